What follows belongs to an exercise in optimizing a design on an open flow for small area, a short achievable clock period and few clock cycles per item; a production flow would make more cautious choices.
RTL that was checked went through simulation tests only; none was proved equivalent to the original.
The runs stand in the order in which they began. Some may have run side by side, so a run need not build on the results above it, and the first need not be the original design.
Not every run is shown, and edits may drop behaviour that the tests do not exercise.
The RTL of runs 3 to 5 was laid out without a check of its function.

`design/flow/config.mk`:
```
export PLATFORM = sky130hd
export DESIGN_NAME = processor
export DESIGN_NICKNAME = processor
export VERILOG_FILES = /design/flow/design.v
export SDC_FILE = /design/flow/constraint.sdc
export NUM_CORES = 4
export LEC_CHECK = 0
export CAP_MARGIN = 20
export CORE_MARGIN = 2
export CORE_UTILIZATION = 40
export PLACE_DENSITY = 0.6
export SLEW_MARGIN = 20
```
`design/flow/constraint.sdc`:
```
create_clock -name core_clock -period 10.0 [get_ports {clock}]
set_input_delay 2.0000 -clock core_clock [delete_from_list [all_inputs] [get_ports {clock}]]
set_output_delay 2.0000 -clock core_clock [all_outputs]
set_load 0.01 [all_outputs]
```
`design/flow/design.v`:
```
module shifter #(parameter REG_WIDTH=32) (
    input  logic sin,
    input  logic [REG_WIDTH-1:0] op_a,
    output logic [REG_WIDTH-1:0] result,
    output logic sout,
    input  logic [4:0] nbits,
    input  logic [2:0] mode
);
always_comb begin
    result = '0;
    sout = 1'b0;
    case (mode)
        3'b000: begin  
            result = op_a << nbits;
            if (nbits > 0)
                sout = op_a[REG_WIDTH - nbits];
            else
                sout = 1'b0;
        end
        3'b001: begin  
            result = op_a >> nbits;
            if (nbits > 0)
                sout = op_a[nbits-1];
            else
                sout = 1'b0;
        end
        3'b010: begin  
            result = $signed(op_a) >>> nbits;
            if (nbits > 0)
                sout = op_a[nbits-1];
            else
                sout = 1'b0;
        end
        default: begin
            result = op_a;
            sout = 1'b0;
        end
    endcase
end
endmodule
module alu (
    input logic clock,
    input logic reset,
    input  logic nss,
    input  logic sclk,
    input  logic mosi,
    output logic miso
);
    typedef enum logic [2:0] { 
        IDLE     = 3'b001,
        RECEIVE  = 3'b010,
        THINK    = 3'b011,
        SEND     = 3'b101
    } slave_state_t;
    slave_state_t state; 
    logic [2:0]  opcode;
    logic [31:0] opa;
    logic [31:0] opb;
    logic [31:0] res;
    logic [66:0] buffer;
    logic [6:0]  counter;
    logic        sclkPrev;
    logic        sclkRise;
    assign opcode = buffer[66:64];
    assign opa    = buffer[63:32];
    assign opb    = buffer[31:0];
    assign sclkRise = sclk & ~sclkPrev;
    assign miso = (state == SEND) ? res[31] : 1'b0;
    logic [31:0] thinkRes;
    always_comb begin
        case (opcode)
            3'b000: thinkRes = opa + opb;  
            3'b001: thinkRes = opa & opb;  
            3'b010: thinkRes = opa | opb;  
            default: thinkRes = 32'h0;
        endcase
    end
    always_ff @(posedge clock or negedge reset) begin
        if (!reset) begin
            state <= IDLE;
            sclkPrev <= 1'b0;
            counter <= 0;
            buffer <= 0;
            res <= 0;
        end else begin
            sclkPrev <= sclk;
            case (state)
                IDLE: begin
                    counter <= 0;
                    if (~nss) begin
                        state <= RECEIVE;
                    end
                end
                RECEIVE: begin
                    if (nss) begin
                        state <= IDLE;
                    end else if (sclkRise) begin
                        buffer <= {buffer[65:0], mosi};
                        counter <= counter + 1;
                        if (counter == 7'd66) begin
                            state <= THINK;
                        end
                    end
                end
                THINK: begin
                    res <= thinkRes;
                    counter <= 0;
                    state <= SEND;
                end
                SEND: begin
                    if (nss) begin
                        state <= IDLE;
                    end else if (sclkRise) begin
                        res <= {res[30:0], 1'b0};
                        counter <= counter + 1;
                        if (counter == 7'd31) begin
                            state <= IDLE;
                        end
                    end
                end
                default: state <= IDLE;
            endcase
        end
    end
endmodule
module mul (
    input logic clock,
    input logic reset,
    input  logic nss,
    input  logic sclk,
    input  logic mosi,
    output logic miso
);
    typedef enum logic [2:0] { 
        IDLE     = 3'b001,
        RECEIVE  = 3'b010,
        THINK    = 3'b011,
        SEND     = 3'b101
    } slave_state_t;
    slave_state_t state; 
    logic [2:0]  opcode;
    logic [31:0] opa;
    logic [31:0] opb;
    logic [31:0] res;
    logic [66:0] buffer;
    logic [6:0]  counter;
    logic        sclkPrev;
    logic        sclkRise;
    assign opcode = buffer[66:64];
    assign opa    = buffer[63:32];
    assign opb    = buffer[31:0];
    assign sclkRise = sclk & ~sclkPrev;
    assign miso = (state == SEND) ? res[31] : 1'b0;
    logic [31:0] thinkRes;
    assign thinkRes = opa * opb;
    always_ff @(posedge clock or negedge reset) begin
        if (!reset) begin
            state <= IDLE;
            sclkPrev <= 1'b0;
            counter <= 0;
            buffer <= 0;
            res <= 0;
        end else begin
            sclkPrev <= sclk;
            case (state)
                IDLE: begin
                    counter <= 0;
                    if (~nss) begin
                        state <= RECEIVE;
                    end
                end
                RECEIVE: begin
                    if (nss) begin
                        state <= IDLE;
                    end else if (sclkRise) begin
                        buffer <= {buffer[65:0], mosi};
                        counter <= counter + 1;
                        if (counter == 7'd66) begin
                            state <= THINK;
                        end
                    end
                end
                THINK: begin
                    res <= thinkRes;
                    counter <= 0;
                    state <= SEND;
                end
                SEND: begin
                    if (nss) begin
                        state <= IDLE;
                    end else if (sclkRise) begin
                        res <= {res[30:0], 1'b0};
                        counter <= counter + 1;
                        if (counter == 7'd31) begin
                            state <= IDLE;
                        end
                    end
                end
                default: state <= IDLE;
            endcase
        end
    end
endmodule
module bas (
    input logic clock,
    input logic reset,
    input  logic nss,
    input  logic sclk,
    input  logic mosi,
    output logic miso
);
    typedef enum logic [2:0] { 
        IDLE     = 3'b001,
        RECEIVE  = 3'b010,
        THINK    = 3'b011,
        SEND     = 3'b101
    } slave_state_t;
    slave_state_t state; 
    logic [2:0]  opcode;
    logic [31:0] opa;
    logic [31:0] opb;
    logic [31:0] res;
    logic [66:0] buffer;
    logic [6:0]  counter;
    logic        sclkPrev;
    logic        sclkRise;
    assign opcode = buffer[66:64];
    assign opa    = buffer[63:32];
    assign opb    = buffer[31:0];
    assign sclkRise = sclk & ~sclkPrev;
    assign miso = (state == SEND) ? res[31] : 1'b0;
    logic [31:0] thinkRes;
    logic [2:0]  shifterMode;
    always_comb begin
        case (opcode)
            3'b100: shifterMode = 3'b000;
            3'b101: shifterMode = 3'b001;
            default: shifterMode = 3'b111;
        endcase
    end
    shifter #(32) barrel_shifter_inst (
        .sin(1'b0),
        .op_a(opa),
        .result(thinkRes),
        .sout(),
        .nbits(opb[4:0]),
        .mode(shifterMode)
    );
    always_ff @(posedge clock or negedge reset) begin
        if (!reset) begin
            state <= IDLE;
            sclkPrev <= 1'b0;
            counter <= 0;
            buffer <= 0;
            res <= 0;
        end else begin
            sclkPrev <= sclk;
            case (state)
                IDLE: begin
                    counter <= 0;
                    if (~nss) begin
                        state <= RECEIVE;
                    end
                end
                RECEIVE: begin
                    if (nss) begin
                        state <= IDLE;
                    end else if (sclkRise) begin
                        buffer <= {buffer[65:0], mosi};
                        counter <= counter + 1;
                        if (counter == 7'd66) begin
                            state <= THINK;
                        end
                    end
                end
                THINK: begin
                    res <= thinkRes;
                    counter <= 0;
                    state <= SEND;
                end
                SEND: begin
                    if (nss) begin
                        state <= IDLE;
                    end else if (sclkRise) begin
                        res <= {res[30:0], 1'b0};
                        counter <= counter + 1;
                        if (counter == 7'd31) begin
                            state <= IDLE;
                        end
                    end
                end
                default: state <= IDLE;
            endcase
        end
    end
endmodule
module execute (
    input logic clock,
    input logic reset,
    input logic activateExecute,
    input logic [2:0]   decOpcode,
    input logic [31:0]  decOpa,
    input logic [31:0]  decOpb,
    input logic [3:0]   decAddr,
    output logic [31:0] dataRes,
    output logic [3:0]  dataAddr,
    output logic doneExecute
);
    typedef enum logic [2:0] {
        IDLE,
        START,
        SHIFT_OUT,
        GAP,
        SHIFT_IN,
        FINISH
    } executeState_t;
    executeState_t state;
    logic [66:0] dataSend;
    logic [31:0] result;
    logic [6:0]  counter;
    logic mosi;
    logic sclk;
    logic miso;
    logic nssAlu;
    logic nssMul;
    logic nssBas;
    assign dataAddr = decAddr;
    always_ff @(posedge clock or negedge reset) begin
        if(!reset) begin
            state <= IDLE;
            mosi <= 1'b0;
            sclk <= 1'b0;
            nssAlu <= 1'b1;  
            nssMul <= 1'b1;  
            nssBas <= 1'b1;  
            doneExecute <= 1'b0;
            counter <= '0;
            dataSend <= '0;
            result <= '0;
            dataRes <= '0;
        end 
        else begin
            doneExecute <= 1'b0;
            case(state) 
                IDLE: begin
                    if (activateExecute) begin
                        dataSend <= {decOpcode, decOpa, decOpb};
                        counter <= 7'd67;
                        state <= START;
                    end
                end
                START: begin
                    if (decOpcode <= 3'b010) begin  
                        nssAlu <= 1'b0;
                    end
                    else if (decOpcode == 3'b011) begin  
                        nssMul <= 1'b0;
                    end
                    else begin  
                        nssBas <= 1'b0;
                    end
                    state <= SHIFT_OUT;
                end
                SHIFT_OUT: begin
                    if (~sclk) begin
                        sclk <= 1'b1;
                        mosi <= dataSend[66];
                        dataSend <= {dataSend[65:0], 1'b0};
                    end
                    else begin
                        sclk <= 1'b0;
                        counter <= counter - 1;
                        if (counter == 7'd1) begin
                            state <= GAP;
                        end
                    end
                end
                GAP: begin
                    counter <= 7'd32;
                    state <= SHIFT_IN;
                end
                SHIFT_IN: begin
                    if (~sclk) begin
                        sclk <= 1'b1;
                    end
                    else begin
                        sclk <= 1'b0;
                        counter <= counter - 1;
                        result <= {result[30:0], miso};
                        if (counter == 7'd1) begin
                            nssAlu <= 1'b1;
                            nssMul <= 1'b1;
                            nssBas <= 1'b1;
                            state <= FINISH;
                        end
                    end
                end
                FINISH: begin
                    doneExecute <= 1'b1;
                    dataRes <= result;
                    state <= IDLE;
                end
                default: state <= IDLE;
            endcase
        end
    end
    logic miso_alu, miso_mul, miso_bas;
    assign miso = miso_alu | miso_mul | miso_bas; 
    alu alu_inst (
        .clock(clock),
        .reset(reset),
        .nss(nssAlu),  
        .sclk(sclk),
        .mosi(mosi),
        .miso(miso_alu)
    );
    mul mul_inst (
        .clock(clock),
        .reset(reset),
        .nss(nssMul), 
        .sclk(sclk),
        .mosi(mosi),
        .miso(miso_mul) 
    );
    bas bas_inst (
        .clock(clock),
        .reset(reset),
        .nss(nssBas),  
        .sclk(sclk),
        .mosi(mosi),
        .miso(miso_bas) 
    );
endmodule
module fetch (
    input clock,
    input reset,
    input activateFetch,
    input logic [15:0]  dataIn,
    output logic [7:0]   addr,
    output logic [15:0] dataOut
);
    logic [7:0] PC;
    assign addr = PC;
    logic [15:0] barreiraTemp;
    assign dataOut = barreiraTemp;
    always_ff @(posedge clock or negedge reset) begin
        if (!reset) begin
            PC <= 0;
            barreiraTemp <= 0;
        end 
        else if (activateFetch) begin
            barreiraTemp <= dataIn;
            PC <= PC + 1;
        end
    end
endmodule
module decode (
    input  logic         clock,
    input  logic         reset,
    input  logic         activateDecoder,
    input  logic [15:0]  dataFetch,
    input  logic [511:0] regbank,
    output logic [2:0]   opcode,
    output logic [31:0]  dataOpa,
    output logic [31:0]  dataOpb,
    output logic [3:0]   addrMor
); 
    logic [2:0] Topcode;
    logic       i;
    logic [3:0] TaddrMor;
    logic [3:0] Topa; 
    logic [3:0] Topb;
    logic [7:0] Timm;
    assign Topcode  = dataFetch[15:13];
    assign i        = dataFetch[12];
    assign TaddrMor = dataFetch[11:8];
    assign Topa     = dataFetch[7:4]; 
    assign Topb     = dataFetch[3:0];
    assign Timm     = dataFetch[7:0];
    always_ff @(posedge clock or negedge reset) begin
        if (!reset) begin
            opcode  <= 0;
            dataOpa <= 0;
            dataOpb <= 0;
            addrMor <= 0;
        end
        else if (activateDecoder) begin
            opcode   <= Topcode;
            dataOpa  <= regbank[Topa*32 +: 32];
            addrMor  <= TaddrMor;
            if (i) begin
                dataOpb <= {{24{Timm[7]}}, Timm};
            end
            else begin
                dataOpb <= regbank[Topb*32 +: 32];
            end
        end
    end
endmodule
module write_back (
    input  logic        activateWb,
    input  logic [31:0] exeRes,
    input  logic [3:0]  exeAddr,
    output logic        wbEn,
    output logic [3:0]  wbAddr,
    output logic [31:0] wbData
);
    assign wbAddr = exeAddr;
    assign wbData = exeRes;
    assign wbEn = activateWb;
endmodule
module processor (
    input  logic        clock,
    input  logic        reset,
    output logic [7:0]  memAddr,
    input  logic [15:0] memDataIn,
    output logic        wbEn,
    output logic [3:0]  wbAddr,
    output logic [31:0] wbData
);
    typedef enum logic [2:0] { FETCH, DECODE, EXECUTE, EXEC_WAIT, WRITE_BACK } processorState_t;
    processorState_t state, nextState;
    logic doneExecute;
    always_ff @(posedge clock or negedge reset) begin
        if (!reset) state <= FETCH;
        else        state <= nextState;
    end
    always_comb begin
        case (state)
            FETCH:      nextState = DECODE;
            DECODE:     nextState = EXECUTE;
            EXECUTE:    nextState = EXEC_WAIT;
            EXEC_WAIT:  nextState = doneExecute ? WRITE_BACK : EXEC_WAIT;
            WRITE_BACK: nextState = FETCH;
            default:    nextState = FETCH;
        endcase
    end
    logic activateFetch;
    logic activateDecode;
    logic activateExecute;
    logic activateWb;
    assign activateFetch   = (state == FETCH);
    assign activateDecode  = (state == DECODE);
    assign activateExecute = (state == EXECUTE);
    assign activateWb      = (state == WRITE_BACK);
    logic [31:0] regbank [0:15];
    logic [511:0] regbankFlat;
    always_ff @(posedge clock) begin
        if (wbEn) begin
            regbank[wbAddr] <= wbData;
        end
    end
    genvar g;
    generate
        for (g = 0; g < 16; g = g + 1) begin : flat
            assign regbankFlat[g*32 +: 32] = regbank[g];
        end
    endgenerate
    logic [15:0] fetchInstruction;
    logic [2:0]  decOpcode;
    logic [31:0] decOpa;
    logic [31:0] decOpb;
    logic [3:0]  decAddr;
    logic [31:0] exeRes;
    logic [3:0]  exeAddr;
    fetch fetchStage (
        .clock(clock),
        .reset(reset),
        .activateFetch(activateFetch),
        .dataIn(memDataIn),
        .addr(memAddr),
        .dataOut(fetchInstruction)
    );
    decode decodeStage (
        .clock(clock),
        .reset(reset),
        .activateDecoder(activateDecode),
        .dataFetch(fetchInstruction),
        .regbank(regbankFlat),
        .opcode(decOpcode),
        .dataOpa(decOpa),
        .dataOpb(decOpb),
        .addrMor(decAddr)
    );
    execute executeStage (
        .clock(clock),
        .reset(reset),
        .activateExecute(activateExecute),
        .decOpcode(decOpcode),
        .decOpa(decOpa),
        .decOpb(decOpb),
        .decAddr(decAddr),
        .dataRes(exeRes),
        .dataAddr(exeAddr),
        .doneExecute(doneExecute)
    );
    write_back wbStage (
        .activateWb(activateWb),
        .exeRes(exeRes),
        .exeAddr(exeAddr),
        .wbEn(wbEn),
        .wbAddr(wbAddr),
        .wbData(wbData)
    );
endmodule
```
`design/flow/run.sh`:
```
#!/bin/bash
# synth_recipe.tcl (not shown) runs the flow's synth.tcl, then flattens the netlist and writes it again
# the make line also repeats each setting of config.mk as NAME=value (left out here)
make -C /OpenROAD-flow-scripts/flow DESIGN_CONFIG=/design/flow/config.mk WORK_HOME=/design/flow/orfs CLKGATE_MAP_FILE= SYNTH_SCRIPT=/design/flow/synth_recipe.tcl finish
```
==> metrics.yaml, run 1 <==
status: "finished clean"
nets: 6250
drtPass1Iterations: 5
hold_depth: 2
slew_headroom_pct: 24.8
postCtsSetupBuffers: 0
synth_nets: 6363
gr-total-overflow: 0
ant_nets: 0
crit_arrival_ns: 8.28
worstPathCellList: "and2_1 > fa_1 > inv_1 > fa_1 > fa_1 > fa_1 > inv_1 > fa_1 > fa_1 > fa_1 > fa_1 > ha_1 > nand2_1 > nor3_1 > nand3_1 > a211oi_1 > o2111ai_1 > nand4b_1 > xnor2_1 > nand2_1 > a21oi_1"
min_period_ns: 7.64
cpMostUsedCell: "fa_1"
avgSynthCellArea_um2: 11.9
ff2ff_path_depth: 21
critPathBufInv: 2
grt_pass1_vias: 45700
grt_max_degree: 159
dieArea_um2: 174000
crit_slowest_cell: "dfrtp_1"
hp-class: "flop to flop"
core-area_um2: 169000
path_depth: 21
die_x_um: 417
place.gp.congestion: 0.867
start_util_pct: 40.2
vias: 44000
path_clk_slew_ns: 0.06
h-tree-depth: 3
finClkSkew_ns: 0.0569
final_layout_size_suffix_gt1_share_pct: 14.7
drv_slew: 0
numCtsBuffers: 117
cts_buffer_depth: 3
cts_resized: 0
ios: 63
hold_viol_final: 0
syn2layout_area_growth_pct: 9.98
drt_iter0_markers: 3567
drc: 0
maxCapViolCount: 0
clock.fmax_mhz: 131
synth_edf_count: 512
clk_latency_ns: 0.77
rsz0062_at_grt: "false"
antenna_found_initial: 0
grt_pass1_wl_mm: 276
synth_cell_type_count: 81
antenna_cells: 0
syn-cell-area_um2: 68100
clock_sinks: 1082
setup_viol: 0
async_reset_ff_share_pct: 52.7
crit_fanout: 30
drt-vias-per-instance: 5.54
die_y_um: 417
grt_use_total_pct: 20.4
rows: 151
crit_family: "adder cells"
cp-start-kind: "flop"
totalWireLength_mm: 174
period_share_pct: 76.4
portBuffers: 62
cts_hold_buf: 0
cp.required_ns: 10.65
ys_seq_elements: 1082
critical_path_class: "flop to flop"
end_kind: "flop"
dp_hpwl_mm: 112
finalSetupTns_ns: 0
synthFlopType: "dfrtp_1"
cts_tree: "done"
synth_warnings: 8
synthCells: 5740
worstMarginPinSlew_ns: 1.13
max_stage_delay_ns: 0.99
root_buffer: "clkbuf_16"
post_drt_wl_per_cell_um: 22.0
seq_area_frac_synth_pct: 43.5
==> layout make-up <==
cell class                      instances  area [µm²]
Inverter                              468        1760
Multi-Input combinational cell       3807       35400
Fill cell                           15600       94400
Timing Repair Buffer                  151        1360
Clock inverter                         69         718
Tap cell                             2218        2780
Sequential cell                      1082       29700
Clock buffer                          153        3190
==> sequential cells by signal, summed over array words and instances, names as in the netlist, 4 cells and up <==
| signal | flops |
|---|---|
| executeStage.dataSend | 67 |
| executeStage.bas_inst.counter | 7 |
| decodeStage.dataOpa | 32 |
| executeStage.alu_inst.counter | 7 |
| fetchStage.barreiraTemp | 16 |
| decodeStage.dataOpb | 32 |
| decodeStage.addrMor | 4 |
| executeStage.mul_inst.buffer | 64 |
| regbank | 512 |
| executeStage.counter | 7 |
| fetchStage.PC | 8 |
| executeStage.alu_inst.res | 32 |
| executeStage.mul_inst.res | 32 |
| executeStage.bas_inst.buffer | 67 |
| executeStage.bas_inst.res | 32 |
| executeStage.alu_inst.buffer | 67 |
| executeStage.dataRes | 32 |
| executeStage.result | 32 |
| executeStage.mul_inst.counter | 7 |
==> worst paths after layout <==
| check | start | end | slack (ns) |
|---|---|---|---|
| setup reg to reg | executeStage.mul_inst.buffer[4] | executeStage.mul_inst.res[31] | 2.36 |
| min in group asynchronous | reset | executeStage.mul_inst.buffer[52] | 1.25 |
| hold / removal | executeStage.mul_inst.res[11] | executeStage.mul_inst.res[11] | 0.47 |
| setup / recovery | executeStage.mul_inst.buffer[4] | executeStage.mul_inst.res[31] | 2.36 |
| hold reg to reg | executeStage.mul_inst.res[11] | executeStage.mul_inst.res[11] | 0.47 |
| max in group asynchronous | reset | fetchStage.barreiraTemp[7] | 6.69 |
==> Yosys cell counts, types with 6 or more instances <==
library cell | count | area, µm²
o21a_1 | 11 | 82.6
buf_2 | 29 | 145
dfrtp_1 | 564 | 14100
edfxtp_1 | 512 | 15400
xor2_1 | 31 | 272
mux2i_1 | 211 | 2110
xnor2_1 | 87 | 762
a221o_1 | 20 | 200
o31ai_1 | 9 | 67.6
ha_1 | 196 | 2450
a21o_1 | 29 | 218
nand2_1 | 786 | 2950
nor2_1 | 211 | 792
and3_1 | 31 | 194
inv_1 | 466 | 1750
mux2_2 | 189 | 2130
o21bai_1 | 9 | 67.6
a221oi_1 | 38 | 333
nand3_1 | 44 | 220
o22ai_1 | 49 | 307
dfstp_2 | 6 | 158
o211ai_1 | 13 | 97.6
nor3b_1 | 6 | 45.0
nor2b_1 | 21 | 131
a22o_1 | 13 | 114
nand4_1 | 9 | 56.3
a21oi_1 | 144 | 721
nor3_1 | 50 | 250
a31oi_1 | 17 | 106
o21ai_0 | 346 | 1730
nand2b_1 | 40 | 250
a2111oi_0 | 6 | 52.6
a211oi_1 | 18 | 135
or3_1 | 8 | 50.1
buf_1 | 51 | 191
mux4_2 | 321 | 7230
fa_1 | 409 | 8190
clkbuf_1 | 303 | 1140
nor4_1 | 10 | 62.6
a22oi_1 | 17 | 128
and2_1 | 320 | 2000
o21ai_1 | 18 | 90.1
==> through the flow <==
| stage | cells | worst slack (ns) | instance area (µm²) | utilization (%) | hold WS, ns |
|---|---|---|---|---|---|
| 6_report | 7948 | 2.36 | 74900 | 44.3 | 0.471 |
| 5_1_grt | 7948 | 2.00 | 74900 | 44.3 | 0.497 |
| 4_1_cts | 7946 | 2.33 | 74900 | 44.2 | 0.474 |
| 3_5_place_dp | 7724 | 2.35 | 71000 | 41.9 | 0.460 |
| 3_3_place_gp | 7724 | 2.37 | 71000 | 41.9 | 0.451 |
| 2_1_floorplan | 5740 | 3.35 | 68100 | - | 0.352 |
==> worst register-to-register path: stages, from the launching register on <==
cell	delay, ns
dfrtp_1	0.99
and2_1	0.26
fa_1	0.41
inv_1	0.08
fa_1	0.42
fa_1	0.54
fa_1	0.59
inv_1	0.06
fa_1	0.48
fa_1	0.62
fa_1	0.46
fa_1	0.44
ha_1	0.37
nand2_1	0.12
nor3_1	0.31
nand3_1	0.16
a211oi_1	0.57
o2111ai_1	0.22
nand4b_1	0.14
xnor2_1	0.12
nand2_1	0.07
a21oi_1	0.13
==> routing by layer <==
layer	GRT usage (%)	wire length [µm]	part of all wire (%)	vias up
met1	28.3	76300	44	22700
li1	-	-	-	19800
met2	33.7	84400	48	1210
met3	2.73	9470	5.4	274
met5	0	0	0	-
met4	5.15	4320	2.5	0
==> cells by family after synthesis <==
logic type	count (synthesis)	share of synthesized area, %
AND/OR/NAND/NOR	1561	10.6
flip-flops	1082	43.5
buffers and inverters	851	4.74
AO/OA/AOI/OAI	801	7.12
multiplexers	721	16.8
adder cells (fa/ha/maj)	605	15.6
XOR/XNOR	119	1.55
==> placed cells by master, fill, tap and decap left out, drive strengths merged, types with 10 or more instances in the layout <==
| cell | synthesis | final |
|---|---|---|
| nand2 | 786 | 786 |
| dfrtp | 564 | 564 |
| edfxtp | 512 | 512 |
| inv | 467 | 473 |
| fa | 409 | 409 |
| o21ai | 364 | 364 |
| and2 | 322 | 322 |
| mux4 | 321 | 321 |
| mux2i | 211 | 211 |
| nor2 | 211 | 211 |
| ha | 196 | 196 |
| mux2 | 189 | 189 |
| clkbuf | 303 | 153 |
| a21oi | 146 | 146 |
| buf | 80 | 90 |
| xnor2 | 87 | 87 |
| clkdlybuf4s50 | 0 | 61 |
| nor3 | 52 | 52 |
| o22ai | 49 | 49 |
| clkinv | 1 | 49 |
| nand3 | 44 | 44 |
| nand2b | 40 | 40 |
| a221oi | 38 | 38 |
| and3 | 32 | 32 |
| xor2 | 31 | 31 |
| a21o | 29 | 29 |
| nor2b | 21 | 21 |
| a221o | 20 | 20 |
| a211oi | 18 | 18 |
| a22oi | 17 | 17 |
| a31oi | 17 | 17 |
| a22o | 13 | 13 |
| o211ai | 13 | 13 |
| o21a | 11 | 11 |
| nor4 | 10 | 10 |
| o31ai | 10 | 10 |
Testbench counts, summed over its fixed seeds: cycles 421,888, instrs 2,048.
Power of run 1 is not shown: the default activity estimate is doubtful for this run.
==> run 2: changes to the inputs <==
==> design/flow/design.v (replaced) <==
module processor (
    input  logic        clock,
    input  logic        reset,
    output logic [7:0]  memAddr,
    input  logic [15:0] memDataIn,
    output logic        wbEn,
    output logic [3:0]  wbAddr,
    output logic [31:0] wbData
);
    logic [7:0]  pc;
    logic [15:0] ir;
    logic        irValid;
    assign memAddr = pc;
    always_ff @(posedge clock or negedge reset) begin
        if (!reset) begin
            pc      <= 8'd0;
            irValid <= 1'b0;
        end else begin
            pc      <= pc + 8'd1;
            irValid <= 1'b1;
        end
    end
    always_ff @(posedge clock) ir <= memDataIn;
    logic [31:0] rf [0:15];
    always_ff @(posedge clock) begin
        if (wbEn) rf[wbAddr] <= wbData;
    end
    logic [3:0] ra, rb, rd;
    assign ra = ir[7:4];
    assign rb = ir[3:0];
    assign rd = ir[11:8];
    logic [31:0] rdA, rdB;
    assign rdA = (wbEn && wbAddr == ra) ? wbData : rf[ra];
    assign rdB = ir[12] ? {{24{ir[7]}}, ir[7:0]} :
                 (wbEn && wbAddr == rb) ? wbData : rf[rb];
    logic [31:0] exA, exB;
    logic [2:0]  exOp;
    logic [3:0]  exRd;
    logic        exValid, exFwdA, exFwdB;
    always_ff @(posedge clock) begin
        exA  <= rdA;
        exB  <= rdB;
        exOp <= ir[15:13];
        exRd <= rd;
    end
    always_ff @(posedge clock or negedge reset) begin
        if (!reset) begin
            exValid <= 1'b0;
            exFwdA  <= 1'b0;
            exFwdB  <= 1'b0;
        end else begin
            exValid <= irValid;
            exFwdA  <= irValid && exValid && (exRd == ra);
            exFwdB  <= irValid && exValid && (exRd == rb) && !ir[12];
        end
    end
    logic [31:0] a, b, res;
    assign a = exFwdA ? wbData : exA;
    assign b = exFwdB ? wbData : exB;
    always_comb begin
        case (exOp)
            3'd0: res = a + b;
            3'd1: res = a & b;
            3'd2: res = a | b;
            3'd3: res = a * b;
            3'd4: res = a << b[4:0];
            3'd5: res = a >> b[4:0];
            default: res = a;
        endcase
    end
    always_ff @(posedge clock or negedge reset) begin
        if (!reset) wbEn <= 1'b0;
        else        wbEn <= exValid;
    end
    always_ff @(posedge clock) begin
        wbAddr <= exRd;
        wbData <= res;
    end
endmodule
==> metrics.yaml, run 2 <==
dp_hpwl_mm: 121
slew_headroom_pct: 27.3
antenna_found_initial: 2
setup_viol: 0
instances_no_fill: 5767
dieArea_um2: 123000
period_share_pct: 96.2
critical_path_class: "flop to flop"
synth_nets: 4637
met1_length_mm: 66.1
finalSetupTns_ns: 0
cts_tree: "done"
ys_top_cells_by_count: "edfxtp_1 (512), nor2_1 (503), inv_1 (436)"
placed_area_um2: 51400
drt_iter0_markers: 4444
wl_met2_mm: 80.5
synth_warnings: 1
final_cell_area_um2: 53400
highest_layer: "met5"
ff2ff_path_depth: 27
gr-total-overflow: 0
ios: 63
drc: 0
cts_buffer_depth: 3
grt_max_degree: 75
wl_met3_mm: 16.5
yosys-top-cells-area: "edfxtp_1 (32%), fa_1 (17%), mux4_2 (14%), ha_1 (4.9%), dfxtp_1 (4.0%)"
portBuffers: 62
synth_top_area_cell: "edfxtp_1"
status: "finished clean"
hold_depth: 0
dp_cells: 5648
netlist.area_leader.share_pct: 32.1
die_y_um: 350
fillers: 10800
maxCapViolCount: 0
grt_pass1_wl_mm: 250
drv_slew: 0
rsz0062_at_grt: "false"
synthFlopType: "edfxtp_1"
r2r_end: "wbData[31]"
post_drt_wl_per_cell_um: 29.9
avgSynthCellArea_um2: 11.9
ys_seq_elements: 620
start_util_pct: 40.5
drtPass1Iterations: 6
totalWireLength_mm: 172
ant_nets: 0
utilization_pct: 45.1
grt_use_total_pct: 28.3
worstHoldStart: "ir[9]"
antenna_cells: 0
cp.required_ns: 10.61
syn-cell-area_um2: 47900
path_clk_slew_ns: 0.08
end_kind: "flop"
hp-class: "flop to flop"
core-area_um2: 118000
syn2layout_area_growth_pct: 11.6
r2r_setup_slack_ns: 0.38
rows: 126
finClkSkew_ns: 0.0474
top_register: "rf"
numCtsBuffers: 61
top_regs: "rf (512), exB (32), wbData (32)"
die_x_um: 350
min_to: "exRd[1]"
synth_edf_count: 512
clk_latency_ns: 0.67
nets: 4733
synth_cell_type_count: 81
final_layout_size_suffix_gt1_share_pct: 17.0
grt_pass1_vias: 35400
yosysMostFrequentCell: "edfxtp_1"
clock.fmax_mhz: 104
async_reset_ff_share_pct: 2.10
layout_commonest_cell: "edfxtp_1"
crit_fanout: 13
vias: 34800
synthCells: 4021
drt-vias-per-instance: 6.03
clock_sinks: 620
most-common-layout-cells: "edfxtp_1 (512), nor2_1 (490), inv_1 (434)"
seq_area_frac_synth_pct: 36.7
worstMarginPinSlew_ns: 1.08
place.gp.congestion: 1.04
crit_arrival_ns: 10.23
cp-start-kind: "flop"
h-tree-depth: 2
root_buffer: "clkbuf_16"
hold_viol_final: 0
min_period_ns: 9.62
largest_register_ffs: 512
==> run 2: cell types whose count changed after synthesis, moves of 33 or more <==
cell      before  now
o22ai_1       49   16
clkbuf_1     303  152
dfxtp_1        0   95
mux2_2       189   26
nor2_1       211  503
a211oi_1      18   52
mux2i_1      211   81
and2_1       320    8
dfrtp_1      564   13
nand2_1      786  336
o21ai_0      346  122
==> run 2: worst max path at each step <==
| stage | startpoint | endpoint | slack (ns) | depth (start not counted) |
|---|---|---|---|---|
| finish | flop | wbData[31] | 0.38 | 27 |
| global route | flop | wbData[31] | 0.11 | 31 |
| CTS | flop | wbData[26] | 0.16 | 33 |
| detailed placement | flop | wbData[26] | 0.20 | 31 |
| global placement | flop | wbData[26] | 0.21 | 33 |
| floorplan | flop | wbData[31] | 0.75 | 34 |
==> run 2: cells by family (layout without fill, tap and decap cells) <==
family | Yosys count | in the layout | synth area share (%)
and+or+nand+nor | 1007 | 1007 | 8.64
buffers and inverters | 699 | 845 | 5.79
DFF | 620 | 620 | 36.7
adders and majority gates | 598 | 598 | 22.0
AOI/OAI and AO/OA | 563 | 563 | 7.77
muxes | 412 | 412 | 16.6
xor gates and xnor gates | 121 | 121 | 2.40
other | 1 | 1 | 0.00783
==> run 2: layer usage <==
| layer | vias to the layer above | global-route usage [%] |
|---|---|---|
| li1 | 14300 | - |
| met5 | - | 0 |
| met1 | 18000 | 37.3 |
| met2 | 2013 | 45.2 |
| met4 | 4 | 13.6 |
| met3 | 431 | 5.25 |
==> run 2: metrics by stage <==
step                setup slack, ns  hold WS, ns
global route                  0.113        0.312
CTS                           0.165        0.314
global placement              0.205        0.313
floorplan                     0.747        0.310
detailed placement            0.198        0.312
finish                        0.379        0.302
==> run 2: area by class of cell <==
type / count / area, µm² / area share, %
well taps: 1600 / 2000 / 3.75
clock buffers: 81 / 1640 / 3.07
clock inverters: 32 / 340 / 0.637
repair buffers: 273 / 2350 / 4.41
flip-flops and latches: 620 / 17600 / 33.0
multi-input cells: 2702 / 27800 / 51.9
inverters: 459 / 1730 / 3.24
==> run 2: repair_timing <==
| action | 4_1_cts | 5_1_grt |
|---|---|---|
| endpoints found under the setup margin | 0 | 6 |
| gates resized for setup | 0 | 7 |
| hold buffers | 0 | 0 |
| buffers inserted | 0 | 6 |
==> run 2: critical path: stages, from the launching register on <==
cell      delay [ns]
dfxtp_4         0.52
mux4_2          0.58
mux4_2          0.46
nand2_1         0.08
and2_1          0.61
buf_12          0.24
inv_2           0.05
ha_1            0.35
fa_1            0.58
inv_1           0.06
fa_1            0.47
fa_1            0.57
fa_1            0.45
fa_1            0.55
inv_1           0.06
fa_1            0.46
fa_1            0.51
fa_1            0.43
ha_1            0.36
and3_1          0.25
a311oi_1        0.27
o21ai_0         0.22
o21a_1          0.31
a31o_2          0.30
o41a_1          0.33
xnor2_1         0.17
a22oi_1         0.09
a22oi_2         0.19
Testbench counts for the RTL of run 2, summed over its fixed seeds: cycles 2,072, instrs 2,048.
Power of run 2 is not shown: default switching activity piles up to over one toggle a cycle in this logic, so the estimate is an artifact.
==> run 3: changes to the inputs <==
==> design/flow/design.v (replaced) <==
module mul_s1 (input logic [31:0] A, input logic [31:0] B, output logic [118:0] P);
    wire one0 = B[0] ^ 1'b0;
    wire two0 = (B[1] & ~B[0] & ~1'b0) | (~B[1] & B[0] & 1'b0);
    wire neg0 = B[1];
    wire pp0_0 = (one0 & A[0]) ^ neg0;
    wire pp0_1 = ((one0 & A[1]) | (two0 & A[0])) ^ neg0;
    wire pp0_2 = ((one0 & A[2]) | (two0 & A[1])) ^ neg0;
    wire pp0_3 = ((one0 & A[3]) | (two0 & A[2])) ^ neg0;
    wire pp0_4 = ((one0 & A[4]) | (two0 & A[3])) ^ neg0;
    wire pp0_5 = ((one0 & A[5]) | (two0 & A[4])) ^ neg0;
    wire pp0_6 = ((one0 & A[6]) | (two0 & A[5])) ^ neg0;
    wire pp0_7 = ((one0 & A[7]) | (two0 & A[6])) ^ neg0;
    wire pp0_8 = ((one0 & A[8]) | (two0 & A[7])) ^ neg0;
    wire pp0_9 = ((one0 & A[9]) | (two0 & A[8])) ^ neg0;
    wire pp0_10 = ((one0 & A[10]) | (two0 & A[9])) ^ neg0;
    wire pp0_11 = ((one0 & A[11]) | (two0 & A[10])) ^ neg0;
    wire pp0_12 = ((one0 & A[12]) | (two0 & A[11])) ^ neg0;
    wire pp0_13 = ((one0 & A[13]) | (two0 & A[12])) ^ neg0;
    wire pp0_14 = ((one0 & A[14]) | (two0 & A[13])) ^ neg0;
    wire pp0_15 = ((one0 & A[15]) | (two0 & A[14])) ^ neg0;
    wire pp0_16 = ((one0 & A[16]) | (two0 & A[15])) ^ neg0;
    wire pp0_17 = ((one0 & A[17]) | (two0 & A[16])) ^ neg0;
    wire pp0_18 = ((one0 & A[18]) | (two0 & A[17])) ^ neg0;
    wire pp0_19 = ((one0 & A[19]) | (two0 & A[18])) ^ neg0;
    wire pp0_20 = ((one0 & A[20]) | (two0 & A[19])) ^ neg0;
    wire pp0_21 = ((one0 & A[21]) | (two0 & A[20])) ^ neg0;
    wire pp0_22 = ((one0 & A[22]) | (two0 & A[21])) ^ neg0;
    wire pp0_23 = ((one0 & A[23]) | (two0 & A[22])) ^ neg0;
    wire pp0_24 = ((one0 & A[24]) | (two0 & A[23])) ^ neg0;
    wire pp0_25 = ((one0 & A[25]) | (two0 & A[24])) ^ neg0;
    wire pp0_26 = ((one0 & A[26]) | (two0 & A[25])) ^ neg0;
    wire pp0_27 = ((one0 & A[27]) | (two0 & A[26])) ^ neg0;
    wire pp0_28 = ((one0 & A[28]) | (two0 & A[27])) ^ neg0;
    wire pp0_29 = ((one0 & A[29]) | (two0 & A[28])) ^ neg0;
    wire pp0_30 = ((one0 & A[30]) | (two0 & A[29])) ^ neg0;
    wire pp0_31 = ((one0 & A[31]) | (two0 & A[30])) ^ neg0;
    wire one1 = B[2] ^ B[1];
    wire two1 = (B[3] & ~B[2] & ~B[1]) | (~B[3] & B[2] & B[1]);
    wire neg1 = B[3];
    wire pp1_0 = (one1 & A[0]) ^ neg1;
    wire pp1_1 = ((one1 & A[1]) | (two1 & A[0])) ^ neg1;
    wire pp1_2 = ((one1 & A[2]) | (two1 & A[1])) ^ neg1;
    wire pp1_3 = ((one1 & A[3]) | (two1 & A[2])) ^ neg1;
    wire pp1_4 = ((one1 & A[4]) | (two1 & A[3])) ^ neg1;
    wire pp1_5 = ((one1 & A[5]) | (two1 & A[4])) ^ neg1;
    wire pp1_6 = ((one1 & A[6]) | (two1 & A[5])) ^ neg1;
    wire pp1_7 = ((one1 & A[7]) | (two1 & A[6])) ^ neg1;
    wire pp1_8 = ((one1 & A[8]) | (two1 & A[7])) ^ neg1;
    wire pp1_9 = ((one1 & A[9]) | (two1 & A[8])) ^ neg1;
    wire pp1_10 = ((one1 & A[10]) | (two1 & A[9])) ^ neg1;
    wire pp1_11 = ((one1 & A[11]) | (two1 & A[10])) ^ neg1;
    wire pp1_12 = ((one1 & A[12]) | (two1 & A[11])) ^ neg1;
    wire pp1_13 = ((one1 & A[13]) | (two1 & A[12])) ^ neg1;
    wire pp1_14 = ((one1 & A[14]) | (two1 & A[13])) ^ neg1;
    wire pp1_15 = ((one1 & A[15]) | (two1 & A[14])) ^ neg1;
    wire pp1_16 = ((one1 & A[16]) | (two1 & A[15])) ^ neg1;
    wire pp1_17 = ((one1 & A[17]) | (two1 & A[16])) ^ neg1;
    wire pp1_18 = ((one1 & A[18]) | (two1 & A[17])) ^ neg1;
    wire pp1_19 = ((one1 & A[19]) | (two1 & A[18])) ^ neg1;
    wire pp1_20 = ((one1 & A[20]) | (two1 & A[19])) ^ neg1;
    wire pp1_21 = ((one1 & A[21]) | (two1 & A[20])) ^ neg1;
    wire pp1_22 = ((one1 & A[22]) | (two1 & A[21])) ^ neg1;
    wire pp1_23 = ((one1 & A[23]) | (two1 & A[22])) ^ neg1;
    wire pp1_24 = ((one1 & A[24]) | (two1 & A[23])) ^ neg1;
    wire pp1_25 = ((one1 & A[25]) | (two1 & A[24])) ^ neg1;
    wire pp1_26 = ((one1 & A[26]) | (two1 & A[25])) ^ neg1;
    wire pp1_27 = ((one1 & A[27]) | (two1 & A[26])) ^ neg1;
    wire pp1_28 = ((one1 & A[28]) | (two1 & A[27])) ^ neg1;
    wire pp1_29 = ((one1 & A[29]) | (two1 & A[28])) ^ neg1;
    wire one2 = B[4] ^ B[3];
    wire two2 = (B[5] & ~B[4] & ~B[3]) | (~B[5] & B[4] & B[3]);
    wire neg2 = B[5];
    wire pp2_0 = (one2 & A[0]) ^ neg2;
    wire pp2_1 = ((one2 & A[1]) | (two2 & A[0])) ^ neg2;
    wire pp2_2 = ((one2 & A[2]) | (two2 & A[1])) ^ neg2;
    wire pp2_3 = ((one2 & A[3]) | (two2 & A[2])) ^ neg2;
    wire pp2_4 = ((one2 & A[4]) | (two2 & A[3])) ^ neg2;
    wire pp2_5 = ((one2 & A[5]) | (two2 & A[4])) ^ neg2;
    wire pp2_6 = ((one2 & A[6]) | (two2 & A[5])) ^ neg2;
    wire pp2_7 = ((one2 & A[7]) | (two2 & A[6])) ^ neg2;
    wire pp2_8 = ((one2 & A[8]) | (two2 & A[7])) ^ neg2;
    wire pp2_9 = ((one2 & A[9]) | (two2 & A[8])) ^ neg2;
    wire pp2_10 = ((one2 & A[10]) | (two2 & A[9])) ^ neg2;
    wire pp2_11 = ((one2 & A[11]) | (two2 & A[10])) ^ neg2;
    wire pp2_12 = ((one2 & A[12]) | (two2 & A[11])) ^ neg2;
    wire pp2_13 = ((one2 & A[13]) | (two2 & A[12])) ^ neg2;
    wire pp2_14 = ((one2 & A[14]) | (two2 & A[13])) ^ neg2;
    wire pp2_15 = ((one2 & A[15]) | (two2 & A[14])) ^ neg2;
    wire pp2_16 = ((one2 & A[16]) | (two2 & A[15])) ^ neg2;
    wire pp2_17 = ((one2 & A[17]) | (two2 & A[16])) ^ neg2;
    wire pp2_18 = ((one2 & A[18]) | (two2 & A[17])) ^ neg2;
    wire pp2_19 = ((one2 & A[19]) | (two2 & A[18])) ^ neg2;
    wire pp2_20 = ((one2 & A[20]) | (two2 & A[19])) ^ neg2;
    wire pp2_21 = ((one2 & A[21]) | (two2 & A[20])) ^ neg2;
    wire pp2_22 = ((one2 & A[22]) | (two2 & A[21])) ^ neg2;
    wire pp2_23 = ((one2 & A[23]) | (two2 & A[22])) ^ neg2;
    wire pp2_24 = ((one2 & A[24]) | (two2 & A[23])) ^ neg2;
    wire pp2_25 = ((one2 & A[25]) | (two2 & A[24])) ^ neg2;
    wire pp2_26 = ((one2 & A[26]) | (two2 & A[25])) ^ neg2;
    wire pp2_27 = ((one2 & A[27]) | (two2 & A[26])) ^ neg2;
    wire one3 = B[6] ^ B[5];
    wire two3 = (B[7] & ~B[6] & ~B[5]) | (~B[7] & B[6] & B[5]);
    wire neg3 = B[7];
    wire pp3_0 = (one3 & A[0]) ^ neg3;
    wire pp3_1 = ((one3 & A[1]) | (two3 & A[0])) ^ neg3;
    wire pp3_2 = ((one3 & A[2]) | (two3 & A[1])) ^ neg3;
    wire pp3_3 = ((one3 & A[3]) | (two3 & A[2])) ^ neg3;
    wire pp3_4 = ((one3 & A[4]) | (two3 & A[3])) ^ neg3;
    wire pp3_5 = ((one3 & A[5]) | (two3 & A[4])) ^ neg3;
    wire pp3_6 = ((one3 & A[6]) | (two3 & A[5])) ^ neg3;
    wire pp3_7 = ((one3 & A[7]) | (two3 & A[6])) ^ neg3;
    wire pp3_8 = ((one3 & A[8]) | (two3 & A[7])) ^ neg3;
    wire pp3_9 = ((one3 & A[9]) | (two3 & A[8])) ^ neg3;
    wire pp3_10 = ((one3 & A[10]) | (two3 & A[9])) ^ neg3;
    wire pp3_11 = ((one3 & A[11]) | (two3 & A[10])) ^ neg3;
    wire pp3_12 = ((one3 & A[12]) | (two3 & A[11])) ^ neg3;
    wire pp3_13 = ((one3 & A[13]) | (two3 & A[12])) ^ neg3;
    wire pp3_14 = ((one3 & A[14]) | (two3 & A[13])) ^ neg3;
    wire pp3_15 = ((one3 & A[15]) | (two3 & A[14])) ^ neg3;
    wire pp3_16 = ((one3 & A[16]) | (two3 & A[15])) ^ neg3;
    wire pp3_17 = ((one3 & A[17]) | (two3 & A[16])) ^ neg3;
    wire pp3_18 = ((one3 & A[18]) | (two3 & A[17])) ^ neg3;
    wire pp3_19 = ((one3 & A[19]) | (two3 & A[18])) ^ neg3;
    wire pp3_20 = ((one3 & A[20]) | (two3 & A[19])) ^ neg3;
    wire pp3_21 = ((one3 & A[21]) | (two3 & A[20])) ^ neg3;
    wire pp3_22 = ((one3 & A[22]) | (two3 & A[21])) ^ neg3;
    wire pp3_23 = ((one3 & A[23]) | (two3 & A[22])) ^ neg3;
    wire pp3_24 = ((one3 & A[24]) | (two3 & A[23])) ^ neg3;
    wire pp3_25 = ((one3 & A[25]) | (two3 & A[24])) ^ neg3;
    wire one4 = B[8] ^ B[7];
    wire two4 = (B[9] & ~B[8] & ~B[7]) | (~B[9] & B[8] & B[7]);
    wire neg4 = B[9];
    wire pp4_0 = (one4 & A[0]) ^ neg4;
    wire pp4_1 = ((one4 & A[1]) | (two4 & A[0])) ^ neg4;
    wire pp4_2 = ((one4 & A[2]) | (two4 & A[1])) ^ neg4;
    wire pp4_3 = ((one4 & A[3]) | (two4 & A[2])) ^ neg4;
    wire pp4_4 = ((one4 & A[4]) | (two4 & A[3])) ^ neg4;
    wire pp4_5 = ((one4 & A[5]) | (two4 & A[4])) ^ neg4;
    wire pp4_6 = ((one4 & A[6]) | (two4 & A[5])) ^ neg4;
    wire pp4_7 = ((one4 & A[7]) | (two4 & A[6])) ^ neg4;
    wire pp4_8 = ((one4 & A[8]) | (two4 & A[7])) ^ neg4;
    wire pp4_9 = ((one4 & A[9]) | (two4 & A[8])) ^ neg4;
    wire pp4_10 = ((one4 & A[10]) | (two4 & A[9])) ^ neg4;
    wire pp4_11 = ((one4 & A[11]) | (two4 & A[10])) ^ neg4;
    wire pp4_12 = ((one4 & A[12]) | (two4 & A[11])) ^ neg4;
    wire pp4_13 = ((one4 & A[13]) | (two4 & A[12])) ^ neg4;
    wire pp4_14 = ((one4 & A[14]) | (two4 & A[13])) ^ neg4;
    wire pp4_15 = ((one4 & A[15]) | (two4 & A[14])) ^ neg4;
    wire pp4_16 = ((one4 & A[16]) | (two4 & A[15])) ^ neg4;
    wire pp4_17 = ((one4 & A[17]) | (two4 & A[16])) ^ neg4;
    wire pp4_18 = ((one4 & A[18]) | (two4 & A[17])) ^ neg4;
    wire pp4_19 = ((one4 & A[19]) | (two4 & A[18])) ^ neg4;
    wire pp4_20 = ((one4 & A[20]) | (two4 & A[19])) ^ neg4;
    wire pp4_21 = ((one4 & A[21]) | (two4 & A[20])) ^ neg4;
    wire pp4_22 = ((one4 & A[22]) | (two4 & A[21])) ^ neg4;
    wire pp4_23 = ((one4 & A[23]) | (two4 & A[22])) ^ neg4;
    wire one5 = B[10] ^ B[9];
    wire two5 = (B[11] & ~B[10] & ~B[9]) | (~B[11] & B[10] & B[9]);
    wire neg5 = B[11];
    wire pp5_0 = (one5 & A[0]) ^ neg5;
    wire pp5_1 = ((one5 & A[1]) | (two5 & A[0])) ^ neg5;
    wire pp5_2 = ((one5 & A[2]) | (two5 & A[1])) ^ neg5;
    wire pp5_3 = ((one5 & A[3]) | (two5 & A[2])) ^ neg5;
    wire pp5_4 = ((one5 & A[4]) | (two5 & A[3])) ^ neg5;
    wire pp5_5 = ((one5 & A[5]) | (two5 & A[4])) ^ neg5;
    wire pp5_6 = ((one5 & A[6]) | (two5 & A[5])) ^ neg5;
    wire pp5_7 = ((one5 & A[7]) | (two5 & A[6])) ^ neg5;
    wire pp5_8 = ((one5 & A[8]) | (two5 & A[7])) ^ neg5;
    wire pp5_9 = ((one5 & A[9]) | (two5 & A[8])) ^ neg5;
    wire pp5_10 = ((one5 & A[10]) | (two5 & A[9])) ^ neg5;
    wire pp5_11 = ((one5 & A[11]) | (two5 & A[10])) ^ neg5;
    wire pp5_12 = ((one5 & A[12]) | (two5 & A[11])) ^ neg5;
    wire pp5_13 = ((one5 & A[13]) | (two5 & A[12])) ^ neg5;
    wire pp5_14 = ((one5 & A[14]) | (two5 & A[13])) ^ neg5;
    wire pp5_15 = ((one5 & A[15]) | (two5 & A[14])) ^ neg5;
    wire pp5_16 = ((one5 & A[16]) | (two5 & A[15])) ^ neg5;
    wire pp5_17 = ((one5 & A[17]) | (two5 & A[16])) ^ neg5;
    wire pp5_18 = ((one5 & A[18]) | (two5 & A[17])) ^ neg5;
    wire pp5_19 = ((one5 & A[19]) | (two5 & A[18])) ^ neg5;
    wire pp5_20 = ((one5 & A[20]) | (two5 & A[19])) ^ neg5;
    wire pp5_21 = ((one5 & A[21]) | (two5 & A[20])) ^ neg5;
    wire one6 = B[12] ^ B[11];
    wire two6 = (B[13] & ~B[12] & ~B[11]) | (~B[13] & B[12] & B[11]);
    wire neg6 = B[13];
    wire pp6_0 = (one6 & A[0]) ^ neg6;
    wire pp6_1 = ((one6 & A[1]) | (two6 & A[0])) ^ neg6;
    wire pp6_2 = ((one6 & A[2]) | (two6 & A[1])) ^ neg6;
    wire pp6_3 = ((one6 & A[3]) | (two6 & A[2])) ^ neg6;
    wire pp6_4 = ((one6 & A[4]) | (two6 & A[3])) ^ neg6;
    wire pp6_5 = ((one6 & A[5]) | (two6 & A[4])) ^ neg6;
    wire pp6_6 = ((one6 & A[6]) | (two6 & A[5])) ^ neg6;
    wire pp6_7 = ((one6 & A[7]) | (two6 & A[6])) ^ neg6;
    wire pp6_8 = ((one6 & A[8]) | (two6 & A[7])) ^ neg6;
    wire pp6_9 = ((one6 & A[9]) | (two6 & A[8])) ^ neg6;
    wire pp6_10 = ((one6 & A[10]) | (two6 & A[9])) ^ neg6;
    wire pp6_11 = ((one6 & A[11]) | (two6 & A[10])) ^ neg6;
    wire pp6_12 = ((one6 & A[12]) | (two6 & A[11])) ^ neg6;
    wire pp6_13 = ((one6 & A[13]) | (two6 & A[12])) ^ neg6;
    wire pp6_14 = ((one6 & A[14]) | (two6 & A[13])) ^ neg6;
    wire pp6_15 = ((one6 & A[15]) | (two6 & A[14])) ^ neg6;
    wire pp6_16 = ((one6 & A[16]) | (two6 & A[15])) ^ neg6;
    wire pp6_17 = ((one6 & A[17]) | (two6 & A[16])) ^ neg6;
    wire pp6_18 = ((one6 & A[18]) | (two6 & A[17])) ^ neg6;
    wire pp6_19 = ((one6 & A[19]) | (two6 & A[18])) ^ neg6;
    wire one7 = B[14] ^ B[13];
    wire two7 = (B[15] & ~B[14] & ~B[13]) | (~B[15] & B[14] & B[13]);
    wire neg7 = B[15];
    wire pp7_0 = (one7 & A[0]) ^ neg7;
    wire pp7_1 = ((one7 & A[1]) | (two7 & A[0])) ^ neg7;
    wire pp7_2 = ((one7 & A[2]) | (two7 & A[1])) ^ neg7;
    wire pp7_3 = ((one7 & A[3]) | (two7 & A[2])) ^ neg7;
    wire pp7_4 = ((one7 & A[4]) | (two7 & A[3])) ^ neg7;
    wire pp7_5 = ((one7 & A[5]) | (two7 & A[4])) ^ neg7;
    wire pp7_6 = ((one7 & A[6]) | (two7 & A[5])) ^ neg7;
    wire pp7_7 = ((one7 & A[7]) | (two7 & A[6])) ^ neg7;
    wire pp7_8 = ((one7 & A[8]) | (two7 & A[7])) ^ neg7;
    wire pp7_9 = ((one7 & A[9]) | (two7 & A[8])) ^ neg7;
    wire pp7_10 = ((one7 & A[10]) | (two7 & A[9])) ^ neg7;
    wire pp7_11 = ((one7 & A[11]) | (two7 & A[10])) ^ neg7;
    wire pp7_12 = ((one7 & A[12]) | (two7 & A[11])) ^ neg7;
    wire pp7_13 = ((one7 & A[13]) | (two7 & A[12])) ^ neg7;
    wire pp7_14 = ((one7 & A[14]) | (two7 & A[13])) ^ neg7;
    wire pp7_15 = ((one7 & A[15]) | (two7 & A[14])) ^ neg7;
    wire pp7_16 = ((one7 & A[16]) | (two7 & A[15])) ^ neg7;
    wire pp7_17 = ((one7 & A[17]) | (two7 & A[16])) ^ neg7;
    wire one8 = B[16] ^ B[15];
    wire two8 = (B[17] & ~B[16] & ~B[15]) | (~B[17] & B[16] & B[15]);
    wire neg8 = B[17];
    wire pp8_0 = (one8 & A[0]) ^ neg8;
    wire pp8_1 = ((one8 & A[1]) | (two8 & A[0])) ^ neg8;
    wire pp8_2 = ((one8 & A[2]) | (two8 & A[1])) ^ neg8;
    wire pp8_3 = ((one8 & A[3]) | (two8 & A[2])) ^ neg8;
    wire pp8_4 = ((one8 & A[4]) | (two8 & A[3])) ^ neg8;
    wire pp8_5 = ((one8 & A[5]) | (two8 & A[4])) ^ neg8;
    wire pp8_6 = ((one8 & A[6]) | (two8 & A[5])) ^ neg8;
    wire pp8_7 = ((one8 & A[7]) | (two8 & A[6])) ^ neg8;
    wire pp8_8 = ((one8 & A[8]) | (two8 & A[7])) ^ neg8;
    wire pp8_9 = ((one8 & A[9]) | (two8 & A[8])) ^ neg8;
    wire pp8_10 = ((one8 & A[10]) | (two8 & A[9])) ^ neg8;
    wire pp8_11 = ((one8 & A[11]) | (two8 & A[10])) ^ neg8;
    wire pp8_12 = ((one8 & A[12]) | (two8 & A[11])) ^ neg8;
    wire pp8_13 = ((one8 & A[13]) | (two8 & A[12])) ^ neg8;
    wire pp8_14 = ((one8 & A[14]) | (two8 & A[13])) ^ neg8;
    wire pp8_15 = ((one8 & A[15]) | (two8 & A[14])) ^ neg8;
    wire one9 = B[18] ^ B[17];
    wire two9 = (B[19] & ~B[18] & ~B[17]) | (~B[19] & B[18] & B[17]);
    wire neg9 = B[19];
    wire pp9_0 = (one9 & A[0]) ^ neg9;
    wire pp9_1 = ((one9 & A[1]) | (two9 & A[0])) ^ neg9;
    wire pp9_2 = ((one9 & A[2]) | (two9 & A[1])) ^ neg9;
    wire pp9_3 = ((one9 & A[3]) | (two9 & A[2])) ^ neg9;
    wire pp9_4 = ((one9 & A[4]) | (two9 & A[3])) ^ neg9;
    wire pp9_5 = ((one9 & A[5]) | (two9 & A[4])) ^ neg9;
    wire pp9_6 = ((one9 & A[6]) | (two9 & A[5])) ^ neg9;
    wire pp9_7 = ((one9 & A[7]) | (two9 & A[6])) ^ neg9;
    wire pp9_8 = ((one9 & A[8]) | (two9 & A[7])) ^ neg9;
    wire pp9_9 = ((one9 & A[9]) | (two9 & A[8])) ^ neg9;
    wire pp9_10 = ((one9 & A[10]) | (two9 & A[9])) ^ neg9;
    wire pp9_11 = ((one9 & A[11]) | (two9 & A[10])) ^ neg9;
    wire pp9_12 = ((one9 & A[12]) | (two9 & A[11])) ^ neg9;
    wire pp9_13 = ((one9 & A[13]) | (two9 & A[12])) ^ neg9;
    wire one10 = B[20] ^ B[19];
    wire two10 = (B[21] & ~B[20] & ~B[19]) | (~B[21] & B[20] & B[19]);
    wire neg10 = B[21];
    wire pp10_0 = (one10 & A[0]) ^ neg10;
    wire pp10_1 = ((one10 & A[1]) | (two10 & A[0])) ^ neg10;
    wire pp10_2 = ((one10 & A[2]) | (two10 & A[1])) ^ neg10;
    wire pp10_3 = ((one10 & A[3]) | (two10 & A[2])) ^ neg10;
    wire pp10_4 = ((one10 & A[4]) | (two10 & A[3])) ^ neg10;
    wire pp10_5 = ((one10 & A[5]) | (two10 & A[4])) ^ neg10;
    wire pp10_6 = ((one10 & A[6]) | (two10 & A[5])) ^ neg10;
    wire pp10_7 = ((one10 & A[7]) | (two10 & A[6])) ^ neg10;
    wire pp10_8 = ((one10 & A[8]) | (two10 & A[7])) ^ neg10;
    wire pp10_9 = ((one10 & A[9]) | (two10 & A[8])) ^ neg10;
    wire pp10_10 = ((one10 & A[10]) | (two10 & A[9])) ^ neg10;
    wire pp10_11 = ((one10 & A[11]) | (two10 & A[10])) ^ neg10;
    wire one11 = B[22] ^ B[21];
    wire two11 = (B[23] & ~B[22] & ~B[21]) | (~B[23] & B[22] & B[21]);
    wire neg11 = B[23];
    wire pp11_0 = (one11 & A[0]) ^ neg11;
    wire pp11_1 = ((one11 & A[1]) | (two11 & A[0])) ^ neg11;
    wire pp11_2 = ((one11 & A[2]) | (two11 & A[1])) ^ neg11;
    wire pp11_3 = ((one11 & A[3]) | (two11 & A[2])) ^ neg11;
    wire pp11_4 = ((one11 & A[4]) | (two11 & A[3])) ^ neg11;
    wire pp11_5 = ((one11 & A[5]) | (two11 & A[4])) ^ neg11;
    wire pp11_6 = ((one11 & A[6]) | (two11 & A[5])) ^ neg11;
    wire pp11_7 = ((one11 & A[7]) | (two11 & A[6])) ^ neg11;
    wire pp11_8 = ((one11 & A[8]) | (two11 & A[7])) ^ neg11;
    wire pp11_9 = ((one11 & A[9]) | (two11 & A[8])) ^ neg11;
    wire one12 = B[24] ^ B[23];
    wire two12 = (B[25] & ~B[24] & ~B[23]) | (~B[25] & B[24] & B[23]);
    wire neg12 = B[25];
    wire pp12_0 = (one12 & A[0]) ^ neg12;
    wire pp12_1 = ((one12 & A[1]) | (two12 & A[0])) ^ neg12;
    wire pp12_2 = ((one12 & A[2]) | (two12 & A[1])) ^ neg12;
    wire pp12_3 = ((one12 & A[3]) | (two12 & A[2])) ^ neg12;
    wire pp12_4 = ((one12 & A[4]) | (two12 & A[3])) ^ neg12;
    wire pp12_5 = ((one12 & A[5]) | (two12 & A[4])) ^ neg12;
    wire pp12_6 = ((one12 & A[6]) | (two12 & A[5])) ^ neg12;
    wire pp12_7 = ((one12 & A[7]) | (two12 & A[6])) ^ neg12;
    wire one13 = B[26] ^ B[25];
    wire two13 = (B[27] & ~B[26] & ~B[25]) | (~B[27] & B[26] & B[25]);
    wire neg13 = B[27];
    wire pp13_0 = (one13 & A[0]) ^ neg13;
    wire pp13_1 = ((one13 & A[1]) | (two13 & A[0])) ^ neg13;
    wire pp13_2 = ((one13 & A[2]) | (two13 & A[1])) ^ neg13;
    wire pp13_3 = ((one13 & A[3]) | (two13 & A[2])) ^ neg13;
    wire pp13_4 = ((one13 & A[4]) | (two13 & A[3])) ^ neg13;
    wire pp13_5 = ((one13 & A[5]) | (two13 & A[4])) ^ neg13;
    wire one14 = B[28] ^ B[27];
    wire two14 = (B[29] & ~B[28] & ~B[27]) | (~B[29] & B[28] & B[27]);
    wire neg14 = B[29];
    wire pp14_0 = (one14 & A[0]) ^ neg14;
    wire pp14_1 = ((one14 & A[1]) | (two14 & A[0])) ^ neg14;
    wire pp14_2 = ((one14 & A[2]) | (two14 & A[1])) ^ neg14;
    wire pp14_3 = ((one14 & A[3]) | (two14 & A[2])) ^ neg14;
    wire one15 = B[30] ^ B[29];
    wire two15 = (B[31] & ~B[30] & ~B[29]) | (~B[31] & B[30] & B[29]);
    wire neg15 = B[31];
    wire pp15_0 = (one15 & A[0]) ^ neg15;
    wire pp15_1 = ((one15 & A[1]) | (two15 & A[0])) ^ neg15;
    wire s1 = pp0_24 ^ pp1_22;
    wire c2 = pp0_24 & pp1_22;
    wire s3 = pp0_25 ^ pp1_23;
    wire c4 = pp0_25 & pp1_23;
    wire s5 = pp0_26 ^ pp1_24 ^ pp2_22;
    wire c6 = (pp0_26 & pp1_24) | (pp0_26 & pp2_22) | (pp1_24 & pp2_22);
    wire s7 = pp3_20 ^ pp4_18;
    wire c8 = pp3_20 & pp4_18;
    wire s9 = pp0_27 ^ pp1_25 ^ pp2_23;
    wire c10 = (pp0_27 & pp1_25) | (pp0_27 & pp2_23) | (pp1_25 & pp2_23);
    wire s11 = pp3_21 ^ pp4_19;
    wire c12 = pp3_21 & pp4_19;
    wire s13 = pp0_28 ^ pp1_26 ^ pp2_24;
    wire c14 = (pp0_28 & pp1_26) | (pp0_28 & pp2_24) | (pp1_26 & pp2_24);
    wire s15 = pp3_22 ^ pp4_20 ^ pp5_18;
    wire c16 = (pp3_22 & pp4_20) | (pp3_22 & pp5_18) | (pp4_20 & pp5_18);
    wire s17 = pp6_16 ^ pp7_14;
    wire c18 = pp6_16 & pp7_14;
    wire s19 = pp0_29 ^ pp1_27 ^ pp2_25;
    wire c20 = (pp0_29 & pp1_27) | (pp0_29 & pp2_25) | (pp1_27 & pp2_25);
    wire s21 = pp3_23 ^ pp4_21 ^ pp5_19;
    wire c22 = (pp3_23 & pp4_21) | (pp3_23 & pp5_19) | (pp4_21 & pp5_19);
    wire s23 = pp6_17 ^ pp7_15;
    wire c24 = pp6_17 & pp7_15;
    wire s25 = pp0_30 ^ pp1_28 ^ pp2_26;
    wire c26 = (pp0_30 & pp1_28) | (pp0_30 & pp2_26) | (pp1_28 & pp2_26);
    wire s27 = pp3_24 ^ pp4_22 ^ pp5_20;
    wire c28 = (pp3_24 & pp4_22) | (pp3_24 & pp5_20) | (pp4_22 & pp5_20);
    wire s29 = pp6_18 ^ pp7_16 ^ pp8_14;
    wire c30 = (pp6_18 & pp7_16) | (pp6_18 & pp8_14) | (pp7_16 & pp8_14);
    wire s31 = pp9_12 ^ pp10_10;
    wire c32 = pp9_12 & pp10_10;
    wire s33 = pp0_31 ^ pp1_29 ^ pp2_27;
    wire s35 = pp3_25 ^ pp4_23 ^ pp5_21;
    wire s37 = pp6_19 ^ pp7_17 ^ pp8_15;
    wire s39 = pp9_13 ^ pp10_11;
    wire s41 = pp0_16 ^ pp1_14;
    wire c42 = pp0_16 & pp1_14;
    wire s43 = pp0_17 ^ pp1_15;
    wire c44 = pp0_17 & pp1_15;
    wire s45 = pp0_18 ^ pp1_16 ^ pp2_14;
    wire c46 = (pp0_18 & pp1_16) | (pp0_18 & pp2_14) | (pp1_16 & pp2_14);
    wire s47 = pp3_12 ^ pp4_10;
    wire c48 = pp3_12 & pp4_10;
    wire s49 = pp0_19 ^ pp1_17 ^ pp2_15;
    wire c50 = (pp0_19 & pp1_17) | (pp0_19 & pp2_15) | (pp1_17 & pp2_15);
    wire s51 = pp3_13 ^ pp4_11;
    wire c52 = pp3_13 & pp4_11;
    wire s53 = pp0_20 ^ pp1_18 ^ pp2_16;
    wire c54 = (pp0_20 & pp1_18) | (pp0_20 & pp2_16) | (pp1_18 & pp2_16);
    wire s55 = pp3_14 ^ pp4_12 ^ pp5_10;
    wire c56 = (pp3_14 & pp4_12) | (pp3_14 & pp5_10) | (pp4_12 & pp5_10);
    wire s57 = pp6_8 ^ pp7_6;
    wire c58 = pp6_8 & pp7_6;
    wire s59 = pp0_21 ^ pp1_19 ^ pp2_17;
    wire c60 = (pp0_21 & pp1_19) | (pp0_21 & pp2_17) | (pp1_19 & pp2_17);
    wire s61 = pp3_15 ^ pp4_13 ^ pp5_11;
    wire c62 = (pp3_15 & pp4_13) | (pp3_15 & pp5_11) | (pp4_13 & pp5_11);
    wire s63 = pp6_9 ^ pp7_7;
    wire c64 = pp6_9 & pp7_7;
    wire s65 = pp0_22 ^ pp1_20 ^ pp2_18;
    wire c66 = (pp0_22 & pp1_20) | (pp0_22 & pp2_18) | (pp1_20 & pp2_18);
    wire s67 = pp3_16 ^ pp4_14 ^ pp5_12;
    wire c68 = (pp3_16 & pp4_14) | (pp3_16 & pp5_12) | (pp4_14 & pp5_12);
    wire s69 = pp6_10 ^ pp7_8 ^ pp8_6;
    wire c70 = (pp6_10 & pp7_8) | (pp6_10 & pp8_6) | (pp7_8 & pp8_6);
    wire s71 = pp9_4 ^ pp10_2;
    wire c72 = pp9_4 & pp10_2;
    wire s73 = pp0_23 ^ pp1_21 ^ pp2_19;
    wire c74 = (pp0_23 & pp1_21) | (pp0_23 & pp2_19) | (pp1_21 & pp2_19);
    wire s75 = pp3_17 ^ pp4_15 ^ pp5_13;
    wire c76 = (pp3_17 & pp4_15) | (pp3_17 & pp5_13) | (pp4_15 & pp5_13);
    wire s77 = pp6_11 ^ pp7_9 ^ pp8_7;
    wire c78 = (pp6_11 & pp7_9) | (pp6_11 & pp8_7) | (pp7_9 & pp8_7);
    wire s79 = pp9_5 ^ pp10_3;
    wire c80 = pp9_5 & pp10_3;
    wire s81 = pp2_20 ^ pp3_18 ^ pp4_16;
    wire c82 = (pp2_20 & pp3_18) | (pp2_20 & pp4_16) | (pp3_18 & pp4_16);
    wire s83 = pp5_14 ^ pp6_12 ^ pp7_10;
    wire c84 = (pp5_14 & pp6_12) | (pp5_14 & pp7_10) | (pp6_12 & pp7_10);
    wire s85 = pp8_8 ^ pp9_6 ^ pp10_4;
    wire c86 = (pp8_8 & pp9_6) | (pp8_8 & pp10_4) | (pp9_6 & pp10_4);
    wire s87 = pp11_2 ^ pp12_0 ^ neg12;
    wire c88 = (pp11_2 & pp12_0) | (pp11_2 & neg12) | (pp12_0 & neg12);
    wire s89 = pp2_21 ^ pp3_19 ^ pp4_17;
    wire c90 = (pp2_21 & pp3_19) | (pp2_21 & pp4_17) | (pp3_19 & pp4_17);
    wire s91 = pp5_15 ^ pp6_13 ^ pp7_11;
    wire c92 = (pp5_15 & pp6_13) | (pp5_15 & pp7_11) | (pp6_13 & pp7_11);
    wire s93 = pp8_9 ^ pp9_7 ^ pp10_5;
    wire c94 = (pp8_9 & pp9_7) | (pp8_9 & pp10_5) | (pp9_7 & pp10_5);
    wire s95 = pp11_3 ^ pp12_1 ^ c2;
    wire c96 = (pp11_3 & pp12_1) | (pp11_3 & c2) | (pp12_1 & c2);
    wire s97 = pp5_16 ^ pp6_14 ^ pp7_12;
    wire c98 = (pp5_16 & pp6_14) | (pp5_16 & pp7_12) | (pp6_14 & pp7_12);
    wire s99 = pp8_10 ^ pp9_8 ^ pp10_6;
    wire c100 = (pp8_10 & pp9_8) | (pp8_10 & pp10_6) | (pp9_8 & pp10_6);
    wire s101 = pp11_4 ^ pp12_2 ^ pp13_0;
    wire c102 = (pp11_4 & pp12_2) | (pp11_4 & pp13_0) | (pp12_2 & pp13_0);
    wire s103 = neg13 ^ c4 ^ s5;
    wire c104 = (neg13 & c4) | (neg13 & s5) | (c4 & s5);
    wire s105 = pp5_17 ^ pp6_15 ^ pp7_13;
    wire c106 = (pp5_17 & pp6_15) | (pp5_17 & pp7_13) | (pp6_15 & pp7_13);
    wire s107 = pp8_11 ^ pp9_9 ^ pp10_7;
    wire c108 = (pp8_11 & pp9_9) | (pp8_11 & pp10_7) | (pp9_9 & pp10_7);
    wire s109 = pp11_5 ^ pp12_3 ^ pp13_1;
    wire c110 = (pp11_5 & pp12_3) | (pp11_5 & pp13_1) | (pp12_3 & pp13_1);
    wire s111 = c6 ^ c8 ^ s9;
    wire c112 = (c6 & c8) | (c6 & s9) | (c8 & s9);
    wire s113 = pp8_12 ^ pp9_10 ^ pp10_8;
    wire c114 = (pp8_12 & pp9_10) | (pp8_12 & pp10_8) | (pp9_10 & pp10_8);
    wire s115 = pp11_6 ^ pp12_4 ^ pp13_2;
    wire c116 = (pp11_6 & pp12_4) | (pp11_6 & pp13_2) | (pp12_4 & pp13_2);
    wire s117 = pp14_0 ^ neg14 ^ c10;
    wire c118 = (pp14_0 & neg14) | (pp14_0 & c10) | (neg14 & c10);
    wire s119 = c12 ^ s13 ^ s15;
    wire c120 = (c12 & s13) | (c12 & s15) | (s13 & s15);
    wire s121 = pp8_13 ^ pp9_11 ^ pp10_9;
    wire c122 = (pp8_13 & pp9_11) | (pp8_13 & pp10_9) | (pp9_11 & pp10_9);
    wire s123 = pp11_7 ^ pp12_5 ^ pp13_3;
    wire c124 = (pp11_7 & pp12_5) | (pp11_7 & pp13_3) | (pp12_5 & pp13_3);
    wire s125 = pp14_1 ^ c14 ^ c16;
    wire c126 = (pp14_1 & c14) | (pp14_1 & c16) | (c14 & c16);
    wire s127 = c18 ^ s19 ^ s21;
    wire c128 = (c18 & s19) | (c18 & s21) | (s19 & s21);
    wire s129 = pp11_8 ^ pp12_6 ^ pp13_4;
    wire c130 = (pp11_8 & pp12_6) | (pp11_8 & pp13_4) | (pp12_6 & pp13_4);
    wire s131 = pp14_2 ^ pp15_0 ^ neg15;
    wire c132 = (pp14_2 & pp15_0) | (pp14_2 & neg15) | (pp15_0 & neg15);
    wire s133 = c20 ^ c22 ^ c24;
    wire c134 = (c20 & c22) | (c20 & c24) | (c22 & c24);
    wire s135 = s25 ^ s27 ^ s29;
    wire c136 = (s25 & s27) | (s25 & s29) | (s27 & s29);
    wire s137 = pp11_9 ^ pp12_7 ^ pp13_5;
    wire s139 = pp14_3 ^ pp15_1 ^ c26;
    wire s141 = c28 ^ c30 ^ c32;
    wire s143 = s33 ^ s35 ^ s37;
    wire s145 = pp0_10 ^ pp1_8;
    wire c146 = pp0_10 & pp1_8;
    wire s147 = pp0_11 ^ pp1_9;
    wire c148 = pp0_11 & pp1_9;
    wire s149 = pp0_12 ^ pp1_10 ^ pp2_8;
    wire c150 = (pp0_12 & pp1_10) | (pp0_12 & pp2_8) | (pp1_10 & pp2_8);
    wire s151 = pp3_6 ^ pp4_4;
    wire c152 = pp3_6 & pp4_4;
    wire s153 = pp0_13 ^ pp1_11 ^ pp2_9;
    wire c154 = (pp0_13 & pp1_11) | (pp0_13 & pp2_9) | (pp1_11 & pp2_9);
    wire s155 = pp3_7 ^ pp4_5;
    wire c156 = pp3_7 & pp4_5;
    wire s157 = pp0_14 ^ pp1_12 ^ pp2_10;
    wire c158 = (pp0_14 & pp1_12) | (pp0_14 & pp2_10) | (pp1_12 & pp2_10);
    wire s159 = pp3_8 ^ pp4_6 ^ pp5_4;
    wire c160 = (pp3_8 & pp4_6) | (pp3_8 & pp5_4) | (pp4_6 & pp5_4);
    wire s161 = pp6_2 ^ pp7_0;
    wire c162 = pp6_2 & pp7_0;
    wire s163 = pp0_15 ^ pp1_13 ^ pp2_11;
    wire c164 = (pp0_15 & pp1_13) | (pp0_15 & pp2_11) | (pp1_13 & pp2_11);
    wire s165 = pp3_9 ^ pp4_7 ^ pp5_5;
    wire c166 = (pp3_9 & pp4_7) | (pp3_9 & pp5_5) | (pp4_7 & pp5_5);
    wire s167 = pp6_3 ^ pp7_1;
    wire c168 = pp6_3 & pp7_1;
    wire s169 = pp2_12 ^ pp3_10 ^ pp4_8;
    wire c170 = (pp2_12 & pp3_10) | (pp2_12 & pp4_8) | (pp3_10 & pp4_8);
    wire s171 = pp5_6 ^ pp6_4 ^ pp7_2;
    wire c172 = (pp5_6 & pp6_4) | (pp5_6 & pp7_2) | (pp6_4 & pp7_2);
    wire s173 = pp8_0 ^ neg8 ^ s41;
    wire c174 = (pp8_0 & neg8) | (pp8_0 & s41) | (neg8 & s41);
    wire s175 = pp2_13 ^ pp3_11 ^ pp4_9;
    wire c176 = (pp2_13 & pp3_11) | (pp2_13 & pp4_9) | (pp3_11 & pp4_9);
    wire s177 = pp5_7 ^ pp6_5 ^ pp7_3;
    wire c178 = (pp5_7 & pp6_5) | (pp5_7 & pp7_3) | (pp6_5 & pp7_3);
    wire s179 = pp8_1 ^ c42 ^ s43;
    wire c180 = (pp8_1 & c42) | (pp8_1 & s43) | (c42 & s43);
    wire s181 = pp5_8 ^ pp6_6 ^ pp7_4;
    wire c182 = (pp5_8 & pp6_6) | (pp5_8 & pp7_4) | (pp6_6 & pp7_4);
    wire s183 = pp8_2 ^ pp9_0 ^ neg9;
    wire c184 = (pp8_2 & pp9_0) | (pp8_2 & neg9) | (pp9_0 & neg9);
    wire s185 = c44 ^ s45 ^ s47;
    wire c186 = (c44 & s45) | (c44 & s47) | (s45 & s47);
    wire s187 = pp5_9 ^ pp6_7 ^ pp7_5;
    wire c188 = (pp5_9 & pp6_7) | (pp5_9 & pp7_5) | (pp6_7 & pp7_5);
    wire s189 = pp8_3 ^ pp9_1 ^ c46;
    wire c190 = (pp8_3 & pp9_1) | (pp8_3 & c46) | (pp9_1 & c46);
    wire s191 = c48 ^ s49 ^ s51;
    wire c192 = (c48 & s49) | (c48 & s51) | (s49 & s51);
    wire s193 = pp8_4 ^ pp9_2 ^ pp10_0;
    wire c194 = (pp8_4 & pp9_2) | (pp8_4 & pp10_0) | (pp9_2 & pp10_0);
    wire s195 = neg10 ^ c50 ^ c52;
    wire c196 = (neg10 & c50) | (neg10 & c52) | (c50 & c52);
    wire s197 = s53 ^ s55 ^ s57;
    wire c198 = (s53 & s55) | (s53 & s57) | (s55 & s57);
    wire s199 = pp8_5 ^ pp9_3 ^ pp10_1;
    wire c200 = (pp8_5 & pp9_3) | (pp8_5 & pp10_1) | (pp9_3 & pp10_1);
    wire s201 = c54 ^ c56 ^ c58;
    wire c202 = (c54 & c56) | (c54 & c58) | (c56 & c58);
    wire s203 = s59 ^ s61 ^ s63;
    wire c204 = (s59 & s61) | (s59 & s63) | (s61 & s63);
    wire s205 = pp11_0 ^ neg11 ^ c60;
    wire c206 = (pp11_0 & neg11) | (pp11_0 & c60) | (neg11 & c60);
    wire s207 = c62 ^ c64 ^ s65;
    wire c208 = (c62 & c64) | (c62 & s65) | (c64 & s65);
    wire s209 = s67 ^ s69 ^ s71;
    wire c210 = (s67 & s69) | (s67 & s71) | (s69 & s71);
    wire s211 = pp11_1 ^ c66 ^ c68;
    wire c212 = (pp11_1 & c66) | (pp11_1 & c68) | (c66 & c68);
    wire s213 = c70 ^ c72 ^ s73;
    wire c214 = (c70 & c72) | (c70 & s73) | (c72 & s73);
    wire s215 = s75 ^ s77 ^ s79;
    wire c216 = (s75 & s77) | (s75 & s79) | (s77 & s79);
    wire s217 = s1 ^ c74 ^ c76;
    wire c218 = (s1 & c74) | (s1 & c76) | (c74 & c76);
    wire s219 = c78 ^ c80 ^ s81;
    wire c220 = (c78 & c80) | (c78 & s81) | (c80 & s81);
    wire s221 = s83 ^ s85 ^ s87;
    wire c222 = (s83 & s85) | (s83 & s87) | (s85 & s87);
    wire s223 = s3 ^ c82 ^ c84;
    wire c224 = (s3 & c82) | (s3 & c84) | (c82 & c84);
    wire s225 = c86 ^ c88 ^ s89;
    wire c226 = (c86 & c88) | (c86 & s89) | (c88 & s89);
    wire s227 = s91 ^ s93 ^ s95;
    wire c228 = (s91 & s93) | (s91 & s95) | (s93 & s95);
    wire s229 = s7 ^ c90 ^ c92;
    wire c230 = (s7 & c90) | (s7 & c92) | (c90 & c92);
    wire s231 = c94 ^ c96 ^ s97;
    wire c232 = (c94 & c96) | (c94 & s97) | (c96 & s97);
    wire s233 = s99 ^ s101 ^ s103;
    wire c234 = (s99 & s101) | (s99 & s103) | (s101 & s103);
    wire s235 = s11 ^ c98 ^ c100;
    wire c236 = (s11 & c98) | (s11 & c100) | (c98 & c100);
    wire s237 = c102 ^ c104 ^ s105;
    wire c238 = (c102 & c104) | (c102 & s105) | (c104 & s105);
    wire s239 = s107 ^ s109 ^ s111;
    wire c240 = (s107 & s109) | (s107 & s111) | (s109 & s111);
    wire s241 = s17 ^ c106 ^ c108;
    wire c242 = (s17 & c106) | (s17 & c108) | (c106 & c108);
    wire s243 = c110 ^ c112 ^ s113;
    wire c244 = (c110 & c112) | (c110 & s113) | (c112 & s113);
    wire s245 = s115 ^ s117 ^ s119;
    wire c246 = (s115 & s117) | (s115 & s119) | (s117 & s119);
    wire s247 = s23 ^ c114 ^ c116;
    wire c248 = (s23 & c114) | (s23 & c116) | (c114 & c116);
    wire s249 = c118 ^ c120 ^ s121;
    wire c250 = (c118 & c120) | (c118 & s121) | (c120 & s121);
    wire s251 = s123 ^ s125 ^ s127;
    wire c252 = (s123 & s125) | (s123 & s127) | (s125 & s127);
    wire s253 = s31 ^ c122 ^ c124;
    wire c254 = (s31 & c122) | (s31 & c124) | (c122 & c124);
    wire s255 = c126 ^ c128 ^ s129;
    wire c256 = (c126 & c128) | (c126 & s129) | (c128 & s129);
    wire s257 = s131 ^ s133 ^ s135;
    wire c258 = (s131 & s133) | (s131 & s135) | (s133 & s135);
    wire s259 = s39 ^ c130 ^ c132;
    wire s261 = c134 ^ c136 ^ s137;
    wire s263 = s139 ^ s141 ^ s143;
    wire s265 = pp0_6 ^ pp1_4;
    wire c266 = pp0_6 & pp1_4;
    wire s267 = pp0_7 ^ pp1_5;
    wire c268 = pp0_7 & pp1_5;
    wire s269 = pp0_8 ^ pp1_6 ^ pp2_4;
    wire c270 = (pp0_8 & pp1_6) | (pp0_8 & pp2_4) | (pp1_6 & pp2_4);
    wire s271 = pp3_2 ^ pp4_0;
    wire c272 = pp3_2 & pp4_0;
    wire s273 = pp0_9 ^ pp1_7 ^ pp2_5;
    wire c274 = (pp0_9 & pp1_7) | (pp0_9 & pp2_5) | (pp1_7 & pp2_5);
    wire s275 = pp3_3 ^ pp4_1;
    wire c276 = pp3_3 & pp4_1;
    wire s277 = pp2_6 ^ pp3_4 ^ pp4_2;
    wire c278 = (pp2_6 & pp3_4) | (pp2_6 & pp4_2) | (pp3_4 & pp4_2);
    wire s279 = pp5_0 ^ neg5 ^ s145;
    wire c280 = (pp5_0 & neg5) | (pp5_0 & s145) | (neg5 & s145);
    wire s281 = pp2_7 ^ pp3_5 ^ pp4_3;
    wire c282 = (pp2_7 & pp3_5) | (pp2_7 & pp4_3) | (pp3_5 & pp4_3);
    wire s283 = pp5_1 ^ c146 ^ s147;
    wire c284 = (pp5_1 & c146) | (pp5_1 & s147) | (c146 & s147);
    wire s285 = pp5_2 ^ pp6_0 ^ neg6;
    wire c286 = (pp5_2 & pp6_0) | (pp5_2 & neg6) | (pp6_0 & neg6);
    wire s287 = c148 ^ s149 ^ s151;
    wire c288 = (c148 & s149) | (c148 & s151) | (s149 & s151);
    wire s289 = pp5_3 ^ pp6_1 ^ c150;
    wire c290 = (pp5_3 & pp6_1) | (pp5_3 & c150) | (pp6_1 & c150);
    wire s291 = c152 ^ s153 ^ s155;
    wire c292 = (c152 & s153) | (c152 & s155) | (s153 & s155);
    wire s293 = neg7 ^ c154 ^ c156;
    wire c294 = (neg7 & c154) | (neg7 & c156) | (c154 & c156);
    wire s295 = s157 ^ s159 ^ s161;
    wire c296 = (s157 & s159) | (s157 & s161) | (s159 & s161);
    wire s297 = c158 ^ c160 ^ c162;
    wire c298 = (c158 & c160) | (c158 & c162) | (c160 & c162);
    wire s299 = s163 ^ s165 ^ s167;
    wire c300 = (s163 & s165) | (s163 & s167) | (s165 & s167);
    wire s301 = c164 ^ c166 ^ c168;
    wire c302 = (c164 & c166) | (c164 & c168) | (c166 & c168);
    wire s303 = s169 ^ s171 ^ s173;
    wire c304 = (s169 & s171) | (s169 & s173) | (s171 & s173);
    wire s305 = c170 ^ c172 ^ c174;
    wire c306 = (c170 & c172) | (c170 & c174) | (c172 & c174);
    wire s307 = s175 ^ s177 ^ s179;
    wire c308 = (s175 & s177) | (s175 & s179) | (s177 & s179);
    wire s309 = c176 ^ c178 ^ c180;
    wire c310 = (c176 & c178) | (c176 & c180) | (c178 & c180);
    wire s311 = s181 ^ s183 ^ s185;
    wire c312 = (s181 & s183) | (s181 & s185) | (s183 & s185);
    wire s313 = c182 ^ c184 ^ c186;
    wire c314 = (c182 & c184) | (c182 & c186) | (c184 & c186);
    wire s315 = s187 ^ s189 ^ s191;
    wire c316 = (s187 & s189) | (s187 & s191) | (s189 & s191);
    wire s317 = c188 ^ c190 ^ c192;
    wire c318 = (c188 & c190) | (c188 & c192) | (c190 & c192);
    wire s319 = s193 ^ s195 ^ s197;
    wire c320 = (s193 & s195) | (s193 & s197) | (s195 & s197);
    wire s321 = c194 ^ c196 ^ c198;
    wire c322 = (c194 & c196) | (c194 & c198) | (c196 & c198);
    wire s323 = s199 ^ s201 ^ s203;
    wire c324 = (s199 & s201) | (s199 & s203) | (s201 & s203);
    wire s325 = c200 ^ c202 ^ c204;
    wire c326 = (c200 & c202) | (c200 & c204) | (c202 & c204);
    wire s327 = s205 ^ s207 ^ s209;
    wire c328 = (s205 & s207) | (s205 & s209) | (s207 & s209);
    wire s329 = c206 ^ c208 ^ c210;
    wire c330 = (c206 & c208) | (c206 & c210) | (c208 & c210);
    wire s331 = s211 ^ s213 ^ s215;
    wire c332 = (s211 & s213) | (s211 & s215) | (s213 & s215);
    wire s333 = c212 ^ c214 ^ c216;
    wire c334 = (c212 & c214) | (c212 & c216) | (c214 & c216);
    wire s335 = s217 ^ s219 ^ s221;
    wire c336 = (s217 & s219) | (s217 & s221) | (s219 & s221);
    wire s337 = c218 ^ c220 ^ c222;
    wire c338 = (c218 & c220) | (c218 & c222) | (c220 & c222);
    wire s339 = s223 ^ s225 ^ s227;
    wire c340 = (s223 & s225) | (s223 & s227) | (s225 & s227);
    wire s341 = c224 ^ c226 ^ c228;
    wire c342 = (c224 & c226) | (c224 & c228) | (c226 & c228);
    wire s343 = s229 ^ s231 ^ s233;
    wire c344 = (s229 & s231) | (s229 & s233) | (s231 & s233);
    wire s345 = c230 ^ c232 ^ c234;
    wire c346 = (c230 & c232) | (c230 & c234) | (c232 & c234);
    wire s347 = s235 ^ s237 ^ s239;
    wire c348 = (s235 & s237) | (s235 & s239) | (s237 & s239);
    wire s349 = c236 ^ c238 ^ c240;
    wire c350 = (c236 & c238) | (c236 & c240) | (c238 & c240);
    wire s351 = s241 ^ s243 ^ s245;
    wire c352 = (s241 & s243) | (s241 & s245) | (s243 & s245);
    wire s353 = c242 ^ c244 ^ c246;
    wire c354 = (c242 & c244) | (c242 & c246) | (c244 & c246);
    wire s355 = s247 ^ s249 ^ s251;
    wire c356 = (s247 & s249) | (s247 & s251) | (s249 & s251);
    wire s357 = c248 ^ c250 ^ c252;
    wire c358 = (c248 & c250) | (c248 & c252) | (c250 & c252);
    wire s359 = s253 ^ s255 ^ s257;
    wire c360 = (s253 & s255) | (s253 & s257) | (s255 & s257);
    wire s361 = c254 ^ c256 ^ c258;
    wire s363 = s259 ^ s261 ^ s263;
    assign P[0] = pp0_0;
    assign P[1] = neg0;
    assign P[2] = pp0_1;
    assign P[3] = pp0_2;
    assign P[4] = pp1_0;
    assign P[5] = neg1;
    assign P[6] = pp0_3;
    assign P[7] = pp1_1;
    assign P[8] = pp0_4;
    assign P[9] = pp1_2;
    assign P[10] = pp2_0;
    assign P[11] = neg2;
    assign P[12] = pp0_5;
    assign P[13] = pp1_3;
    assign P[14] = pp2_1;
    assign P[15] = pp2_2;
    assign P[16] = pp3_0;
    assign P[17] = neg3;
    assign P[18] = s265;
    assign P[19] = pp2_3;
    assign P[20] = pp3_1;
    assign P[21] = c266;
    assign P[22] = s267;
    assign P[23] = neg4;
    assign P[24] = c268;
    assign P[25] = s269;
    assign P[26] = s271;
    assign P[27] = c270;
    assign P[28] = c272;
    assign P[29] = s273;
    assign P[30] = s275;
    assign P[31] = c274;
    assign P[32] = c276;
    assign P[33] = s277;
    assign P[34] = s279;
    assign P[35] = c278;
    assign P[36] = c280;
    assign P[37] = s281;
    assign P[38] = s283;
    assign P[39] = c282;
    assign P[40] = c284;
    assign P[41] = s285;
    assign P[42] = s287;
    assign P[43] = c286;
    assign P[44] = c288;
    assign P[45] = s289;
    assign P[46] = s291;
    assign P[47] = c290;
    assign P[48] = c292;
    assign P[49] = s293;
    assign P[50] = s295;
    assign P[51] = c294;
    assign P[52] = c296;
    assign P[53] = s297;
    assign P[54] = s299;
    assign P[55] = c298;
    assign P[56] = c300;
    assign P[57] = s301;
    assign P[58] = s303;
    assign P[59] = c302;
    assign P[60] = c304;
    assign P[61] = s305;
    assign P[62] = s307;
    assign P[63] = c306;
    assign P[64] = c308;
    assign P[65] = s309;
    assign P[66] = s311;
    assign P[67] = c310;
    assign P[68] = c312;
    assign P[69] = s313;
    assign P[70] = s315;
    assign P[71] = c314;
    assign P[72] = c316;
    assign P[73] = s317;
    assign P[74] = s319;
    assign P[75] = c318;
    assign P[76] = c320;
    assign P[77] = s321;
    assign P[78] = s323;
    assign P[79] = c322;
    assign P[80] = c324;
    assign P[81] = s325;
    assign P[82] = s327;
    assign P[83] = c326;
    assign P[84] = c328;
    assign P[85] = s329;
    assign P[86] = s331;
    assign P[87] = c330;
    assign P[88] = c332;
    assign P[89] = s333;
    assign P[90] = s335;
    assign P[91] = c334;
    assign P[92] = c336;
    assign P[93] = s337;
    assign P[94] = s339;
    assign P[95] = c338;
    assign P[96] = c340;
    assign P[97] = s341;
    assign P[98] = s343;
    assign P[99] = c342;
    assign P[100] = c344;
    assign P[101] = s345;
    assign P[102] = s347;
    assign P[103] = c346;
    assign P[104] = c348;
    assign P[105] = s349;
    assign P[106] = s351;
    assign P[107] = c350;
    assign P[108] = c352;
    assign P[109] = s353;
    assign P[110] = s355;
    assign P[111] = c354;
    assign P[112] = c356;
    assign P[113] = s357;
    assign P[114] = s359;
    assign P[115] = c358;
    assign P[116] = c360;
    assign P[117] = s361;
    assign P[118] = s363;
endmodule
module mul_s2 (input logic [118:0] P, output logic [31:0] Y);
    wire s365 = P[8] ^ P[9];
    wire c366 = P[8] & P[9];
    wire s367 = P[12] ^ P[13];
    wire c368 = P[12] & P[13];
    wire s369 = P[15] ^ P[16] ^ P[17];
    wire c370 = (P[15] & P[16]) | (P[15] & P[17]) | (P[16] & P[17]);
    wire s371 = P[19] ^ P[20] ^ P[21];
    wire c372 = (P[19] & P[20]) | (P[19] & P[21]) | (P[20] & P[21]);
    wire s373 = P[23] ^ P[24] ^ P[25];
    wire c374 = (P[23] & P[24]) | (P[23] & P[25]) | (P[24] & P[25]);
    wire s375 = P[27] ^ P[28] ^ P[29];
    wire c376 = (P[27] & P[28]) | (P[27] & P[29]) | (P[28] & P[29]);
    wire s377 = P[31] ^ P[32] ^ P[33];
    wire c378 = (P[31] & P[32]) | (P[31] & P[33]) | (P[32] & P[33]);
    wire s379 = P[35] ^ P[36] ^ P[37];
    wire c380 = (P[35] & P[36]) | (P[35] & P[37]) | (P[36] & P[37]);
    wire s381 = P[39] ^ P[40] ^ P[41];
    wire c382 = (P[39] & P[40]) | (P[39] & P[41]) | (P[40] & P[41]);
    wire s383 = P[43] ^ P[44] ^ P[45];
    wire c384 = (P[43] & P[44]) | (P[43] & P[45]) | (P[44] & P[45]);
    wire s385 = P[47] ^ P[48] ^ P[49];
    wire c386 = (P[47] & P[48]) | (P[47] & P[49]) | (P[48] & P[49]);
    wire s387 = P[51] ^ P[52] ^ P[53];
    wire c388 = (P[51] & P[52]) | (P[51] & P[53]) | (P[52] & P[53]);
    wire s389 = P[55] ^ P[56] ^ P[57];
    wire c390 = (P[55] & P[56]) | (P[55] & P[57]) | (P[56] & P[57]);
    wire s391 = P[59] ^ P[60] ^ P[61];
    wire c392 = (P[59] & P[60]) | (P[59] & P[61]) | (P[60] & P[61]);
    wire s393 = P[63] ^ P[64] ^ P[65];
    wire c394 = (P[63] & P[64]) | (P[63] & P[65]) | (P[64] & P[65]);
    wire s395 = P[67] ^ P[68] ^ P[69];
    wire c396 = (P[67] & P[68]) | (P[67] & P[69]) | (P[68] & P[69]);
    wire s397 = P[71] ^ P[72] ^ P[73];
    wire c398 = (P[71] & P[72]) | (P[71] & P[73]) | (P[72] & P[73]);
    wire s399 = P[75] ^ P[76] ^ P[77];
    wire c400 = (P[75] & P[76]) | (P[75] & P[77]) | (P[76] & P[77]);
    wire s401 = P[79] ^ P[80] ^ P[81];
    wire c402 = (P[79] & P[80]) | (P[79] & P[81]) | (P[80] & P[81]);
    wire s403 = P[83] ^ P[84] ^ P[85];
    wire c404 = (P[83] & P[84]) | (P[83] & P[85]) | (P[84] & P[85]);
    wire s405 = P[87] ^ P[88] ^ P[89];
    wire c406 = (P[87] & P[88]) | (P[87] & P[89]) | (P[88] & P[89]);
    wire s407 = P[91] ^ P[92] ^ P[93];
    wire c408 = (P[91] & P[92]) | (P[91] & P[93]) | (P[92] & P[93]);
    wire s409 = P[95] ^ P[96] ^ P[97];
    wire c410 = (P[95] & P[96]) | (P[95] & P[97]) | (P[96] & P[97]);
    wire s411 = P[99] ^ P[100] ^ P[101];
    wire c412 = (P[99] & P[100]) | (P[99] & P[101]) | (P[100] & P[101]);
    wire s413 = P[103] ^ P[104] ^ P[105];
    wire c414 = (P[103] & P[104]) | (P[103] & P[105]) | (P[104] & P[105]);
    wire s415 = P[107] ^ P[108] ^ P[109];
    wire c416 = (P[107] & P[108]) | (P[107] & P[109]) | (P[108] & P[109]);
    wire s417 = P[111] ^ P[112] ^ P[113];
    wire c418 = (P[111] & P[112]) | (P[111] & P[113]) | (P[112] & P[113]);
    wire s419 = P[115] ^ P[116] ^ P[117];
    wire s421 = P[3] ^ P[4];
    wire c422 = P[3] & P[4];
    wire s423 = P[6] ^ P[7];
    wire c424 = P[6] & P[7];
    wire s425 = P[10] ^ P[11] ^ s365;
    wire c426 = (P[10] & P[11]) | (P[10] & s365) | (P[11] & s365);
    wire s427 = P[14] ^ c366 ^ s367;
    wire c428 = (P[14] & c366) | (P[14] & s367) | (c366 & s367);
    wire s429 = P[18] ^ c368 ^ s369;
    wire c430 = (P[18] & c368) | (P[18] & s369) | (c368 & s369);
    wire s431 = P[22] ^ c370 ^ s371;
    wire c432 = (P[22] & c370) | (P[22] & s371) | (c370 & s371);
    wire s433 = P[26] ^ c372 ^ s373;
    wire c434 = (P[26] & c372) | (P[26] & s373) | (c372 & s373);
    wire s435 = P[30] ^ c374 ^ s375;
    wire c436 = (P[30] & c374) | (P[30] & s375) | (c374 & s375);
    wire s437 = P[34] ^ c376 ^ s377;
    wire c438 = (P[34] & c376) | (P[34] & s377) | (c376 & s377);
    wire s439 = P[38] ^ c378 ^ s379;
    wire c440 = (P[38] & c378) | (P[38] & s379) | (c378 & s379);
    wire s441 = P[42] ^ c380 ^ s381;
    wire c442 = (P[42] & c380) | (P[42] & s381) | (c380 & s381);
    wire s443 = P[46] ^ c382 ^ s383;
    wire c444 = (P[46] & c382) | (P[46] & s383) | (c382 & s383);
    wire s445 = P[50] ^ c384 ^ s385;
    wire c446 = (P[50] & c384) | (P[50] & s385) | (c384 & s385);
    wire s447 = P[54] ^ c386 ^ s387;
    wire c448 = (P[54] & c386) | (P[54] & s387) | (c386 & s387);
    wire s449 = P[58] ^ c388 ^ s389;
    wire c450 = (P[58] & c388) | (P[58] & s389) | (c388 & s389);
    wire s451 = P[62] ^ c390 ^ s391;
    wire c452 = (P[62] & c390) | (P[62] & s391) | (c390 & s391);
    wire s453 = P[66] ^ c392 ^ s393;
    wire c454 = (P[66] & c392) | (P[66] & s393) | (c392 & s393);
    wire s455 = P[70] ^ c394 ^ s395;
    wire c456 = (P[70] & c394) | (P[70] & s395) | (c394 & s395);
    wire s457 = P[74] ^ c396 ^ s397;
    wire c458 = (P[74] & c396) | (P[74] & s397) | (c396 & s397);
    wire s459 = P[78] ^ c398 ^ s399;
    wire c460 = (P[78] & c398) | (P[78] & s399) | (c398 & s399);
    wire s461 = P[82] ^ c400 ^ s401;
    wire c462 = (P[82] & c400) | (P[82] & s401) | (c400 & s401);
    wire s463 = P[86] ^ c402 ^ s403;
    wire c464 = (P[86] & c402) | (P[86] & s403) | (c402 & s403);
    wire s465 = P[90] ^ c404 ^ s405;
    wire c466 = (P[90] & c404) | (P[90] & s405) | (c404 & s405);
    wire s467 = P[94] ^ c406 ^ s407;
    wire c468 = (P[94] & c406) | (P[94] & s407) | (c406 & s407);
    wire s469 = P[98] ^ c408 ^ s409;
    wire c470 = (P[98] & c408) | (P[98] & s409) | (c408 & s409);
    wire s471 = P[102] ^ c410 ^ s411;
    wire c472 = (P[102] & c410) | (P[102] & s411) | (c410 & s411);
    wire s473 = P[106] ^ c412 ^ s413;
    wire c474 = (P[106] & c412) | (P[106] & s413) | (c412 & s413);
    wire s475 = P[110] ^ c414 ^ s415;
    wire c476 = (P[110] & c414) | (P[110] & s415) | (c414 & s415);
    wire s477 = P[114] ^ c416 ^ s417;
    wire c478 = (P[114] & c416) | (P[114] & s417) | (c416 & s417);
    wire s479 = P[118] ^ c418 ^ s419;
    wire [31:0] row0 = {c478, c476, c474, c472, c470, c468, c466, c464, c462, c460, c458, c456, c454, c452, c450, c448, c446, c444, c442, c440, c438, c436, c434, c432, c430, c428, c426, c424, c422, P[5], P[2], P[0]};
    wire [31:0] row1 = {s479, s477, s475, s473, s471, s469, s467, s465, s463, s461, s459, s457, s455, s453, s451, s449, s447, s445, s443, s441, s439, s437, s435, s433, s431, s429, s427, s425, s423, s421, 1'b0, P[1]};
    assign Y = row0 + row1;
endmodule
module processor (
    input  logic        clock,
    input  logic        reset,
    output logic [7:0]  memAddr,
    input  logic [15:0] memDataIn,
    output logic        wbEn,
    output logic [3:0]  wbAddr,
    output logic [31:0] wbData
);
    localparam MULB = 119;
    logic stall;
    logic [7:0]  pc;
    logic [15:0] ir;
    logic        irValid;
    assign memAddr = pc;
    always_ff @(posedge clock or negedge reset) begin
        if (!reset) begin
            pc      <= 8'd0;
            irValid <= 1'b0;
        end else if (!stall) begin
            pc      <= pc + 8'd1;
            irValid <= 1'b1;
        end
    end
    always_ff @(posedge clock) if (!stall) ir <= memDataIn;
    logic [31:0] rf [0:15];
    always_ff @(posedge clock) begin
        if (wbEn) rf[wbAddr] <= wbData;
    end
    logic [3:0] ra, rb, rd;
    logic       imm;
    assign ra  = ir[7:4];
    assign rb  = ir[3:0];
    assign rd  = ir[11:8];
    assign imm = ir[12];
    logic [31:0] rdA, rdB;
    assign rdA = (wbEn && wbAddr == ra) ? wbData : rf[ra];
    assign rdB = imm ? {{24{ir[7]}}, ir[7:0]} :
                 (wbEn && wbAddr == rb) ? wbData : rf[rb];
    logic [31:0] exA, exB;
    logic [2:0]  exOp;
    logic [3:0]  exRd;
    logic        exValid;
    logic        exF1A, exF1B, exF2A, exF2B;
    logic [31:0] m2Res;
    logic [MULB-1:0] m2P;
    logic        m2Mul;
    logic [3:0]  m2Rd;
    logic        m2Valid;
    logic exMul;
    assign exMul = (exOp == 3'd3);
    logic depA1, depB1, depA2, depB2;
    assign depA1 = exValid && (exRd == ra);
    assign depB1 = exValid && (exRd == rb) && !imm;
    assign depA2 = m2Valid && (m2Rd == ra);
    assign depB2 = m2Valid && (m2Rd == rb) && !imm;
    assign stall = irValid && exMul && (depA1 || depB1);
    always_ff @(posedge clock) begin
        exA  <= rdA;
        exB  <= rdB;
        exOp <= ir[15:13];
        exRd <= rd;
    end
    always_ff @(posedge clock or negedge reset) begin
        if (!reset) begin
            exValid <= 1'b0;
            exF1A   <= 1'b0;
            exF1B   <= 1'b0;
            exF2A   <= 1'b0;
            exF2B   <= 1'b0;
        end else begin
            exValid <= irValid && !stall;
            exF1A   <= depA1;
            exF1B   <= depB1;
            exF2A   <= depA2;
            exF2B   <= depB2;
        end
    end
    logic [31:0] a, b, res;
    assign a = exF1A ? m2Res : exF2A ? wbData : exA;
    assign b = exF1B ? m2Res : exF2B ? wbData : exB;
    always_comb begin
        case (exOp)
            3'd0: res = a + b;
            3'd1: res = a & b;
            3'd2: res = a | b;
            3'd4: res = a << b[4:0];
            3'd5: res = a >> b[4:0];
            default: res = a;
        endcase
    end
    logic [MULB-1:0] mulP;
    mul_s1 mulStage1 (.A(a), .B(b), .P(mulP));
    always_ff @(posedge clock) begin
        m2Res <= res;
        m2P   <= mulP;
        m2Mul <= exMul;
        m2Rd  <= exRd;
    end
    always_ff @(posedge clock or negedge reset) begin
        if (!reset) m2Valid <= 1'b0;
        else        m2Valid <= exValid;
    end
    logic [31:0] mulY;
    mul_s2 mulStage2 (.P(m2P), .Y(mulY));
    always_ff @(posedge clock or negedge reset) begin
        if (!reset) wbEn <= 1'b0;
        else        wbEn <= m2Valid;
    end
    always_ff @(posedge clock) begin
        wbAddr <= m2Rd;
        wbData <= m2Mul ? mulY : m2Res;
    end
endmodule
--- a/design/flow/config.mk
+++ b/design/flow/config.mk
@@ -11,2 +11,3 @@
 export PLACE_DENSITY = 0.6
+export SETUP_SLACK_MARGIN = 5
 export SLEW_MARGIN = 20
==> metrics.yaml, run 3 <==
synth_warnings: 1
hp-class: "flop to flop"
ys_top_cells_by_count: "edfxtp_1 (528), mux4_2 (292), nand2_1 (284)"
drt-vias-per-instance: 6.48
root_buffer: "clkbuf_16"
status: "finished clean"
drv_slew: 0
die_x_um: 362
post_drt_wl_per_cell_um: 31.2
largest_register_ffs: 512
cts_buffer_depth: 3
crit_fanout: 29
min_period_ns: 5.06
crit_arrival_ns: 5.56
critical_path_class: "flop to flop"
drtPass1Iterations: 6
grt_pass1_wl_mm: 272
drt_iter0_markers: 5860
grt_pass1_vias: 38800
cp-start-kind: "flop"
rows: 131
finalSetupTns_ns: 0
dp_hpwl_mm: 122
avgSynthCellArea_um2: 11.5
top_regs: "rf (512), m2P (119)"
numCtsBuffers: 84
ant_nets: 0
antenna_found_initial: 6
slew_headroom_pct: 27.6
clk_latency_ns: 0.70
most-common-layout-cells: "edfxtp_1 (528), mux4_2 (292), nand2_1 (279)"
finClkSkew_ns: 0.0473
top_register: "rf"
yosysMostFrequentCell: "edfxtp_1"
core-area_um2: 127000
yosys-top-cells-area: "edfxtp_1 (31%), mux4_2 (13%), dfxtp_1 (9.3%), fa_1 (7.4%), xnor2_1 (4.4%)"
syn2layout_area_growth_pct: 14.4
h-tree-depth: 3
totalWireLength_mm: 193
place.gp.congestion: 1.03
clock.fmax_mhz: 198
cts_tree: "done"
synthCells: 4445
ys_seq_elements: 783
rsz0062_at_grt: "true"
seq_area_frac_synth_pct: 41.1
clock_sinks: 783
synth_top_area_cell: "edfxtp_1"
setup_viol: 0
grt_use_total_pct: 28.5
synthFlopType: "edfxtp_1"
period_share_pct: 50.6
hold_viol_final: 0
synth_edf_count: 528
ios: 63
synth_nets: 4778
grt_max_degree: 105
gr-total-overflow: 0
final_layout_size_suffix_gt1_share_pct: 19.6
vias: 40100
nets: 4788
portBuffers: 62
worstMarginPinSlew_ns: 1.08
dieArea_um2: 131000
maxCapViolCount: 0
path_clk_slew_ns: 0.06
start_util_pct: 40.2
end_kind: "flop"
cts_hold_buf: 0
synth_cell_type_count: 91
cp.required_ns: 10.50
syn-cell-area_um2: 51300
netlist.area_leader.share_pct: 30.9
layout_commonest_cell: "edfxtp_1"
die_y_um: 362
async_reset_ff_share_pct: 2.04
drc: 0
==> run 3: cell types whose count changed in the layout (fill, tap and decap cells not counted), sizes merged, moves of 40 or more <==
cell    previous run  this run
mux2              26        66
ha               189       126
o21ai            131       239
clkbuf            81       124
a21oi            135       251
mux2i             87       153
nand2            336       284
fa               409       189
xnor2             84       259
o22ai             16       188
nor2             503       230
inv              448       267
dfxtp             95       239
==> run 3: logic make-up after synthesis <==
kind of cell | after synthesis | share of synthesized area [%]
flops | 783 | 41.1
buf+inv | 644 | 4.99
mux | 512 | 17.3
other cells | 1 | 0.00732
compound gates | 1162 | 14.7
simple gates | 727 | 6.25
fa+ha+maj | 318 | 10.5
xor+xnor | 298 | 5.15
==> run 3: final timing paths <==
kind	cells past startpoint	slack, ns	end	start
max	17	4.94	m2Res[17]	flop
min	0	0.34	exRd[0]	ir[8]
max reg2reg	17	4.94	m2Res[17]	flop
min reg2reg	0	0.34	exRd[0]	ir[8]
max in group asynchronous	1	7.73	exF2B	reset
min in group asynchronous	1	1.75	pc[4]	reset
==> run 3: final cells by class <==
| class | count | area [µm²] |
|---|---|---|
| timing repair buffer | 292 | 3160 |
| clock buffer | 112 | 2340 |
| antenna | 1 | 2.50 |
| tap | 1662 | 2080 |
| sequential | 783 | 21100 |
| fill | 11400 | 68700 |
| clock inverter | 39 | 520 |
| inverter | 272 | 1080 |
| multi-input combinational | 3022 | 28400 |
==> run 3: repair_timing <==
action / 4_1_cts / 5_1_grt
setup endpoints to repair: 103 / 48
cloned: 10 / 11
buffers inserted: 28 / 48
gates resized for setup: 113 / 105
pin swaps: 8 / 21
==> run 3: critical path, stage by stage, from the launching register on <==
cell and delay (ns):
dfxtp_4 0.48, buf_12 0.20, buf_4 0.14, clkbuf_16 0.18
buf_4 0.13, mux4_2 0.47, mux2i_1 0.21, o211a_2 0.39
buf_6 0.31, ha_1 0.32, inv_1 0.15, o21bai_1 0.17
a2111oi_4 0.41, o21bai_2 0.16, nor2_1 0.19, xnor2_1 0.16
a21oi_1 0.16, a32oi_1 0.59
==> run 3: metal layers <==
layer	GRT usage (%)	vias up	routed length, µm
met4	15.9	4	12300
met3	5.79	526	20700
met2	43.0	2708	85000
met1	38.3	20100	74900
li1	-	16700	-
met5	0	-	25
==> run 3: per-stage QoR <==
stage	utilization, %	instances	area [µm²]	setup slack [ns]	hold slack (ns)
2_1_floorplan	-	4445	51300	4.85	0.323
6_report	46.1	6183	58700	4.94	0.339
4_1_cts	45.2	6123	57600	4.80	0.338
3_3_place_gp	42.2	5934	53800	3.56	0.326
3_5_place_dp	42.2	5934	53800	3.61	0.327
5_1_grt	46.1	6182	58700	4.80	0.344
Power of run 3 is not shown: the default activity estimate is doubtful for this run.
==> run 4: changes to the inputs <==
--- a/design/flow/config.mk
+++ b/design/flow/config.mk
@@ -11,3 +11,2 @@
 export PLACE_DENSITY = 0.6
-export SETUP_SLACK_MARGIN = 5
 export SLEW_MARGIN = 20
==> metrics.yaml, run 4 <==
syn-cell-area_um2: 51300
clock_sinks: 783
top_regs: "rf (512), m2P (119)"
root_buffer: "clkbuf_16"
totalWireLength_mm: 186
drtPass1Iterations: 6
ant_nets: 0
dieArea_um2: 131000
crit_fanout: 79
worstPathCellList: "buf_4 > inv_1 > a21oi_4 > buf_4 > buf_4 > nand2_1 > nand2_1 > nand2_1 > o221ai_1 > fa_1 > fa_1 > xor2_1 > xnor2_1 > xnor2_1 > xnor2_1 > xnor2_1 > xnor2_1 > xnor2_1 > xnor3_1"
ys_top_cells_by_count: "edfxtp_1 (528), mux4_2 (292), nand2_1 (284)"
antenna_found_initial: 6
post_drt_wl_per_cell_um: 30.5
postCtsSetupBuffers: 0
cp.required_ns: 10.56
yosysMostFrequentCell: "edfxtp_1"
placed_area_um2: 53700
final_layout_size_suffix_gt1_share_pct: 16.3
cts_hold_buf: 0
grt_max_degree: 80
synthCells: 4445
drv_slew: 0
grt_use_total_pct: 28.0
maxCapViolCount: 0
grt_pass1_vias: 38200
core-area_um2: 127000
min_period_ns: 6.66
synth_warnings: 1
ios: 63
largest_register_ffs: 512
ff2ff_path_depth: 19
top_register: "rf"
nets: 4689
path_depth: 19
synth_cell_type_count: 91
gr-total-overflow: 0
synth_edf_count: 528
utilization_pct: 44.6
syn2layout_area_growth_pct: 10.9
grt_pass1_wl_mm: 268
worstMarginPinSlew_ns: 1.18
hold_viol_final: 0
cpMostUsedCell: "xnor2_1"
critPathBufInv: 4
dp_hpwl_mm: 126
slew_headroom_pct: 19.3
crit_arrival_ns: 7.23
rsz0062_at_grt: "false"
rows: 131
cts_tree: "done"
final_cell_area_um2: 56800
cp-start-kind: "flop"
synth_nets: 4778
netlist.area_leader.share_pct: 30.9
crit_slowest_cell: "buf_4"
avgSynthCellArea_um2: 11.5
hp-class: "flop to flop"
finClkSkew_ns: 0.0425
critical_path_class: "flop to flop"
die_x_um: 362
clock.fmax_mhz: 150
die_y_um: 362
clk_latency_ns: 0.71
start_util_pct: 40.2
layout_commonest_cell: "edfxtp_1"
synthFlopType: "edfxtp_1"
async_reset_ff_share_pct: 2.04
period_share_pct: 66.6
vias: 39100
numCtsBuffers: 84
end_kind: "flop"
cts_resized: 0
status: "finished clean"
hold_depth: 0
setup_viol: 0
ys_seq_elements: 783
max_stage_delay_ns: 0.72
drc: 0
crit_family: "buffers and inverters"
drt-vias-per-instance: 6.42
drt_iter0_markers: 4896
yosys-top-cells-area: "edfxtp_1 (31%), mux4_2 (13%), dfxtp_1 (9.3%), fa_1 (7.4%), xnor2_1 (4.4%)"
path_clk_slew_ns: 0.07
synth_top_area_cell: "edfxtp_1"
most-common-layout-cells: "edfxtp_1 (528), mux4_2 (292), nand2_1 (284)"
portBuffers: 62
finalSetupTns_ns: 0
seq_area_frac_synth_pct: 41.1
place.gp.congestion: 1.03
h-tree-depth: 3
cts_buffer_depth: 3
run 4: changes by cell type in the layout (fill, tap and decap cells not counted), moves of 7 or more:
cell / before / now
dfxtp_1: 224 / 231
buf_4: 157 / 133
a21oi_1: 242 / 249
buf_12: 20 / 2
buf_16: 11 / 0
buf_6: 21 / 0
o21ai_0: 225 / 232
bufinv_16: 8 / 15
clkbuf_16: 96 / 85
run 4: through the flow:
stage               setup WS (ns)  cells  hold WS (ns)
global placement             3.49   5932         0.325
CTS                          3.50   6090         0.339
floorplan                    4.49   4445         0.323
detailed placement           3.52   5932         0.327
finish                       3.34   6091         0.339
global route                 2.98   6090         0.346
run 4: path summary, 6_finish.rpt:
check,from,end,slack (ns)
min in group asynchronous,reset,wbEn,1.76
min,ir[8],exRd[0],0.34
max,exF1B,m2P[118],3.34
max in group asynchronous,reset,exF2B,7.71
max reg2reg,exF1B,m2P[118],3.34
min reg2reg,ir[8],exRd[0],0.34
run 4: kinds of logic (layout without fill, tap and decap cells):
kind of cell    after synthesis  after routing  synth area share (%)
compound gates             1162           1162                  14.7
xor+xnor                    298            298                  5.15
fa+ha+maj                   318            318                  10.5
buf+inv                     644            627                  4.99
flops                       783            783                  41.1
mux                         512            512                  17.3
other cells                   1              2               0.00732
simple gates                727            727                  6.25
run 4: cell type report:
type,instances,area [µm²]
Antenna cell,1,2.50
Clock buffer,114,2360
Clock inverter,44,714
Fill cell,11500,70500
Inverter,272,1030
Multi-Input combinational cell,3018,27900
Sequential cell,783,21100
Tap cell,1662,2080
Timing Repair Buffer,197,1660
run 4: per-layer routing:
metal	wire [µm]	vias up	global-route usage, %
met3	17700	453	5.05
met2	83000	2390	43.2
met4	10600	2	14.2
met5	11	-	0
li1	-	16500	-
met1	74800	19800	38.0
Power of run 4 is not shown: the default activity estimate is doubtful for this run.
==> run 5: changes to the inputs <==
--- a/design/flow/design.v
+++ b/design/flow/design.v
@@ -1,2 +1,2 @@
-module mul_s1 (input logic [31:0] A, input logic [31:0] B, output logic [118:0] P);
+module mul_s1 (input logic [31:0] A, input logic [31:0] B, output logic [166:0] P);
     wire one0 = B[0] ^ 1'b0;
@@ -574,100 +574,2 @@
     wire s263 = s139 ^ s141 ^ s143;
-    wire s265 = pp0_6 ^ pp1_4;
-    wire c266 = pp0_6 & pp1_4;
-    wire s267 = pp0_7 ^ pp1_5;
-    wire c268 = pp0_7 & pp1_5;
-    wire s269 = pp0_8 ^ pp1_6 ^ pp2_4;
-    wire c270 = (pp0_8 & pp1_6) | (pp0_8 & pp2_4) | (pp1_6 & pp2_4);
-    wire s271 = pp3_2 ^ pp4_0;
-    wire c272 = pp3_2 & pp4_0;
-    wire s273 = pp0_9 ^ pp1_7 ^ pp2_5;
-    wire c274 = (pp0_9 & pp1_7) | (pp0_9 & pp2_5) | (pp1_7 & pp2_5);
-    wire s275 = pp3_3 ^ pp4_1;
-    wire c276 = pp3_3 & pp4_1;
-    wire s277 = pp2_6 ^ pp3_4 ^ pp4_2;
-    wire c278 = (pp2_6 & pp3_4) | (pp2_6 & pp4_2) | (pp3_4 & pp4_2);
-    wire s279 = pp5_0 ^ neg5 ^ s145;
-    wire c280 = (pp5_0 & neg5) | (pp5_0 & s145) | (neg5 & s145);
-    wire s281 = pp2_7 ^ pp3_5 ^ pp4_3;
-    wire c282 = (pp2_7 & pp3_5) | (pp2_7 & pp4_3) | (pp3_5 & pp4_3);
-    wire s283 = pp5_1 ^ c146 ^ s147;
-    wire c284 = (pp5_1 & c146) | (pp5_1 & s147) | (c146 & s147);
-    wire s285 = pp5_2 ^ pp6_0 ^ neg6;
-    wire c286 = (pp5_2 & pp6_0) | (pp5_2 & neg6) | (pp6_0 & neg6);
-    wire s287 = c148 ^ s149 ^ s151;
-    wire c288 = (c148 & s149) | (c148 & s151) | (s149 & s151);
-    wire s289 = pp5_3 ^ pp6_1 ^ c150;
-    wire c290 = (pp5_3 & pp6_1) | (pp5_3 & c150) | (pp6_1 & c150);
-    wire s291 = c152 ^ s153 ^ s155;
-    wire c292 = (c152 & s153) | (c152 & s155) | (s153 & s155);
-    wire s293 = neg7 ^ c154 ^ c156;
-    wire c294 = (neg7 & c154) | (neg7 & c156) | (c154 & c156);
-    wire s295 = s157 ^ s159 ^ s161;
-    wire c296 = (s157 & s159) | (s157 & s161) | (s159 & s161);
-    wire s297 = c158 ^ c160 ^ c162;
-    wire c298 = (c158 & c160) | (c158 & c162) | (c160 & c162);
-    wire s299 = s163 ^ s165 ^ s167;
-    wire c300 = (s163 & s165) | (s163 & s167) | (s165 & s167);
-    wire s301 = c164 ^ c166 ^ c168;
-    wire c302 = (c164 & c166) | (c164 & c168) | (c166 & c168);
-    wire s303 = s169 ^ s171 ^ s173;
-    wire c304 = (s169 & s171) | (s169 & s173) | (s171 & s173);
-    wire s305 = c170 ^ c172 ^ c174;
-    wire c306 = (c170 & c172) | (c170 & c174) | (c172 & c174);
-    wire s307 = s175 ^ s177 ^ s179;
-    wire c308 = (s175 & s177) | (s175 & s179) | (s177 & s179);
-    wire s309 = c176 ^ c178 ^ c180;
-    wire c310 = (c176 & c178) | (c176 & c180) | (c178 & c180);
-    wire s311 = s181 ^ s183 ^ s185;
-    wire c312 = (s181 & s183) | (s181 & s185) | (s183 & s185);
-    wire s313 = c182 ^ c184 ^ c186;
-    wire c314 = (c182 & c184) | (c182 & c186) | (c184 & c186);
-    wire s315 = s187 ^ s189 ^ s191;
-    wire c316 = (s187 & s189) | (s187 & s191) | (s189 & s191);
-    wire s317 = c188 ^ c190 ^ c192;
-    wire c318 = (c188 & c190) | (c188 & c192) | (c190 & c192);
-    wire s319 = s193 ^ s195 ^ s197;
-    wire c320 = (s193 & s195) | (s193 & s197) | (s195 & s197);
-    wire s321 = c194 ^ c196 ^ c198;
-    wire c322 = (c194 & c196) | (c194 & c198) | (c196 & c198);
-    wire s323 = s199 ^ s201 ^ s203;
-    wire c324 = (s199 & s201) | (s199 & s203) | (s201 & s203);
-    wire s325 = c200 ^ c202 ^ c204;
-    wire c326 = (c200 & c202) | (c200 & c204) | (c202 & c204);
-    wire s327 = s205 ^ s207 ^ s209;
-    wire c328 = (s205 & s207) | (s205 & s209) | (s207 & s209);
-    wire s329 = c206 ^ c208 ^ c210;
-    wire c330 = (c206 & c208) | (c206 & c210) | (c208 & c210);
-    wire s331 = s211 ^ s213 ^ s215;
-    wire c332 = (s211 & s213) | (s211 & s215) | (s213 & s215);
-    wire s333 = c212 ^ c214 ^ c216;
-    wire c334 = (c212 & c214) | (c212 & c216) | (c214 & c216);
-    wire s335 = s217 ^ s219 ^ s221;
-    wire c336 = (s217 & s219) | (s217 & s221) | (s219 & s221);
-    wire s337 = c218 ^ c220 ^ c222;
-    wire c338 = (c218 & c220) | (c218 & c222) | (c220 & c222);
-    wire s339 = s223 ^ s225 ^ s227;
-    wire c340 = (s223 & s225) | (s223 & s227) | (s225 & s227);
-    wire s341 = c224 ^ c226 ^ c228;
-    wire c342 = (c224 & c226) | (c224 & c228) | (c226 & c228);
-    wire s343 = s229 ^ s231 ^ s233;
-    wire c344 = (s229 & s231) | (s229 & s233) | (s231 & s233);
-    wire s345 = c230 ^ c232 ^ c234;
-    wire c346 = (c230 & c232) | (c230 & c234) | (c232 & c234);
-    wire s347 = s235 ^ s237 ^ s239;
-    wire c348 = (s235 & s237) | (s235 & s239) | (s237 & s239);
-    wire s349 = c236 ^ c238 ^ c240;
-    wire c350 = (c236 & c238) | (c236 & c240) | (c238 & c240);
-    wire s351 = s241 ^ s243 ^ s245;
-    wire c352 = (s241 & s243) | (s241 & s245) | (s243 & s245);
-    wire s353 = c242 ^ c244 ^ c246;
-    wire c354 = (c242 & c244) | (c242 & c246) | (c244 & c246);
-    wire s355 = s247 ^ s249 ^ s251;
-    wire c356 = (s247 & s249) | (s247 & s251) | (s249 & s251);
-    wire s357 = c248 ^ c250 ^ c252;
-    wire c358 = (c248 & c250) | (c248 & c252) | (c250 & c252);
-    wire s359 = s253 ^ s255 ^ s257;
-    wire c360 = (s253 & s255) | (s253 & s257) | (s255 & s257);
-    wire s361 = c254 ^ c256 ^ c258;
-    wire s363 = s259 ^ s261 ^ s263;
     assign P[0] = pp0_0;
@@ -687,108 +589,254 @@
     assign P[14] = pp2_1;
-    assign P[15] = pp2_2;
-    assign P[16] = pp3_0;
-    assign P[17] = neg3;
-    assign P[18] = s265;
-    assign P[19] = pp2_3;
-    assign P[20] = pp3_1;
-    assign P[21] = c266;
-    assign P[22] = s267;
-    assign P[23] = neg4;
-    assign P[24] = c268;
-    assign P[25] = s269;
-    assign P[26] = s271;
-    assign P[27] = c270;
-    assign P[28] = c272;
-    assign P[29] = s273;
-    assign P[30] = s275;
-    assign P[31] = c274;
-    assign P[32] = c276;
-    assign P[33] = s277;
-    assign P[34] = s279;
-    assign P[35] = c278;
-    assign P[36] = c280;
-    assign P[37] = s281;
-    assign P[38] = s283;
-    assign P[39] = c282;
-    assign P[40] = c284;
-    assign P[41] = s285;
-    assign P[42] = s287;
-    assign P[43] = c286;
-    assign P[44] = c288;
-    assign P[45] = s289;
-    assign P[46] = s291;
-    assign P[47] = c290;
-    assign P[48] = c292;
-    assign P[49] = s293;
-    assign P[50] = s295;
-    assign P[51] = c294;
-    assign P[52] = c296;
-    assign P[53] = s297;
-    assign P[54] = s299;
-    assign P[55] = c298;
-    assign P[56] = c300;
-    assign P[57] = s301;
-    assign P[58] = s303;
-    assign P[59] = c302;
-    assign P[60] = c304;
-    assign P[61] = s305;
-    assign P[62] = s307;
-    assign P[63] = c306;
-    assign P[64] = c308;
-    assign P[65] = s309;
-    assign P[66] = s311;
-    assign P[67] = c310;
-    assign P[68] = c312;
-    assign P[69] = s313;
-    assign P[70] = s315;
-    assign P[71] = c314;
-    assign P[72] = c316;
-    assign P[73] = s317;
-    assign P[74] = s319;
-    assign P[75] = c318;
-    assign P[76] = c320;
-    assign P[77] = s321;
-    assign P[78] = s323;
-    assign P[79] = c322;
-    assign P[80] = c324;
-    assign P[81] = s325;
-    assign P[82] = s327;
-    assign P[83] = c326;
-    assign P[84] = c328;
-    assign P[85] = s329;
-    assign P[86] = s331;
-    assign P[87] = c330;
-    assign P[88] = c332;
-    assign P[89] = s333;
-    assign P[90] = s335;
-    assign P[91] = c334;
-    assign P[92] = c336;
-    assign P[93] = s337;
-    assign P[94] = s339;
-    assign P[95] = c338;
-    assign P[96] = c340;
-    assign P[97] = s341;
-    assign P[98] = s343;
-    assign P[99] = c342;
-    assign P[100] = c344;
-    assign P[101] = s345;
-    assign P[102] = s347;
-    assign P[103] = c346;
-    assign P[104] = c348;
-    assign P[105] = s349;
-    assign P[106] = s351;
-    assign P[107] = c350;
-    assign P[108] = c352;
-    assign P[109] = s353;
-    assign P[110] = s355;
-    assign P[111] = c354;
-    assign P[112] = c356;
-    assign P[113] = s357;
-    assign P[114] = s359;
-    assign P[115] = c358;
-    assign P[116] = c360;
-    assign P[117] = s361;
-    assign P[118] = s363;
+    assign P[15] = pp0_6;
+    assign P[16] = pp1_4;
+    assign P[17] = pp2_2;
+    assign P[18] = pp3_0;
+    assign P[19] = neg3;
+    assign P[20] = pp0_7;
+    assign P[21] = pp1_5;
+    assign P[22] = pp2_3;
+    assign P[23] = pp3_1;
+    assign P[24] = pp0_8;
+    assign P[25] = pp1_6;
+    assign P[26] = pp2_4;
+    assign P[27] = pp3_2;
+    assign P[28] = pp4_0;
+    assign P[29] = neg4;
+    assign P[30] = pp0_9;
+    assign P[31] = pp1_7;
+    assign P[32] = pp2_5;
+    assign P[33] = pp3_3;
+    assign P[34] = pp4_1;
+    assign P[35] = pp2_6;
+    assign P[36] = pp3_4;
+    assign P[37] = pp4_2;
+    assign P[38] = pp5_0;
+    assign P[39] = neg5;
+    assign P[40] = s145;
+    assign P[41] = pp2_7;
+    assign P[42] = pp3_5;
+    assign P[43] = pp4_3;
+    assign P[44] = pp5_1;
+    assign P[45] = c146;
+    assign P[46] = s147;
+    assign P[47] = pp5_2;
+    assign P[48] = pp6_0;
+    assign P[49] = neg6;
+    assign P[50] = c148;
+    assign P[51] = s149;
+    assign P[52] = s151;
+    assign P[53] = pp5_3;
+    assign P[54] = pp6_1;
+    assign P[55] = c150;
+    assign P[56] = c152;
+    assign P[57] = s153;
+    assign P[58] = s155;
+    assign P[59] = neg7;
+    assign P[60] = c154;
+    assign P[61] = c156;
+    assign P[62] = s157;
+    assign P[63] = s159;
+    assign P[64] = s161;
+    assign P[65] = c158;
+    assign P[66] = c160;
+    assign P[67] = c162;
+    assign P[68] = s163;
+    assign P[69] = s165;
+    assign P[70] = s167;
+    assign P[71] = c164;
+    assign P[72] = c166;
+    assign P[73] = c168;
+    assign P[74] = s169;
+    assign P[75] = s171;
+    assign P[76] = s173;
+    assign P[77] = c170;
+    assign P[78] = c172;
+    assign P[79] = c174;
+    assign P[80] = s175;
+    assign P[81] = s177;
+    assign P[82] = s179;
+    assign P[83] = c176;
+    assign P[84] = c178;
+    assign P[85] = c180;
+    assign P[86] = s181;
+    assign P[87] = s183;
+    assign P[88] = s185;
+    assign P[89] = c182;
+    assign P[90] = c184;
+    assign P[91] = c186;
+    assign P[92] = s187;
+    assign P[93] = s189;
+    assign P[94] = s191;
+    assign P[95] = c188;
+    assign P[96] = c190;
+    assign P[97] = c192;
+    assign P[98] = s193;
+    assign P[99] = s195;
+    assign P[100] = s197;
+    assign P[101] = c194;
+    assign P[102] = c196;
+    assign P[103] = c198;
+    assign P[104] = s199;
+    assign P[105] = s201;
+    assign P[106] = s203;
+    assign P[107] = c200;
+    assign P[108] = c202;
+    assign P[109] = c204;
+    assign P[110] = s205;
+    assign P[111] = s207;
+    assign P[112] = s209;
+    assign P[113] = c206;
+    assign P[114] = c208;
+    assign P[115] = c210;
+    assign P[116] = s211;
+    assign P[117] = s213;
+    assign P[118] = s215;
+    assign P[119] = c212;
+    assign P[120] = c214;
+    assign P[121] = c216;
+    assign P[122] = s217;
+    assign P[123] = s219;
+    assign P[124] = s221;
+    assign P[125] = c218;
+    assign P[126] = c220;
+    assign P[127] = c222;
+    assign P[128] = s223;
+    assign P[129] = s225;
+    assign P[130] = s227;
+    assign P[131] = c224;
+    assign P[132] = c226;
+    assign P[133] = c228;
+    assign P[134] = s229;
+    assign P[135] = s231;
+    assign P[136] = s233;
+    assign P[137] = c230;
+    assign P[138] = c232;
+    assign P[139] = c234;
+    assign P[140] = s235;
+    assign P[141] = s237;
+    assign P[142] = s239;
+    assign P[143] = c236;
+    assign P[144] = c238;
+    assign P[145] = c240;
+    assign P[146] = s241;
+    assign P[147] = s243;
+    assign P[148] = s245;
+    assign P[149] = c242;
+    assign P[150] = c244;
+    assign P[151] = c246;
+    assign P[152] = s247;
+    assign P[153] = s249;
+    assign P[154] = s251;
+    assign P[155] = c248;
+    assign P[156] = c250;
+    assign P[157] = c252;
+    assign P[158] = s253;
+    assign P[159] = s255;
+    assign P[160] = s257;
+    assign P[161] = c254;
+    assign P[162] = c256;
+    assign P[163] = c258;
+    assign P[164] = s259;
+    assign P[165] = s261;
+    assign P[166] = s263;
 endmodule
-module mul_s2 (input logic [118:0] P, output logic [31:0] Y);
+module mul_s2 (input logic [166:0] P, output logic [31:0] Y);
+    wire s265 = P[15] ^ P[16];
+    wire c266 = P[15] & P[16];
+    wire s267 = P[20] ^ P[21];
+    wire c268 = P[20] & P[21];
+    wire s269 = P[24] ^ P[25] ^ P[26];
+    wire c270 = (P[24] & P[25]) | (P[24] & P[26]) | (P[25] & P[26]);
+    wire s271 = P[27] ^ P[28];
+    wire c272 = P[27] & P[28];
+    wire s273 = P[30] ^ P[31] ^ P[32];
+    wire c274 = (P[30] & P[31]) | (P[30] & P[32]) | (P[31] & P[32]);
+    wire s275 = P[33] ^ P[34];
+    wire c276 = P[33] & P[34];
+    wire s277 = P[35] ^ P[36] ^ P[37];
+    wire c278 = (P[35] & P[36]) | (P[35] & P[37]) | (P[36] & P[37]);
+    wire s279 = P[38] ^ P[39] ^ P[40];
+    wire c280 = (P[38] & P[39]) | (P[38] & P[40]) | (P[39] & P[40]);
+    wire s281 = P[41] ^ P[42] ^ P[43];
+    wire c282 = (P[41] & P[42]) | (P[41] & P[43]) | (P[42] & P[43]);
+    wire s283 = P[44] ^ P[45] ^ P[46];
+    wire c284 = (P[44] & P[45]) | (P[44] & P[46]) | (P[45] & P[46]);
+    wire s285 = P[47] ^ P[48] ^ P[49];
+    wire c286 = (P[47] & P[48]) | (P[47] & P[49]) | (P[48] & P[49]);
+    wire s287 = P[50] ^ P[51] ^ P[52];
+    wire c288 = (P[50] & P[51]) | (P[50] & P[52]) | (P[51] & P[52]);
+    wire s289 = P[53] ^ P[54] ^ P[55];
+    wire c290 = (P[53] & P[54]) | (P[53] & P[55]) | (P[54] & P[55]);
+    wire s291 = P[56] ^ P[57] ^ P[58];
+    wire c292 = (P[56] & P[57]) | (P[56] & P[58]) | (P[57] & P[58]);
+    wire s293 = P[59] ^ P[60] ^ P[61];
+    wire c294 = (P[59] & P[60]) | (P[59] & P[61]) | (P[60] & P[61]);
+    wire s295 = P[62] ^ P[63] ^ P[64];
+    wire c296 = (P[62] & P[63]) | (P[62] & P[64]) | (P[63] & P[64]);
+    wire s297 = P[65] ^ P[66] ^ P[67];
+    wire c298 = (P[65] & P[66]) | (P[65] & P[67]) | (P[66] & P[67]);
+    wire s299 = P[68] ^ P[69] ^ P[70];
+    wire c300 = (P[68] & P[69]) | (P[68] & P[70]) | (P[69] & P[70]);
+    wire s301 = P[71] ^ P[72] ^ P[73];
+    wire c302 = (P[71] & P[72]) | (P[71] & P[73]) | (P[72] & P[73]);
+    wire s303 = P[74] ^ P[75] ^ P[76];
+    wire c304 = (P[74] & P[75]) | (P[74] & P[76]) | (P[75] & P[76]);
+    wire s305 = P[77] ^ P[78] ^ P[79];
+    wire c306 = (P[77] & P[78]) | (P[77] & P[79]) | (P[78] & P[79]);
+    wire s307 = P[80] ^ P[81] ^ P[82];
+    wire c308 = (P[80] & P[81]) | (P[80] & P[82]) | (P[81] & P[82]);
+    wire s309 = P[83] ^ P[84] ^ P[85];
+    wire c310 = (P[83] & P[84]) | (P[83] & P[85]) | (P[84] & P[85]);
+    wire s311 = P[86] ^ P[87] ^ P[88];
+    wire c312 = (P[86] & P[87]) | (P[86] & P[88]) | (P[87] & P[88]);
+    wire s313 = P[89] ^ P[90] ^ P[91];
+    wire c314 = (P[89] & P[90]) | (P[89] & P[91]) | (P[90] & P[91]);
+    wire s315 = P[92] ^ P[93] ^ P[94];
+    wire c316 = (P[92] & P[93]) | (P[92] & P[94]) | (P[93] & P[94]);
+    wire s317 = P[95] ^ P[96] ^ P[97];
+    wire c318 = (P[95] & P[96]) | (P[95] & P[97]) | (P[96] & P[97]);
+    wire s319 = P[98] ^ P[99] ^ P[100];
+    wire c320 = (P[98] & P[99]) | (P[98] & P[100]) | (P[99] & P[100]);
+    wire s321 = P[101] ^ P[102] ^ P[103];
+    wire c322 = (P[101] & P[102]) | (P[101] & P[103]) | (P[102] & P[103]);
+    wire s323 = P[104] ^ P[105] ^ P[106];
+    wire c324 = (P[104] & P[105]) | (P[104] & P[106]) | (P[105] & P[106]);
+    wire s325 = P[107] ^ P[108] ^ P[109];
+    wire c326 = (P[107] & P[108]) | (P[107] & P[109]) | (P[108] & P[109]);
+    wire s327 = P[110] ^ P[111] ^ P[112];
+    wire c328 = (P[110] & P[111]) | (P[110] & P[112]) | (P[111] & P[112]);
+    wire s329 = P[113] ^ P[114] ^ P[115];
+    wire c330 = (P[113] & P[114]) | (P[113] & P[115]) | (P[114] & P[115]);
+    wire s331 = P[116] ^ P[117] ^ P[118];
+    wire c332 = (P[116] & P[117]) | (P[116] & P[118]) | (P[117] & P[118]);
+    wire s333 = P[119] ^ P[120] ^ P[121];
+    wire c334 = (P[119] & P[120]) | (P[119] & P[121]) | (P[120] & P[121]);
+    wire s335 = P[122] ^ P[123] ^ P[124];
+    wire c336 = (P[122] & P[123]) | (P[122] & P[124]) | (P[123] & P[124]);
+    wire s337 = P[125] ^ P[126] ^ P[127];
+    wire c338 = (P[125] & P[126]) | (P[125] & P[127]) | (P[126] & P[127]);
+    wire s339 = P[128] ^ P[129] ^ P[130];
+    wire c340 = (P[128] & P[129]) | (P[128] & P[130]) | (P[129] & P[130]);
+    wire s341 = P[131] ^ P[132] ^ P[133];
+    wire c342 = (P[131] & P[132]) | (P[131] & P[133]) | (P[132] & P[133]);
+    wire s343 = P[134] ^ P[135] ^ P[136];
+    wire c344 = (P[134] & P[135]) | (P[134] & P[136]) | (P[135] & P[136]);
+    wire s345 = P[137] ^ P[138] ^ P[139];
+    wire c346 = (P[137] & P[138]) | (P[137] & P[139]) | (P[138] & P[139]);
+    wire s347 = P[140] ^ P[141] ^ P[142];
+    wire c348 = (P[140] & P[141]) | (P[140] & P[142]) | (P[141] & P[142]);
+    wire s349 = P[143] ^ P[144] ^ P[145];
+    wire c350 = (P[143] & P[144]) | (P[143] & P[145]) | (P[144] & P[145]);
+    wire s351 = P[146] ^ P[147] ^ P[148];
+    wire c352 = (P[146] & P[147]) | (P[146] & P[148]) | (P[147] & P[148]);
+    wire s353 = P[149] ^ P[150] ^ P[151];
+    wire c354 = (P[149] & P[150]) | (P[149] & P[151]) | (P[150] & P[151]);
+    wire s355 = P[152] ^ P[153] ^ P[154];
+    wire c356 = (P[152] & P[153]) | (P[152] & P[154]) | (P[153] & P[154]);
+    wire s357 = P[155] ^ P[156] ^ P[157];
+    wire c358 = (P[155] & P[156]) | (P[155] & P[157]) | (P[156] & P[157]);
+    wire s359 = P[158] ^ P[159] ^ P[160];
+    wire c360 = (P[158] & P[159]) | (P[158] & P[160]) | (P[159] & P[160]);
+    wire s361 = P[161] ^ P[162] ^ P[163];
+    wire s363 = P[164] ^ P[165] ^ P[166];
     wire s365 = P[8] ^ P[9];
@@ -797,53 +845,53 @@
     wire c368 = P[12] & P[13];
-    wire s369 = P[15] ^ P[16] ^ P[17];
-    wire c370 = (P[15] & P[16]) | (P[15] & P[17]) | (P[16] & P[17]);
-    wire s371 = P[19] ^ P[20] ^ P[21];
-    wire c372 = (P[19] & P[20]) | (P[19] & P[21]) | (P[20] & P[21]);
-    wire s373 = P[23] ^ P[24] ^ P[25];
-    wire c374 = (P[23] & P[24]) | (P[23] & P[25]) | (P[24] & P[25]);
-    wire s375 = P[27] ^ P[28] ^ P[29];
-    wire c376 = (P[27] & P[28]) | (P[27] & P[29]) | (P[28] & P[29]);
-    wire s377 = P[31] ^ P[32] ^ P[33];
-    wire c378 = (P[31] & P[32]) | (P[31] & P[33]) | (P[32] & P[33]);
-    wire s379 = P[35] ^ P[36] ^ P[37];
-    wire c380 = (P[35] & P[36]) | (P[35] & P[37]) | (P[36] & P[37]);
-    wire s381 = P[39] ^ P[40] ^ P[41];
-    wire c382 = (P[39] & P[40]) | (P[39] & P[41]) | (P[40] & P[41]);
-    wire s383 = P[43] ^ P[44] ^ P[45];
-    wire c384 = (P[43] & P[44]) | (P[43] & P[45]) | (P[44] & P[45]);
-    wire s385 = P[47] ^ P[48] ^ P[49];
-    wire c386 = (P[47] & P[48]) | (P[47] & P[49]) | (P[48] & P[49]);
-    wire s387 = P[51] ^ P[52] ^ P[53];
-    wire c388 = (P[51] & P[52]) | (P[51] & P[53]) | (P[52] & P[53]);
-    wire s389 = P[55] ^ P[56] ^ P[57];
-    wire c390 = (P[55] & P[56]) | (P[55] & P[57]) | (P[56] & P[57]);
-    wire s391 = P[59] ^ P[60] ^ P[61];
-    wire c392 = (P[59] & P[60]) | (P[59] & P[61]) | (P[60] & P[61]);
-    wire s393 = P[63] ^ P[64] ^ P[65];
-    wire c394 = (P[63] & P[64]) | (P[63] & P[65]) | (P[64] & P[65]);
-    wire s395 = P[67] ^ P[68] ^ P[69];
-    wire c396 = (P[67] & P[68]) | (P[67] & P[69]) | (P[68] & P[69]);
-    wire s397 = P[71] ^ P[72] ^ P[73];
-    wire c398 = (P[71] & P[72]) | (P[71] & P[73]) | (P[72] & P[73]);
-    wire s399 = P[75] ^ P[76] ^ P[77];
-    wire c400 = (P[75] & P[76]) | (P[75] & P[77]) | (P[76] & P[77]);
-    wire s401 = P[79] ^ P[80] ^ P[81];
-    wire c402 = (P[79] & P[80]) | (P[79] & P[81]) | (P[80] & P[81]);
-    wire s403 = P[83] ^ P[84] ^ P[85];
-    wire c404 = (P[83] & P[84]) | (P[83] & P[85]) | (P[84] & P[85]);
-    wire s405 = P[87] ^ P[88] ^ P[89];
-    wire c406 = (P[87] & P[88]) | (P[87] & P[89]) | (P[88] & P[89]);
-    wire s407 = P[91] ^ P[92] ^ P[93];
-    wire c408 = (P[91] & P[92]) | (P[91] & P[93]) | (P[92] & P[93]);
-    wire s409 = P[95] ^ P[96] ^ P[97];
-    wire c410 = (P[95] & P[96]) | (P[95] & P[97]) | (P[96] & P[97]);
-    wire s411 = P[99] ^ P[100] ^ P[101];
-    wire c412 = (P[99] & P[100]) | (P[99] & P[101]) | (P[100] & P[101]);
-    wire s413 = P[103] ^ P[104] ^ P[105];
-    wire c414 = (P[103] & P[104]) | (P[103] & P[105]) | (P[104] & P[105]);
-    wire s415 = P[107] ^ P[108] ^ P[109];
-    wire c416 = (P[107] & P[108]) | (P[107] & P[109]) | (P[108] & P[109]);
-    wire s417 = P[111] ^ P[112] ^ P[113];
-    wire c418 = (P[111] & P[112]) | (P[111] & P[113]) | (P[112] & P[113]);
-    wire s419 = P[115] ^ P[116] ^ P[117];
+    wire s369 = P[17] ^ P[18] ^ P[19];
+    wire c370 = (P[17] & P[18]) | (P[17] & P[19]) | (P[18] & P[19]);
+    wire s371 = P[22] ^ P[23] ^ c266;
+    wire c372 = (P[22] & P[23]) | (P[22] & c266) | (P[23] & c266);
+    wire s373 = P[29] ^ c268 ^ s269;
+    wire c374 = (P[29] & c268) | (P[29] & s269) | (c268 & s269);
+    wire s375 = c270 ^ c272 ^ s273;
+    wire c376 = (c270 & c272) | (c270 & s273) | (c272 & s273);
+    wire s377 = c274 ^ c276 ^ s277;
+    wire c378 = (c274 & c276) | (c274 & s277) | (c276 & s277);
+    wire s379 = c278 ^ c280 ^ s281;
+    wire c380 = (c278 & c280) | (c278 & s281) | (c280 & s281);
+    wire s381 = c282 ^ c284 ^ s285;
+    wire c382 = (c282 & c284) | (c282 & s285) | (c284 & s285);
+    wire s383 = c286 ^ c288 ^ s289;
+    wire c384 = (c286 & c288) | (c286 & s289) | (c288 & s289);
+    wire s385 = c290 ^ c292 ^ s293;
+    wire c386 = (c290 & c292) | (c290 & s293) | (c292 & s293);
+    wire s387 = c294 ^ c296 ^ s297;
+    wire c388 = (c294 & c296) | (c294 & s297) | (c296 & s297);
+    wire s389 = c298 ^ c300 ^ s301;
+    wire c390 = (c298 & c300) | (c298 & s301) | (c300 & s301);
+    wire s391 = c302 ^ c304 ^ s305;
+    wire c392 = (c302 & c304) | (c302 & s305) | (c304 & s305);
+    wire s393 = c306 ^ c308 ^ s309;
+    wire c394 = (c306 & c308) | (c306 & s309) | (c308 & s309);
+    wire s395 = c310 ^ c312 ^ s313;
+    wire c396 = (c310 & c312) | (c310 & s313) | (c312 & s313);
+    wire s397 = c314 ^ c316 ^ s317;
+    wire c398 = (c314 & c316) | (c314 & s317) | (c316 & s317);
+    wire s399 = c318 ^ c320 ^ s321;
+    wire c400 = (c318 & c320) | (c318 & s321) | (c320 & s321);
+    wire s401 = c322 ^ c324 ^ s325;
+    wire c402 = (c322 & c324) | (c322 & s325) | (c324 & s325);
+    wire s403 = c326 ^ c328 ^ s329;
+    wire c404 = (c326 & c328) | (c326 & s329) | (c328 & s329);
+    wire s405 = c330 ^ c332 ^ s333;
+    wire c406 = (c330 & c332) | (c330 & s333) | (c332 & s333);
+    wire s407 = c334 ^ c336 ^ s337;
+    wire c408 = (c334 & c336) | (c334 & s337) | (c336 & s337);
+    wire s409 = c338 ^ c340 ^ s341;
+    wire c410 = (c338 & c340) | (c338 & s341) | (c340 & s341);
+    wire s411 = c342 ^ c344 ^ s345;
+    wire c412 = (c342 & c344) | (c342 & s345) | (c344 & s345);
+    wire s413 = c346 ^ c348 ^ s349;
+    wire c414 = (c346 & c348) | (c346 & s349) | (c348 & s349);
+    wire s415 = c350 ^ c352 ^ s353;
+    wire c416 = (c350 & c352) | (c350 & s353) | (c352 & s353);
+    wire s417 = c354 ^ c356 ^ s357;
+    wire c418 = (c354 & c356) | (c354 & s357) | (c356 & s357);
+    wire s419 = c358 ^ c360 ^ s361;
     wire s421 = P[3] ^ P[4];
@@ -856,53 +904,53 @@
     wire c428 = (P[14] & c366) | (P[14] & s367) | (c366 & s367);
-    wire s429 = P[18] ^ c368 ^ s369;
-    wire c430 = (P[18] & c368) | (P[18] & s369) | (c368 & s369);
-    wire s431 = P[22] ^ c370 ^ s371;
-    wire c432 = (P[22] & c370) | (P[22] & s371) | (c370 & s371);
-    wire s433 = P[26] ^ c372 ^ s373;
-    wire c434 = (P[26] & c372) | (P[26] & s373) | (c372 & s373);
-    wire s435 = P[30] ^ c374 ^ s375;
-    wire c436 = (P[30] & c374) | (P[30] & s375) | (c374 & s375);
-    wire s437 = P[34] ^ c376 ^ s377;
-    wire c438 = (P[34] & c376) | (P[34] & s377) | (c376 & s377);
-    wire s439 = P[38] ^ c378 ^ s379;
-    wire c440 = (P[38] & c378) | (P[38] & s379) | (c378 & s379);
-    wire s441 = P[42] ^ c380 ^ s381;
-    wire c442 = (P[42] & c380) | (P[42] & s381) | (c380 & s381);
-    wire s443 = P[46] ^ c382 ^ s383;
-    wire c444 = (P[46] & c382) | (P[46] & s383) | (c382 & s383);
-    wire s445 = P[50] ^ c384 ^ s385;
-    wire c446 = (P[50] & c384) | (P[50] & s385) | (c384 & s385);
-    wire s447 = P[54] ^ c386 ^ s387;
-    wire c448 = (P[54] & c386) | (P[54] & s387) | (c386 & s387);
-    wire s449 = P[58] ^ c388 ^ s389;
-    wire c450 = (P[58] & c388) | (P[58] & s389) | (c388 & s389);
-    wire s451 = P[62] ^ c390 ^ s391;
-    wire c452 = (P[62] & c390) | (P[62] & s391) | (c390 & s391);
-    wire s453 = P[66] ^ c392 ^ s393;
-    wire c454 = (P[66] & c392) | (P[66] & s393) | (c392 & s393);
-    wire s455 = P[70] ^ c394 ^ s395;
-    wire c456 = (P[70] & c394) | (P[70] & s395) | (c394 & s395);
-    wire s457 = P[74] ^ c396 ^ s397;
-    wire c458 = (P[74] & c396) | (P[74] & s397) | (c396 & s397);
-    wire s459 = P[78] ^ c398 ^ s399;
-    wire c460 = (P[78] & c398) | (P[78] & s399) | (c398 & s399);
-    wire s461 = P[82] ^ c400 ^ s401;
-    wire c462 = (P[82] & c400) | (P[82] & s401) | (c400 & s401);
-    wire s463 = P[86] ^ c402 ^ s403;
-    wire c464 = (P[86] & c402) | (P[86] & s403) | (c402 & s403);
-    wire s465 = P[90] ^ c404 ^ s405;
-    wire c466 = (P[90] & c404) | (P[90] & s405) | (c404 & s405);
-    wire s467 = P[94] ^ c406 ^ s407;
-    wire c468 = (P[94] & c406) | (P[94] & s407) | (c406 & s407);
-    wire s469 = P[98] ^ c408 ^ s409;
-    wire c470 = (P[98] & c408) | (P[98] & s409) | (c408 & s409);
-    wire s471 = P[102] ^ c410 ^ s411;
-    wire c472 = (P[102] & c410) | (P[102] & s411) | (c410 & s411);
-    wire s473 = P[106] ^ c412 ^ s413;
-    wire c474 = (P[106] & c412) | (P[106] & s413) | (c412 & s413);
-    wire s475 = P[110] ^ c414 ^ s415;
-    wire c476 = (P[110] & c414) | (P[110] & s415) | (c414 & s415);
-    wire s477 = P[114] ^ c416 ^ s417;
-    wire c478 = (P[114] & c416) | (P[114] & s417) | (c416 & s417);
-    wire s479 = P[118] ^ c418 ^ s419;
+    wire s429 = s265 ^ c368 ^ s369;
+    wire c430 = (s265 & c368) | (s265 & s369) | (c368 & s369);
+    wire s431 = s267 ^ c370 ^ s371;
+    wire c432 = (s267 & c370) | (s267 & s371) | (c370 & s371);
+    wire s433 = s271 ^ c372 ^ s373;
+    wire c434 = (s271 & c372) | (s271 & s373) | (c372 & s373);
+    wire s435 = s275 ^ c374 ^ s375;
+    wire c436 = (s275 & c374) | (s275 & s375) | (c374 & s375);
+    wire s437 = s279 ^ c376 ^ s377;
+    wire c438 = (s279 & c376) | (s279 & s377) | (c376 & s377);
+    wire s439 = s283 ^ c378 ^ s379;
+    wire c440 = (s283 & c378) | (s283 & s379) | (c378 & s379);
+    wire s441 = s287 ^ c380 ^ s381;
+    wire c442 = (s287 & c380) | (s287 & s381) | (c380 & s381);
+    wire s443 = s291 ^ c382 ^ s383;
+    wire c444 = (s291 & c382) | (s291 & s383) | (c382 & s383);
+    wire s445 = s295 ^ c384 ^ s385;
+    wire c446 = (s295 & c384) | (s295 & s385) | (c384 & s385);
+    wire s447 = s299 ^ c386 ^ s387;
+    wire c448 = (s299 & c386) | (s299 & s387) | (c386 & s387);
+    wire s449 = s303 ^ c388 ^ s389;
+    wire c450 = (s303 & c388) | (s303 & s389) | (c388 & s389);
+    wire s451 = s307 ^ c390 ^ s391;
+    wire c452 = (s307 & c390) | (s307 & s391) | (c390 & s391);
+    wire s453 = s311 ^ c392 ^ s393;
+    wire c454 = (s311 & c392) | (s311 & s393) | (c392 & s393);
+    wire s455 = s315 ^ c394 ^ s395;
+    wire c456 = (s315 & c394) | (s315 & s395) | (c394 & s395);
+    wire s457 = s319 ^ c396 ^ s397;
+    wire c458 = (s319 & c396) | (s319 & s397) | (c396 & s397);
+    wire s459 = s323 ^ c398 ^ s399;
+    wire c460 = (s323 & c398) | (s323 & s399) | (c398 & s399);
+    wire s461 = s327 ^ c400 ^ s401;
+    wire c462 = (s327 & c400) | (s327 & s401) | (c400 & s401);
+    wire s463 = s331 ^ c402 ^ s403;
+    wire c464 = (s331 & c402) | (s331 & s403) | (c402 & s403);
+    wire s465 = s335 ^ c404 ^ s405;
+    wire c466 = (s335 & c404) | (s335 & s405) | (c404 & s405);
+    wire s467 = s339 ^ c406 ^ s407;
+    wire c468 = (s339 & c406) | (s339 & s407) | (c406 & s407);
+    wire s469 = s343 ^ c408 ^ s409;
+    wire c470 = (s343 & c408) | (s343 & s409) | (c408 & s409);
+    wire s471 = s347 ^ c410 ^ s411;
+    wire c472 = (s347 & c410) | (s347 & s411) | (c410 & s411);
+    wire s473 = s351 ^ c412 ^ s413;
+    wire c474 = (s351 & c412) | (s351 & s413) | (c412 & s413);
+    wire s475 = s355 ^ c414 ^ s415;
+    wire c476 = (s355 & c414) | (s355 & s415) | (c414 & s415);
+    wire s477 = s359 ^ c416 ^ s417;
+    wire c478 = (s359 & c416) | (s359 & s417) | (c416 & s417);
+    wire s479 = s363 ^ c418 ^ s419;
     wire [31:0] row0 = {c478, c476, c474, c472, c470, c468, c466, c464, c462, c460, c458, c456, c454, c452, c450, c448, c446, c444, c442, c440, c438, c436, c434, c432, c430, c428, c426, c424, c422, P[5], P[2], P[0]};
@@ -920,3 +968,3 @@
 );
-    localparam MULB = 119;
+    localparam MULB = 167;
     logic stall;
@@ -946,6 +994,22 @@
     assign imm = ir[12];
-    logic [31:0] rdA, rdB;
-    assign rdA = (wbEn && wbAddr == ra) ? wbData : rf[ra];
-    assign rdB = imm ? {{24{ir[7]}}, ir[7:0]} :
-                 (wbEn && wbAddr == rb) ? wbData : rf[rb];
+    logic [15:0] selA, selB;
+    logic        bypA, bypB;
+    assign bypA = wbEn && (wbAddr == ra);
+    assign bypB = wbEn && (wbAddr == rb);
+    always_comb begin
+        for (int i = 0; i < 16; i++) begin
+            selA[i] = (ra == i[3:0]) && !bypA;
+            selB[i] = (rb == i[3:0]) && !bypB;
+        end
+    end
+    logic [31:0] rdA, rdB, rfB;
+    always_comb begin
+        rdA = {32{bypA}} & wbData;
+        rfB = {32{bypB}} & wbData;
+        for (int i = 0; i < 16; i++) begin
+            rdA = rdA | ({32{selA[i]}} & rf[i]);
+            rfB = rfB | ({32{selB[i]}} & rf[i]);
+        end
+    end
+    assign rdB = imm ? {{24{ir[7]}}, ir[7:0]} : rfB;
     logic [31:0] exA, exB;
==> design/flow/flow/run.sh (new file) <==
#!/bin/bash
export SETUP_SLACK_MARGIN=${MARGIN:-6.5}
bash standard.sh > standard.log 2>&1
==> design/flow/standard.sh (new file) <==
#!/bin/bash
# synth_recipe.tcl (not shown) runs the flow's synth.tcl, then flattens the netlist and writes it again
# the make line also repeats each setting of config.mk as NAME=value (left out here)
make -C /OpenROAD-flow-scripts/flow DESIGN_CONFIG=/design/flow/config.mk WORK_HOME=/design/flow/orfs CLKGATE_MAP_FILE= SYNTH_SCRIPT=/design/flow/synth_recipe.tcl "${@:-finish}"
removed: design/flow/run.sh
==> metrics.yaml, run 5 <==
status: "finished clean"
most-common-layout-cells: "edfxtp_1 (528), a21oi_1 (395), buf_4 (380)"
ff2ff_path_depth: 15
ys_top_cells_by_count: "edfxtp_1 (528), a21oi_1 (459), nand2_1 (400)"
syn-cell-area_um2: 52300
crit_family: "adder cells"
portBuffers: 62
grt_pass1_wl_mm: 370
hold_depth: 0
synth_nets: 5556
drv_slew: 0
numCtsBuffers: 91
critical_path_class: "flop to flop"
hold_viol_final: 0
nets: 5889
drt-vias-per-instance: 7.11
end_kind: "flop"
totalWireLength_mm: 275
dieArea_um2: 134000
worstHoldStart: "ir[15]"
syn2layout_area_growth_pct: 30.2
startpoint: "m2P[49]"
core-area_um2: 130000
maxCapViolCount: 0
crit_fanout: 3
path_clk_slew_ns: 0.06
synth_warnings: 1
ys_seq_elements: 855
synth_top_area_cell: "edfxtp_1"
avgSynthCellArea_um2: 10.0
synthCells: 5221
r2r_end: "wbData[29]"
post_drt_wl_per_cell_um: 37.2
cts_tree: "done"
drtPass1Iterations: 17
max_stage_delay_ns: 0.59
slew_headroom_pct: 12.7
setup_viol: 0
dp_hpwl_mm: 151
root_buffer: "clkbuf_16"
cts_hold_buf: 0
cp-start-kind: "flop"
grt_max_degree: 65
worstPathCellList: "inv_2 > fa_1 > inv_2 > fa_2 > fa_1 > ha_4 > a21o_1 > o21bai_4 > a211oi_4 > o31a_1 > o2111a_1 > nor2_2 > a31oi_1 > xnor2_2 > mux2_2"
rsz0062_at_grt: "true"
gr-total-overflow: 0
min_to: "exOp[2]"
r2r_setup_slack_ns: 5.67
seq_area_frac_synth_pct: 43.0
fillers: 11100
worstMarginPinSlew_ns: 1.31
yosys-top-cells-area: "edfxtp_1 (30%), dfxtp_1 (12%), fa_1 (7.3%), a21oi_1 (4.4%), a22oi_1 (4.4%)"
hp-class: "flop to flop"
rr_startpoint: "m2P[49]"
largest_register_ffs: 512
period_share_pct: 43.3
clock.fmax_mhz: 231
crit_slowest_cell: "fa_2"
layout_commonest_cell: "edfxtp_1"
ios: 63
ant_nets: 0
synth_edf_count: 528
finalSetupTns_ns: 0
crit_arrival_ns: 4.89
grt_use_total_pct: 39.2
antenna_found_initial: 11
top_regs: "rf (512), m2P (167)"
critPathBufInv: 2
rows: 132
netlist.area_leader.share_pct: 30.3
yosysMostFrequentCell: "edfxtp_1"
start_util_pct: 40.3
async_reset_ff_share_pct: 1.87
drc: 0
drt_iter0_markers: 11000
top_register: "rf"
vias: 52500
clock_sinks: 855
place.gp.congestion: 1.00
synth_cell_type_count: 98
die_y_um: 366
h-tree-depth: 3
min_period_ns: 4.33
cts_buffer_depth: 3
grt_pass1_vias: 48600
final_layout_size_suffix_gt1_share_pct: 27.9
clk_latency_ns: 0.74
synthFlopType: "edfxtp_1"
finClkSkew_ns: 0.0685
cp.required_ns: 10.56
die_x_um: 366
==> run 5: area by class of cell <==
| type | instances | area, µm² | area share (%) |
|---|---|---|---|
| Clock inverter | 47 | 529 | 0.777 |
| Sequential cell | 855 | 22600 | 33.2 |
| Tap cell | 1742 | 2180 | 3.20 |
| Clock buffer | 124 | 2640 | 3.87 |
| Antenna cell | 14 | 35.0 | 0.0514 |
| Multi-Input combinational cell | 3557 | 30400 | 44.6 |
| Timing Repair inverter | 7 | 56.3 | 0.0827 |
| Timing Repair Buffer | 690 | 8100 | 11.9 |
| Inverter | 352 | 1550 | 2.27 |
==> run 5: repair_timing <==
action	4_1_cts	5_1_grt
pin swaps	178	201
endpoints found under the setup margin	290	147
resized for setup	893	364
setup buffers	307	116
gates cloned	67	14
==> run 5: logic make-up (layout without fill, tap and decap cells) <==
| family | Yosys count | after routing | share of synthesized area [%] |
|---|---|---|---|
| XOR/XNOR | 146 | 146 | 2.45 |
| buffers and inverters | 829 | 1220 | 6.51 |
| AO/OA/AOI/OAI | 1876 | 1882 | 24.8 |
| adder cells (fa/ha/maj) | 317 | 317 | 10.3 |
| flip-flops | 855 | 855 | 43.0 |
| multiplexers | 237 | 237 | 4.67 |
| other | 1 | 15 | 0.00717 |
| AND/OR/NAND/NOR | 960 | 974 | 8.22 |
==> run 5: stage by stage <==
step                      setup WS (ns)  std cells  utilization (%)  hold WS, ns  cell area, µm²
final                              5.67       7388             52.5        0.336           68100
after global routing               5.57       7380             52.5        0.342           68100
after CTS                          5.70       7244             50.5        0.338           65400
after detailed placement           4.99       6699             42.4        0.327           55000
after global placement             4.97       6699             42.4        0.324           55000
after floorplan                    6.19       5221                -        0.323           53100
==> run 5: worst max path at each step <==
| stage | to | depth (start not counted) |
|---|---|---|
| global route | wbData[29] | 15 |
| CTS | wbData[31] | 15 |
| global placement | m2Res[31] | 15 |
| finish | wbData[29] | 15 |
| detailed placement | m2Res[31] | 15 |
| floorplan | wbData[31] | 15 |
==> run 5: layer usage <==
metal	global-route usage (%)	vias to the layer above	wire length [µm]
met2	54.0	5311	108000
met1	48.7	25200	94600
li1	-	20400	-
met5	3.52	-	926
met4	26.5	26	24600
met3	17.6	1536	46800
Power of run 5 is not shown: the default activity estimate is doubtful for this run.
==> run 6: changes to the inputs <==
--- a/design/flow/design.v
+++ b/design/flow/design.v
@@ -1,5 +1,5 @@
-module mul_s1 (input logic [31:0] A, input logic [31:0] B, output logic [166:0] P);
-    wire one0 = B[0] ^ 1'b0;
-    wire two0 = (B[1] & ~B[0] & ~1'b0) | (~B[1] & B[0] & 1'b0);
-    wire neg0 = B[1];
+module mul_s1 (input logic [31:0] A, input logic [31:0] B, input logic S, output logic [166:0] P);
+    wire one0 = S ? (B[4:0] == 5'd0) : (B[0] ^ 1'b0);
+    wire two0 = S ? (B[4:0] == 5'd1) : ((B[1] & ~B[0] & ~1'b0) | (~B[1] & B[0] & 1'b0));
+    wire neg0 = ~S & B[1];
     wire pp0_0 = (one0 & A[0]) ^ neg0;
@@ -36,5 +36,5 @@
     wire pp0_31 = ((one0 & A[31]) | (two0 & A[30])) ^ neg0;
-    wire one1 = B[2] ^ B[1];
-    wire two1 = (B[3] & ~B[2] & ~B[1]) | (~B[3] & B[2] & B[1]);
-    wire neg1 = B[3];
+    wire one1 = S ? (B[4:0] == 5'd2) : (B[2] ^ B[1]);
+    wire two1 = S ? (B[4:0] == 5'd3) : ((B[3] & ~B[2] & ~B[1]) | (~B[3] & B[2] & B[1]));
+    wire neg1 = ~S & B[3];
     wire pp1_0 = (one1 & A[0]) ^ neg1;
@@ -69,5 +69,5 @@
     wire pp1_29 = ((one1 & A[29]) | (two1 & A[28])) ^ neg1;
-    wire one2 = B[4] ^ B[3];
-    wire two2 = (B[5] & ~B[4] & ~B[3]) | (~B[5] & B[4] & B[3]);
-    wire neg2 = B[5];
+    wire one2 = S ? (B[4:0] == 5'd4) : (B[4] ^ B[3]);
+    wire two2 = S ? (B[4:0] == 5'd5) : ((B[5] & ~B[4] & ~B[3]) | (~B[5] & B[4] & B[3]));
+    wire neg2 = ~S & B[5];
     wire pp2_0 = (one2 & A[0]) ^ neg2;
@@ -100,5 +100,5 @@
     wire pp2_27 = ((one2 & A[27]) | (two2 & A[26])) ^ neg2;
-    wire one3 = B[6] ^ B[5];
-    wire two3 = (B[7] & ~B[6] & ~B[5]) | (~B[7] & B[6] & B[5]);
-    wire neg3 = B[7];
+    wire one3 = S ? (B[4:0] == 5'd6) : (B[6] ^ B[5]);
+    wire two3 = S ? (B[4:0] == 5'd7) : ((B[7] & ~B[6] & ~B[5]) | (~B[7] & B[6] & B[5]));
+    wire neg3 = ~S & B[7];
     wire pp3_0 = (one3 & A[0]) ^ neg3;
@@ -129,5 +129,5 @@
     wire pp3_25 = ((one3 & A[25]) | (two3 & A[24])) ^ neg3;
-    wire one4 = B[8] ^ B[7];
-    wire two4 = (B[9] & ~B[8] & ~B[7]) | (~B[9] & B[8] & B[7]);
-    wire neg4 = B[9];
+    wire one4 = S ? (B[4:0] == 5'd8) : (B[8] ^ B[7]);
+    wire two4 = S ? (B[4:0] == 5'd9) : ((B[9] & ~B[8] & ~B[7]) | (~B[9] & B[8] & B[7]));
+    wire neg4 = ~S & B[9];
     wire pp4_0 = (one4 & A[0]) ^ neg4;
@@ -156,5 +156,5 @@
     wire pp4_23 = ((one4 & A[23]) | (two4 & A[22])) ^ neg4;
-    wire one5 = B[10] ^ B[9];
-    wire two5 = (B[11] & ~B[10] & ~B[9]) | (~B[11] & B[10] & B[9]);
-    wire neg5 = B[11];
+    wire one5 = S ? (B[4:0] == 5'd10) : (B[10] ^ B[9]);
+    wire two5 = S ? (B[4:0] == 5'd11) : ((B[11] & ~B[10] & ~B[9]) | (~B[11] & B[10] & B[9]));
+    wire neg5 = ~S & B[11];
     wire pp5_0 = (one5 & A[0]) ^ neg5;
@@ -181,5 +181,5 @@
     wire pp5_21 = ((one5 & A[21]) | (two5 & A[20])) ^ neg5;
-    wire one6 = B[12] ^ B[11];
-    wire two6 = (B[13] & ~B[12] & ~B[11]) | (~B[13] & B[12] & B[11]);
-    wire neg6 = B[13];
+    wire one6 = S ? (B[4:0] == 5'd12) : (B[12] ^ B[11]);
+    wire two6 = S ? (B[4:0] == 5'd13) : ((B[13] & ~B[12] & ~B[11]) | (~B[13] & B[12] & B[11]));
+    wire neg6 = ~S & B[13];
     wire pp6_0 = (one6 & A[0]) ^ neg6;
@@ -204,5 +204,5 @@
     wire pp6_19 = ((one6 & A[19]) | (two6 & A[18])) ^ neg6;
-    wire one7 = B[14] ^ B[13];
-    wire two7 = (B[15] & ~B[14] & ~B[13]) | (~B[15] & B[14] & B[13]);
-    wire neg7 = B[15];
+    wire one7 = S ? (B[4:0] == 5'd14) : (B[14] ^ B[13]);
+    wire two7 = S ? (B[4:0] == 5'd15) : ((B[15] & ~B[14] & ~B[13]) | (~B[15] & B[14] & B[13]));
+    wire neg7 = ~S & B[15];
     wire pp7_0 = (one7 & A[0]) ^ neg7;
@@ -225,5 +225,5 @@
     wire pp7_17 = ((one7 & A[17]) | (two7 & A[16])) ^ neg7;
-    wire one8 = B[16] ^ B[15];
-    wire two8 = (B[17] & ~B[16] & ~B[15]) | (~B[17] & B[16] & B[15]);
-    wire neg8 = B[17];
+    wire one8 = S ? (B[4:0] == 5'd16) : (B[16] ^ B[15]);
+    wire two8 = S ? (B[4:0] == 5'd17) : ((B[17] & ~B[16] & ~B[15]) | (~B[17] & B[16] & B[15]));
+    wire neg8 = ~S & B[17];
     wire pp8_0 = (one8 & A[0]) ^ neg8;
@@ -244,5 +244,5 @@
     wire pp8_15 = ((one8 & A[15]) | (two8 & A[14])) ^ neg8;
-    wire one9 = B[18] ^ B[17];
-    wire two9 = (B[19] & ~B[18] & ~B[17]) | (~B[19] & B[18] & B[17]);
-    wire neg9 = B[19];
+    wire one9 = S ? (B[4:0] == 5'd18) : (B[18] ^ B[17]);
+    wire two9 = S ? (B[4:0] == 5'd19) : ((B[19] & ~B[18] & ~B[17]) | (~B[19] & B[18] & B[17]));
+    wire neg9 = ~S & B[19];
     wire pp9_0 = (one9 & A[0]) ^ neg9;
@@ -261,5 +261,5 @@
     wire pp9_13 = ((one9 & A[13]) | (two9 & A[12])) ^ neg9;
-    wire one10 = B[20] ^ B[19];
-    wire two10 = (B[21] & ~B[20] & ~B[19]) | (~B[21] & B[20] & B[19]);
-    wire neg10 = B[21];
+    wire one10 = S ? (B[4:0] == 5'd20) : (B[20] ^ B[19]);
+    wire two10 = S ? (B[4:0] == 5'd21) : ((B[21] & ~B[20] & ~B[19]) | (~B[21] & B[20] & B[19]));
+    wire neg10 = ~S & B[21];
     wire pp10_0 = (one10 & A[0]) ^ neg10;
@@ -276,5 +276,5 @@
     wire pp10_11 = ((one10 & A[11]) | (two10 & A[10])) ^ neg10;
-    wire one11 = B[22] ^ B[21];
-    wire two11 = (B[23] & ~B[22] & ~B[21]) | (~B[23] & B[22] & B[21]);
-    wire neg11 = B[23];
+    wire one11 = S ? (B[4:0] == 5'd22) : (B[22] ^ B[21]);
+    wire two11 = S ? (B[4:0] == 5'd23) : ((B[23] & ~B[22] & ~B[21]) | (~B[23] & B[22] & B[21]));
+    wire neg11 = ~S & B[23];
     wire pp11_0 = (one11 & A[0]) ^ neg11;
@@ -289,5 +289,5 @@
     wire pp11_9 = ((one11 & A[9]) | (two11 & A[8])) ^ neg11;
-    wire one12 = B[24] ^ B[23];
-    wire two12 = (B[25] & ~B[24] & ~B[23]) | (~B[25] & B[24] & B[23]);
-    wire neg12 = B[25];
+    wire one12 = S ? (B[4:0] == 5'd24) : (B[24] ^ B[23]);
+    wire two12 = S ? (B[4:0] == 5'd25) : ((B[25] & ~B[24] & ~B[23]) | (~B[25] & B[24] & B[23]));
+    wire neg12 = ~S & B[25];
     wire pp12_0 = (one12 & A[0]) ^ neg12;
@@ -300,5 +300,5 @@
     wire pp12_7 = ((one12 & A[7]) | (two12 & A[6])) ^ neg12;
-    wire one13 = B[26] ^ B[25];
-    wire two13 = (B[27] & ~B[26] & ~B[25]) | (~B[27] & B[26] & B[25]);
-    wire neg13 = B[27];
+    wire one13 = S ? (B[4:0] == 5'd26) : (B[26] ^ B[25]);
+    wire two13 = S ? (B[4:0] == 5'd27) : ((B[27] & ~B[26] & ~B[25]) | (~B[27] & B[26] & B[25]));
+    wire neg13 = ~S & B[27];
     wire pp13_0 = (one13 & A[0]) ^ neg13;
@@ -309,5 +309,5 @@
     wire pp13_5 = ((one13 & A[5]) | (two13 & A[4])) ^ neg13;
-    wire one14 = B[28] ^ B[27];
-    wire two14 = (B[29] & ~B[28] & ~B[27]) | (~B[29] & B[28] & B[27]);
-    wire neg14 = B[29];
+    wire one14 = S ? (B[4:0] == 5'd28) : (B[28] ^ B[27]);
+    wire two14 = S ? (B[4:0] == 5'd29) : ((B[29] & ~B[28] & ~B[27]) | (~B[29] & B[28] & B[27]));
+    wire neg14 = ~S & B[29];
     wire pp14_0 = (one14 & A[0]) ^ neg14;
@@ -316,5 +316,5 @@
     wire pp14_3 = ((one14 & A[3]) | (two14 & A[2])) ^ neg14;
-    wire one15 = B[30] ^ B[29];
-    wire two15 = (B[31] & ~B[30] & ~B[29]) | (~B[31] & B[30] & B[29]);
-    wire neg15 = B[31];
+    wire one15 = S ? (B[4:0] == 5'd30) : (B[30] ^ B[29]);
+    wire two15 = S ? (B[4:0] == 5'd31) : ((B[31] & ~B[30] & ~B[29]) | (~B[31] & B[30] & B[29]));
+    wire neg15 = ~S & B[31];
     wire pp15_0 = (one15 & A[0]) ^ neg15;
@@ -1025,3 +1025,3 @@
     logic exMul;
-    assign exMul = (exOp == 3'd3);
+    assign exMul = (exOp == 3'd3) || (exOp == 3'd4);    
     logic depA1, depB1, depA2, depB2;
@@ -1061,3 +1061,2 @@
             3'd2: res = a | b;
-            3'd4: res = a << b[4:0];
             3'd5: res = a >> b[4:0];
@@ -1067,3 +1066,3 @@
     logic [MULB-1:0] mulP;
-    mul_s1 mulStage1 (.A(a), .B(b), .P(mulP));
+    mul_s1 mulStage1 (.A(a), .B(b), .S(exOp[2]), .P(mulP));
     always_ff @(posedge clock) begin
==> design/flow/flow/run.sh (replaced) <==
#!/bin/bash
# The standard layout (standard.sh), with two changes to how it is made:
#  - no full-adder cell extraction in synthesis (ADDER_MAP_FILE empty), so ABC
#    maps the adders and the multiplier tree itself, with timing in view;
#  - timing repair aims for setup slack of 6.5 ns at the 10 ns clock.
# The registers are those of the standard synthesis.
export ADDER_MAP_FILE=
export SETUP_SLACK_MARGIN=6.5
bash standard.sh > standard.log 2>&1
==> metrics.yaml, run 6 <==
maxCapViolCount: 0
async_reset_ff_share_pct: 1.87
final_cell_area_um2: 64200
grt_max_degree: 72
vias: 45000
finalSetupTns_ns: 0
yosys-top-cells-area: "edfxtp_1 (32%), dfxtp_1 (13%), xnor2_1 (7.7%), xor2_1 (5.9%), maj3_1 (4.3%)"
place_ws_ns: 4.99
place.gp.congestion: 0.937
clock.fmax_mhz: 232
synth_nets: 4720
utilization_pct: 52.7
grt_use_total_pct: 31.1
cp.required_ns: 10.55
fillers: 10300
top_regs: "rf (512), m2P (167)"
most-common-layout-cells: "edfxtp_1 (528), buf_4 (345), xnor2_1 (331)"
yosysMostFrequentCell: "edfxtp_1"
synthFlopType: "edfxtp_1"
synth_edf_count: 528
grt_pass1_wl_mm: 289
ios: 63
drv_slew: 0
multi_input_area_um2: 29800
clk_latency_ns: 0.73
die_y_um: 354
start_util_pct: 40.3
cts_buffer_depth: 3
drt_iter0_markers: 8040
end_kind: "flop"
antenna_found_initial: 4
nets: 5052
synth_cell_type_count: 85
root_buffer: "clkbuf_16"
min_period_ns: 4.31
dieArea_um2: 125000
rows: 128
slew_headroom_pct: 12.0
rsz0062_at_grt: "true"
ant_nets: 0
synth_top_area_cell: "edfxtp_1"
finClkSkew_ns: 0.0672
portBuffers: 62
synth_warnings: 1
crit_arrival_ns: 4.86
hold_viol_final: 0
crit_fanout: 4
worst_slack_ns: 5.69
synthCells: 4702
grt_pass1_vias: 42300
ys_seq_elements: 855
netlist.area_leader.share_pct: 32.4
h-tree-depth: 3
placed_area_um2: 52000
top_register: "rf"
core-area_um2: 122000
period_share_pct: 43.1
cts_hold_buf: 0
critical_path_class: "flop to flop"
cp-start-kind: "flop"
gr-total-overflow: 0
ys_top_cells_by_count: "edfxtp_1 (528), xnor2_1 (430), xor2_1 (332)"
setup_viol: 0
hp-class: "flop to flop"
largest_register_ffs: 512
worstMarginPinSlew_ns: 1.29
post_drt_wl_per_cell_um: 31.0
status: "finished clean"
syn-cell-area_um2: 49000
drt-vias-per-instance: 6.69
drc: 0
clock_sinks: 855
syn2layout_area_growth_pct: 30.9
path_clk_slew_ns: 0.06
final_layout_size_suffix_gt1_share_pct: 29.4
drtPass1Iterations: 11
die_x_um: 354
seqCellArea_um2: 22600
layout_commonest_cell: "edfxtp_1"
cts_tree: "done"
dp_hpwl_mm: 110
numCtsBuffers: 88
seq_area_frac_synth_pct: 45.9
avgSynthCellArea_um2: 10.4
totalWireLength_mm: 209
## run 6: cell count changes in the layout (fill, tap and decap cells not counted), moves of 118 or more
cell | previous run | this run
a21oi_1 | 395 | 162
nor2_1 | 154 | 272
xor2_1 | 27 | 252
inv_1 | 283 | 38
xnor2_1 | 89 | 331
nand2_1 | 373 | 255
a221oi_1 | 211 | 88
fa_1 | 140 | 0
## run 6: layout make-up
type / count / share of cell area (%)
antenna: 2 / 0.00780
clock buffer: 115 / 3.81
timing repair buffer: 589 / 10.0
multi-input combinational: 3458 / 46.5
tap: 1625 / 3.17
sequential: 855 / 35.3
inverter: 42 / 0.259
clock inverter: 50 / 0.993
## run 6: path summary, 6_finish.rpt
kind / startpoint / endpoint / slack [ns] / depth (start not counted)
min in group asynchronous: reset / pc[0] / 1.77 / 1
worst min-delay path: ir[15] / exOp[2] / 0.34 / 0
worst max register to register: m2P[37] / wbData[29] / 5.69 / 13
max in group asynchronous: reset / exF2B / 7.65 / 1
worst max-delay path: m2P[37] / wbData[29] / 5.69 / 13
worst min register to register: ir[15] / exOp[2] / 0.34 / 0
## run 6: cell families after synthesis
| family | count (synthesis) | share of synthesized area [%] |
|---|---|---|
| AO/OA/AOI/OAI | 1354 | 19.4 |
| AND/OR/NAND/NOR | 940 | 8.69 |
| flip-flops | 855 | 45.9 |
| XOR/XNOR | 805 | 15.7 |
| buffers and inverters | 397 | 3.09 |
| adder cells (fa/ha/maj) | 212 | 4.34 |
| multiplexers | 138 | 2.96 |
| other | 1 | 0.00765 |
## run 6: worst max-delay path, stage by stage (launching register included)
cell,delay (ns)
dfxtp_2,0.32
xor3_1,0.40
xor3_1,0.45
maj3_2,0.37
o2111ai_4,0.23
o311ai_4,0.13
maj3_2,0.34
a41o_4,0.28
a31o_4,0.26
or3b_4,0.41
a211oi_4,0.30
nor3_1,0.09
or3_1,0.36
a31o_1,0.23
## run 6: through the flow
stage               hold WS, ns  std cells
finish                    0.341       6736
global route              0.342       6734
CTS                       0.343       6603
detailed placement        0.329       6167
global placement          0.324       6167
floorplan                 0.323       4702
## run 6: layer usage
layer,wire length (µm),track usage [%]
met1,75600,40.8
met2,88500,46.3
met3,29100,7.92
met4,15400,18.2
met5,29,0
## run 6: timing repair
action                                  in CTS  in global routing
endpoints found under the setup margin     303                149
pin swaps                                  157                271
gates resized for setup                    664                498
buffers inserted                           232                127
gates cloned                                39                  4
Testbench counts for the RTL of run 6, summed over its fixed seeds: cycles 2,129, instrs 2,048.
Power of run 6 is not shown: the default activity estimate is doubtful for this run.
==> run 7: changes to the inputs <==
--- a/design/flow/design.v
+++ b/design/flow/design.v
@@ -1,2 +1,2 @@
-module mul_s1 (input logic [31:0] A, input logic [31:0] B, input logic S, output logic [166:0] P);
+module mul_s1 (input logic [31:0] A, input logic [31:0] B, input logic S, output logic [118:0] P);
     wire one0 = S ? (B[4:0] == 5'd0) : (B[0] ^ 1'b0);
@@ -574,2 +574,100 @@
     wire s263 = s139 ^ s141 ^ s143;
+    wire s265 = pp0_6 ^ pp1_4;
+    wire c266 = pp0_6 & pp1_4;
+    wire s267 = pp0_7 ^ pp1_5;
+    wire c268 = pp0_7 & pp1_5;
+    wire s269 = pp0_8 ^ pp1_6 ^ pp2_4;
+    wire c270 = (pp0_8 & pp1_6) | (pp0_8 & pp2_4) | (pp1_6 & pp2_4);
+    wire s271 = pp3_2 ^ pp4_0;
+    wire c272 = pp3_2 & pp4_0;
+    wire s273 = pp0_9 ^ pp1_7 ^ pp2_5;
+    wire c274 = (pp0_9 & pp1_7) | (pp0_9 & pp2_5) | (pp1_7 & pp2_5);
+    wire s275 = pp3_3 ^ pp4_1;
+    wire c276 = pp3_3 & pp4_1;
+    wire s277 = pp2_6 ^ pp3_4 ^ pp4_2;
+    wire c278 = (pp2_6 & pp3_4) | (pp2_6 & pp4_2) | (pp3_4 & pp4_2);
+    wire s279 = pp5_0 ^ neg5 ^ s145;
+    wire c280 = (pp5_0 & neg5) | (pp5_0 & s145) | (neg5 & s145);
+    wire s281 = pp2_7 ^ pp3_5 ^ pp4_3;
+    wire c282 = (pp2_7 & pp3_5) | (pp2_7 & pp4_3) | (pp3_5 & pp4_3);
+    wire s283 = pp5_1 ^ c146 ^ s147;
+    wire c284 = (pp5_1 & c146) | (pp5_1 & s147) | (c146 & s147);
+    wire s285 = pp5_2 ^ pp6_0 ^ neg6;
+    wire c286 = (pp5_2 & pp6_0) | (pp5_2 & neg6) | (pp6_0 & neg6);
+    wire s287 = c148 ^ s149 ^ s151;
+    wire c288 = (c148 & s149) | (c148 & s151) | (s149 & s151);
+    wire s289 = pp5_3 ^ pp6_1 ^ c150;
+    wire c290 = (pp5_3 & pp6_1) | (pp5_3 & c150) | (pp6_1 & c150);
+    wire s291 = c152 ^ s153 ^ s155;
+    wire c292 = (c152 & s153) | (c152 & s155) | (s153 & s155);
+    wire s293 = neg7 ^ c154 ^ c156;
+    wire c294 = (neg7 & c154) | (neg7 & c156) | (c154 & c156);
+    wire s295 = s157 ^ s159 ^ s161;
+    wire c296 = (s157 & s159) | (s157 & s161) | (s159 & s161);
+    wire s297 = c158 ^ c160 ^ c162;
+    wire c298 = (c158 & c160) | (c158 & c162) | (c160 & c162);
+    wire s299 = s163 ^ s165 ^ s167;
+    wire c300 = (s163 & s165) | (s163 & s167) | (s165 & s167);
+    wire s301 = c164 ^ c166 ^ c168;
+    wire c302 = (c164 & c166) | (c164 & c168) | (c166 & c168);
+    wire s303 = s169 ^ s171 ^ s173;
+    wire c304 = (s169 & s171) | (s169 & s173) | (s171 & s173);
+    wire s305 = c170 ^ c172 ^ c174;
+    wire c306 = (c170 & c172) | (c170 & c174) | (c172 & c174);
+    wire s307 = s175 ^ s177 ^ s179;
+    wire c308 = (s175 & s177) | (s175 & s179) | (s177 & s179);
+    wire s309 = c176 ^ c178 ^ c180;
+    wire c310 = (c176 & c178) | (c176 & c180) | (c178 & c180);
+    wire s311 = s181 ^ s183 ^ s185;
+    wire c312 = (s181 & s183) | (s181 & s185) | (s183 & s185);
+    wire s313 = c182 ^ c184 ^ c186;
+    wire c314 = (c182 & c184) | (c182 & c186) | (c184 & c186);
+    wire s315 = s187 ^ s189 ^ s191;
+    wire c316 = (s187 & s189) | (s187 & s191) | (s189 & s191);
+    wire s317 = c188 ^ c190 ^ c192;
+    wire c318 = (c188 & c190) | (c188 & c192) | (c190 & c192);
+    wire s319 = s193 ^ s195 ^ s197;
+    wire c320 = (s193 & s195) | (s193 & s197) | (s195 & s197);
+    wire s321 = c194 ^ c196 ^ c198;
+    wire c322 = (c194 & c196) | (c194 & c198) | (c196 & c198);
+    wire s323 = s199 ^ s201 ^ s203;
+    wire c324 = (s199 & s201) | (s199 & s203) | (s201 & s203);
+    wire s325 = c200 ^ c202 ^ c204;
+    wire c326 = (c200 & c202) | (c200 & c204) | (c202 & c204);
+    wire s327 = s205 ^ s207 ^ s209;
+    wire c328 = (s205 & s207) | (s205 & s209) | (s207 & s209);
+    wire s329 = c206 ^ c208 ^ c210;
+    wire c330 = (c206 & c208) | (c206 & c210) | (c208 & c210);
+    wire s331 = s211 ^ s213 ^ s215;
+    wire c332 = (s211 & s213) | (s211 & s215) | (s213 & s215);
+    wire s333 = c212 ^ c214 ^ c216;
+    wire c334 = (c212 & c214) | (c212 & c216) | (c214 & c216);
+    wire s335 = s217 ^ s219 ^ s221;
+    wire c336 = (s217 & s219) | (s217 & s221) | (s219 & s221);
+    wire s337 = c218 ^ c220 ^ c222;
+    wire c338 = (c218 & c220) | (c218 & c222) | (c220 & c222);
+    wire s339 = s223 ^ s225 ^ s227;
+    wire c340 = (s223 & s225) | (s223 & s227) | (s225 & s227);
+    wire s341 = c224 ^ c226 ^ c228;
+    wire c342 = (c224 & c226) | (c224 & c228) | (c226 & c228);
+    wire s343 = s229 ^ s231 ^ s233;
+    wire c344 = (s229 & s231) | (s229 & s233) | (s231 & s233);
+    wire s345 = c230 ^ c232 ^ c234;
+    wire c346 = (c230 & c232) | (c230 & c234) | (c232 & c234);
+    wire s347 = s235 ^ s237 ^ s239;
+    wire c348 = (s235 & s237) | (s235 & s239) | (s237 & s239);
+    wire s349 = c236 ^ c238 ^ c240;
+    wire c350 = (c236 & c238) | (c236 & c240) | (c238 & c240);
+    wire s351 = s241 ^ s243 ^ s245;
+    wire c352 = (s241 & s243) | (s241 & s245) | (s243 & s245);
+    wire s353 = c242 ^ c244 ^ c246;
+    wire c354 = (c242 & c244) | (c242 & c246) | (c244 & c246);
+    wire s355 = s247 ^ s249 ^ s251;
+    wire c356 = (s247 & s249) | (s247 & s251) | (s249 & s251);
+    wire s357 = c248 ^ c250 ^ c252;
+    wire c358 = (c248 & c250) | (c248 & c252) | (c250 & c252);
+    wire s359 = s253 ^ s255 ^ s257;
+    wire c360 = (s253 & s255) | (s253 & s257) | (s255 & s257);
+    wire s361 = c254 ^ c256 ^ c258;
+    wire s363 = s259 ^ s261 ^ s263;
     assign P[0] = pp0_0;
@@ -589,254 +687,108 @@
     assign P[14] = pp2_1;
-    assign P[15] = pp0_6;
-    assign P[16] = pp1_4;
-    assign P[17] = pp2_2;
-    assign P[18] = pp3_0;
-    assign P[19] = neg3;
-    assign P[20] = pp0_7;
-    assign P[21] = pp1_5;
-    assign P[22] = pp2_3;
-    assign P[23] = pp3_1;
-    assign P[24] = pp0_8;
-    assign P[25] = pp1_6;
-    assign P[26] = pp2_4;
-    assign P[27] = pp3_2;
-    assign P[28] = pp4_0;
-    assign P[29] = neg4;
-    assign P[30] = pp0_9;
-    assign P[31] = pp1_7;
-    assign P[32] = pp2_5;
-    assign P[33] = pp3_3;
-    assign P[34] = pp4_1;
-    assign P[35] = pp2_6;
-    assign P[36] = pp3_4;
-    assign P[37] = pp4_2;
-    assign P[38] = pp5_0;
-    assign P[39] = neg5;
-    assign P[40] = s145;
-    assign P[41] = pp2_7;
-    assign P[42] = pp3_5;
-    assign P[43] = pp4_3;
-    assign P[44] = pp5_1;
-    assign P[45] = c146;
-    assign P[46] = s147;
-    assign P[47] = pp5_2;
-    assign P[48] = pp6_0;
-    assign P[49] = neg6;
-    assign P[50] = c148;
-    assign P[51] = s149;
-    assign P[52] = s151;
-    assign P[53] = pp5_3;
-    assign P[54] = pp6_1;
-    assign P[55] = c150;
-    assign P[56] = c152;
-    assign P[57] = s153;
-    assign P[58] = s155;
-    assign P[59] = neg7;
-    assign P[60] = c154;
-    assign P[61] = c156;
-    assign P[62] = s157;
-    assign P[63] = s159;
-    assign P[64] = s161;
-    assign P[65] = c158;
-    assign P[66] = c160;
-    assign P[67] = c162;
-    assign P[68] = s163;
-    assign P[69] = s165;
-    assign P[70] = s167;
-    assign P[71] = c164;
-    assign P[72] = c166;
-    assign P[73] = c168;
-    assign P[74] = s169;
-    assign P[75] = s171;
-    assign P[76] = s173;
-    assign P[77] = c170;
-    assign P[78] = c172;
-    assign P[79] = c174;
-    assign P[80] = s175;
-    assign P[81] = s177;
-    assign P[82] = s179;
-    assign P[83] = c176;
-    assign P[84] = c178;
-    assign P[85] = c180;
-    assign P[86] = s181;
-    assign P[87] = s183;
-    assign P[88] = s185;
-    assign P[89] = c182;
-    assign P[90] = c184;
-    assign P[91] = c186;
-    assign P[92] = s187;
-    assign P[93] = s189;
-    assign P[94] = s191;
-    assign P[95] = c188;
-    assign P[96] = c190;
-    assign P[97] = c192;
-    assign P[98] = s193;
-    assign P[99] = s195;
-    assign P[100] = s197;
-    assign P[101] = c194;
-    assign P[102] = c196;
-    assign P[103] = c198;
-    assign P[104] = s199;
-    assign P[105] = s201;
-    assign P[106] = s203;
-    assign P[107] = c200;
-    assign P[108] = c202;
-    assign P[109] = c204;
-    assign P[110] = s205;
-    assign P[111] = s207;
-    assign P[112] = s209;
-    assign P[113] = c206;
-    assign P[114] = c208;
-    assign P[115] = c210;
-    assign P[116] = s211;
-    assign P[117] = s213;
-    assign P[118] = s215;
-    assign P[119] = c212;
-    assign P[120] = c214;
-    assign P[121] = c216;
-    assign P[122] = s217;
-    assign P[123] = s219;
-    assign P[124] = s221;
-    assign P[125] = c218;
-    assign P[126] = c220;
-    assign P[127] = c222;
-    assign P[128] = s223;
-    assign P[129] = s225;
-    assign P[130] = s227;
-    assign P[131] = c224;
-    assign P[132] = c226;
-    assign P[133] = c228;
-    assign P[134] = s229;
-    assign P[135] = s231;
-    assign P[136] = s233;
-    assign P[137] = c230;
-    assign P[138] = c232;
-    assign P[139] = c234;
-    assign P[140] = s235;
-    assign P[141] = s237;
-    assign P[142] = s239;
-    assign P[143] = c236;
-    assign P[144] = c238;
-    assign P[145] = c240;
-    assign P[146] = s241;
-    assign P[147] = s243;
-    assign P[148] = s245;
-    assign P[149] = c242;
-    assign P[150] = c244;
-    assign P[151] = c246;
-    assign P[152] = s247;
-    assign P[153] = s249;
-    assign P[154] = s251;
-    assign P[155] = c248;
-    assign P[156] = c250;
-    assign P[157] = c252;
-    assign P[158] = s253;
-    assign P[159] = s255;
-    assign P[160] = s257;
-    assign P[161] = c254;
-    assign P[162] = c256;
-    assign P[163] = c258;
-    assign P[164] = s259;
-    assign P[165] = s261;
-    assign P[166] = s263;
+    assign P[15] = pp2_2;
+    assign P[16] = pp3_0;
+    assign P[17] = neg3;
+    assign P[18] = s265;
+    assign P[19] = pp2_3;
+    assign P[20] = pp3_1;
+    assign P[21] = c266;
+    assign P[22] = s267;
+    assign P[23] = neg4;
+    assign P[24] = c268;
+    assign P[25] = s269;
+    assign P[26] = s271;
+    assign P[27] = c270;
+    assign P[28] = c272;
+    assign P[29] = s273;
+    assign P[30] = s275;
+    assign P[31] = c274;
+    assign P[32] = c276;
+    assign P[33] = s277;
+    assign P[34] = s279;
+    assign P[35] = c278;
+    assign P[36] = c280;
+    assign P[37] = s281;
+    assign P[38] = s283;
+    assign P[39] = c282;
+    assign P[40] = c284;
+    assign P[41] = s285;
+    assign P[42] = s287;
+    assign P[43] = c286;
+    assign P[44] = c288;
+    assign P[45] = s289;
+    assign P[46] = s291;
+    assign P[47] = c290;
+    assign P[48] = c292;
+    assign P[49] = s293;
+    assign P[50] = s295;
+    assign P[51] = c294;
+    assign P[52] = c296;
+    assign P[53] = s297;
+    assign P[54] = s299;
+    assign P[55] = c298;
+    assign P[56] = c300;
+    assign P[57] = s301;
+    assign P[58] = s303;
+    assign P[59] = c302;
+    assign P[60] = c304;
+    assign P[61] = s305;
+    assign P[62] = s307;
+    assign P[63] = c306;
+    assign P[64] = c308;
+    assign P[65] = s309;
+    assign P[66] = s311;
+    assign P[67] = c310;
+    assign P[68] = c312;
+    assign P[69] = s313;
+    assign P[70] = s315;
+    assign P[71] = c314;
+    assign P[72] = c316;
+    assign P[73] = s317;
+    assign P[74] = s319;
+    assign P[75] = c318;
+    assign P[76] = c320;
+    assign P[77] = s321;
+    assign P[78] = s323;
+    assign P[79] = c322;
+    assign P[80] = c324;
+    assign P[81] = s325;
+    assign P[82] = s327;
+    assign P[83] = c326;
+    assign P[84] = c328;
+    assign P[85] = s329;
+    assign P[86] = s331;
+    assign P[87] = c330;
+    assign P[88] = c332;
+    assign P[89] = s333;
+    assign P[90] = s335;
+    assign P[91] = c334;
+    assign P[92] = c336;
+    assign P[93] = s337;
+    assign P[94] = s339;
+    assign P[95] = c338;
+    assign P[96] = c340;
+    assign P[97] = s341;
+    assign P[98] = s343;
+    assign P[99] = c342;
+    assign P[100] = c344;
+    assign P[101] = s345;
+    assign P[102] = s347;
+    assign P[103] = c346;
+    assign P[104] = c348;
+    assign P[105] = s349;
+    assign P[106] = s351;
+    assign P[107] = c350;
+    assign P[108] = c352;
+    assign P[109] = s353;
+    assign P[110] = s355;
+    assign P[111] = c354;
+    assign P[112] = c356;
+    assign P[113] = s357;
+    assign P[114] = s359;
+    assign P[115] = c358;
+    assign P[116] = c360;
+    assign P[117] = s361;
+    assign P[118] = s363;
 endmodule
-module mul_s2 (input logic [166:0] P, output logic [31:0] Y);
-    wire s265 = P[15] ^ P[16];
-    wire c266 = P[15] & P[16];
-    wire s267 = P[20] ^ P[21];
-    wire c268 = P[20] & P[21];
-    wire s269 = P[24] ^ P[25] ^ P[26];
-    wire c270 = (P[24] & P[25]) | (P[24] & P[26]) | (P[25] & P[26]);
-    wire s271 = P[27] ^ P[28];
-    wire c272 = P[27] & P[28];
-    wire s273 = P[30] ^ P[31] ^ P[32];
-    wire c274 = (P[30] & P[31]) | (P[30] & P[32]) | (P[31] & P[32]);
-    wire s275 = P[33] ^ P[34];
-    wire c276 = P[33] & P[34];
-    wire s277 = P[35] ^ P[36] ^ P[37];
-    wire c278 = (P[35] & P[36]) | (P[35] & P[37]) | (P[36] & P[37]);
-    wire s279 = P[38] ^ P[39] ^ P[40];
-    wire c280 = (P[38] & P[39]) | (P[38] & P[40]) | (P[39] & P[40]);
-    wire s281 = P[41] ^ P[42] ^ P[43];
-    wire c282 = (P[41] & P[42]) | (P[41] & P[43]) | (P[42] & P[43]);
-    wire s283 = P[44] ^ P[45] ^ P[46];
-    wire c284 = (P[44] & P[45]) | (P[44] & P[46]) | (P[45] & P[46]);
-    wire s285 = P[47] ^ P[48] ^ P[49];
-    wire c286 = (P[47] & P[48]) | (P[47] & P[49]) | (P[48] & P[49]);
-    wire s287 = P[50] ^ P[51] ^ P[52];
-    wire c288 = (P[50] & P[51]) | (P[50] & P[52]) | (P[51] & P[52]);
-    wire s289 = P[53] ^ P[54] ^ P[55];
-    wire c290 = (P[53] & P[54]) | (P[53] & P[55]) | (P[54] & P[55]);
-    wire s291 = P[56] ^ P[57] ^ P[58];
-    wire c292 = (P[56] & P[57]) | (P[56] & P[58]) | (P[57] & P[58]);
-    wire s293 = P[59] ^ P[60] ^ P[61];
-    wire c294 = (P[59] & P[60]) | (P[59] & P[61]) | (P[60] & P[61]);
-    wire s295 = P[62] ^ P[63] ^ P[64];
-    wire c296 = (P[62] & P[63]) | (P[62] & P[64]) | (P[63] & P[64]);
-    wire s297 = P[65] ^ P[66] ^ P[67];
-    wire c298 = (P[65] & P[66]) | (P[65] & P[67]) | (P[66] & P[67]);
-    wire s299 = P[68] ^ P[69] ^ P[70];
-    wire c300 = (P[68] & P[69]) | (P[68] & P[70]) | (P[69] & P[70]);
-    wire s301 = P[71] ^ P[72] ^ P[73];
-    wire c302 = (P[71] & P[72]) | (P[71] & P[73]) | (P[72] & P[73]);
-    wire s303 = P[74] ^ P[75] ^ P[76];
-    wire c304 = (P[74] & P[75]) | (P[74] & P[76]) | (P[75] & P[76]);
-    wire s305 = P[77] ^ P[78] ^ P[79];
-    wire c306 = (P[77] & P[78]) | (P[77] & P[79]) | (P[78] & P[79]);
-    wire s307 = P[80] ^ P[81] ^ P[82];
-    wire c308 = (P[80] & P[81]) | (P[80] & P[82]) | (P[81] & P[82]);
-    wire s309 = P[83] ^ P[84] ^ P[85];
-    wire c310 = (P[83] & P[84]) | (P[83] & P[85]) | (P[84] & P[85]);
-    wire s311 = P[86] ^ P[87] ^ P[88];
-    wire c312 = (P[86] & P[87]) | (P[86] & P[88]) | (P[87] & P[88]);
-    wire s313 = P[89] ^ P[90] ^ P[91];
-    wire c314 = (P[89] & P[90]) | (P[89] & P[91]) | (P[90] & P[91]);
-    wire s315 = P[92] ^ P[93] ^ P[94];
-    wire c316 = (P[92] & P[93]) | (P[92] & P[94]) | (P[93] & P[94]);
-    wire s317 = P[95] ^ P[96] ^ P[97];
-    wire c318 = (P[95] & P[96]) | (P[95] & P[97]) | (P[96] & P[97]);
-    wire s319 = P[98] ^ P[99] ^ P[100];
-    wire c320 = (P[98] & P[99]) | (P[98] & P[100]) | (P[99] & P[100]);
-    wire s321 = P[101] ^ P[102] ^ P[103];
-    wire c322 = (P[101] & P[102]) | (P[101] & P[103]) | (P[102] & P[103]);
-    wire s323 = P[104] ^ P[105] ^ P[106];
-    wire c324 = (P[104] & P[105]) | (P[104] & P[106]) | (P[105] & P[106]);
-    wire s325 = P[107] ^ P[108] ^ P[109];
-    wire c326 = (P[107] & P[108]) | (P[107] & P[109]) | (P[108] & P[109]);
-    wire s327 = P[110] ^ P[111] ^ P[112];
-    wire c328 = (P[110] & P[111]) | (P[110] & P[112]) | (P[111] & P[112]);
-    wire s329 = P[113] ^ P[114] ^ P[115];
-    wire c330 = (P[113] & P[114]) | (P[113] & P[115]) | (P[114] & P[115]);
-    wire s331 = P[116] ^ P[117] ^ P[118];
-    wire c332 = (P[116] & P[117]) | (P[116] & P[118]) | (P[117] & P[118]);
-    wire s333 = P[119] ^ P[120] ^ P[121];
-    wire c334 = (P[119] & P[120]) | (P[119] & P[121]) | (P[120] & P[121]);
-    wire s335 = P[122] ^ P[123] ^ P[124];
-    wire c336 = (P[122] & P[123]) | (P[122] & P[124]) | (P[123] & P[124]);
-    wire s337 = P[125] ^ P[126] ^ P[127];
-    wire c338 = (P[125] & P[126]) | (P[125] & P[127]) | (P[126] & P[127]);
-    wire s339 = P[128] ^ P[129] ^ P[130];
-    wire c340 = (P[128] & P[129]) | (P[128] & P[130]) | (P[129] & P[130]);
-    wire s341 = P[131] ^ P[132] ^ P[133];
-    wire c342 = (P[131] & P[132]) | (P[131] & P[133]) | (P[132] & P[133]);
-    wire s343 = P[134] ^ P[135] ^ P[136];
-    wire c344 = (P[134] & P[135]) | (P[134] & P[136]) | (P[135] & P[136]);
-    wire s345 = P[137] ^ P[138] ^ P[139];
-    wire c346 = (P[137] & P[138]) | (P[137] & P[139]) | (P[138] & P[139]);
-    wire s347 = P[140] ^ P[141] ^ P[142];
-    wire c348 = (P[140] & P[141]) | (P[140] & P[142]) | (P[141] & P[142]);
-    wire s349 = P[143] ^ P[144] ^ P[145];
-    wire c350 = (P[143] & P[144]) | (P[143] & P[145]) | (P[144] & P[145]);
-    wire s351 = P[146] ^ P[147] ^ P[148];
-    wire c352 = (P[146] & P[147]) | (P[146] & P[148]) | (P[147] & P[148]);
-    wire s353 = P[149] ^ P[150] ^ P[151];
-    wire c354 = (P[149] & P[150]) | (P[149] & P[151]) | (P[150] & P[151]);
-    wire s355 = P[152] ^ P[153] ^ P[154];
-    wire c356 = (P[152] & P[153]) | (P[152] & P[154]) | (P[153] & P[154]);
-    wire s357 = P[155] ^ P[156] ^ P[157];
-    wire c358 = (P[155] & P[156]) | (P[155] & P[157]) | (P[156] & P[157]);
-    wire s359 = P[158] ^ P[159] ^ P[160];
-    wire c360 = (P[158] & P[159]) | (P[158] & P[160]) | (P[159] & P[160]);
-    wire s361 = P[161] ^ P[162] ^ P[163];
-    wire s363 = P[164] ^ P[165] ^ P[166];
+module mul_s2 (input logic [118:0] P, output logic [31:0] Y);
     wire s365 = P[8] ^ P[9];
@@ -845,53 +797,53 @@
     wire c368 = P[12] & P[13];
-    wire s369 = P[17] ^ P[18] ^ P[19];
-    wire c370 = (P[17] & P[18]) | (P[17] & P[19]) | (P[18] & P[19]);
-    wire s371 = P[22] ^ P[23] ^ c266;
-    wire c372 = (P[22] & P[23]) | (P[22] & c266) | (P[23] & c266);
-    wire s373 = P[29] ^ c268 ^ s269;
-    wire c374 = (P[29] & c268) | (P[29] & s269) | (c268 & s269);
-    wire s375 = c270 ^ c272 ^ s273;
-    wire c376 = (c270 & c272) | (c270 & s273) | (c272 & s273);
-    wire s377 = c274 ^ c276 ^ s277;
-    wire c378 = (c274 & c276) | (c274 & s277) | (c276 & s277);
-    wire s379 = c278 ^ c280 ^ s281;
-    wire c380 = (c278 & c280) | (c278 & s281) | (c280 & s281);
-    wire s381 = c282 ^ c284 ^ s285;
-    wire c382 = (c282 & c284) | (c282 & s285) | (c284 & s285);
-    wire s383 = c286 ^ c288 ^ s289;
-    wire c384 = (c286 & c288) | (c286 & s289) | (c288 & s289);
-    wire s385 = c290 ^ c292 ^ s293;
-    wire c386 = (c290 & c292) | (c290 & s293) | (c292 & s293);
-    wire s387 = c294 ^ c296 ^ s297;
-    wire c388 = (c294 & c296) | (c294 & s297) | (c296 & s297);
-    wire s389 = c298 ^ c300 ^ s301;
-    wire c390 = (c298 & c300) | (c298 & s301) | (c300 & s301);
-    wire s391 = c302 ^ c304 ^ s305;
-    wire c392 = (c302 & c304) | (c302 & s305) | (c304 & s305);
-    wire s393 = c306 ^ c308 ^ s309;
-    wire c394 = (c306 & c308) | (c306 & s309) | (c308 & s309);
-    wire s395 = c310 ^ c312 ^ s313;
-    wire c396 = (c310 & c312) | (c310 & s313) | (c312 & s313);
-    wire s397 = c314 ^ c316 ^ s317;
-    wire c398 = (c314 & c316) | (c314 & s317) | (c316 & s317);
-    wire s399 = c318 ^ c320 ^ s321;
-    wire c400 = (c318 & c320) | (c318 & s321) | (c320 & s321);
-    wire s401 = c322 ^ c324 ^ s325;
-    wire c402 = (c322 & c324) | (c322 & s325) | (c324 & s325);
-    wire s403 = c326 ^ c328 ^ s329;
-    wire c404 = (c326 & c328) | (c326 & s329) | (c328 & s329);
-    wire s405 = c330 ^ c332 ^ s333;
-    wire c406 = (c330 & c332) | (c330 & s333) | (c332 & s333);
-    wire s407 = c334 ^ c336 ^ s337;
-    wire c408 = (c334 & c336) | (c334 & s337) | (c336 & s337);
-    wire s409 = c338 ^ c340 ^ s341;
-    wire c410 = (c338 & c340) | (c338 & s341) | (c340 & s341);
-    wire s411 = c342 ^ c344 ^ s345;
-    wire c412 = (c342 & c344) | (c342 & s345) | (c344 & s345);
-    wire s413 = c346 ^ c348 ^ s349;
-    wire c414 = (c346 & c348) | (c346 & s349) | (c348 & s349);
-    wire s415 = c350 ^ c352 ^ s353;
-    wire c416 = (c350 & c352) | (c350 & s353) | (c352 & s353);
-    wire s417 = c354 ^ c356 ^ s357;
-    wire c418 = (c354 & c356) | (c354 & s357) | (c356 & s357);
-    wire s419 = c358 ^ c360 ^ s361;
+    wire s369 = P[15] ^ P[16] ^ P[17];
+    wire c370 = (P[15] & P[16]) | (P[15] & P[17]) | (P[16] & P[17]);
+    wire s371 = P[19] ^ P[20] ^ P[21];
+    wire c372 = (P[19] & P[20]) | (P[19] & P[21]) | (P[20] & P[21]);
+    wire s373 = P[23] ^ P[24] ^ P[25];
+    wire c374 = (P[23] & P[24]) | (P[23] & P[25]) | (P[24] & P[25]);
+    wire s375 = P[27] ^ P[28] ^ P[29];
+    wire c376 = (P[27] & P[28]) | (P[27] & P[29]) | (P[28] & P[29]);
+    wire s377 = P[31] ^ P[32] ^ P[33];
+    wire c378 = (P[31] & P[32]) | (P[31] & P[33]) | (P[32] & P[33]);
+    wire s379 = P[35] ^ P[36] ^ P[37];
+    wire c380 = (P[35] & P[36]) | (P[35] & P[37]) | (P[36] & P[37]);
+    wire s381 = P[39] ^ P[40] ^ P[41];
+    wire c382 = (P[39] & P[40]) | (P[39] & P[41]) | (P[40] & P[41]);
+    wire s383 = P[43] ^ P[44] ^ P[45];
+    wire c384 = (P[43] & P[44]) | (P[43] & P[45]) | (P[44] & P[45]);
+    wire s385 = P[47] ^ P[48] ^ P[49];
+    wire c386 = (P[47] & P[48]) | (P[47] & P[49]) | (P[48] & P[49]);
+    wire s387 = P[51] ^ P[52] ^ P[53];
+    wire c388 = (P[51] & P[52]) | (P[51] & P[53]) | (P[52] & P[53]);
+    wire s389 = P[55] ^ P[56] ^ P[57];
+    wire c390 = (P[55] & P[56]) | (P[55] & P[57]) | (P[56] & P[57]);
+    wire s391 = P[59] ^ P[60] ^ P[61];
+    wire c392 = (P[59] & P[60]) | (P[59] & P[61]) | (P[60] & P[61]);
+    wire s393 = P[63] ^ P[64] ^ P[65];
+    wire c394 = (P[63] & P[64]) | (P[63] & P[65]) | (P[64] & P[65]);
+    wire s395 = P[67] ^ P[68] ^ P[69];
+    wire c396 = (P[67] & P[68]) | (P[67] & P[69]) | (P[68] & P[69]);
+    wire s397 = P[71] ^ P[72] ^ P[73];
+    wire c398 = (P[71] & P[72]) | (P[71] & P[73]) | (P[72] & P[73]);
+    wire s399 = P[75] ^ P[76] ^ P[77];
+    wire c400 = (P[75] & P[76]) | (P[75] & P[77]) | (P[76] & P[77]);
+    wire s401 = P[79] ^ P[80] ^ P[81];
+    wire c402 = (P[79] & P[80]) | (P[79] & P[81]) | (P[80] & P[81]);
+    wire s403 = P[83] ^ P[84] ^ P[85];
+    wire c404 = (P[83] & P[84]) | (P[83] & P[85]) | (P[84] & P[85]);
+    wire s405 = P[87] ^ P[88] ^ P[89];
+    wire c406 = (P[87] & P[88]) | (P[87] & P[89]) | (P[88] & P[89]);
+    wire s407 = P[91] ^ P[92] ^ P[93];
+    wire c408 = (P[91] & P[92]) | (P[91] & P[93]) | (P[92] & P[93]);
+    wire s409 = P[95] ^ P[96] ^ P[97];
+    wire c410 = (P[95] & P[96]) | (P[95] & P[97]) | (P[96] & P[97]);
+    wire s411 = P[99] ^ P[100] ^ P[101];
+    wire c412 = (P[99] & P[100]) | (P[99] & P[101]) | (P[100] & P[101]);
+    wire s413 = P[103] ^ P[104] ^ P[105];
+    wire c414 = (P[103] & P[104]) | (P[103] & P[105]) | (P[104] & P[105]);
+    wire s415 = P[107] ^ P[108] ^ P[109];
+    wire c416 = (P[107] & P[108]) | (P[107] & P[109]) | (P[108] & P[109]);
+    wire s417 = P[111] ^ P[112] ^ P[113];
+    wire c418 = (P[111] & P[112]) | (P[111] & P[113]) | (P[112] & P[113]);
+    wire s419 = P[115] ^ P[116] ^ P[117];
     wire s421 = P[3] ^ P[4];
@@ -904,53 +856,53 @@
     wire c428 = (P[14] & c366) | (P[14] & s367) | (c366 & s367);
-    wire s429 = s265 ^ c368 ^ s369;
-    wire c430 = (s265 & c368) | (s265 & s369) | (c368 & s369);
-    wire s431 = s267 ^ c370 ^ s371;
-    wire c432 = (s267 & c370) | (s267 & s371) | (c370 & s371);
-    wire s433 = s271 ^ c372 ^ s373;
-    wire c434 = (s271 & c372) | (s271 & s373) | (c372 & s373);
-    wire s435 = s275 ^ c374 ^ s375;
-    wire c436 = (s275 & c374) | (s275 & s375) | (c374 & s375);
-    wire s437 = s279 ^ c376 ^ s377;
-    wire c438 = (s279 & c376) | (s279 & s377) | (c376 & s377);
-    wire s439 = s283 ^ c378 ^ s379;
-    wire c440 = (s283 & c378) | (s283 & s379) | (c378 & s379);
-    wire s441 = s287 ^ c380 ^ s381;
-    wire c442 = (s287 & c380) | (s287 & s381) | (c380 & s381);
-    wire s443 = s291 ^ c382 ^ s383;
-    wire c444 = (s291 & c382) | (s291 & s383) | (c382 & s383);
-    wire s445 = s295 ^ c384 ^ s385;
-    wire c446 = (s295 & c384) | (s295 & s385) | (c384 & s385);
-    wire s447 = s299 ^ c386 ^ s387;
-    wire c448 = (s299 & c386) | (s299 & s387) | (c386 & s387);
-    wire s449 = s303 ^ c388 ^ s389;
-    wire c450 = (s303 & c388) | (s303 & s389) | (c388 & s389);
-    wire s451 = s307 ^ c390 ^ s391;
-    wire c452 = (s307 & c390) | (s307 & s391) | (c390 & s391);
-    wire s453 = s311 ^ c392 ^ s393;
-    wire c454 = (s311 & c392) | (s311 & s393) | (c392 & s393);
-    wire s455 = s315 ^ c394 ^ s395;
-    wire c456 = (s315 & c394) | (s315 & s395) | (c394 & s395);
-    wire s457 = s319 ^ c396 ^ s397;
-    wire c458 = (s319 & c396) | (s319 & s397) | (c396 & s397);
-    wire s459 = s323 ^ c398 ^ s399;
-    wire c460 = (s323 & c398) | (s323 & s399) | (c398 & s399);
-    wire s461 = s327 ^ c400 ^ s401;
-    wire c462 = (s327 & c400) | (s327 & s401) | (c400 & s401);
-    wire s463 = s331 ^ c402 ^ s403;
-    wire c464 = (s331 & c402) | (s331 & s403) | (c402 & s403);
-    wire s465 = s335 ^ c404 ^ s405;
-    wire c466 = (s335 & c404) | (s335 & s405) | (c404 & s405);
-    wire s467 = s339 ^ c406 ^ s407;
-    wire c468 = (s339 & c406) | (s339 & s407) | (c406 & s407);
-    wire s469 = s343 ^ c408 ^ s409;
-    wire c470 = (s343 & c408) | (s343 & s409) | (c408 & s409);
-    wire s471 = s347 ^ c410 ^ s411;
-    wire c472 = (s347 & c410) | (s347 & s411) | (c410 & s411);
-    wire s473 = s351 ^ c412 ^ s413;
-    wire c474 = (s351 & c412) | (s351 & s413) | (c412 & s413);
-    wire s475 = s355 ^ c414 ^ s415;
-    wire c476 = (s355 & c414) | (s355 & s415) | (c414 & s415);
-    wire s477 = s359 ^ c416 ^ s417;
-    wire c478 = (s359 & c416) | (s359 & s417) | (c416 & s417);
-    wire s479 = s363 ^ c418 ^ s419;
+    wire s429 = P[18] ^ c368 ^ s369;
+    wire c430 = (P[18] & c368) | (P[18] & s369) | (c368 & s369);
+    wire s431 = P[22] ^ c370 ^ s371;
+    wire c432 = (P[22] & c370) | (P[22] & s371) | (c370 & s371);
+    wire s433 = P[26] ^ c372 ^ s373;
+    wire c434 = (P[26] & c372) | (P[26] & s373) | (c372 & s373);
+    wire s435 = P[30] ^ c374 ^ s375;
+    wire c436 = (P[30] & c374) | (P[30] & s375) | (c374 & s375);
+    wire s437 = P[34] ^ c376 ^ s377;
+    wire c438 = (P[34] & c376) | (P[34] & s377) | (c376 & s377);
+    wire s439 = P[38] ^ c378 ^ s379;
+    wire c440 = (P[38] & c378) | (P[38] & s379) | (c378 & s379);
+    wire s441 = P[42] ^ c380 ^ s381;
+    wire c442 = (P[42] & c380) | (P[42] & s381) | (c380 & s381);
+    wire s443 = P[46] ^ c382 ^ s383;
+    wire c444 = (P[46] & c382) | (P[46] & s383) | (c382 & s383);
+    wire s445 = P[50] ^ c384 ^ s385;
+    wire c446 = (P[50] & c384) | (P[50] & s385) | (c384 & s385);
+    wire s447 = P[54] ^ c386 ^ s387;
+    wire c448 = (P[54] & c386) | (P[54] & s387) | (c386 & s387);
+    wire s449 = P[58] ^ c388 ^ s389;
+    wire c450 = (P[58] & c388) | (P[58] & s389) | (c388 & s389);
+    wire s451 = P[62] ^ c390 ^ s391;
+    wire c452 = (P[62] & c390) | (P[62] & s391) | (c390 & s391);
+    wire s453 = P[66] ^ c392 ^ s393;
+    wire c454 = (P[66] & c392) | (P[66] & s393) | (c392 & s393);
+    wire s455 = P[70] ^ c394 ^ s395;
+    wire c456 = (P[70] & c394) | (P[70] & s395) | (c394 & s395);
+    wire s457 = P[74] ^ c396 ^ s397;
+    wire c458 = (P[74] & c396) | (P[74] & s397) | (c396 & s397);
+    wire s459 = P[78] ^ c398 ^ s399;
+    wire c460 = (P[78] & c398) | (P[78] & s399) | (c398 & s399);
+    wire s461 = P[82] ^ c400 ^ s401;
+    wire c462 = (P[82] & c400) | (P[82] & s401) | (c400 & s401);
+    wire s463 = P[86] ^ c402 ^ s403;
+    wire c464 = (P[86] & c402) | (P[86] & s403) | (c402 & s403);
+    wire s465 = P[90] ^ c404 ^ s405;
+    wire c466 = (P[90] & c404) | (P[90] & s405) | (c404 & s405);
+    wire s467 = P[94] ^ c406 ^ s407;
+    wire c468 = (P[94] & c406) | (P[94] & s407) | (c406 & s407);
+    wire s469 = P[98] ^ c408 ^ s409;
+    wire c470 = (P[98] & c408) | (P[98] & s409) | (c408 & s409);
+    wire s471 = P[102] ^ c410 ^ s411;
+    wire c472 = (P[102] & c410) | (P[102] & s411) | (c410 & s411);
+    wire s473 = P[106] ^ c412 ^ s413;
+    wire c474 = (P[106] & c412) | (P[106] & s413) | (c412 & s413);
+    wire s475 = P[110] ^ c414 ^ s415;
+    wire c476 = (P[110] & c414) | (P[110] & s415) | (c414 & s415);
+    wire s477 = P[114] ^ c416 ^ s417;
+    wire c478 = (P[114] & c416) | (P[114] & s417) | (c416 & s417);
+    wire s479 = P[118] ^ c418 ^ s419;
     wire [31:0] row0 = {c478, c476, c474, c472, c470, c468, c466, c464, c462, c460, c458, c456, c454, c452, c450, c448, c446, c444, c442, c440, c438, c436, c434, c432, c430, c428, c426, c424, c422, P[5], P[2], P[0]};
@@ -968,3 +920,3 @@
 );
-    localparam MULB = 167;
+    localparam MULB = 119;
     logic stall;
@@ -989,15 +941,37 @@
     logic [3:0] ra, rb, rd;
-    logic       imm;
-    assign ra  = ir[7:4];
-    assign rb  = ir[3:0];
-    assign rd  = ir[11:8];
-    assign imm = ir[12];
+    logic       imm, irMul;
+    assign ra    = ir[7:4];
+    assign rb    = ir[3:0];
+    assign rd    = ir[11:8];
+    assign imm   = ir[12];
+    assign irMul = (ir[15:13] == 3'd3) || (ir[15:13] == 3'd4);
+    logic [31:0] exA, exB;
+    logic [2:0]  exOp;
+    logic [3:0]  exRd;
+    logic        exValid, exMul;
+    logic        exFA, exFB;
+    logic [31:0] m2Res;
+    logic [MULB-1:0] m2P;
+    logic        m2Mul;
+    logic [3:0]  m2Rd;
+    logic        m2Valid;
+    logic depA1, depB1, depA2, depB2, depA3, depB3;
+    assign depA1 = exValid && (exRd == ra);
+    assign depB1 = exValid && (exRd == rb) && !imm;
+    assign depA2 = m2Valid && (m2Rd == ra);
+    assign depB2 = m2Valid && (m2Rd == rb) && !imm;
+    assign depA3 = wbEn && (wbAddr == ra);
+    assign depB3 = wbEn && (wbAddr == rb);
+    assign stall = irValid && (((depA1 || depB1) && (irMul || exMul)) ||
+                               ((depA2 || depB2) && m2Mul));
     logic [15:0] selA, selB;
-    logic        bypA, bypB;
-    assign bypA = wbEn && (wbAddr == ra);
-    assign bypB = wbEn && (wbAddr == rb);
+    logic        bypA2, bypB2, bypA3, bypB3;
+    assign bypA2 = depA2;
+    assign bypB2 = m2Valid && (m2Rd == rb);
+    assign bypA3 = depA3 && !bypA2;
+    assign bypB3 = depB3 && !bypB2;
     always_comb begin
         for (int i = 0; i < 16; i++) begin
-            selA[i] = (ra == i[3:0]) && !bypA;
-            selB[i] = (rb == i[3:0]) && !bypB;
+            selA[i] = (ra == i[3:0]) && !bypA2 && !bypA3;
+            selB[i] = (rb == i[3:0]) && !bypB2 && !bypB3;
         end
@@ -1006,4 +980,4 @@
     always_comb begin
-        rdA = {32{bypA}} & wbData;
-        rfB = {32{bypB}} & wbData;
+        rdA = ({32{bypA2}} & m2Res) | ({32{bypA3}} & wbData);
+        rfB = ({32{bypB2}} & m2Res) | ({32{bypB3}} & wbData);
         for (int i = 0; i < 16; i++) begin
@@ -1014,20 +988,2 @@
     assign rdB = imm ? {{24{ir[7]}}, ir[7:0]} : rfB;
-    logic [31:0] exA, exB;
-    logic [2:0]  exOp;
-    logic [3:0]  exRd;
-    logic        exValid;
-    logic        exF1A, exF1B, exF2A, exF2B;
-    logic [31:0] m2Res;
-    logic [MULB-1:0] m2P;
-    logic        m2Mul;
-    logic [3:0]  m2Rd;
-    logic        m2Valid;
-    logic exMul;
-    assign exMul = (exOp == 3'd3) || (exOp == 3'd4);    
-    logic depA1, depB1, depA2, depB2;
-    assign depA1 = exValid && (exRd == ra);
-    assign depB1 = exValid && (exRd == rb) && !imm;
-    assign depA2 = m2Valid && (m2Rd == ra);
-    assign depB2 = m2Valid && (m2Rd == rb) && !imm;
-    assign stall = irValid && exMul && (depA1 || depB1);
     always_ff @(posedge clock) begin
@@ -1041,20 +997,30 @@
             exValid <= 1'b0;
-            exF1A   <= 1'b0;
-            exF1B   <= 1'b0;
-            exF2A   <= 1'b0;
-            exF2B   <= 1'b0;
+            exMul   <= 1'b0;
+            exFA    <= 1'b0;
+            exFB    <= 1'b0;
         end else begin
             exValid <= irValid && !stall;
-            exF1A   <= depA1;
-            exF1B   <= depB1;
-            exF2A   <= depA2;
-            exF2B   <= depB2;
+            exMul   <= irValid && !stall && irMul;
+            exFA    <= depA1;
+            exFB    <= depB1;
         end
     end
-    logic [31:0] a, b, res;
-    assign a = exF1A ? m2Res : exF2A ? wbData : exA;
-    assign b = exF1B ? m2Res : exF2B ? wbData : exB;
+    logic [31:0] a, b, sum, res;
+    assign a = exFA ? m2Res : exA;
+    assign b = exFB ? m2Res : exB;
+    logic [31:0] sumRR, sumFR, sumRF;
+    assign sumRR = exA + exB;
+    assign sumFR = m2Res + exB;
+    assign sumRF = exA + m2Res;
+    always_comb begin
+        case ({exFA, exFB})
+            2'b00:   sum = sumRR;
+            2'b10:   sum = sumFR;
+            2'b01:   sum = sumRF;
+            default: sum = {m2Res[30:0], 1'b0};
+        endcase
+    end
     always_comb begin
         case (exOp)
-            3'd0: res = a + b;
+            3'd0: res = sum;
             3'd1: res = a & b;
@@ -1066,3 +1032,3 @@
     logic [MULB-1:0] mulP;
-    mul_s1 mulStage1 (.A(a), .B(b), .S(exOp[2]), .P(mulP));
+    mul_s1 mulStage1 (.A(exA), .B(exB), .S(exOp[2]), .P(mulP));
     always_ff @(posedge clock) begin
@@ -1070,3 +1036,2 @@
         m2P   <= mulP;
-        m2Mul <= exMul;
         m2Rd  <= exRd;
@@ -1074,4 +1039,9 @@
     always_ff @(posedge clock or negedge reset) begin
-        if (!reset) m2Valid <= 1'b0;
-        else        m2Valid <= exValid;
+        if (!reset) begin
+            m2Valid <= 1'b0;
+            m2Mul   <= 1'b0;
+        end else begin
+            m2Valid <= exValid;
+            m2Mul   <= exMul;
+        end
     end
==> design/flow/flow/run.sh (replaced) <==
#!/bin/bash
set -euo pipefail
W=$(pwd)
F=$W/flow
sed 's#log_cmd abc {\*}\$abc_args#log_cmd abc {*}[lreplace $abc_args 1 1 '"$F"'/abc_delay.script]#' \
    "$FLOW_HOME/scripts/synth.tcl" > "$W/synth_core.tcl"
grep -q abc_delay.script "$W/synth_core.tcl"
sed "s#source \$::env(SCRIPTS_DIR)/synth.tcl#source $W/synth_core.tcl#" synth_recipe.tcl > "$W/synth_top.tcl"
grep -q synth_core.tcl "$W/synth_top.tcl"
sed "s#SYNTH_SCRIPT=[^ ]*#SYNTH_SCRIPT=$W/synth_top.tcl#" standard.sh > "$W/standard_mod.sh"
grep -q synth_top.tcl "$W/standard_mod.sh"
export ADDER_MAP_FILE=
export SETUP_SLACK_MARGIN=${SETUP_SLACK_MARGIN_OVERRIDE:-6.5}
bash "$W/standard_mod.sh" > "$W/standard.log" 2>&1
==> design/flow/flow/abc_delay.script (new file) <==
&get -n
&st
&dch
&nf -D 2000
&put
buffer -c
topo
stime -c
upsize -c
dnsize -c
==> metrics.yaml, run 7 <==
synth_edf_count: 528
top_register: "rf"
antenna_found_initial: 10
rsz0062_at_grt: "true"
highest_layer: "met5"
numCtsBuffers: 89
layout_commonest_cell: "edfxtp_1"
met1_length_mm: 80.5
maxCapViolCount: 0
critPathBufInv: 1
crit_fanout: 7
async_reset_ff_share_pct: 1.99
clk_latency_ns: 0.71
clock_sinks: 806
vias: 47500
yosys-top-cells-area: "edfxtp_1 (31%), dfxtp_1 (10%), xnor2_1 (9.2%), a22oi_1 (6.0%), xor2_1 (4.2%)"
grt_pass1_vias: 43900
cts_buffer_depth: 3
ios: 63
worstPathCellList: "nand2b_4 > buf_12 > mux2i_4 > maj3_2 > o31a_1 > o21ai_4 > a41oi_4 > o31a_1 > o41ai_2 > xnor2_1 > a21boi_1 > or4_4"
cts_tree: "done"
syn2layout_area_growth_pct: 22.9
largest_register_ffs: 512
wl_met2_mm: 95.4
drv_slew: 0
worstMarginPinSlew_ns: 1.18
critical_path_class: "flop to flop"
finClkSkew_ns: 0.0696
synthCells: 5193
ant_nets: 0
slew_headroom_pct: 21.5
top_regs: "rf (512), m2P (119)"
hold_viol_final: 0
synth_cell_type_count: 99
period_share_pct: 39.2
end_kind: "flop"
final_layout_size_suffix_gt1_share_pct: 22.3
crit_arrival_ns: 4.44
nets: 5394
drt_iter0_markers: 8691
core-area_um2: 126000
ys_top_cells_by_count: "xnor2_1 (531), edfxtp_1 (528), nand2_1 (454)"
cpMostUsedCell: "o31a_1"
grt_pass1_wl_mm: 311
gr-total-overflow: 0
h-tree-depth: 3
dp_hpwl_mm: 135
max_stage_delay_ns: 0.56
setup_viol: 0
cp-start-kind: "flop"
cp.required_ns: 10.52
drtPass1Iterations: 12
clock.fmax_mhz: 255
seq_area_frac_synth_pct: 42.4
post_drt_wl_per_cell_um: 31.5
crit_family: "compound AO/OA/AOI/OAI gates"
status: "finished clean"
syn-cell-area_um2: 50700
cts_hold_buf: 0
path_clk_slew_ns: 0.06
yosysMostFrequentCell: "xnor2_1"
totalWireLength_mm: 223
grt_use_total_pct: 32.5
synth_warnings: 1
finalSetupTns_ns: 0
drc: 0
portBuffers: 62
avgSynthCellArea_um2: 9.76
start_util_pct: 40.3
synthFlopType: "edfxtp_1"
die_y_um: 360
synth_nets: 5211
dieArea_um2: 130000
rows: 130
root_buffer: "clkbuf_16"
synth_top_area_cell: "edfxtp_1"
most-common-layout-cells: "edfxtp_1 (528), xnor2_1 (457), nand2_1 (451)"
netlist.area_leader.share_pct: 31.3
drt-vias-per-instance: 6.69
grt_max_degree: 65
min_period_ns: 3.92
place.gp.congestion: 0.991
crit_slowest_cell: "dfrtp_4"
wl_met3_mm: 31.2
die_x_um: 360
ys_seq_elements: 806
hp-class: "flop to flop"
## run 7: changes by cell type after synthesis, sizes merged, moves of 88 or more
cell   change
a22oi    +162
maj3     -101
nand2    +187
o21ai    +106
o22ai    -254
xnor2    +105
xor2      -88
## run 7: cell type report
| class | count | area (µm²) |
|---|---|---|
| flip-flops and latches | 806 | 21700 |
| multi-input cells | 3907 | 29900 |
| clock inverters | 50 | 644 |
| well taps | 1650 | 2060 |
| inverters | 55 | 219 |
| diodes | 2 | 5.00 |
| fillers | 11300 | 63400 |
| clock buffers | 117 | 2540 |
| repair buffers | 517 | 5200 |
## run 7: stage by stage
| stage | area (µm²) | hold slack [ns] | instances | util (%) | setup slack, ns |
|---|---|---|---|---|---|
| after floorplan | 50700 | 0.323 | 5193 | - | 6.59 |
| after global placement | 53300 | 0.329 | 6647 | 42.4 | 4.97 |
| after detailed placement | 53300 | 0.331 | 6647 | 42.4 | 5.07 |
| after CTS | 59700 | 0.338 | 6987 | 47.5 | 6.17 |
| after global routing | 62300 | 0.354 | 7102 | 49.5 | 6.00 |
| final | 62300 | 0.339 | 7104 | 49.5 | 6.08 |
## run 7: worst paths after layout
kind	slack [ns]	to	depth (start not counted)	startpoint
setup / recovery	6.08	m2Res[28]	12	exFA
hold / removal	0.34	exRd[1]	0	ir[9]
setup reg to reg	6.08	m2Res[28]	12	exFA
hold reg to reg	0.34	exRd[1]	0	ir[9]
max in group asynchronous	7.74	exFA	1	reset
min in group asynchronous	1.73	pc[1]	1	reset
## run 7: timing repair
action / in CTS / in global routing
buffers inserted: 154 / 106
cloned: 19 / 9
pin swaps: 105 / 176
setup endpoints to repair: 242 / 113
resized for setup: 451 / 346
## run 7: kinds of logic after synthesis
logic type                 Yosys count  share of synthesized area (%)
muxes                               92                           1.87
adders and majority gates          111                           2.22
xor gates and xnor gates           809                           14.9
AOI/OAI and AO/OA                 1557                           21.9
DFF                                806                           42.4
buffers and inverters              484                           3.88
other                                1                        0.00740
and+or+nand+nor                   1333                           12.8
## run 7: metal layers
layer	global-route usage, %	vias up
met5	0	-
met4	19.2	10
met3	9.81	998
met1	41.0	22800
met2	48.9	3801
li1	-	19900
## run 7: worst register-to-register path, delay by kind of cell, from the launching register on
kind	cells	cell delay (ns)
xor+xnor	1	0.24
fa+ha+maj	1	0.34
mux	1	0.19
simple gates	2	0.75
compound gates	6	1.53
buf+inv	1	0.14
flops	1	0.56
Testbench counts for the RTL of run 7, summed over its fixed seeds: cycles 2,264, instrs 2,048.
Power of run 7 is not shown: the default activity estimate is doubtful for this run.
==> run 8: changes to the inputs <==
--- a/design/flow/design.v
+++ b/design/flow/design.v
@@ -964,3 +964,3 @@
     assign depB3 = wbEn && (wbAddr == rb);
-    assign stall = irValid && (((depA1 || depB1) && (irMul || exMul)) ||
+    assign stall = irValid && ((depA1 && exMul) || (depB1 && (irMul || exMul)) ||
                                ((depA2 || depB2) && m2Mul));
@@ -1010,14 +1010,3 @@
     assign b = exFB ? m2Res : exB;
-    logic [31:0] sumRR, sumFR, sumRF;
-    assign sumRR = exA + exB;
-    assign sumFR = m2Res + exB;
-    assign sumRF = exA + m2Res;
-    always_comb begin
-        case ({exFA, exFB})
-            2'b00:   sum = sumRR;
-            2'b10:   sum = sumFR;
-            2'b01:   sum = sumRF;
-            default: sum = {m2Res[30:0], 1'b0};
-        endcase
-    end
+    assign sum = a + b;
     always_comb begin
@@ -1032,3 +1021,3 @@
     logic [MULB-1:0] mulP;
-    mul_s1 mulStage1 (.A(exA), .B(exB), .S(exOp[2]), .P(mulP));
+    mul_s1 mulStage1 (.A(a), .B(exB), .S(exOp[2]), .P(mulP));
     always_ff @(posedge clock) begin
--- a/design/flow/flow/run.sh
+++ b/design/flow/flow/run.sh
@@ -12,3 +12,3 @@
 export ADDER_MAP_FILE=
-export SETUP_SLACK_MARGIN=${SETUP_SLACK_MARGIN_OVERRIDE:-6.5}
+export SETUP_SLACK_MARGIN=6.5
 bash "$W/standard_mod.sh" > "$W/standard.log" 2>&1
==> metrics.yaml, run 8 <==
finalSetupTns_ns: 0
rsz0062_at_grt: "true"
synth_nets: 4623
crit_arrival_ns: 4.16
cts_tree: "done"
drt-vias-per-instance: 6.56
most-common-layout-cells: "edfxtp_1 (528), nand2_1 (444), xnor2_1 (419)"
synth_cell_type_count: 97
cts_hold_buf: 0
async_reset_ff_share_pct: 1.99
ys_top_cells_by_count: "edfxtp_1 (528), xnor2_1 (474), nand2_1 (446)"
rows: 126
cp.required_ns: 10.56
ys_seq_elements: 806
status: "finished clean"
grt_pass1_vias: 39200
yosysMostFrequentCell: "edfxtp_1"
path_clk_slew_ns: 0.07
avgSynthCellArea_um2: 10.3
min_period_ns: 3.60
cts_buffer_depth: 3
worstMarginPinSlew_ns: 1.17
largest_register_ffs: 512
top_regs: "rf (512), m2P (119)"
grt_max_degree: 65
cp-start-kind: "flop"
netlist.area_leader.share_pct: 33.5
dieArea_um2: 121000
core-area_um2: 118000
die_x_um: 348
drv_slew: 0
hp-class: "flop to flop"
post_drt_wl_per_cell_um: 30.8
numCtsBuffers: 87
top_register: "rf"
critical_path_class: "flop to flop"
synth_warnings: 1
setup_viol: 0
ios: 63
yosys-top-cells-area: "edfxtp_1 (33%), dfxtp_1 (11%), xnor2_1 (8.8%), a222oi_1 (4.3%), a22oi_1 (4.2%)"
finClkSkew_ns: 0.0553
clock.fmax_mhz: 277
h-tree-depth: 3
drtPass1Iterations: 9
drt_iter0_markers: 7146
synthFlopType: "edfxtp_1"
gr-total-overflow: 0
synth_top_area_cell: "edfxtp_1"
layout_commonest_cell: "edfxtp_1"
synthCells: 4605
antenna_found_initial: 9
start_util_pct: 40.2
crit_fanout: 16
vias: 42000
dp_hpwl_mm: 117
period_share_pct: 36.0
totalWireLength_mm: 197
place.gp.congestion: 0.992
slew_headroom_pct: 21.9
grt_use_total_pct: 30.7
clk_latency_ns: 0.71
clock_sinks: 806
ant_nets: 0
portBuffers: 62
seq_area_frac_synth_pct: 45.4
end_kind: "flop"
maxCapViolCount: 0
syn-cell-area_um2: 47300
hold_viol_final: 0
drc: 0
syn2layout_area_growth_pct: 21.4
die_y_um: 348
nets: 4806
synth_edf_count: 528
root_buffer: "clkbuf_16"
grt_pass1_wl_mm: 273
final_layout_size_suffix_gt1_share_pct: 19.9
run 8: cell count changes in the layout (fill, tap and decap cells not counted), moves of 24 or more:
cell,delta
a22oi_1,-140
dfxtp_1,+24
o22ai_1,+30
o21ai_0,-101
xnor2_1,-38
o211ai_1,-26
buf_4,-96
maj3_1,+35
maj3_2,-29
a222oi_1,+37
run 8: timing repair:
item,CTS,global route
setup buffers,116,100
pin swaps,40,75
gates cloned,17,12
endpoints found under the setup margin,251,123
gates resized for setup,395,202
run 8: critical path: stages, from the launching register on:
cell and delay (ns):
dfxtp_4 0.40, or4b_4 0.59, a2111o_1 0.46, buf_12 0.19
o22ai_2 0.14, xnor2_1 0.22, xor2_1 0.26, xnor2_2 0.18
xor2_1 0.25, xnor2_2 0.16, xnor2_1 0.11, xnor2_1 0.18
maj3_2 0.32
run 8: metal layers:
layer | up-vias | routed length, µm | track usage, %
met2 | 2917 | 88700 | 48.7
met3 | 668 | 23900 | 8.00
met5 | - | 153 | 0
met1 | 20500 | 73800 | 39.0
li1 | 17900 | - | -
met4 | 10 | 10600 | 14.3
run 8: cell type report:
cell class | instances | area (µm²)
antenna | 4 | 10.0
clock buffer | 120 | 2450
clock inverter | 43 | 469
fill | 10600 | 60300
inverter | 36 | 143
multi-input combinational | 3463 | 26900
sequential | 806 | 21600
tap | 1536 | 1920
timing repair buffer | 394 | 3910
run 8: path summary, 6_finish.rpt:
path	startpoint	to	slack, ns	cells after the start
hold / removal	ir[10]	exRd[2]	0.34	0
hold reg to reg	ir[10]	exRd[2]	0.34	0
setup / recovery	exB[1]	m2P[116]	6.40	12
min in group asynchronous	reset	pc[3]	1.73	1
max in group asynchronous	reset	m2Mul	7.76	1
setup reg to reg	exB[1]	m2P[116]	6.40	12
run 8: kinds of logic after synthesis:
group	count (synthesis)	synth area share, %
flip-flops	806	45.4
XOR/XNOR	734	14.8
buffers and inverters	347	2.92
adder cells (fa/ha/maj)	118	2.51
AND/OR/NAND/NOR	1199	11.9
AO/OA/AOI/OAI	1286	20.0
other	1	0.00792
multiplexers	114	2.52
run 8: through the flow:
step	utilization, %	instance area [µm²]	cells	hold slack (ns)	worst slack (ns)
after floorplan	-	47300	4605	0.323	6.61
after global placement	42.3	49800	5990	0.326	4.85
after detailed placement	42.3	49900	5990	0.329	4.89
after CTS	47.1	55400	6286	0.343	6.41
after global routing	48.8	57500	6399	0.346	6.31
final	48.8	57500	6402	0.342	6.40
Testbench counts for the RTL of run 8, summed over its fixed seeds: cycles 2,238, instrs 2,048.
Power of run 8 is not shown: the default activity estimate is doubtful for this run.
==> run 9: changes to the inputs <==
--- a/design/flow/design.v
+++ b/design/flow/design.v
@@ -1,5 +1,5 @@
-module mul_s1 (input logic [31:0] A, input logic [31:0] B, input logic S, output logic [118:0] P);
-    wire one0 = S ? (B[4:0] == 5'd0) : (B[0] ^ 1'b0);
-    wire two0 = S ? (B[4:0] == 5'd1) : ((B[1] & ~B[0] & ~1'b0) | (~B[1] & B[0] & 1'b0));
-    wire neg0 = ~S & B[1];
+module mul_s1 (input logic [31:0] A, input logic [31:0] B, output logic [118:0] P);
+    wire one0 = B[0] ^ 1'b0;
+    wire two0 = (B[1] & ~B[0] & ~1'b0) | (~B[1] & B[0] & 1'b0);
+    wire neg0 = B[1];
     wire pp0_0 = (one0 & A[0]) ^ neg0;
@@ -36,5 +36,5 @@
     wire pp0_31 = ((one0 & A[31]) | (two0 & A[30])) ^ neg0;
-    wire one1 = S ? (B[4:0] == 5'd2) : (B[2] ^ B[1]);
-    wire two1 = S ? (B[4:0] == 5'd3) : ((B[3] & ~B[2] & ~B[1]) | (~B[3] & B[2] & B[1]));
-    wire neg1 = ~S & B[3];
+    wire one1 = B[2] ^ B[1];
+    wire two1 = (B[3] & ~B[2] & ~B[1]) | (~B[3] & B[2] & B[1]);
+    wire neg1 = B[3];
     wire pp1_0 = (one1 & A[0]) ^ neg1;
@@ -69,5 +69,5 @@
     wire pp1_29 = ((one1 & A[29]) | (two1 & A[28])) ^ neg1;
-    wire one2 = S ? (B[4:0] == 5'd4) : (B[4] ^ B[3]);
-    wire two2 = S ? (B[4:0] == 5'd5) : ((B[5] & ~B[4] & ~B[3]) | (~B[5] & B[4] & B[3]));
-    wire neg2 = ~S & B[5];
+    wire one2 = B[4] ^ B[3];
+    wire two2 = (B[5] & ~B[4] & ~B[3]) | (~B[5] & B[4] & B[3]);
+    wire neg2 = B[5];
     wire pp2_0 = (one2 & A[0]) ^ neg2;
@@ -100,5 +100,5 @@
     wire pp2_27 = ((one2 & A[27]) | (two2 & A[26])) ^ neg2;
-    wire one3 = S ? (B[4:0] == 5'd6) : (B[6] ^ B[5]);
-    wire two3 = S ? (B[4:0] == 5'd7) : ((B[7] & ~B[6] & ~B[5]) | (~B[7] & B[6] & B[5]));
-    wire neg3 = ~S & B[7];
+    wire one3 = B[6] ^ B[5];
+    wire two3 = (B[7] & ~B[6] & ~B[5]) | (~B[7] & B[6] & B[5]);
+    wire neg3 = B[7];
     wire pp3_0 = (one3 & A[0]) ^ neg3;
@@ -129,5 +129,5 @@
     wire pp3_25 = ((one3 & A[25]) | (two3 & A[24])) ^ neg3;
-    wire one4 = S ? (B[4:0] == 5'd8) : (B[8] ^ B[7]);
-    wire two4 = S ? (B[4:0] == 5'd9) : ((B[9] & ~B[8] & ~B[7]) | (~B[9] & B[8] & B[7]));
-    wire neg4 = ~S & B[9];
+    wire one4 = B[8] ^ B[7];
+    wire two4 = (B[9] & ~B[8] & ~B[7]) | (~B[9] & B[8] & B[7]);
+    wire neg4 = B[9];
     wire pp4_0 = (one4 & A[0]) ^ neg4;
@@ -156,5 +156,5 @@
     wire pp4_23 = ((one4 & A[23]) | (two4 & A[22])) ^ neg4;
-    wire one5 = S ? (B[4:0] == 5'd10) : (B[10] ^ B[9]);
-    wire two5 = S ? (B[4:0] == 5'd11) : ((B[11] & ~B[10] & ~B[9]) | (~B[11] & B[10] & B[9]));
-    wire neg5 = ~S & B[11];
+    wire one5 = B[10] ^ B[9];
+    wire two5 = (B[11] & ~B[10] & ~B[9]) | (~B[11] & B[10] & B[9]);
+    wire neg5 = B[11];
     wire pp5_0 = (one5 & A[0]) ^ neg5;
@@ -181,5 +181,5 @@
     wire pp5_21 = ((one5 & A[21]) | (two5 & A[20])) ^ neg5;
-    wire one6 = S ? (B[4:0] == 5'd12) : (B[12] ^ B[11]);
-    wire two6 = S ? (B[4:0] == 5'd13) : ((B[13] & ~B[12] & ~B[11]) | (~B[13] & B[12] & B[11]));
-    wire neg6 = ~S & B[13];
+    wire one6 = B[12] ^ B[11];
+    wire two6 = (B[13] & ~B[12] & ~B[11]) | (~B[13] & B[12] & B[11]);
+    wire neg6 = B[13];
     wire pp6_0 = (one6 & A[0]) ^ neg6;
@@ -204,5 +204,5 @@
     wire pp6_19 = ((one6 & A[19]) | (two6 & A[18])) ^ neg6;
-    wire one7 = S ? (B[4:0] == 5'd14) : (B[14] ^ B[13]);
-    wire two7 = S ? (B[4:0] == 5'd15) : ((B[15] & ~B[14] & ~B[13]) | (~B[15] & B[14] & B[13]));
-    wire neg7 = ~S & B[15];
+    wire one7 = B[14] ^ B[13];
+    wire two7 = (B[15] & ~B[14] & ~B[13]) | (~B[15] & B[14] & B[13]);
+    wire neg7 = B[15];
     wire pp7_0 = (one7 & A[0]) ^ neg7;
@@ -225,5 +225,5 @@
     wire pp7_17 = ((one7 & A[17]) | (two7 & A[16])) ^ neg7;
-    wire one8 = S ? (B[4:0] == 5'd16) : (B[16] ^ B[15]);
-    wire two8 = S ? (B[4:0] == 5'd17) : ((B[17] & ~B[16] & ~B[15]) | (~B[17] & B[16] & B[15]));
-    wire neg8 = ~S & B[17];
+    wire one8 = B[16] ^ B[15];
+    wire two8 = (B[17] & ~B[16] & ~B[15]) | (~B[17] & B[16] & B[15]);
+    wire neg8 = B[17];
     wire pp8_0 = (one8 & A[0]) ^ neg8;
@@ -244,5 +244,5 @@
     wire pp8_15 = ((one8 & A[15]) | (two8 & A[14])) ^ neg8;
-    wire one9 = S ? (B[4:0] == 5'd18) : (B[18] ^ B[17]);
-    wire two9 = S ? (B[4:0] == 5'd19) : ((B[19] & ~B[18] & ~B[17]) | (~B[19] & B[18] & B[17]));
-    wire neg9 = ~S & B[19];
+    wire one9 = B[18] ^ B[17];
+    wire two9 = (B[19] & ~B[18] & ~B[17]) | (~B[19] & B[18] & B[17]);
+    wire neg9 = B[19];
     wire pp9_0 = (one9 & A[0]) ^ neg9;
@@ -261,5 +261,5 @@
     wire pp9_13 = ((one9 & A[13]) | (two9 & A[12])) ^ neg9;
-    wire one10 = S ? (B[4:0] == 5'd20) : (B[20] ^ B[19]);
-    wire two10 = S ? (B[4:0] == 5'd21) : ((B[21] & ~B[20] & ~B[19]) | (~B[21] & B[20] & B[19]));
-    wire neg10 = ~S & B[21];
+    wire one10 = B[20] ^ B[19];
+    wire two10 = (B[21] & ~B[20] & ~B[19]) | (~B[21] & B[20] & B[19]);
+    wire neg10 = B[21];
     wire pp10_0 = (one10 & A[0]) ^ neg10;
@@ -276,5 +276,5 @@
     wire pp10_11 = ((one10 & A[11]) | (two10 & A[10])) ^ neg10;
-    wire one11 = S ? (B[4:0] == 5'd22) : (B[22] ^ B[21]);
-    wire two11 = S ? (B[4:0] == 5'd23) : ((B[23] & ~B[22] & ~B[21]) | (~B[23] & B[22] & B[21]));
-    wire neg11 = ~S & B[23];
+    wire one11 = B[22] ^ B[21];
+    wire two11 = (B[23] & ~B[22] & ~B[21]) | (~B[23] & B[22] & B[21]);
+    wire neg11 = B[23];
     wire pp11_0 = (one11 & A[0]) ^ neg11;
@@ -289,5 +289,5 @@
     wire pp11_9 = ((one11 & A[9]) | (two11 & A[8])) ^ neg11;
-    wire one12 = S ? (B[4:0] == 5'd24) : (B[24] ^ B[23]);
-    wire two12 = S ? (B[4:0] == 5'd25) : ((B[25] & ~B[24] & ~B[23]) | (~B[25] & B[24] & B[23]));
-    wire neg12 = ~S & B[25];
+    wire one12 = B[24] ^ B[23];
+    wire two12 = (B[25] & ~B[24] & ~B[23]) | (~B[25] & B[24] & B[23]);
+    wire neg12 = B[25];
     wire pp12_0 = (one12 & A[0]) ^ neg12;
@@ -300,5 +300,5 @@
     wire pp12_7 = ((one12 & A[7]) | (two12 & A[6])) ^ neg12;
-    wire one13 = S ? (B[4:0] == 5'd26) : (B[26] ^ B[25]);
-    wire two13 = S ? (B[4:0] == 5'd27) : ((B[27] & ~B[26] & ~B[25]) | (~B[27] & B[26] & B[25]));
-    wire neg13 = ~S & B[27];
+    wire one13 = B[26] ^ B[25];
+    wire two13 = (B[27] & ~B[26] & ~B[25]) | (~B[27] & B[26] & B[25]);
+    wire neg13 = B[27];
     wire pp13_0 = (one13 & A[0]) ^ neg13;
@@ -309,5 +309,5 @@
     wire pp13_5 = ((one13 & A[5]) | (two13 & A[4])) ^ neg13;
-    wire one14 = S ? (B[4:0] == 5'd28) : (B[28] ^ B[27]);
-    wire two14 = S ? (B[4:0] == 5'd29) : ((B[29] & ~B[28] & ~B[27]) | (~B[29] & B[28] & B[27]));
-    wire neg14 = ~S & B[29];
+    wire one14 = B[28] ^ B[27];
+    wire two14 = (B[29] & ~B[28] & ~B[27]) | (~B[29] & B[28] & B[27]);
+    wire neg14 = B[29];
     wire pp14_0 = (one14 & A[0]) ^ neg14;
@@ -316,5 +316,5 @@
     wire pp14_3 = ((one14 & A[3]) | (two14 & A[2])) ^ neg14;
-    wire one15 = S ? (B[4:0] == 5'd30) : (B[30] ^ B[29]);
-    wire two15 = S ? (B[4:0] == 5'd31) : ((B[31] & ~B[30] & ~B[29]) | (~B[31] & B[30] & B[29]));
-    wire neg15 = ~S & B[31];
+    wire one15 = B[30] ^ B[29];
+    wire two15 = (B[31] & ~B[30] & ~B[29]) | (~B[31] & B[30] & B[29]);
+    wire neg15 = B[31];
     wire pp15_0 = (one15 & A[0]) ^ neg15;
@@ -951,3 +951,3 @@
     logic        exValid, exMul;
-    logic        exFA, exFB;
+    logic        exFA, exFB, exGA, exGB;
     logic [31:0] m2Res;
@@ -964,22 +964,22 @@
     assign depB3 = wbEn && (wbAddr == rb);
-    assign stall = irValid && ((depA1 && exMul) || (depB1 && (irMul || exMul)) ||
-                               ((depA2 || depB2) && m2Mul));
+    assign stall = irValid && (((depA1 || depB1) && exMul) ||
+                               (depB1 && irMul) ||
+                               (depB2 && irMul && m2Mul));
     logic [15:0] selA, selB;
-    logic        bypA2, bypB2, bypA3, bypB3;
-    assign bypA2 = depA2;
+    logic        bypB2, bypA3, bypB3;
     assign bypB2 = m2Valid && (m2Rd == rb);
-    assign bypA3 = depA3 && !bypA2;
-    assign bypB3 = depB3 && !bypB2;
+    assign bypA3 = wbEn && (wbAddr == ra);
+    assign bypB3 = wbEn && (wbAddr == rb);
     always_comb begin
         for (int i = 0; i < 16; i++) begin
-            selA[i] = (ra == i[3:0]) && !bypA2 && !bypA3;
-            selB[i] = (rb == i[3:0]) && !bypB2 && !bypB3;
+            selA[i] = (ra == i[3:0]);
+            selB[i] = (rb == i[3:0]);
         end
     end
-    logic [31:0] rdA, rdB, rfB;
+    logic [31:0] rfA, rfB, rdA, rdB;
     always_comb begin
-        rdA = ({32{bypA2}} & m2Res) | ({32{bypA3}} & wbData);
-        rfB = ({32{bypB2}} & m2Res) | ({32{bypB3}} & wbData);
+        rfA = '0;
+        rfB = '0;
         for (int i = 0; i < 16; i++) begin
-            rdA = rdA | ({32{selA[i]}} & rf[i]);
+            rfA = rfA | ({32{selA[i]}} & rf[i]);
             rfB = rfB | ({32{selB[i]}} & rf[i]);
@@ -987,3 +987,6 @@
     end
-    assign rdB = imm ? {{24{ir[7]}}, ir[7:0]} : rfB;
+    assign rdA = bypA3 ? wbData : rfA;
+    logic [31:0] opB;
+    assign opB = imm ? {{24{ir[7]}}, ir[7:0]} : bypB2 ? m2Res : bypB3 ? wbData : rfB;
+    assign rdB = (ir[15:13] == 3'd4) ? (32'd1 << opB[4:0]) : opB;
     always_ff @(posedge clock) begin
@@ -1000,2 +1003,4 @@
             exFB    <= 1'b0;
+            exGA    <= 1'b0;
+            exGB    <= 1'b0;
         end else begin
@@ -1005,2 +1010,4 @@
             exFB    <= depB1;
+            exGA    <= depA2 && !depA1;
+            exGB    <= depB2 && !depB1;
         end
@@ -1008,4 +1015,4 @@
     logic [31:0] a, b, sum, res;
-    assign a = exFA ? m2Res : exA;
-    assign b = exFB ? m2Res : exB;
+    assign a = exFA ? m2Res : exGA ? wbData : exA;
+    assign b = exFB ? m2Res : exGB ? wbData : exB;
     assign sum = a + b;
@@ -1021,3 +1028,3 @@
     logic [MULB-1:0] mulP;
-    mul_s1 mulStage1 (.A(a), .B(exB), .S(exOp[2]), .P(mulP));
+    mul_s1 mulStage1 (.A(a), .B(exB), .P(mulP));
     always_ff @(posedge clock) begin
--- a/design/flow/flow/run.sh
+++ b/design/flow/flow/run.sh
@@ -13,2 +13,3 @@
 export SETUP_SLACK_MARGIN=6.5
+export BUFFER_PORTS_ARGS="-buffer_cell sky130_fd_sc_hd__buf_4"
 bash "$W/standard_mod.sh" > "$W/standard.log" 2>&1
==> metrics.yaml, run 9 <==
yosys-top-cells-area: "edfxtp_1 (33%), dfxtp_1 (11%), xnor2_1 (9.7%), a22oi_1 (5.7%), a222oi_1 (4.5%)"
worstHoldStart: "ir[11]"
hold_depth: 0
min_period_ns: 3.58
cpMostUsedCell: "a21oi_1"
top_register: "rf"
min_to: "exRd[3]"
critical_path_class: "flop to flop"
place.gp.congestion: 0.994
rsz0062_at_grt: "true"
path_clk_slew_ns: 0.07
crit_slowest_cell: "mux2i_1"
r2r_end: "m2Res[15]"
worstMarginPinSlew_ns: 1.07
yosysMostFrequentCell: "xnor2_1"
crit_arrival_ns: 4.09
ff2ff_path_depth: 10
numCtsBuffers: 88
max_stage_delay_ns: 0.57
antenna_found_initial: 3
synth_edf_count: 528
cts_tree: "done"
grt_use_total_pct: 29.6
die_x_um: 352
synthFlopType: "edfxtp_1"
r2r_setup_slack_ns: 6.42
cts_hold_buf: 0
drc: 0
end_kind: "flop"
root_buffer: "clkbuf_16"
largest_register_ffs: 512
rows: 127
ys_top_cells_by_count: "xnor2_1 (535), edfxtp_1 (528), nand2_1 (400)"
rr_startpoint: "exGA"
core-area_um2: 120000
slew_headroom_pct: 28.2
maxCapViolCount: 0
top_regs: "rf (512), m2P (119)"
gr-total-overflow: 0
ios: 63
clk_latency_ns: 0.71
dieArea_um2: 124000
cp-start-kind: "flop"
syn2layout_area_growth_pct: 16.2
portBuffers: 62
drt-vias-per-instance: 6.58
drtPass1Iterations: 11
vias: 41300
cts_buffer_depth: 3
antenna_cells: 0
start_util_pct: 40.3
syn-cell-area_um2: 48300
clock.fmax_mhz: 279
ant_nets: 0
period_share_pct: 35.8
drv_slew: 0
grt_pass1_wl_mm: 268
die_y_um: 352
post_drt_wl_per_cell_um: 30.2
nets: 4616
synth_cell_type_count: 89
clock_sinks: 808
avgSynthCellArea_um2: 10.6
finClkSkew_ns: 0.0633
finalSetupTns_ns: 0
ys_seq_elements: 808
h-tree-depth: 3
most-common-layout-cells: "edfxtp_1 (528), xnor2_1 (511), nand2_1 (396)"
worstPathCellList: "buf_12 > mux2_4 > mux2i_1 > nor2_1 > o211ai_1 > a21oi_1 > a211oi_2 > o21bai_2 > o21ai_0 > a21oi_1"
status: "finished clean"
synth_nets: 4575
final_layout_size_suffix_gt1_share_pct: 16.3
hold_viol_final: 0
async_reset_ff_share_pct: 2.23
totalWireLength_mm: 190
layout_commonest_cell: "edfxtp_1"
seq_area_frac_synth_pct: 44.6
setup_viol: 0
cp.required_ns: 10.51
netlist.area_leader.share_pct: 32.8
dp_hpwl_mm: 118
hp-class: "flop to flop"
drt_iter0_markers: 7142
synth_top_area_cell: "edfxtp_1"
synth_warnings: 1
crit_fanout: 16
grt_pass1_vias: 39300
synthCells: 4557
grt_max_degree: 66
-- run 9: logic make-up after synthesis --
logic type / Yosys count / share of synthesized area (%)
adder cells (fa/ha/maj): 143 / 3.00
multiplexers: 159 / 3.43
AND/OR/NAND/NOR: 1051 / 10.1
XOR/XNOR: 780 / 16.1
AO/OA/AOI/OAI: 1251 / 19.3
buffers and inverters: 364 / 3.38
flip-flops: 808 / 44.6
other: 1 / 0.00776
-- run 9: routing by layer --
layer | up-vias | GRT usage, % | share of wire (%)
met1 | 20100 | 39.1 | 38
met4 | 4 | 16.4 | 6.6
li1 | 17500 | - | -
met3 | 618 | 7.09 | 13
met5 | - | 0 | 0.013
met2 | 3072 | 44.6 | 43
-- run 9: worst max-delay path, delay by kind of cell, from the launching register on --
| kind | cells | cell delay, ns |
|---|---|---|
| mux | 2 | 0.91 |
| buf+inv | 1 | 0.21 |
| compound gates | 6 | 1.60 |
| flops | 1 | 0.41 |
| simple gates | 1 | 0.22 |
-- run 9: worst max-delay path by stage --
stage	slack (ns)	end	start	depth (start not counted)
floorplan	6.59	rf[12][0]	wbEn	3
global placement	5.71	m2P[114]	exB[3]	12
detailed placement	5.82	m2P[114]	exB[19]	8
CTS	6.32	m2Res[31]	exB[25]	10
global route	6.38	m2Res[31]	exGB	11
finish	6.42	m2Res[15]	exGA	10
-- run 9: timing repair --
item,in CTS,in global routing
resized for setup,155,172
cloned,6,8
pin swaps,10,31
endpoints found under the hold margin,0,0
buffers inserted,27,45
setup endpoints to repair,139,93
-- run 9: layout make-up --
class                      instances  area (µm²)
sequential                       808       21600
fill                           11000       63700
tap                             1612        2020
timing repair buffer             286        2750
multi-input combinational       3388       26700
inverter                          26        97.6
clock inverter                    53         602
clock buffer                     105        2320
-- run 9: stage by stage --
step	setup slack, ns	util, %	hold WS [ns]	area, µm²	std cells
2_1_floorplan	6.59	-	0.323	48300	4557
3_3_place_gp	5.71	42.4	0.330	50800	6034
3_5_place_dp	5.82	42.4	0.332	50800	6034
4_1_cts	6.32	45.7	0.346	54800	6225
5_1_grt	6.38	46.9	0.355	56100	6278
6_report	6.42	46.9	0.343	56100	6278
Testbench counts for the RTL of run 9, summed over its fixed seeds: cycles 2,150, instrs 2,048.
Power of run 9 is not shown: the default activity estimate is doubtful for this run.
==> run 10: changes to the inputs <==
--- a/design/flow/flow/run.sh
+++ b/design/flow/flow/run.sh
@@ -14,2 +14,3 @@
 export BUFFER_PORTS_ARGS="-buffer_cell sky130_fd_sc_hd__buf_4"
+export POST_GLOBAL_ROUTE_TCL="$F/post_grt.tcl"
 bash "$W/standard_mod.sh" > "$W/standard.log" 2>&1
==> design/flow/flow/post_grt.tcl (new file) <==
# Run after ORFS's global route step (POST_GLOBAL_ROUTE_TCL): a second round
# of setup repair on global-route parasitics, done as global_route.tcl does
# its own, then the route guides are written again.
log_cmd estimate_parasitics -global_routing
repair_timing_helper
log_cmd global_route -start_incremental
log_cmd detailed_placement
log_cmd global_route -end_incremental
log_cmd estimate_parasitics -global_routing
report_worst_slack -max
write_guides $::env(RESULTS_DIR)/route.guide
==> metrics.yaml, run 10 <==
grt_max_degree: 66
drtPass1Iterations: 10
crit_fanout: 20
path_clk_slew_ns: 0.06
cp-start-kind: "flop"
totalWireLength_mm: 190
root_buffer: "clkbuf_16"
rows: 127
status: "finished clean"
async_reset_ff_share_pct: 2.23
synth_warnings: 1
worstPathCellList: "buf_8 > buf_4"
syn2layout_area_growth_pct: 16.7
numCtsBuffers: 88
synth_cell_type_count: 89
dieArea_um2: 124000
postCtsSetupBuffers: 27
synthCells: 4557
crit_slowest_cell: "dfxtp_1"
gr-total-overflow: 0
synthFlopType: "edfxtp_1"
drc: 0
synth_nets: 4575
finClkSkew_ns: 0.0629
yosysMostFrequentCell: "xnor2_1"
dp_hpwl_mm: 118
cts_tree: "done"
hold_depth: 0
largest_register_ffs: 512
hold_viol_final: 0
final_layout_size_suffix_gt1_share_pct: 16.8
syn-cell-area_um2: 48300
netlist.area_leader.share_pct: 32.8
hp-class: "flop to flop"
synth_top_area_cell: "edfxtp_1"
ys_seq_elements: 808
top_regs: "rf (512), m2P (119)"
grt_use_total_pct: 29.6
vias: 41200
drt-vias-per-instance: 6.55
core-area_um2: 120000
post_drt_wl_per_cell_um: 30.2
clk_latency_ns: 0.71
layout_commonest_cell: "edfxtp_1"
grt_pass1_wl_mm: 268
ant_nets: 0
ff2ff_path_depth: 11
crit_family: "flip-flops"
ys_top_cells_by_count: "xnor2_1 (535), edfxtp_1 (528), nand2_1 (400)"
die_x_um: 352
critical_path_class: "flop to output port"
nets: 4626
utilization_pct: 47.1
rr_startpoint: "exGB"
avgSynthCellArea_um2: 10.6
worstHoldStart: "ir[11]"
end_kind: "output port"
cts_buffer_depth: 3
portBuffers: 62
yosys-top-cells-area: "edfxtp_1 (33%), dfxtp_1 (11%), xnor2_1 (9.7%), a22oi_1 (5.7%), a222oi_1 (4.5%)"
grt_pass1_vias: 39300
finalSetupTns_ns: 0
place.gp.congestion: 0.994
r2r_end: "m2Res[6]"
drt_iter0_markers: 7416
critPathBufInv: 2
slew_headroom_pct: 28.1
most-common-layout-cells: "edfxtp_1 (528), xnor2_1 (509), nand2_1 (395)"
maxCapViolCount: 0
antenna_cells: 0
min_period_ns: 3.49
cp.required_ns: 8.00
clock.fmax_mhz: 286
holdWs_ns: 0.343
min_to: "exRd[3]"
crit_arrival_ns: 1.49
worstMarginPinSlew_ns: 1.07
antenna_found_initial: 3
setup_viol: 0
period_share_pct: 34.9
synth_edf_count: 528
drv_slew: 0
seq_area_frac_synth_pct: 44.6
top_register: "rf"
r2r_setup_slack_ns: 6.51
start_util_pct: 40.3
ios: 63
clock_sinks: 808
cts_resized: 155
die_y_um: 352
max_stage_delay_ns: 0.42
h-tree-depth: 3
cts_hold_buf: 0
## run 10: cell counts after synthesis
Identical to the previous run, type by type.
## run 10: logic make-up after synthesis
logic type | count (synthesis) | synth area share [%]
DFF | 808 | 44.6
and+or+nand+nor | 1051 | 10.1
xor gates and xnor gates | 780 | 16.1
other | 1 | 0.00776
AOI/OAI and AO/OA | 1251 | 19.3
adders and majority gates | 143 | 3.00
muxes | 159 | 3.43
buffers and inverters | 364 | 3.38
## run 10: per-stage QoR
| stage | setup WS (ns) | instances | cell area (µm²) |
|---|---|---|---|
| detailed placement | 5.82 | 6034 | 50800 |
| finish | 6.51 | 6288 | 56400 |
| CTS | 6.32 | 6225 | 54800 |
| global placement | 5.71 | 6034 | 50800 |
| floorplan | 6.59 | 4557 | 48300 |
## run 10: routing by layer
layer / track usage, % / wire length [µm] / vias to the layer above
met5: 0 / 24 / -
met4: 16.4 / 12500 / 4
met3: 7.09 / 24200 / 642
met2: 44.6 / 81100 / 3047
met1: 39.1 / 72000 / 19900
li1: - / - / 17500
## run 10: worst max-delay path by stage
stage | from | endpoint | slack [ns] | cells after the start
after floorplan | wbEn | rf[12][0] | 6.59 | 3
after global placement | exB[3] | m2P[114] | 5.71 | 12
after detailed placement | exB[19] | m2P[114] | 5.82 | 8
after CTS | exB[25] | m2Res[31] | 6.32 | 10
final | wbData[28] | wbData[28] | 6.51 | 2
## run 10: worst register-to-register path, cell delays in order, from the launching register on
cell	delay, ns
dfrtp_2	0.47
buf_12	0.21
mux2_2	0.39
mux2i_4	0.20
buf_12	0.19
buf_4	0.16
mux2i_1	0.27
mux2i_1	0.16
mux2i_1	0.23
mux2i_1	0.19
a221oi_1	0.52
o211ai_1	0.30
## run 10: cell type report
class / instances / area, µm²
clock buffers: 105 / 2320
clock inverters: 53 / 602
fillers: 11000 / 63400
inverters: 26 / 97.6
multi-input cells: 3388 / 26800
flip-flops and latches: 808 / 21600
well taps: 1612 / 2020
repair buffers: 296 / 2860
Power of run 10 is not shown: the default activity estimate is doubtful for this run.
==> run 11: changes to the inputs <==
--- a/design/flow/design.v
+++ b/design/flow/design.v
@@ -964,5 +964,7 @@
     assign depB3 = wbEn && (wbAddr == rb);
+    logic irBrr;
+    assign irBrr = irMul || (ir[15:13] == 3'd5);
     assign stall = irValid && (((depA1 || depB1) && exMul) ||
-                               (depB1 && irMul) ||
-                               (depB2 && irMul && m2Mul));
+                               (depB1 && irBrr) ||
+                               (depB2 && irBrr && m2Mul));
     logic [15:0] selA, selB;
@@ -1023,3 +1025,3 @@
             3'd2: res = a | b;
-            3'd5: res = a >> b[4:0];
+            3'd5: res = a >> exB[4:0];
             default: res = a;
--- a/design/flow/flow/run.sh
+++ b/design/flow/flow/run.sh
@@ -1,2 +1,12 @@
 #!/bin/bash
+# The standard layout (standard.sh) with these changes to how it is made:
+#  - synthesis is the standard flow's own script (synth_recipe.tcl, ORFS synth.tcl) except
+#    that ABC maps with flow/abc_delay.script, a delay-driven mapping;
+#  - no full-adder cell extraction (ADDER_MAP_FILE empty), so ABC maps the
+#    adders and the multiplier tree itself;
+#  - ports are buffered with buf_4 cells (BUFFER_PORTS_ARGS) rather than the
+#    default choice of buffer cell;
+#  - after global routing, flow/post_grt.tcl runs a second round of setup
+#    repair on global-route parasitics.
+# The registers are exactly those of the standard synthesis.
 set -euo pipefail
==> metrics.yaml, run 11 <==
top_register: "rf"
status: "finished clean"
min_period_ns: 3.52
grt_pass1_wl_mm: 271
maxCapViolCount: 0
seq_area_frac_synth_pct: 44.7
clock_sinks: 808
synth_warnings: 1
grt_use_total_pct: 30.1
ant_nets: 0
syn-cell-area_um2: 48200
place_ws_ns: 5.53
period_share_pct: 35.2
antenna_found_initial: 11
start_util_pct: 40.3
grt_max_degree: 66
dieArea_um2: 123000
avgSynthCellArea_um2: 10.6
totalWireLength_mm: 194
syn2layout_area_growth_pct: 17.2
setup_viol: 0
crit_fanout: 3
netlist.area_leader.share_pct: 32.9
cp-start-kind: "flop"
cts_hold_buf: 0
async_reset_ff_share_pct: 2.23
yosysMostFrequentCell: "xnor2_1"
synthCells: 4563
path_clk_slew_ns: 0.06
synth_top_area_cell: "edfxtp_1"
vias: 41200
place.gp.congestion: 0.978
clock.fmax_mhz: 284
clk_latency_ns: 0.72
crit_arrival_ns: 4.08
synth_edf_count: 528
drt_iter0_markers: 6746
final_layout_size_suffix_gt1_share_pct: 18.5
cts_resized: 166
slew_headroom_pct: 26.8
root_buffer: "clkbuf_16"
finalSetupTns_ns: 0
critical_path_class: "flop to flop"
rows: 127
post_drt_wl_per_cell_um: 30.9
h-tree-depth: 3
die_x_um: 351
portBuffers: 62
yosys-top-cells-area: "edfxtp_1 (33%), dfxtp_1 (11%), xnor2_1 (10%), a22oi_1 (5.6%), a222oi_1 (4.2%)"
hold_viol_final: 0
synth_nets: 4581
end_kind: "flop"
ios: 63
layout_commonest_cell: "edfxtp_1"
ys_seq_elements: 808
seqCellArea_um2: 21600
numCtsBuffers: 88
finClkSkew_ns: 0.0566
die_y_um: 351
drt-vias-per-instance: 6.53
worstMarginPinSlew_ns: 1.10
hp-class: "flop to flop"
cts_buffer_depth: 3
multi_input_area_um2: 27000
drc: 0
nets: 4633
core-area_um2: 120000
fillers: 11000
drtPass1Iterations: 13
dp_hpwl_mm: 122
gr-total-overflow: 0
synthFlopType: "edfxtp_1"
synth_cell_type_count: 98
worst_slack_ns: 6.48
cts_tree: "done"
postCtsSetupBuffers: 27
cp.required_ns: 10.55
top_regs: "rf (512), m2P (119)"
largest_register_ffs: 512
most-common-layout-cells: "edfxtp_1 (528), xnor2_1 (510), nand2_1 (360)"
ys_top_cells_by_count: "xnor2_1 (551), edfxtp_1 (528), nand2_1 (374)"
grt_pass1_vias: 38900
drv_slew: 0
run 11: metal layers:
metal / track usage (%) / vias up / share of wire (%)
li1: - / 17600 / -
met1: 37.4 / 20100 / 37
met2: 47.4 / 2808 / 45
met3: 7.84 / 721 / 12
met4: 17.3 / 6 / 7.0
met5: 0 / - / 0.018
run 11: logic make-up (layout without fill, tap and decap cells):
group / count (synthesis) / in the layout / synth area share [%]
AO/OA/AOI/OAI: 1290 / 1290 / 19.8
AND/OR/NAND/NOR: 1035 / 1036 / 10.1
flip-flops: 808 / 808 / 44.7
XOR/XNOR: 765 / 765 / 15.6
buffers and inverters: 363 / 486 / 3.18
multiplexers: 153 / 154 / 3.48
adder cells (fa/ha/maj): 148 / 148 / 3.12
other: 1 / 4 / 0.00778
run 11: worst paths after layout:
path	start	end	slack (ns)	cells after the start
worst max-delay path	m2P[57]	wbData[31]	6.48	10
worst min-delay path	ir[10]	exRd[2]	0.34	0
worst max register to register	m2P[57]	wbData[31]	6.48	10
worst min register to register	ir[10]	exRd[2]	0.34	0
max in group asynchronous	reset	exFB	8.62	1
min in group asynchronous	reset	pc[6]	1.14	1
run 11: worst max-delay path, stage by stage, from the launching register on:
cell      delay, ns
dfxtp_2        0.33
xor3_2         0.46
maj3_2         0.38
xor2_4         0.20
or4_4          0.52
or2_4          0.28
or4b_4         0.50
o211ai_4       0.16
a31oi_4        0.19
xnor2_2        0.29
a21oi_2        0.09
run 11: final cells by class:
type | instances | area share, %
well taps | 1612 | 3.57
inverters | 27 | 0.184
multi-input cells | 3394 | 47.7
flip-flops and latches | 808 | 38.3
clock inverters | 55 | 1.01
clock buffers | 108 | 4.20
diodes | 3 | 0.0133
repair buffers | 296 | 4.97
run 11: stage by stage:
step / area (µm²) / util (%) / cells / hold slack (ns)
2_1_floorplan: 48200 / - / 4563 / 0.323
3_3_place_gp: 50800 / 42.4 / 6043 / 0.328
3_5_place_dp: 50800 / 42.4 / 6043 / 0.330
4_1_cts: 54700 / 45.7 / 6234 / 0.345
6_report: 56500 / 47.2 / 6303 / 0.343
Testbench counts for the RTL of run 11, summed over its fixed seeds: cycles 2,155, instrs 2,048.
Power of run 11 is not shown: the default activity estimate is doubtful for this run.

==> afterwards: timing with drivers on the ports <==
The flow's constraints put no driver on any port. The routed layouts listed below were extracted and timed again, unchanged, in two steps.
Step 1 (the two cells are an assumption about what drives the block):
set clk [get_ports {clock}]
set_driving_cell -lib_cell sky130_fd_sc_hd__clkbuf_16 $clk
set_driving_cell -lib_cell sky130_fd_sc_hd__buf_2 [delete_from_list [all_inputs] $clk]
Step 2 adds t to the input delays and takes it off the output delays; t is the mean of the earliest and latest rising clock arrival at the registers after step 1. Input paths then give back, and output paths get back, about the clock's delay inside the block.
Slacks: ideal / step 1 / step 2; pairs: ideal / step 1.
run | t, ns | slack for setup (ns) | hold slack, ns | worst slew at a driven data input, ns | pins driven straight from the clock port
run 1 | 0.833 | 2.364 / 2.364 / 2.364 | 0.471 / 0.471 / 0.471 | 0.09 | 1
run 2 | 0.716 | 0.379 / 0.379 / 0.379 | 0.302 / 0.302 / 0.302 | 0.04 | 1
run 3 | 0.760 | 4.941 / 4.941 / 4.941 | 0.339 / 0.339 / 0.339 | 0.04 | 1
run 4 | 0.760 | 3.337 / 3.337 / 3.337 | 0.339 / 0.339 / 0.339 | 0.03 | 1
run 5 | 0.776 | 5.674 / 5.674 / 5.674 | 0.336 / 0.336 / 0.336 | 0.04 | 1
run 6 | 0.759 | 5.688 / 5.688 / 5.688 | 0.341 / 0.341 / 0.341 | 0.04 | 1
run 7 | 0.751 | 6.079 / 6.079 / 6.079 | 0.339 / 0.339 / 0.339 | 0.05 | 1
run 8 | 0.756 | 6.395 / 6.395 / 6.395 | 0.342 / 0.342 / 0.342 | 0.04 | 1
run 9 | 0.756 | 6.418 / 6.418 / 6.418 | 0.343 / 0.343 / 0.343 | 0.04 | 1
run 10 | 0.756 | 6.508 / 6.435 / 6.511 | 0.343 / 0.343 / 0.343 | 0.04 | 1
run 11 | 0.764 | 6.476 / 6.459 / 6.476 | 0.343 / 0.343 / 0.343 | 0.04 | 1
After both steps setup and hold are still met in every run listed.
